From an optimization exercise on the open Yosys and OpenROAD flow, aimed at small area; shortcuts taken in it are not production practice. At most, simulation tests tie the RTL to the original design; equivalence was not proved. Runs are listed by start time; runs that overlapped did not see each other's results, and the first one shown may already differ from the original design. The series may have gaps, and a smaller design here may also do less where the tests do not look. Only the layout flow was run in runs 9 and 10; the RTL was not checked for function there. The flow treats the clock pin as an ideal source. Dropping or thinning the clock tree relies on that and would not hold on a real chip.

`flow/config.mk`:
```
export PLATFORM = sky130hd
export DESIGN_NAME = SDI_Delay_NB6L295
export DESIGN_NICKNAME = SDI_Delay_NB6L295
export VERILOG_FILES = /design/flow/design.v
export SDC_FILE = /design/flow/constraint.sdc
export NUM_CORES = 4
export LEC_CHECK = 0
export CAP_MARGIN = 20
export CORE_MARGIN = 2
export CORE_UTILIZATION = 40
export PLACE_DENSITY = 0.6
export SLEW_MARGIN = 20
```
`flow/design.v`:
```
`timescale 1ns / 1ps
module SDI_Delay_NB6L295(
    input [10:0]        In_1, In_2, In_3, In_4, In_5, In_6, In_7, In_8,   
    input               Clk,
    input               Reset,
    output reg          [7:0] EN,  
    output reg          SDIN,  
    output reg          SLOAD,  
    output              SCLK  
    );
    reg                 start_clk;
    assign SCLK = start_clk;  
    reg                 phase;      
    reg [21:0]          In_1_reg, In_2_reg, In_3_reg, In_4_reg, In_5_reg, In_6_reg, In_7_reg, In_8_reg;  
    reg [7:0]           select;  
    parameter           DATA_SHIFT_WIDTH = 11;  
    reg [4:0]           clk_cnt;
    reg [DATA_SHIFT_WIDTH-1:0]  Data_reg;   
    reg                  start;  
    reg                  dataSent;  
    parameter            dly = 1;  
    reg                  delayReady;
    parameter RESET		= 3'd0;
    parameter IDLE      = 3'd1;
    parameter LOAD      = 3'd2;
    parameter SHIFT     = 3'd3;
    parameter END       = 3'd4;    
    reg [2:0] STATE;  
    wire                 fsm_idle = (STATE == RESET) | (STATE == IDLE);
    always @ (posedge Clk)
    begin   
        if (select == 'd0)     delayReady <= 'b1;
        else                   delayReady <= 'b0;   
    end
    always @ (posedge Clk)
        begin
            if (Reset)
                begin
                    In_1_reg         <= 'd0;
                    In_2_reg         <= 'd0;
                    In_3_reg         <= 'd0;
                    In_4_reg         <= 'd0;
                    In_5_reg         <= 'd0;
                    In_6_reg         <= 'd0;
                    In_7_reg         <= 'd0;
                    In_8_reg         <= 'd0; 
                    Data_reg         <= 'd0;
                    select           <= 'd0;
                    start            <= 1'b0;;                 
                    EN               <= 8'b11111111;
                end
            else
                begin
                     if (~start & delayReady & (select == 8'd0))
                        begin  
                                select[7]    <= In_1_reg != In_1;
                                select[6]    <= In_2_reg != In_2;  
                                select[5]    <= In_3_reg != In_3;
                                select[4]    <= In_4_reg != In_4;
                                select[3]    <= In_5_reg != In_5;
                                select[2]    <= In_6_reg != In_6;
                                select[1]    <= In_7_reg != In_7;
                                select[0]    <= In_8_reg != In_8;
                          end
                      else
                         begin
                            if (clk_cnt == 4'd12 & ~start_clk)  
                                    start                 <= 1'b0;
                                else
                                    start                 <= 1'b1;
                          end                    
                        casex (select)
                            8'b1???????: 
                               begin 
                                 if (~dataSent)
                                   begin
                                        if (fsm_idle) In_1_reg            <= In_1;
                                        if (fsm_idle) Data_reg            <= In_1;
                                        EN                  <= 8'b01111111;
                                        start               <= 1'b1;
                                        end
                                   else 
                                     begin
                                        start               <= 1'b0;
                                        select[7]           <= 1'b0;
                                     end
                                end
                            8'b01??????: 
                                begin 
                                 if (~dataSent)
                                   begin
                                        if (fsm_idle) In_2_reg             <= In_2;
                                        if (fsm_idle) Data_reg             <= In_2;
                                        EN                   <= 8'b10111111;
                                        start                <= 1'b1;
                                    end
                                  else 
                                    begin
                                        select[6]            <= 1'b0;
                                        start                <= 1'b0;
                                    end
                                end
                            8'b001?????: 
                                begin 
                                if (~dataSent)
                                   begin
                                       if (fsm_idle) In_3_reg              <= In_3;
                                       if (fsm_idle) Data_reg              <= In_3;
                                       EN                    <= 8'b11011111;
                                       start                 <= 1'b1;                                      
                                   end
                                 else 
                                        begin
                                           select[5]         <= 1'b0;
                                           start             <= 1'b0;
                                         end
                                end
                            8'b0001????: 
                                begin 
                                if (~dataSent)
                                   begin
                                       if (fsm_idle) In_4_reg              <= In_4;
                                       if (fsm_idle) Data_reg              <= In_4;
                                       EN                    <= 8'b11101111;
                                       start                 <= 1'b1;
                                   end
                                 else 
                                        begin
                                           select[4]         <= 1'b0;
                                           start             <= 1'b0;
                                         end
                                end
                            8'b00001???: 
                                begin 
                                if (~dataSent)
                                    begin
                                       if (fsm_idle) In_5_reg              <= In_5;
                                       if (fsm_idle) Data_reg              <= In_5;
                                       EN                    <= 8'b11110111;
                                       start                 <= 1'b1;
                                    end
                                 else 
                                        begin
                                           select[3]         <= 1'b0;
                                           start             <= 1'b0;
                                         end
                                end
                            8'b000001??: 
                                begin
                                if (~dataSent)
                                    begin 
                                       if (fsm_idle) In_6_reg              <= In_6;
                                       if (fsm_idle) Data_reg              <= In_6;
                                       EN                    <= 8'b11111011;
                                       start                 <= 1'b1;
                                    end
                                 else 
                                        begin
                                           select[2]         <= 1'b0;
                                           start             <= 1'b0;
                                         end
                                end
                            8'b0000001?: 
                                begin 
                                 if (~dataSent)
                                    begin
                                       if (fsm_idle) In_7_reg              <= In_7;
                                       if (fsm_idle) Data_reg              <= In_7;
                                       EN                    <= 8'b11111101;
                                       start                 <= 1'b1;
                                    end
                                  else 
                                        begin
                                           select[1]         <= 1'b0;
                                           start             <= 1'b0;
                                         end
                                end
                            8'b00000001: 
                                begin 
                                 if (~dataSent)
                                    begin
                                       if (fsm_idle) In_8_reg              <= In_8;
                                       if (fsm_idle) Data_reg              <= In_8;
                                       EN                    <= 8'b11111110;
                                       start                 <= 1'b1;
                                    end
                                   else 
                                        begin
                                           select[0]         <= 1'b0;
                                           start             <= 1'b0;
                                         end
                                end
                            default: 
                                begin
                                    EN                       <= 8'b11111111;
                                    start                    <= 1'b0;
                                end
                        endcase
                    end 
          end        
        reg [DATA_SHIFT_WIDTH-1:0]	tmp;
        always @ (posedge Clk)
        begin
            if (Reset)
                begin
                    STATE         <= RESET;
                    tmp           <= 'd0;
                    dataSent      <= 1'b0;
                    start_clk     <= 1'b0;
                    SLOAD         <= 1'b0;  
                    clk_cnt       <= 1'b0; 
                    SDIN          <= 1'b0;
                    phase         <= 1'b0;
                end
            else
                begin
                    case (STATE)
                        RESET:
                            begin
                                if (Reset)
                                    STATE    <= RESET;
                                else
                                    STATE    <= IDLE;
                            end  
                        IDLE:
                           begin
                                SDIN         <= 1'b0;
                                clk_cnt      <= 5'd0;
                                dataSent     <= 1'b0;
                                SLOAD        <= 1'b0;
                                phase        <= 1'b0;
                                if (start & ~dataSent)
                                    STATE    <= LOAD;
                                else
                                    STATE    <= IDLE;
                            end  
                        LOAD:
                            begin
                                tmp          <= Data_reg;
                                STATE        <= SHIFT;
                            end  
                        SHIFT:
                            begin
                                if (clk_cnt < 4'd12)  
                                    begin
                                        phase           <= ~phase;
                                        if (~phase)
                                            begin
                                                start_clk       <= 1'b0;
                                                tmp             <= {tmp[DATA_SHIFT_WIDTH-2:0], 1'b0}; 
                                                SDIN            <= tmp[DATA_SHIFT_WIDTH-1];
                                            end
                                        else
                                            begin
                                                start_clk       <= 1'b1;
                                                clk_cnt         <= clk_cnt +1;                                       
                                            end
                                    end    
                                else
                                     begin
                                         SLOAD          <= 1'b1;
                                         clk_cnt		   <= clk_cnt;
                                         start_clk      <= 1'b0;
                                         STATE          <= END;
                                         SDIN           <= 1'b0;
                                     end
                              end  
                        END:
                            begin
                                SLOAD            <= 1'b0;
                                start_clk        <= 1'b0;
                                dataSent         <= 1'b1;
                                clk_cnt		     <= clk_cnt;
                                SDIN             <= 1'b0;   
                                STATE            <= IDLE;
                            end  
                        default:
                            STATE    <= RESET;
                    endcase
                end    
        end     
endmodule
```
`flow/run.sh`:
```
#!/bin/bash
# synth_recipe.tcl (not shown) runs the flow's synth.tcl, then flattens the netlist and writes it again
# the make line also repeats each setting of config.mk as NAME=value (left out here)
make -C /OpenROAD-flow-scripts/flow DESIGN_CONFIG=/design/flow/config.mk WORK_HOME=/design/flow/orfs CLKGATE_MAP_FILE= SYNTH_SCRIPT=/design/flow/synth_recipe.tcl finish
```
`flow/constraint.sdc`:
```
create_clock -name core_clock -period 5.0 [get_ports {Clk}]
set_input_delay 1.0000 -clock core_clock [delete_from_list [all_inputs] [get_ports {Clk}]]
set_output_delay 1.0000 -clock core_clock [all_outputs]
set_load 0.01 [all_outputs]
```
==> impl_results.md, run 1 <==
- WHS Path Cells: 2
- Min-Delay Path Class: flop to flop
- Slew HR: 0.392
- Mapped Cells: 828
- Status: no timing/DRC/antenna violations
- First-pass GRT wire length: 31.0 mm
- Total gr overflow: 0
- Clock latency on the worst-skew pair: 0.43 ns
- Initial antenna violation count: 0
- Max-cap violations: 0
- Iteration-0 DRC Markers: 442
- Flops & latches, synth: 141
- ANT cells: 0
- Fin nets: 986
- Layout cells sized above 1: 0.0518
- Post_cts resized: 0
- Reg2Reg Setup Slack: 2.52 ns
- Crit Reg-Reg Endpoint: select[6]
- Fin Clk Skew: 0.00512 ns
- Final core utilization: 0.504
- Crit-path cells: or4_1, nor4_4, o22ai_1, a211oi_1
- Starting density of the core: 0.406
- Clock Path Buffers: 2
- Worst EP required: 5.34 ns
- DRC errors left: 0
- WL/cell: 17.3 um
- Post-DRT Antenna Nets: 0
- FP Rows: 48
- Setup Buffers After CTS: 0
- Total Routed Length: 19.7 mm
- P&R area growth vs syn: 24.2%
- Chip height: 136 um
- CP max-delay cell: or4_1
- Ys async rst share: 0
- Yosys cell types: 50
- TritonCTS clock tree: done
- Crit start category: flop
- Clk slew on worst S/H paths: 0.06 ns
- Worst Max-Slew Pin Slew: 0.911 ns
- Vias per cell: 5.43
- Setup TNS: 0 ns
- GPL Wtd Cong: 0.830
- Worst EP arrival: 2.82 ns
- Ys Warns: 1
- Root Driver: clkbuf_16
- Slowest stage delay, CP: 0.75 ns
- Final Max Slew Viols: 0
- WHS Endpoint: In_1_reg[5]
- First-pass DRT Iterations: 5
- Sequential fraction of the synthesis area: 0.405
- Clock sink count: 141
- Fin crit period: 2.48 ns
- Post-CTS Hold Buffers: 0
- Maximum clock frequency: 404 MHz
- Die X: 136 um
- Number of I/O port buffers: 100
- Core area: 0.0172 mm2
- H-tree Lvls: 4
- CP endpoint kind: flop
- Number of global-route vias before repair: 5735
- Die area: 0.0185 mm2
- Mapped cell area: 0.00697 mm2
- Endpoints failing hold: 0
- EDFF count, synth: 0
- I/O Pins: 101
- RSZ-0062 raised after global routing: false
- Total track usage: 0.219
- Mean area per synthesized cell: 8.42 um2
- Prevailing post-synth register cell: dfxtp_1
- Final setup fails: 0
- CTS Buf Count: 17
- CP Class: flop to flop
- Worst r2r path cells: 4
- Dpl hpwl: 14.1 mm
- Via count: 6155
- Fin crit share: 0.495
- Reg-to-Reg Start: select[6]
- Startpoint of the worst hold path: In_1_reg[5]
- Crit-path max FO: 31
- Pin count of the biggest net entering global routing: 69
[cells in the mapped netlist (10+ instances only)]
cell type  number  area [um2]
clkbuf_1       47         176
mux2i_1        57         571
nor4_1         10        62.6
a221oi_1       11        96.3
nand4_1        14        87.6
xnor2_1        65         569
xor2_1         23         201
dfxtp_1       141        2820
buf_2          10        50.1
o211ai_1       10        75.1
nor2_1         68         255
nand3b_1       14         105
a32oi_1        11        96.3
nand2_1       112         420
o21ai_0        26         130
a21oi_1        82         410
a211oi_1       12        90.1
nor3_1         18        90.1
nand3_1        21         105
[final cells by class]
class	instances	area (um2)
fill	1720	8520
multi-input combinational	616	3880
sequential	141	2820
timing repair buffer	110	1070
clock buffer	26	509
tap	225	282
clock inverter	6	57.6
inverter	9	33.8
[metrics by stage]
stage                     hold WS [ns]  worst slack (ns)  area, um2  std cells
after global routing             0.481              2.26       8660       1133
after global placement           0.454              2.26       8090       1101
final                            0.465              2.52       8660       1133
after detailed placement         0.459              2.24       8090       1101
after floorplan                  0.435              2.63       6970        828
after CTS                        0.467              2.51       8660       1133
[logic make-up (layout without fill, tap and decap cells)]
| family | Yosys count | after routing | synth area share |
|---|---|---|---|
| xor+xnor | 88 | 88 | 0.111 |
| buf+inv | 71 | 151 | 0.0411 |
| fa+ha+maj | 1 | 1 | 0.00179 |
| simple gates | 286 | 286 | 0.192 |
| compound gates | 184 | 184 | 0.167 |
| flops | 141 | 141 | 0.405 |
| mux | 57 | 57 | 0.0818 |
[how the worst max path moves through the flow]
| stage | depth (start not counted) | end | startpoint | slack [ns] |
|---|---|---|---|---|
| 2_1_floorplan | 5 | Data_reg[0] | Reset | 2.63 |
| 3_3_place_gp | 5 | Data_reg[9] | Reset | 2.26 |
| 3_5_place_dp | 5 | Data_reg[3] | Reset | 2.24 |
| 4_1_cts | 4 | select[6] | select[6] | 2.51 |
| 5_1_grt | 5 | In_7_reg[1] | select[6] | 2.26 |
| 6_report | 4 | select[6] | select[6] | 2.52 |
[worst max-delay path, delay by kind of cell, from the launching register on]
kind	cells	cell delay, ns
AO/OA/AOI/OAI	2	0.39
AND/OR/NAND/NOR	2	1.39
flip-flops	1	0.60
[layer usage]
metal / part of all wire / wire [um] / vias to the layer above / global-route usage
li1: - / - / 3065 / -
met1: 0.47 / 9250 / 2906 / 0.297
met2: 0.46 / 9100 / 155 / 0.351
met3: 0.043 / 850 / 29 / 0.0336
met4: 0.023 / 454 / 0 / 0.0851
met5: 0 / 0 / - / 0
[cells in the final DEF, fill, tap and decap left out, types with 21 or more instances in the layout]
| cell | n |
|---|---|
| o21ai_0 | 26 |
| dfxtp_1 | 141 |
| nand2_1 | 112 |
| mux2i_1 | 57 |
| xor2_1 | 23 |
| xnor2_1 | 65 |
| nor2_1 | 68 |
| a21oi_1 | 82 |
| clkdlybuf4s50_1 | 99 |
| nand3_1 | 21 |
Power of run 1 is not shown: the default activity estimate is doubtful for this run.
==> run 2, diff against run 1 <==
==> flow/design.v (replaced) <==
`timescale 1ns / 1ps
module SDI_Delay_NB6L295(
    input [10:0]        In_1, In_2, In_3, In_4, In_5, In_6, In_7, In_8,
    input               Clk,
    input               Reset,
    output [7:0]        EN,       
    output reg          SDIN,     
    output reg          SLOAD,    
    output              SCLK      
    );
    reg                 start_clk;
    assign SCLK = start_clk;
    reg [10:0]          In_1_reg, In_2_reg, In_3_reg, In_4_reg, In_5_reg, In_6_reg, In_7_reg, In_8_reg;
    reg [7:0]           select;   
    reg [4:0]           cnt;
    wire idle    = (cnt == 5'd25);
    wire c24     = (cnt == 5'd24);
    wire c23     = (cnt == 5'd23);
    wire last    = (cnt == 5'd26);
    wire [7:0] cur;
    assign cur[7] = select[7];
    assign cur[6] = select[6] & ~select[7];
    assign cur[5] = select[5] & ~|select[7:6];
    assign cur[4] = select[4] & ~|select[7:5];
    assign cur[3] = select[3] & ~|select[7:4];
    assign cur[2] = select[2] & ~|select[7:3];
    assign cur[1] = select[1] & ~|select[7:2];
    assign cur[0] = select[0] & ~|select[7:1];
    wire [7:0] rest = select & ~cur;
    assign EN = (idle | c24) ? 8'hFF : ~cur;
    wire [7:0] diff;
    assign diff[7] = In_1_reg != In_1;
    assign diff[6] = In_2_reg != In_2;
    assign diff[5] = In_3_reg != In_3;
    assign diff[4] = In_4_reg != In_4;
    assign diff[3] = In_5_reg != In_5;
    assign diff[2] = In_6_reg != In_6;
    assign diff[1] = In_7_reg != In_7;
    assign diff[0] = In_8_reg != In_8;
    wire [10:0] word = ({11{cur[7]}} & In_1_reg) | ({11{cur[6]}} & In_2_reg)
                     | ({11{cur[5]}} & In_3_reg) | ({11{cur[4]}} & In_4_reg)
                     | ({11{cur[3]}} & In_5_reg) | ({11{cur[2]}} & In_6_reg)
                     | ({11{cur[1]}} & In_7_reg) | ({11{cur[0]}} & In_8_reg);
    wire [15:0] bits = {5'd0, word};
    always @(posedge Clk) begin
        if (Reset) begin
            In_1_reg <= 11'd0;
            In_2_reg <= 11'd0;
            In_3_reg <= 11'd0;
            In_4_reg <= 11'd0;
            In_5_reg <= 11'd0;
            In_6_reg <= 11'd0;
            In_7_reg <= 11'd0;
            In_8_reg <= 11'd0;
        end else if (c23) begin
            if (cur[7]) In_1_reg <= In_1;
            if (cur[6]) In_2_reg <= In_2;
            if (cur[5]) In_3_reg <= In_3;
            if (cur[4]) In_4_reg <= In_4;
            if (cur[3]) In_5_reg <= In_5;
            if (cur[2]) In_6_reg <= In_6;
            if (cur[1]) In_7_reg <= In_7;
            if (cur[0]) In_8_reg <= In_8;
        end
    end
    always @(posedge Clk) begin
        if (Reset) begin
            select    <= 8'd0;
            cnt       <= 5'd25;
            SDIN      <= 1'b0;
            start_clk <= 1'b0;
            SLOAD     <= 1'b0;
        end else begin
            if (idle)
                select <= diff;
            else if (last)
                select <= rest;
            if (idle & ~|diff)
                cnt <= 5'd25;
            else if (last & |rest)
                cnt <= 5'd23;
            else
                cnt <= cnt - 5'd1;
            SDIN      <= bits[cnt[4:1]];
            start_clk <= ~cnt[0] & ((cnt <= 5'd20) | (cnt == 5'd30));
            SLOAD     <= (cnt == 5'd29);
        end
    end
endmodule
==> impl_results.md, run 2 <==
- Via count: 5129 (-17%)
- Worst r2r path cells: 5 (+1)
- Worst Max-Slew Pin Slew: 0.960 ns (+0.0495 ns)
- Layout cells sized above 1: 0.0336 (-0.0182)
- Synth top cells by count: 134 x nand2_1, 104 x dfxtp_1, 79 x xor2_1
- Endpoints failing hold: 0 (unchanged)
- CP max-delay cell: o21ai_1
- Multi-input logic area: 0.00338 mm2 (-13%)
- Setup Buffers After CTS: 0 (unchanged)
- H-tree Lvls: 3 (-1)
- Prevailing post-synth register cell: dfxtp_1
- Sequential cell area: 0.00208 mm2 (-26%)
- Fin Clk Skew: 0.00687 ns (+0.00174 ns)
- Die X: 123 um (-9.6%)
- Crit-path cells: inv_1, ha_1, o21ai_1, nand3_1, clkdlybuf4s50_1
- Slowest stage delay, CP: 0.76 ns (about the same)
- Final WS setup: 1.02 ns (-1.50 ns)
- Crit start category: flop
- I/O Pins: 101 (unchanged)
- DRC errors left: 0 (unchanged)
- Most frequent cells in the layout: 134 x nand2_1, 104 x dfxtp_1, 99 x clkdlybuf4s50_1
- RSZ-0062 raised after global routing: false
- Most common cell after layout, fill and taps aside: nand2_1
- Total gr overflow: 0 (unchanged)
- Die area: 0.0151 mm2 (-18%)
- Fin crit share: 0.796 (+0.301)
- Ys async rst share: 0 (unchanged)
- Clk slew on worst S/H paths: 0.08 ns (+0.02 ns)
- Post_cts resized: 0 (unchanged)
- Worst EP required: 4.00 ns (-1.34 ns)
- CP Class: flop to output pin
- Fin crit period: 3.98 ns (+1.50 ns)
- Reg-to-Reg Start: select[6]
- TritonCTS clock tree: done
- Vias per cell: 5.38 (-1.0%)
- Slew HR: 0.356 (-0.0365)
- Total Routed Length: 16.5 mm (-16%)
- Clock latency on the worst-skew pair: 0.36 ns (-0.07 ns)
- Post-CTS Hold Buffers: 0 (unchanged)
- Final setup fails: 0 (unchanged)
- Chip height: 123 um (-9.6%)
- WHS Path Cells: 2 (unchanged)
- Post-DRT Antenna Nets: 0 (unchanged)
- Buffers & Inverters on Critical Path: 2 (+2)
- Core area: 0.0138 mm2 (-20%)
- Initial antenna violation count: 0 (unchanged)
- Top delay family on crit path: compound AO/OA/AOI/OAI gates
- EDFF count, synth: 0 (unchanged)
- Mapped cell area: 0.00566 mm2 (-19%)
- # fillers: 1318 (-23%)
- Max-cap violations: 0 (unchanged)
- CP endpoint kind: output pin
- Min-Delay Path Class: flop to flop
- Top Layer Used: met4
- Yosys cell types: 49 (-2.0%)
- Worst slack at placement: 1.46 ns (-0.775 ns)
- Number of I/O port buffers: 100 (unchanged)
- ANT cells: 0 (unchanged)
- Ys Warns: 1 (unchanged)
- Worst Setup SP: cnt[1]
- Total track usage: 0.224 (+0.00494)
- Mapped Cells: 699 (-16%)
- CTS Buf Count: 9 (-8)
- Sequential fraction of the synthesis area: 0.368 (-0.0371)
- Status: no timing/DRC/antenna violations
- Number of global-route vias before repair: 4861 (-15%)
- Top post-synthesis cells by area: dfxtp_1 37%, xor2_1 12%, nand2_1 8.9%, mux2i_1 7.8%, a21oi_1 5.7%
- Area leader, netlist: dfxtp_1
- Flops & latches, synth: 104 (-26%)
- Startpoint of the worst hold path: In_1_reg[2]
- Synth top area share: 0.368 (-0.0371)
- WP depth: 5 (+1)
- Met2 wire len: 7.56 mm (-17%)
- Crit-path max FO: 14 (-55%)
- Met3 WL: 952 um (+12%)
- Worst EP arrival: 2.98 ns (+0.16 ns)
- Count leader, synth: nand2_1
- Final Max Slew Viols: 0 (unchanged)
- First-pass GRT wire length: 25.9 mm (-17%)
- Pin count of the biggest net entering global routing: 39 (-43%)
- Reg2Reg Setup Slack: 1.96 ns (-0.56 ns)
- FP Rows: 43 (-10%)
- M1 wire length: 7.85 mm (-15%)
- Mean area per synthesized cell: 8.10 um2 (-3.8%)
- Iteration-0 DRC Markers: 482 (+9.0%)
- Dpl hpwl: 12.4 mm (-12%)
- First-pass DRT Iterations: 5 (unchanged)
- WL/cell: 17.3 um (-0.17%)
- WHS Endpoint: In_1_reg[2]
- GPL Wtd Cong: 0.871 (+5.0%)
- Clock sink count: 104 (-26%)
- Starting density of the core: 0.409 (+0.00358)
- Setup TNS: 0 ns (unchanged)
- Worst hold margin: 0.494 ns (+0.0282 ns)
- Maximum clock frequency: 251 MHz (-38%)
- Root Driver: clkbuf_16
- Clock Path Buffers: 2 (unchanged)
- P&R area growth vs syn: 24.5%
- Crit Reg-Reg Endpoint: In_7_reg[1]
- Final core utilization: 0.510 (+0.00556)
- Fin nets: 864 (-12%)
==> run 2: changes by cell type in the layout (fill, tap and decap cells not counted), sizes merged, moves of 13 or more <==
cell	change
mux2i	-13
a21oi	-18
xnor2	-53
dfxtp	-37
nor2	-13
xor2	+56
o21ai	-15
nand2	+22
clkbuf	-17
==> run 2: tightest hold or removal path, stage by stage, from the launching register on <==
cell and delay (ns):
dfxtp_1 0.33, nand2_1 0.06, a21oi_1 0.06
==> run 2: worst max-delay path by stage <==
stage | slack, ns | end
2_1_floorplan | 2.36 | EN[0]
3_3_place_gp | 1.42 | EN[0]
3_5_place_dp | 1.46 | EN[1]
4_1_cts | 1.06 | EN[1]
5_1_grt | 0.87 | EN[1]
6_report | 1.02 | EN[0]
==> run 2: cell families (layout without fill, tap and decap cells) <==
family | count (synthesis) | in the layout | synth area share
simple gates | 277 | 277 | 0.221
mux | 44 | 44 | 0.0778
fa+ha+maj | 7 | 7 | 0.0146
flops | 104 | 104 | 0.368
xor+xnor | 91 | 91 | 0.141
buf+inv | 51 | 126 | 0.0378
compound gates | 125 | 125 | 0.140
==> run 2: routing by layer <==
layer | vias to the layer above | GRT usage
met5 | - | 0
met4 | 0 | 0.0469
met3 | 7 | 0.0512
met2 | 146 | 0.351
met1 | 2425 | 0.317
li1 | 2551 | -
==> run 2: area by class of cell <==
class,instances,area share
Clock buffer,9,0.0320
Clock inverter,7,0.0126
Inverter,6,0.00320
Multi-Input combinational cell,544,0.479
Sequential cell,104,0.295
Tap cell,180,0.0320
Timing Repair Buffer,104,0.146
==> run 2: through the flow <==
stage | instances | area [um2]
after floorplan | 699 | 5660
after global placement | 938 | 6730
after detailed placement | 938 | 6730
after CTS | 954 | 7050
after global routing | 954 | 7050
final | 954 | 7050
Power of run 2 is not shown: the default activity estimate is doubtful for this run.
==> run 3, diff against run 2 <==
--- a/flow/design.v
+++ b/flow/design.v
@@ -30,37 +30,35 @@
     assign EN = (idle | c24) ? 8'hFF : ~cur;
     wire [7:0] diff;
-    assign diff[7] = In_1_reg != In_1;
-    assign diff[6] = In_2_reg != In_2;
-    assign diff[5] = In_3_reg != In_3;
-    assign diff[4] = In_4_reg != In_4;
-    assign diff[3] = In_5_reg != In_5;
-    assign diff[2] = In_6_reg != In_6;
-    assign diff[1] = In_7_reg != In_7;
-    assign diff[0] = In_8_reg != In_8;
-    wire [10:0] word = ({11{cur[7]}} & In_1_reg) | ({11{cur[6]}} & In_2_reg)
-                     | ({11{cur[5]}} & In_3_reg) | ({11{cur[4]}} & In_4_reg)
-                     | ({11{cur[3]}} & In_5_reg) | ({11{cur[2]}} & In_6_reg)
-                     | ({11{cur[1]}} & In_7_reg) | ({11{cur[0]}} & In_8_reg);
-    wire [15:0] bits = {5'd0, word};
+    wire [10:0] word;
+    genvar j;
+    generate
+        for (j = 0; j < 11; j = j + 1) begin : g_word
+            sdi_sel8 sel (.s(cur), .v({In_1_reg[j], In_2_reg[j], In_3_reg[j], In_4_reg[j],
+                                       In_5_reg[j], In_6_reg[j], In_7_reg[j], In_8_reg[j]}),
+                          .y(word[j]));
+        end
+    endgenerate
+    wire sbit;
+    sdi_bitmux bmux (.a(cnt[4:1]), .w(word), .y(sbit));
+    wire [7:0] ld = {8{c23 & ~Reset}} & cur;
+    wire [7:0] hd = ~ld & {8{~Reset}};
+    wire [10:0] d1, d2, d3, d4, d5, d6, d7, d8;
+    sdi_chan ch1 (.i(In_1), .r(In_1_reg), .ld(ld[7]), .hd(hd[7]), .d(d1), .diff(diff[7]));
+    sdi_chan ch2 (.i(In_2), .r(In_2_reg), .ld(ld[6]), .hd(hd[6]), .d(d2), .diff(diff[6]));
+    sdi_chan ch3 (.i(In_3), .r(In_3_reg), .ld(ld[5]), .hd(hd[5]), .d(d3), .diff(diff[5]));
+    sdi_chan ch4 (.i(In_4), .r(In_4_reg), .ld(ld[4]), .hd(hd[4]), .d(d4), .diff(diff[4]));
+    sdi_chan ch5 (.i(In_5), .r(In_5_reg), .ld(ld[3]), .hd(hd[3]), .d(d5), .diff(diff[3]));
+    sdi_chan ch6 (.i(In_6), .r(In_6_reg), .ld(ld[2]), .hd(hd[2]), .d(d6), .diff(diff[2]));
+    sdi_chan ch7 (.i(In_7), .r(In_7_reg), .ld(ld[1]), .hd(hd[1]), .d(d7), .diff(diff[1]));
+    sdi_chan ch8 (.i(In_8), .r(In_8_reg), .ld(ld[0]), .hd(hd[0]), .d(d8), .diff(diff[0]));
     always @(posedge Clk) begin
-        if (Reset) begin
-            In_1_reg <= 11'd0;
-            In_2_reg <= 11'd0;
-            In_3_reg <= 11'd0;
-            In_4_reg <= 11'd0;
-            In_5_reg <= 11'd0;
-            In_6_reg <= 11'd0;
-            In_7_reg <= 11'd0;
-            In_8_reg <= 11'd0;
-        end else if (c23) begin
-            if (cur[7]) In_1_reg <= In_1;
-            if (cur[6]) In_2_reg <= In_2;
-            if (cur[5]) In_3_reg <= In_3;
-            if (cur[4]) In_4_reg <= In_4;
-            if (cur[3]) In_5_reg <= In_5;
-            if (cur[2]) In_6_reg <= In_6;
-            if (cur[1]) In_7_reg <= In_7;
-            if (cur[0]) In_8_reg <= In_8;
-        end
+        In_1_reg <= d1;
+        In_2_reg <= d2;
+        In_3_reg <= d3;
+        In_4_reg <= d4;
+        In_5_reg <= d5;
+        In_6_reg <= d6;
+        In_7_reg <= d7;
+        In_8_reg <= d8;
     end
     always @(posedge Clk) begin
@@ -82,5 +80,5 @@
             else
                 cnt <= cnt - 5'd1;
-            SDIN      <= bits[cnt[4:1]];
+            SDIN      <= sbit;
             start_clk <= ~cnt[0] & ((cnt <= 5'd20) | (cnt == 5'd30));
             SLOAD     <= (cnt == 5'd29);
@@ -88,2 +86,35 @@
     end
 endmodule
+module sdi_chan(
+    input  [10:0] i,      
+    input  [10:0] r,      
+    input         ld,     
+    input         hd,     
+    output [10:0] d,      
+    output        diff    
+    );
+    wire [10:0] x;
+    sdi_bit b0  (.i(i[0]),  .r(r[0]),  .ld(ld), .hd(hd), .d(d[0]),  .x(x[0]));
+    sdi_bit b1  (.i(i[1]),  .r(r[1]),  .ld(ld), .hd(hd), .d(d[1]),  .x(x[1]));
+    sdi_bit b2  (.i(i[2]),  .r(r[2]),  .ld(ld), .hd(hd), .d(d[2]),  .x(x[2]));
+    sdi_bit b3  (.i(i[3]),  .r(r[3]),  .ld(ld), .hd(hd), .d(d[3]),  .x(x[3]));
+    sdi_bit b4  (.i(i[4]),  .r(r[4]),  .ld(ld), .hd(hd), .d(d[4]),  .x(x[4]));
+    sdi_bit b5  (.i(i[5]),  .r(r[5]),  .ld(ld), .hd(hd), .d(d[5]),  .x(x[5]));
+    sdi_bit b6  (.i(i[6]),  .r(r[6]),  .ld(ld), .hd(hd), .d(d[6]),  .x(x[6]));
+    sdi_bit b7  (.i(i[7]),  .r(r[7]),  .ld(ld), .hd(hd), .d(d[7]),  .x(x[7]));
+    sdi_bit b8  (.i(i[8]),  .r(r[8]),  .ld(ld), .hd(hd), .d(d[8]),  .x(x[8]));
+    sdi_bit b9  (.i(i[9]),  .r(r[9]),  .ld(ld), .hd(hd), .d(d[9]),  .x(x[9]));
+    sdi_bit b10 (.i(i[10]), .r(r[10]), .ld(ld), .hd(hd), .d(d[10]), .x(x[10]));
+    assign diff = |x;
+endmodule
+module sdi_bit(input i, input r, input ld, input hd, output d, output x);
+    assign d = (ld & i) | (hd & r);
+    assign x = i ^ r;
+endmodule
+module sdi_sel8(input [7:0] s, input [7:0] v, output y);
+    assign y = |(s & v);
+endmodule
+module sdi_bitmux(input [3:0] a, input [10:0] w, output y);
+    wire [15:0] b = {5'd0, w};
+    assign y = b[a];
+endmodule
--- a/flow/config.mk
+++ b/flow/config.mk
@@ -11,2 +11,3 @@
 export PLACE_DENSITY = 0.6
 export SLEW_MARGIN = 20
+export SYNTH_HIERARCHICAL = 1
==> impl_results.md, run 3 <==
- Status: no timing/DRC/antenna violations
- Final setup fails: 0 (unchanged)
- Reg-to-Reg Start: select[7]
- Slew HR: 0.340 (-0.0152)
- First-pass DRT Iterations: 5 (unchanged)
- Setup Buffers After CTS: 0 (unchanged)
- Via count: 4462 (-13%)
- Setup crit end: EN[3]
- Most common cell after layout, fill and taps aside: dfxtp_1
- FP Rows: 40 (-7.0%)
- Fin crit share: 0.757 (-0.0386)
- Synth top area share: 0.416 (+0.0486)
- Maximum clock frequency: 264 MHz (+5.1%)
- Min-Delay Path Class: flop to flop
- I/O Pins: 101 (unchanged)
- TritonCTS clock tree: done
- CP Class: flop to output pin
- Layout cells sized above 1: 0.0427 (+0.00910)
- Yosys cell types: 40 (-18%)
- Ys async rst share: 0 (unchanged)
- M1 wire length: 6.78 mm (-14%)
- Crit Reg-Reg Endpoint: SDIN
- Dpl hpwl: 11.5 mm (-7.3%)
- Number of global-route vias before repair: 4247 (-13%)
- Top Layer Used: met4
- Core area: 0.0121 mm2 (-12%)
- Post-CTS Hold Buffers: 0 (unchanged)
- Flops & latches, synth: 104 (unchanged)
- Max-cap violations: 0 (unchanged)
- Clock Path Buffers: 2 (unchanged)
- Clock sink count: 104 (unchanged)
- Number of I/O port buffers: 100 (unchanged)
- DRC errors left: 0 (unchanged)
- ANT cells: 0 (unchanged)
- Most frequent cells in the layout: 104 x dfxtp_1, 100 x clkdlybuf4s50_1, 90 x xor2_1
- Fin crit period: 3.79 ns (-0.193 ns)
- Reg2Reg Setup Slack: 2.04 ns (+0.08 ns)
- Mapped Cells: 499 (-29%)
- Final Max Slew Viols: 0 (unchanged)
- Crit-path max FO: 11 (-3)
- Chip height: 116 um (-5.8%)
- Post_cts resized: 0 (unchanged)
- First-pass GRT wire length: 22.9 mm (-12%)
- WL/cell: 19.3 um (+12%)
- Starting density of the core: 0.413 (+0.00345)
- H-tree Lvls: 3 (unchanged)
- CP endpoint kind: output pin
- Crit start category: flop
- Post-DRT Antenna Nets: 0 (unchanged)
- Total track usage: 0.227 (+0.00262)
- Synth top cells by count: 104 x dfxtp_1, 90 x xor2_1, 89 x a22o_1
- Final WS setup: 1.21 ns (+0.193 ns)
- Prevailing post-synth register cell: dfxtp_1
- Initial antenna violation count: 0 (unchanged)
- Area leader, netlist: dfxtp_1
- Endpoints failing hold: 0 (unchanged)
- Worst slack at placement: 1.40 ns (-0.0553 ns)
- EDFF count, synth: 0 (unchanged)
- Worst EP arrival: 2.79 ns (-0.19 ns)
- Worst Setup SP: cnt[1]
- Worst Max-Slew Pin Slew: 0.988 ns (+0.0279 ns)
- Met3 WL: 845 um (-11%)
- # fillers: 1145 (-13%)
- CTS Buf Count: 9 (unchanged)
- Met2 wire len: 7.21 mm (-4.6%)
- Mean area per synthesized cell: 10.0 um2 (+24%)
- Die X: 116 um (-5.8%)
- Pin count of the biggest net entering global routing: 26 (-33%)
- P&R area growth vs syn: 29.8%
- Clock latency on the worst-skew pair: 0.35 ns (about the same)
- Total gr overflow: 0 (unchanged)
- Worst r2r path cells: 8 (+3)
- GPL Wtd Cong: 0.876 (+0.49%)
- RSZ-0062 raised after global routing: false
- Top post-synthesis cells by area: dfxtp_1 42%, xor2_1 16%, a22o_1 16%, a22oi_1 6.9%, nor4_1 2.6%
- Setup TNS: 0 ns (unchanged)
- Vias per cell: 5.74 (+6.8%)
- Total Routed Length: 15.0 mm (-9.2%)
- Sequential fraction of the synthesis area: 0.416 (+0.0486)
- Mapped cell area: 0.00500 mm2 (-12%)
- Count leader, synth: dfxtp_1
- Die area: 0.0134 mm2 (-11%)
- Iteration-0 DRC Markers: 417 (-13%)
- Fin nets: 701 (-19%)
- Clk slew on worst S/H paths: 0.06 ns (-0.02 ns)
- Worst EP required: 4.00 ns (about the same)
- Root Driver: clkbuf_16
- Final core utilization: 0.536 (+0.0265)
- Fin Clk Skew: 0.00489 ns (-0.00198 ns)
- Ys Warns: 7 (+6)
-- run 3: cell count changes in the layout (fill, tap and decap cells not counted), sizes merged, moves of 11 or more --
cell / change
nand2: -115
a22o: +86
a21oi: -50
mux2i: -43
a22oi: +38
nor2: -36
nand3: -13
xnor2: -11
xor2: +11
-- run 3: area by class of cell --
cell class	instances	area, um2	share of cell area
multi-input cells	383	2880	0.443
flip-flops and latches	104	2080	0.321
repair buffers	105	1040	0.160
clock buffers	14	274	0.0422
well taps	168	210	0.0324
inverters	3	11.3	0.00173
-- run 3: metrics by stage --
step,cells,hold WS (ns),area [um2]
6_report,777,0.483,6490
5_1_grt,777,0.521,6490
4_1_cts,777,0.483,6490
3_5_place_dp,763,0.471,6220
3_3_place_gp,763,0.459,6220
2_1_floorplan,499,0.425,5000
-- run 3: cells by family after synthesis --
logic type | count (synthesis) | synth area share
mux | 3 | 0.0118
buf+inv | 12 | 0.00951
compound gates | 167 | 0.264
simple gates | 117 | 0.127
fa+ha+maj | 5 | 0.0125
xor+xnor | 91 | 0.159
flops | 104 | 0.416
-- run 3: critical path: stages, from the launching register on --
cell	delay [ns]
dfxtp_1	0.56
inv_1	0.15
ha_1	0.35
o21ai_1	0.65
nand2_1	0.19
clkdlybuf4s50_1	0.52
-- run 3: worst min path at each step --
stage / start / to / slack [ns] / cells after the start
floorplan: cnt[0] / cnt[0] / 0.43 / 1
global placement: cnt[0] / cnt[0] / 0.46 / 1
detailed placement: cnt[0] / cnt[0] / 0.47 / 1
CTS: cnt[0] / cnt[0] / 0.48 / 1
global route: cnt[0] / cnt[0] / 0.52 / 1
finish: cnt[0] / cnt[0] / 0.48 / 1
-- run 3: Yosys stat by module (local to each module, per instance) --
module	copies in the design	cells inside	flip-flops and latches	cell area (um2)
sdi_chan	8	4	0	22.5
sdi_bit	88	2	0	17.5
SDI_Delay_NB6L295	1	228	104	2780
sdi_sel8	11	5	0	36.3
sdi_bitmux	1	8	0	100
-- run 3: metal layers --
metal  global-route usage  vias up
met5                    0        -
met4               0.0524        0
met3               0.0523       13
met2                0.375      152
met1                0.303     2158
li1                     -     2139
Power of run 3 is not shown: the default activity estimate is doubtful for this run.
==> run 4, diff against run 3 <==
==> flow/flow/run.sh (new file) <==
#!/bin/bash
# Layout flow: the standard ORFS flow (standard.sh, unchanged synthesis,
# floorplan, power grid, placement, CTS and routing) with one difference: the
# buffers that buffer_ports puts on every input and output port are the
# smallest buffer cell, sky130_fd_sc_hd__buf_1, instead of the cell the
# resizer picks by default. Timing repair may still resize them.
# make's full output goes to flow_make.log in this folder; each ORFS step
# writes its own log under orfs/logs/.
set -euo pipefail
export BUFFER_PORTS_ARGS="-buffer_cell sky130_fd_sc_hd__buf_1"
bash standard.sh finish > flow_make.log 2>&1
==> flow/standard.sh (new file) <==
#!/bin/bash
# synth_recipe.tcl (not shown) runs the flow's synth.tcl, then flattens the netlist and writes it again
# the make line also repeats each setting of config.mk as NAME=value (left out here)
make -C /OpenROAD-flow-scripts/flow DESIGN_CONFIG=/design/flow/config.mk WORK_HOME=/design/flow/orfs CLKGATE_MAP_FILE= SYNTH_SCRIPT=/design/flow/synth_recipe.tcl "${@:-finish}"
removed: flow/run.sh
==> impl_results.md, run 4 <==
- Top post-synthesis cells by area: dfxtp_1 42%, xor2_1 16%, a22o_1 16%, a22oi_1 6.9%, nor4_1 2.6%
- Iteration-0 DRC Markers: 367 (-12%)
- Setup TNS: 0 ns (unchanged)
- Layout cells sized above 1: 0.0460 (+0.00328)
- CTS Buf Count: 9 (unchanged)
- Post-route cell area: 0.00592 mm2 (-8.8%)
- Mean area per synthesized cell: 10.0 um2 (unchanged)
- DRC errors left: 0 (unchanged)
- Reg-to-Reg Start: select[7]
- Endpoints failing hold: 0 (unchanged)
- Vias per cell: 5.73 (-0.29%)
- Core area: 0.0121 mm2 (unchanged)
- Post-DRT Antenna Nets: 0 (unchanged)
- Fin nets: 700 (-0.14%)
- CP Class: flop to output pin
- Slew HR: 0.324 (-0.0162)
- I/O Pins: 101 (unchanged)
- Worst EP required: 4.00 ns (about the same)
- Root Driver: clkbuf_16
- Clock sink count: 104 (unchanged)
- Placed cell area: 0.00559 mm2 (-10%)
- Die X: 116 um (unchanged)
- Fin Clk Skew: 0.00833 ns (+0.00344 ns)
- Fin crit share: 0.680 (-0.0774)
- Crit start category: flop
- Crit-path max FO: 11 (unchanged)
- Synth top cells by count: 104 x dfxtp_1, 90 x xor2_1, 89 x a22o_1
- First-pass DRT Iterations: 5 (unchanged)
- Synth top area share: 0.416 (unchanged)
- Non-filler cells, final: 777 (unchanged)
- Worst EP arrival: 2.40 ns (-0.39 ns)
- Prevailing post-synth register cell: dfxtp_1
- Most common cell after layout, fill and taps aside: dfxtp_1
- Startpoint of the worst hold path: cnt[0]
- Starting density of the core: 0.413 (unchanged)
- First-pass GRT wire length: 22.2 mm (-3.1%)
- FP Rows: 40 (unchanged)
- Clk slew on worst S/H paths: 0.07 ns (about the same)
- Dpl hpwl: 11.0 mm (-4.1%)
- Count leader, synth: dfxtp_1
- Yosys cell types: 40 (unchanged)
- Maximum clock frequency: 294 MHz (+11%)
- Clock Path Buffers: 2 (unchanged)
- Total gr overflow: 0 (unchanged)
- Worst Setup SP: cnt[1]
- CP endpoint kind: output pin
- Final setup fails: 0 (unchanged)
- TritonCTS clock tree: done
- Mapped cell area: 0.00500 mm2 (unchanged)
- Number of I/O port buffers: 100 (unchanged)
- Sequential fraction of the synthesis area: 0.416 (unchanged)
- Fin crit period: 3.40 ns (-0.387 ns)
- WL/cell: 18.4 um (-4.5%)
- # placed instances: 762 (-0.13%)
- Setup Buffers After CTS: 0 (unchanged)
- Total track usage: 0.218 (-0.00875)
- Post_cts resized: 0 (unchanged)
- Number of global-route vias before repair: 4178 (-1.6%)
- Flops & latches, synth: 104 (unchanged)
- GPL Wtd Cong: 0.870 (-0.70%)
- Post-CTS Hold Buffers: 0 (unchanged)
- Total Routed Length: 14.3 mm (-4.5%)
- H-tree Lvls: 3 (unchanged)
- RSZ-0062 raised after global routing: false
- Area leader, netlist: dfxtp_1
- Ys async rst share: 0 (unchanged)
- Final Max Slew Viols: 0 (unchanged)
- ANT cells: 0 (unchanged)
- Clock latency on the worst-skew pair: 0.35 ns (about the same)
- EDFF count, synth: 0 (unchanged)
- Max-cap violations: 0 (unchanged)
- Chip height: 116 um (unchanged)
- Die area: 0.0134 mm2 (unchanged)
- Initial antenna violation count: 0 (unchanged)
- Status: no timing/DRC/antenna violations
- P&R area growth vs syn: 18.5%
- Pin count of the biggest net entering global routing: 26 (unchanged)
- Min-Delay Path Class: flop to flop
- Most frequent cells in the layout: 104 x dfxtp_1, 100 x buf_1, 90 x xor2_1
- Worst Max-Slew Pin Slew: 1.01 ns (+0.0243 ns)
- Via count: 4449 (-0.29%)
- Ys Warns: 7 (unchanged)
- Mapped Cells: 499 (unchanged)
==> run 4: cell counts after synthesis <==
Identical to the previous run, type by type.
==> run 4: layout make-up <==
cell class              count  area (um2)
flip-flops and latches    104        2080
repair buffers            104         405
clock inverters             4        76.3
clock buffers              11         253
multi-input cells         383        2890
inverters                   3        11.3
well taps                 168         210
fillers                  1177        6190
==> run 4: per-layer routing <==
metal  wire (um)  track usage  vias up
met5           0            0        -
met3         923       0.0455       19
met4         266       0.0738        0
met1        6450        0.292     2139
li1            -            -     2137
met2        6680        0.352      154
==> run 4: modules after synthesis, one instance, submodules excluded <==
module	cells	times used	flops+latches	area [um2]
SDI_Delay_NB6L295	228	1	104	2780
sdi_sel8	5	11	0	36.3
sdi_bitmux	8	1	0	100
sdi_bit	2	88	0	17.5
sdi_chan	4	8	0	22.5
==> run 4: worst max-delay path, stage by stage (launching register included) <==
cell and delay [ns]:
dfxtp_1 0.55, inv_1 0.15, ha_1 0.33, o21ai_1 0.62, nand2_1 0.22, buf_1 0.17
==> run 4: kinds of logic (layout without fill, tap and decap cells) <==
| family | Yosys count | count (layout) | synth area share |
|---|---|---|---|
| xor gates and xnor gates | 91 | 91 | 0.159 |
| DFF | 104 | 104 | 0.416 |
| buffers and inverters | 12 | 122 | 0.00951 |
| muxes | 3 | 3 | 0.0118 |
| AOI/OAI and AO/OA | 167 | 167 | 0.264 |
| adders and majority gates | 5 | 5 | 0.0125 |
| and+or+nand+nor | 117 | 117 | 0.127 |
==> run 4: worst paths after layout <==
path                            endpoint  slack (ns)  cells past startpoint
worst max register to register      SDIN        2.07                      8
worst min-delay path              cnt[0]        0.47                      1
worst min register to register    cnt[0]        0.47                      1
worst max-delay path               EN[3]        1.60                      5
==> run 4: stage by stage <==
step                      utilization  hold WS, ns  setup slack [ns]
after floorplan                     -        0.425              1.98
after global placement          0.461        0.462              1.81
after detailed placement        0.461        0.460              1.71
after CTS                       0.488        0.476              1.55
after global routing            0.489        0.511              1.46
final                           0.489        0.474              1.60
Power of run 4 is not shown: the default activity estimate is doubtful for this run.
==> run 5, diff against run 4 <==
==> flow/run.sh (new file) <==
#!/bin/bash
# synth_recipe.tcl (not shown) runs the flow's synth.tcl, then flattens the netlist and writes it again
# the make line also repeats each setting of config.mk as NAME=value (left out here)
make -C /OpenROAD-flow-scripts/flow DESIGN_CONFIG=/design/flow/config.mk WORK_HOME=/design/flow/orfs CLKGATE_MAP_FILE= SYNTH_SCRIPT=/design/flow/synth_recipe.tcl finish
--- a/flow/config.mk
+++ b/flow/config.mk
@@ -9,4 +9,5 @@
 export CORE_MARGIN = 2
 export CORE_UTILIZATION = 40
+export CTS_BUF_LIST = sky130_fd_sc_hd__clkbuf_8
 export PLACE_DENSITY = 0.6
 export SLEW_MARGIN = 20
removed: flow/flow/run.sh
removed: flow/standard.sh
==> impl_results.md, run 5 <==
- Status: no timing/DRC/antenna violations
- Endpoints failing hold: 0 (unchanged)
- Fin crit period: 3.84 ns (+0.446 ns)
- Number of I/O port buffers: 100 (unchanged)
- Worst EP arrival: 2.84 ns (+0.44 ns)
- Fin nets: 701 (+0.14%)
- EDFF count, synth: 0 (unchanged)
- Non-filler cells, final: 777 (unchanged)
- Final Max Slew Viols: 0 (unchanged)
- Total Routed Length: 15.0 mm (+4.4%)
- Final setup fails: 0 (unchanged)
- Fin crit share: 0.769 (+0.0891)
- Initial antenna violation count: 0 (unchanged)
- Post-DRT Antenna Nets: 0 (unchanged)
- Ys async rst share: 0 (unchanged)
- Dpl hpwl: 11.5 mm (+4.2%)
- CP Class: flop to output pin
- Worst Max-Slew Pin Slew: 0.963 ns (-0.0499 ns)
- Slew HR: 0.357 (+0.0333)
- Count leader, synth: dfxtp_1
- Flops & latches, synth: 104 (unchanged)
- TritonCTS clock tree: done
- Core area: 0.0121 mm2 (unchanged)
- Post_cts resized: 0 (unchanged)
- Top post-synthesis cells by area: dfxtp_1 42%, xor2_1 16%, a22o_1 16%, a22oi_1 6.9%, nor4_1 2.6%
- RSZ-0062 raised after global routing: false
- Area leader, netlist: dfxtp_1
- Maximum clock frequency: 260 MHz (-12%)
- Min-Delay Path Class: flop to flop
- First-pass GRT wire length: 22.9 mm (+3.5%)
- Vias per cell: 5.72 (-0.18%)
- Clock latency on the worst-skew pair: 0.38 ns (+0.03 ns)
- Synth top cells by count: 104 x dfxtp_1, 90 x xor2_1, 89 x a22o_1
- GPL Wtd Cong: 0.876 (+0.70%)
- Starting density of the core: 0.413 (unchanged)
- Iteration-0 DRC Markers: 344 (-6.3%)
- Fin Clk Skew: 0.00626 ns (-0.00207 ns)
- Most common cell after layout, fill and taps aside: dfxtp_1
- Mapped Cells: 499 (unchanged)
- Pin count of the biggest net entering global routing: 26 (unchanged)
- WL/cell: 19.2 um (+4.4%)
- Clk slew on worst S/H paths: 0.09 ns (+0.02 ns)
- Most frequent cells in the layout: 104 x dfxtp_1, 100 x clkdlybuf4s50_1, 90 x xor2_1
- Max-cap violations: 0 (unchanged)
- ANT cells: 0 (unchanged)
- Total track usage: 0.227 (+0.00875)
- First-pass DRT Iterations: 5 (unchanged)
- Yosys cell types: 40 (unchanged)
- Die X: 116 um (unchanged)
- Crit-path max FO: 11 (unchanged)
- Synth top area share: 0.416 (unchanged)
- Layout cells sized above 1: 0.0427 (-0.00328)
- Die area: 0.0134 mm2 (unchanged)
- Worst EP required: 4.00 ns (about the same)
- Via count: 4441 (-0.18%)
- Root Driver: clkbuf_8
- Mapped cell area: 0.00500 mm2 (unchanged)
- Total gr overflow: 0 (unchanged)
- Sequential fraction of the synthesis area: 0.416 (unchanged)
- Crit start category: flop
- DRC errors left: 0 (unchanged)
- Mean area per synthesized cell: 10.0 um2 (unchanged)
- I/O Pins: 101 (unchanged)
- Prevailing post-synth register cell: dfxtp_1
- FP Rows: 40 (unchanged)
- Clock sink count: 104 (unchanged)
- Setup TNS: 0 ns (unchanged)
- P&R area growth vs syn: 27.8%
- Setup Buffers After CTS: 0 (unchanged)
- # fillers: 1157 (-1.7%)
- Clock Path Buffers: 2 (unchanged)
- Ys Warns: 7 (unchanged)
- H-tree Lvls: 3 (unchanged)
- Post-CTS Hold Buffers: 0 (unchanged)
- # placed instances: 763 (+0.13%)
- CTS Buf Count: 9 (unchanged)
- Chip height: 116 um (unchanged)
- Number of global-route vias before repair: 4259 (+1.9%)
- CP endpoint kind: output pin
==> run 5: critical path, stage by stage (launching register included) <==
cell             delay [ns]
dfxtp_1                0.58
inv_1                  0.16
ha_1                   0.35
o21ai_1                0.65
nand2_1                0.21
clkdlybuf4s50_1        0.52
==> run 5: modules after synthesis, one instance, submodules excluded <==
module | area, um2 | flops+latches
SDI_Delay_NB6L295 | 2780 | 104
sdi_bit | 17.5 | 0
sdi_bitmux | 100 | 0
sdi_chan | 22.5 | 0
sdi_sel8 | 36.3 | 0
==> run 5: cells by family after synthesis <==
| logic type | synth area share |
|---|---|
| simple gates | 0.127 |
| fa+ha+maj | 0.0125 |
| buf+inv | 0.00951 |
| xor+xnor | 0.159 |
| flops | 0.416 |
| compound gates | 0.264 |
| mux | 0.0118 |
==> run 5: worst paths after layout <==
| kind | start | endpoint | slack (ns) | cells after the start |
|---|---|---|---|---|
| worst min-delay path | cnt[0] | cnt[0] | 0.49 | 1 |
| worst max-delay path | cnt[1] | EN[3] | 1.16 | 5 |
| worst min register to register | cnt[0] | cnt[0] | 0.49 | 1 |
| worst max register to register | select[7] | SDIN | 2.07 | 8 |
==> run 5: area by class of cell <==
cell class | instances | area, um2 | area share
Multi-Input combinational cell | 383 | 2880 | 0.450
Clock inverter | 2 | 7.51 | 0.00117
Sequential cell | 104 | 2080 | 0.326
Tap cell | 168 | 210 | 0.0329
Inverter | 3 | 11.3 | 0.00176
Clock buffer | 12 | 165 | 0.0258
Timing Repair Buffer | 105 | 1040 | 0.162
==> run 5: per-layer routing <==
| layer | part of all wire | vias up | GRT usage |
|---|---|---|---|
| met3 | 0.057 | 14 | 0.0539 |
| met1 | 0.45 | 2137 | 0.303 |
| met5 | 0 | - | 0 |
| met2 | 0.48 | 150 | 0.376 |
| li1 | - | 2140 | - |
| met4 | 0.010 | 0 | 0.0476 |
==> run 5: metrics by stage <==
| step | instance area, um2 | util | setup slack (ns) | hold WS (ns) |
|---|---|---|---|---|
| after floorplan | 5000 | - | 1.98 | 0.425 |
| final | 6390 | 0.528 | 1.16 | 0.491 |
| after global routing | 6390 | 0.528 | 0.963 | 0.528 |
| after global placement | 6220 | 0.514 | 1.45 | 0.459 |
| after CTS | 6390 | 0.528 | 1.11 | 0.488 |
| after detailed placement | 6220 | 0.514 | 1.40 | 0.471 |
Power of run 5 is not shown: the default activity estimate is doubtful for this run.
==> run 6, diff against run 5 <==
==> flow/flow/run.sh (new file) <==
#!/bin/bash
# Layout flow: the standard ORFS flow (standard.sh: unchanged synthesis,
# floorplan, power grid, placement, CTS and routing) with these settings:
#  - the buffers that buffer_ports puts on every input and output port are the
#    smallest buffer cell, sky130_fd_sc_hd__buf_1 (timing repair may resize them);
#  - the clock tree is built from sky130_fd_sc_hd__clkbuf_4 (root clkbuf_16) without dummy loads;
#  - the buffers ABC inserted are removed at floorplan (repair_design adds back
#    what is needed), and non-critical gates are downsized after global routing.
# make's full output goes to flow_make.log in this folder; each ORFS step
# writes its own log under orfs/logs/.
set -euo pipefail
export BUFFER_PORTS_ARGS="-buffer_cell sky130_fd_sc_hd__buf_1"
export CTS_ARGS="-sink_clustering_enable -repair_clock_nets -root_buf sky130_fd_sc_hd__clkbuf_16 -buf_list sky130_fd_sc_hd__clkbuf_4 -dont_use_dummy_load"
export REMOVE_ABC_BUFFERS=1
export RECOVER_POWER=100
bash standard.sh finish > flow_make.log 2>&1
==> flow/standard.sh (new file) <==
#!/bin/bash
# synth_recipe.tcl (not shown) runs the flow's synth.tcl, then flattens the netlist and writes it again
# the make line also repeats each setting of config.mk as NAME=value (left out here)
make -C /OpenROAD-flow-scripts/flow DESIGN_CONFIG=/design/flow/config.mk WORK_HOME=/design/flow/orfs CLKGATE_MAP_FILE= SYNTH_SCRIPT=/design/flow/synth_recipe.tcl "${@:-finish}"
--- a/flow/config.mk
+++ b/flow/config.mk
@@ -9,5 +9,4 @@
 export CORE_MARGIN = 2
 export CORE_UTILIZATION = 40
-export CTS_BUF_LIST = sky130_fd_sc_hd__clkbuf_8
 export PLACE_DENSITY = 0.6
 export SLEW_MARGIN = 20
removed: flow/run.sh
==> impl_results.md, run 6 <==
- Status: no timing/DRC/antenna violations
- Die X: 116 um (unchanged)
- Ys Warns: 7 (unchanged)
- CP max-delay cell: o21ai_0
- Post_cts resized: 0 (unchanged)
- Dpl hpwl: 10.9 mm (-5.3%)
- Starting density of the core: 0.413 (unchanged)
- Max-cap violations: 0 (unchanged)
- CP Class: flop to output pin
- Setup Buffers After CTS: 0 (unchanged)
- RSZ-0062 raised after global routing: false
- Vias per cell: 5.72 (about the same)
- Total gr overflow: 0 (unchanged)
- Endpoints failing hold: 0 (unchanged)
- Die area: 0.0134 mm2 (unchanged)
- Most frequent cells in the layout: 104 x dfxtp_1, 100 x buf_1, 90 x xor2_1
- FP Rows: 40 (unchanged)
- Synth top cells by count: 104 x dfxtp_1, 90 x xor2_1, 89 x a22o_1
- Crit-path cells: inv_1, ha_1, o21ai_0, nand2_1, buf_1
- Crit start category: flop
- Total track usage: 0.219 (-0.00750)
- Reg2Reg Setup Slack: 1.79 ns (-0.28 ns)
- Mapped Cells: 499 (unchanged)
- Iteration-0 DRC Markers: 383 (+11%)
- Area leader, netlist: dfxtp_1
- P&R area growth vs syn: 16.0%
- Non-filler cells, final: 771 (-0.77%)
- CTS Buf Count: 9 (unchanged)
- Root Driver: clkbuf_16
- Fin Clk Skew: 0.0194 ns (+0.0131 ns)
- ANT cells: 0 (unchanged)
- Clock latency on the worst-skew pair: 0.35 ns (-0.03 ns)
- Via count: 4410 (-0.70%)
- Fin crit share: 0.764 (-0.00474)
- WL/cell: 18.5 um (-3.8%)
- Worst Max-Slew Pin Slew: 1.27 ns (+0.311 ns)
- Slowest stage delay, CP: 1.04 ns (+0.39 ns)
- EDFF count, synth: 0 (unchanged)
- Post-route cell area: 0.00580 mm2 (-9.3%)
- Fin nets: 700 (-0.14%)
- CP endpoint kind: output pin
- First-pass GRT wire length: 22.4 mm (-2.5%)
- # placed instances: 762 (-0.13%)
- Layout cells sized above 1: 0.0282 (-0.0145)
- WHS Path Cells: 1 (unchanged)
- Total Routed Length: 14.3 mm (-4.6%)
- # fillers: 1194 (+3.2%)
- Maximum clock frequency: 262 MHz (+0.62%)
- DRC errors left: 0 (unchanged)
- Clock Path Buffers: 2 (unchanged)
- Flops & latches, synth: 104 (unchanged)
- Worst EP arrival: 2.82 ns (-0.02 ns)
- Worst r2r path cells: 6 (-2)
- First-pass DRT Iterations: 6 (+1)
- Slew HR: 0.142 (-0.215)
- Core area: 0.0121 mm2 (unchanged)
- I/O Pins: 101 (unchanged)
- Final Max Slew Viols: 0 (unchanged)
- Min-Delay Path Class: flop to flop
- Post-CTS Hold Buffers: 0 (unchanged)
- H-tree Lvls: 3 (unchanged)
- Post-DRT Antenna Nets: 0 (unchanged)
- Worst EP required: 4.00 ns (about the same)
- Number of global-route vias before repair: 4312 (+1.2%)
- Chip height: 116 um (unchanged)
- Clock sink count: 104 (unchanged)
- Prevailing post-synth register cell: dfxtp_1
- Sequential fraction of the synthesis area: 0.416 (unchanged)
- Count leader, synth: dfxtp_1
- Fin crit period: 3.82 ns (-0.0237 ns)
- Most common cell after layout, fill and taps aside: dfxtp_1
- Synth top area share: 0.416 (unchanged)
- Pin count of the biggest net entering global routing: 26 (unchanged)
- Yosys cell types: 40 (unchanged)
- Initial antenna violation count: 0 (unchanged)
- Final setup fails: 0 (unchanged)
- Number of I/O port buffers: 100 (unchanged)
- Setup TNS: 0 ns (unchanged)
- GPL Wtd Cong: 0.890 (+1.7%)
- Clk slew on worst S/H paths: 0.06 ns (-0.03 ns)
- Placed cell area: 0.00559 mm2 (-10%)
- Crit-path max FO: 11 (unchanged)
- Final WS setup: 1.18 ns (+0.0237 ns)
- Ys async rst share: 0 (unchanged)
- Top post-synthesis cells by area: dfxtp_1 42%, xor2_1 16%, a22o_1 16%, a22oi_1 6.9%, nor4_1 2.6%
- Mapped cell area: 0.00500 mm2 (unchanged)
- Worst slack at placement: 1.80 ns (+0.400 ns)
- TritonCTS clock tree: done
- Mean area per synthesized cell: 10.0 um2 (unchanged)
-- run 6: layer usage --
| metal | GRT usage | routed length (um) | share of wire |
|---|---|---|---|
| met5 | 0 | 0 | 0 |
| met4 | 0.0730 | 327 | 0.023 |
| met3 | 0.0575 | 1050 | 0.074 |
| met2 | 0.347 | 6520 | 0.46 |
| met1 | 0.293 | 6380 | 0.45 |
-- run 6: through the flow --
stage / util / hold slack [ns]
3_5_place_dp: 0.461 / 0.466
2_1_floorplan: - / 0.425
5_1_grt: 0.479 / 0.509
4_1_cts: 0.480 / 0.479
3_3_place_gp: 0.461 / 0.459
6_report: 0.479 / 0.478
-- run 6: worst paths after layout --
check,end,startpoint
setup / recovery,EN[4],cnt[1]
hold / removal,cnt[0],cnt[0]
setup reg to reg,In_8_reg[4],select[5]
hold reg to reg,cnt[0],cnt[0]
-- run 6: modules after synthesis (local to each module, per instance) --
module / cells inside / copies in the design / flops+latches
sdi_bit: 2 / 88 / 0
sdi_sel8: 5 / 11 / 0
sdi_bitmux: 8 / 1 / 0
sdi_chan: 4 / 8 / 0
SDI_Delay_NB6L295: 228 / 1 / 104
-- run 6: kinds of logic after synthesis --
kind of cell / Yosys count / share of synthesized area
buffers and inverters: 12 / 0.00951
flip-flops: 104 / 0.416
adder cells (fa/ha/maj): 5 / 0.0125
AO/OA/AOI/OAI: 167 / 0.264
multiplexers: 3 / 0.0118
AND/OR/NAND/NOR: 117 / 0.127
XOR/XNOR: 91 / 0.159
-- run 6: worst max-delay path, delay by kind of cell (launching register included) --
family                   cells  cell delay (ns)
AND/OR/NAND/NOR              1             0.22
AO/OA/AOI/OAI                1             1.04
adder cells (fa/ha/maj)      1             0.34
buffers and inverters        2             0.33
flip-flops                   1             0.55
-- run 6: area by class of cell --
type / instances / area (um2) / area share
multi-input combinational: 383 / 2870 / 0.495
sequential: 104 / 2080 / 0.359
timing repair buffer: 104 / 398 / 0.0686
clock buffer: 9 / 225 / 0.0388
tap: 168 / 210 / 0.0362
inverter: 3 / 11.3 / 0.00194
Power of run 6 is not shown: the default activity estimate is doubtful for this run.
==> run 7, diff against run 6 <==
==> flow/flow/run.sh (replaced) <==
#!/bin/bash
# Layout flow: the standard ORFS flow (standard.sh: unchanged synthesis,
# floorplan, power grid, placement, CTS and routing) with these settings:
#  - the buffers that buffer_ports puts on every input and output port are the
#    smallest buffer cell, sky130_fd_sc_hd__buf_1 (timing repair may resize them);
#  - the clock tree is built from sky130_fd_sc_hd__clkbuf_8 without dummy loads;
#  - the buffers ABC inserted are removed at floorplan (repair_design adds back
#    what is needed), and non-critical gates are downsized after global routing.
# make's full output goes to flow_make.log in this folder; each ORFS step
# writes its own log under orfs/logs/.
set -euo pipefail
export BUFFER_PORTS_ARGS="-buffer_cell sky130_fd_sc_hd__buf_1"
export CTS_ARGS="-sink_clustering_enable -repair_clock_nets -buf_list sky130_fd_sc_hd__clkbuf_8 -dont_use_dummy_load"
export REMOVE_ABC_BUFFERS=1
export RECOVER_POWER=100
bash standard.sh finish > flow_make.log 2>&1
==> impl_results.md, run 7 <==
- Status: no timing/DRC/antenna violations
- Crit start category: flop
- CP endpoint kind: output pin
- Ys async rst share: 0 (unchanged)
- P&R area growth vs syn: 14.1%
- Largest family of logic cells by synthesized area: compound AO/OA/AOI/OAI gates
- Pin count of the biggest net entering global routing: 26 (unchanged)
- Non-filler cells, final: 771 (unchanged)
- Area leader, netlist: dfxtp_1
- Crit-path max FO: 11 (unchanged)
- Starting density of the core: 0.413 (unchanged)
- CP Class: flop to output pin
- Multi-input logic area: 0.00288 mm2 (+0.22%)
- Fin crit period: 3.84 ns (+0.0173 ns)
- Post-synthesis simple-gate area fraction: 0.127 (unchanged)
- Max-cap violations: 0 (unchanged)
- Total gr overflow: 0 (unchanged)
- Startpoint of the worst hold path: cnt[0]
- Root Driver: clkbuf_8
- Worst EP required: 4.00 ns (about the same)
- Prevailing post-synth register cell: dfxtp_1
- WL/cell: 18.5 um (-0.11%)
- Worst r2r path cells: 6 (unchanged)
- Post-DRT Antenna Nets: 0 (unchanged)
- Die area: 0.0134 mm2 (unchanged)
- Top post-synthesis cells by area: dfxtp_1 42%, xor2_1 16%, a22o_1 16%, a22oi_1 6.9%, nor4_1 2.6%
- Post_cts resized: 0 (unchanged)
- Number of I/O port buffers: 100 (unchanged)
- Endpoints failing hold: 0 (unchanged)
- H-tree Lvls: 3 (unchanged)
- First-pass GRT wire length: 22.2 mm (-0.80%)
- TritonCTS clock tree: done
- Die X: 116 um (unchanged)
- I/O Pins: 101 (unchanged)
- Most common cell after layout, fill and taps aside: dfxtp_1
- Ys Warns: 7 (unchanged)
- Final core utilization: 0.471 (-0.00785)
- Total track usage: 0.217 (-0.00253)
- Complex-gate fraction of the synthesized area: 0.264 (unchanged)
- Worst Max-Slew Pin Slew: 1.23 ns (-0.0394 ns)
- Iteration-0 DRC Markers: 384 (+0.26%)
- Number of global-route vias before repair: 4322 (+0.23%)
- Min-Delay Path Class: flop to flop
- Chip height: 116 um (unchanged)
- Mean area per synthesized cell: 10.0 um2 (unchanged)
- Count leader, synth: dfxtp_1
- Most frequent cells in the layout: 104 x dfxtp_1, 100 x buf_1, 90 x xor2_1
- Mapped cell area: 0.00500 mm2 (unchanged)
- First-pass DRT Iterations: 5 (-1)
- Post-Synth XOR/XNOR Area: 0.159 (unchanged)
- Adder and majority gate portion of the synthesized area: 0.0125 (unchanged)
- Sequential cell area: 0.00208 mm2 (unchanged)
- Via count: 4431 (+0.48%)
- Total Routed Length: 14.3 mm (-0.11%)
- Reg-to-Reg Start: select[5]
- Final setup fails: 0 (unchanged)
- Synth top area share: 0.416 (unchanged)
- WHS Path Cells: 1 (unchanged)
- # fillers: 1200 (+0.50%)
- Setup Buffers After CTS: 0 (unchanged)
- Clock Path Buffers: 2 (unchanged)
- Initial antenna violation count: 0 (unchanged)
- Placed cell area: 0.00559 mm2 (unchanged)
- Multiplexer area fraction after synthesis: 0.0118 (unchanged)
- Setup TNS: 0 ns (unchanged)
- # placed instances: 762 (unchanged)
- Clock sink count: 104 (unchanged)
- Mapped Cells: 499 (unchanged)
- Fin Clk Skew: 0.0317 ns (+0.0123 ns)
- Synth top cells by count: 104 x dfxtp_1, 90 x xor2_1, 89 x a22o_1
- Worst EP arrival: 2.84 ns (+0.02 ns)
- CTS Buf Count: 9 (unchanged)
- Layout cells sized above 1: 0.0299 (+0.00166)
- ANT cells: 0 (unchanged)
- Core area: 0.0121 mm2 (unchanged)
- Final Max Slew Viols: 0 (unchanged)
- Post-CTS Hold Buffers: 0 (unchanged)
- Maximum clock frequency: 261 MHz (-0.45%)
- Fin nets: 700 (unchanged)
- EDFF count, synth: 0 (unchanged)
- DRC errors left: 0 (unchanged)
- GPL Wtd Cong: 0.890 (unchanged)
- RSZ-0062 raised after global routing: false
- Yosys cell types: 40 (unchanged)
- Clock latency on the worst-skew pair: 0.38 ns (+0.03 ns)
- FP Rows: 40 (unchanged)
- Worst Setup SP: cnt[1]
- Dpl hpwl: 10.9 mm (unchanged)
- Vias per cell: 5.75 (+0.48%)
- Sequential fraction of the synthesis area: 0.416 (unchanged)
- Flops & latches, synth: 104 (unchanged)
- Slew HR: 0.169 (+0.0265)
- Clk slew on worst S/H paths: 0.08 ns (+0.02 ns)
- Fin crit share: 0.768 (+0.00345)
- Post-route cell area: 0.00571 mm2 (-1.6%)
## run 7: cell types whose count changed in the layout (fill, tap and decap cells not counted)
cell | before | now
nor4_1 | 22 | 21
clkbuf_16 | 9 | 0
and2_0 | 7 | 8
and2_1 | 2 | 1
clkbuf_8 | 0 | 9
nor4_2 | 0 | 1
## run 7: cells by family (layout without fill, tap and decap cells)
| group | Yosys count | count (layout) |
|---|---|---|
| AO/OA/AOI/OAI | 167 | 167 |
| AND/OR/NAND/NOR | 117 | 117 |
| flip-flops | 104 | 104 |
| XOR/XNOR | 91 | 91 |
| buffers and inverters | 12 | 116 |
| adder cells (fa/ha/maj) | 5 | 5 |
| multiplexers | 3 | 3 |
## run 7: area by class of cell
cell class                      count  share of cell area
Sequential cell                   104               0.365
Tap cell                          168              0.0368
Timing Repair Buffer              104              0.0697
Clock buffer                        9              0.0217
Multi-Input combinational cell    383               0.505
Inverter                            3             0.00197
## run 7: worst paths after layout
path | to | slack, ns
worst max register to register | In_7_reg[5] | 1.86
worst max-delay path | EN[4] | 1.16
worst min-delay path | cnt[0] | 0.48
worst min register to register | cnt[0] | 0.48
## run 7: critical path: stages (launching register included)
cell and delay (ns):
dfxtp_1 0.56, inv_1 0.16, ha_1 0.34, o21ai_0 1.01, nand2_1 0.22, buf_1 0.19
## run 7: through the flow
| step | setup WS [ns] | hold slack, ns |
|---|---|---|
| floorplan | 2.03 | 0.425 |
| global placement | 1.83 | 0.459 |
| detailed placement | 1.80 | 0.466 |
| CTS | 1.46 | 0.482 |
| global route | 0.944 | 0.512 |
| finish | 1.16 | 0.477 |
## run 7: metal layers
metal  global-route usage  part of all wire  up-vias
met5                    0                 0        -
met3               0.0659             0.069       26
li1                     -                 -     2125
met4               0.0754             0.025        0
met1                0.285              0.45     2128
met2                0.340              0.46      152
## run 7: modules after synthesis (local to each module, per instance)
module | flops+latches | cells | copies in the design | cell area [um2]
sdi_sel8 | 0 | 5 | 11 | 36.3
sdi_bitmux | 0 | 8 | 1 | 100
SDI_Delay_NB6L295 | 104 | 228 | 1 | 2780
sdi_bit | 0 | 2 | 88 | 17.5
sdi_chan | 0 | 4 | 8 | 22.5
Power of run 7 is not shown: the default activity estimate is doubtful for this run.
==> run 8, diff against run 7 <==
--- a/flow/config.mk
+++ b/flow/config.mk
@@ -8,6 +8,6 @@
 export CAP_MARGIN = 20
 export CORE_MARGIN = 2
-export CORE_UTILIZATION = 40
-export PLACE_DENSITY = 0.6
+export CORE_UTILIZATION = 70
+export PLACE_DENSITY = 0.85
 export SLEW_MARGIN = 20
 export SYNTH_HIERARCHICAL = 1
==> impl_results.md, run 8 <==
- Non-filler cells, final: 699 (-9.3%)
- Root Driver: clkbuf_8
- ANT cells: 0 (unchanged)
- I/O Pins: 101 (unchanged)
- TritonCTS clock tree: done
- Mean area per synthesized cell: 10.0 um2 (unchanged)
- Maximum clock frequency: 283 MHz (+8.5%)
- Buffers & Inverters on Critical Path: 2 (unchanged)
- Prevailing post-synth register cell: dfxtp_1
- Yosys cell types: 40 (unchanged)
- CP max-delay cell: and2_0
- Reg2Reg Setup Slack: 1.77 ns (-0.09 ns)
- Iteration-0 DRC Markers: 380 (-1.0%)
- Layout cells sized above 1: 0.0299 (unchanged)
- WHS Endpoint: cnt[0]
- Final core utilization: 0.817 (+0.346)
- Most common cell after layout, fill and taps aside: dfxtp_1
- Top post-synthesis cells by area: dfxtp_1 42%, xor2_1 16%, a22o_1 16%, a22oi_1 6.9%, nor4_1 2.6%
- Worst EP required: 5.25 ns (+1.25 ns)
- Final WS setup: 1.46 ns (+0.301 ns)
- H-tree Lvls: 3 (unchanged)
- WHS Path Cells: 1 (unchanged)
- Clk slew on worst S/H paths: 0.09 ns (about the same)
- Top cell by count, worst path: nor2_1
- Setup Buffers After CTS: 0 (unchanged)
- Total gr overflow: 0 (unchanged)
- CTS Buf Count: 9 (unchanged)
- Sequential fraction of the synthesis area: 0.416 (unchanged)
- Fin Clk Skew: 0.0190 ns (-0.0127 ns)
- Pin count of the biggest net entering global routing: 26 (unchanged)
- Startpoint of the worst hold path: cnt[0]
- Number of global-route vias before repair: 4233 (-2.1%)
- First-pass DRT Iterations: 5 (unchanged)
- Total track usage: 0.350 (+0.133)
- First-pass GRT wire length: 20.9 mm (-5.8%)
- CP Class: primary input to flop
- Via count: 4605 (+3.9%)
- Slowest stage delay, CP: 0.63 ns (-0.38 ns)
- DRC errors left: 0 (unchanged)
- Fin crit share: 0.707 (-0.0602)
- Clock latency on the worst-skew pair: 0.37 ns (about the same)
- Worst Setup SP: Reset
- Final setup fails: 0 (unchanged)
- Slew HR: 0.259 (+0.0903)
- Worst Max-Slew Pin Slew: 1.11 ns (-0.122 ns)
- Min-Delay Path Class: flop to flop
- Mapped Cells: 499 (unchanged)
- Endpoints failing hold: 0 (unchanged)
- Number of I/O port buffers: 100 (unchanged)
- Area leader, netlist: dfxtp_1
- Post-CTS Hold Buffers: 0 (unchanged)
- Crit start category: primary input
- Dpl hpwl: 10.1 mm (-6.6%)
- Worst r2r path cells: 6 (unchanged)
- Vias per cell: 6.59 (+15%)
- EDFF count, synth: 0 (unchanged)
- Crit-path cells: buf_1, clkbuf_1, nor2b_1, nand3_1, nor2_1, and2_0, nor2_1, a22o_1
- Flops & latches, synth: 104 (unchanged)
- Die area: 0.00784 mm2 (-42%)
- Mapped cell area: 0.00500 mm2 (unchanged)
- Ys async rst share: 0 (unchanged)
- Initial antenna violation count: 0 (unchanged)
- Crit Reg-Reg Endpoint: In_7_reg[5]
- Fin nets: 700 (unchanged)
- Post_cts resized: 0 (unchanged)
- Die X: 88.5 um (-24%)
- Ys Warns: 7 (unchanged)
- Chip height: 88.5 um (-24%)
- Synth top area share: 0.416 (unchanged)
- Clock Path Buffers: 2 (unchanged)
- Clock sink count: 104 (unchanged)
- Most frequent cells in the layout: 104 x dfxtp_1, 100 x buf_1, 90 x xor2_1
- Crit-path max FO: 21 (+10)
- FP Rows: 30 (-25%)
- Core area: 0.00687 mm2 (-43%)
- # placed instances: 690 (-9.4%)
- Final Max Slew Viols: 0 (unchanged)
- Post-DRT Antenna Nets: 0 (unchanged)
- Reg-to-Reg Start: select[5]
- Setup TNS: 0 ns (unchanged)
- Status: no timing/DRC/antenna violations
- Worst slack at placement: 1.82 ns (+0.0186 ns)
- CP endpoint kind: flop
- Fin crit period: 3.54 ns (-0.301 ns)
- Total Routed Length: 13.5 mm (-5.5%)
- Worst EP arrival: 3.79 ns (+0.95 ns)
- GPL Wtd Cong: 0.987 (+11%)
- Starting density of the core: 0.728 (+0.315)
- Count leader, synth: dfxtp_1
- RSZ-0062 raised after global routing: false
- Max-cap violations: 0 (unchanged)
- Top delay family on crit path: simple AND/OR/NAND/NOR gates
- Synth top cells by count: 104 x dfxtp_1, 90 x xor2_1, 89 x a22o_1
- P&R area growth vs syn: 12.3%
- WL/cell: 19.3 um (+4.3%)
[run 8: how the worst max path moves through the flow]
stage	endpoint	slack, ns	depth (start not counted)
after detailed placement	In_3_reg[9]	1.82	8
after floorplan	EN[2]	2.03	3
final	In_3_reg[7]	1.46	8
after global placement	In_3_reg[3]	1.92	8
after CTS	EN[4]	1.64	3
after global routing	EN[0]	1.19	5
[run 8: worst register-to-register path, cell delays in order, from the launching register on]
cell     delay [ns]
dfxtp_1        0.39
or4_1          0.61
nor3_1         0.23
and2_0         0.61
and2_0         0.64
nor2_1         0.35
a22o_1         0.31
[run 8: final cells by class]
cell class / instances / area [um2]
sequential: 104 / 2080
tap: 96 / 120
clock buffer: 9 / 124
inverter: 3 / 11.3
timing repair buffer: 104 / 398
fill: 477 / 1250
multi-input combinational: 383 / 2880
[run 8: stage by stage]
| stage | hold WS (ns) | instance area (um2) |
|---|---|---|
| 2_1_floorplan | 0.425 | 4960 |
| 3_3_place_gp | 0.463 | 5500 |
| 3_5_place_dp | 0.478 | 5500 |
| 4_1_cts | 0.493 | 5620 |
| 5_1_grt | 0.510 | 5610 |
| 6_report | 0.503 | 5610 |
[run 8: cell families after synthesis]
logic type,synth area share
xor gates and xnor gates,0.159
buffers and inverters,0.00951
and+or+nand+nor,0.127
muxes,0.0118
AOI/OAI and AO/OA,0.264
DFF,0.416
adders and majority gates,0.0125
[run 8: modules after synthesis, one instance, submodules excluded]
module	copies in the design	area, um2
SDI_Delay_NB6L295	1	2780
sdi_chan	8	22.5
sdi_sel8	11	36.3
sdi_bit	88	17.5
sdi_bitmux	1	100
[run 8: routing by layer]
layer | vias to the layer above | share of wire | routed length (um) | GRT usage
met2 | 260 | 0.47 | 6270 | 0.560
met4 | 0 | 0.033 | 450 | 0.139
met1 | 2175 | 0.41 | 5520 | 0.453
met5 | - | 0 | 0 | 0
met3 | 42 | 0.092 | 1230 | 0.0924
li1 | 2128 | - | - | -
Power of run 8 is not shown: the default activity estimate is doubtful for this run.
==> run 9, diff against run 8 <==
==> flow/design.v (replaced) <==
`timescale 1ns / 1ps
module SDI_Delay_NB6L295(
    input [10:0]        In_1, In_2, In_3, In_4, In_5, In_6, In_7, In_8,
    input               Clk,
    input               Reset,
    output [7:0]        EN,       
    output reg          SDIN,     
    output reg          SLOAD,    
    output              SCLK      
    );
    reg                 start_clk;
    assign SCLK = start_clk;
    reg [10:0]          In_1_reg, In_2_reg, In_3_reg, In_4_reg, In_5_reg, In_6_reg, In_7_reg, In_8_reg;
    reg [7:0]           select;   
    reg [4:0]           cnt;
    wire idle    = (cnt == 5'd3);
    wire take    = (cnt == 5'd1);
    wire last    = (cnt == 5'd4);
    wire act     = (cnt[4:1] != 4'd1);    
    wire [7:0] above;     
    assign above[7] = 1'b0;
    assign above[6] = select[7];
    assign above[5] = |select[7:6];
    assign above[4] = |select[7:5];
    assign above[3] = |select[7:4];
    assign above[2] = |select[7:3];
    assign above[1] = |select[7:2];
    assign above[0] = |select[7:1];
    wire [7:0] cur  = select & ~above;
    assign EN = ~(cur & {8{act}});
    wire [7:0] ld = {8{take & ~Reset}} & cur;
    wire [7:0] hd = ~ld & {8{~Reset}};
    wire [7:0] diff;
    wire [10:0] d1, d2, d3, d4, d5, d6, d7, d8;
    sdi_chan ch1 (.i(In_1), .r(In_1_reg), .ld(ld[7]), .hd(hd[7]), .d(d1), .diff(diff[7]));
    sdi_chan ch2 (.i(In_2), .r(In_2_reg), .ld(ld[6]), .hd(hd[6]), .d(d2), .diff(diff[6]));
    sdi_chan ch3 (.i(In_3), .r(In_3_reg), .ld(ld[5]), .hd(hd[5]), .d(d3), .diff(diff[5]));
    sdi_chan ch4 (.i(In_4), .r(In_4_reg), .ld(ld[4]), .hd(hd[4]), .d(d4), .diff(diff[4]));
    sdi_chan ch5 (.i(In_5), .r(In_5_reg), .ld(ld[3]), .hd(hd[3]), .d(d5), .diff(diff[3]));
    sdi_chan ch6 (.i(In_6), .r(In_6_reg), .ld(ld[2]), .hd(hd[2]), .d(d6), .diff(diff[2]));
    sdi_chan ch7 (.i(In_7), .r(In_7_reg), .ld(ld[1]), .hd(hd[1]), .d(d7), .diff(diff[1]));
    sdi_chan ch8 (.i(In_8), .r(In_8_reg), .ld(ld[0]), .hd(hd[0]), .d(d8), .diff(diff[0]));
    always @(posedge Clk) begin
        In_1_reg <= d1;
        In_2_reg <= d2;
        In_3_reg <= d3;
        In_4_reg <= d4;
        In_5_reg <= d5;
        In_6_reg <= d6;
        In_7_reg <= d7;
        In_8_reg <= d8;
    end
    wire [10:0] word;
    genvar j;
    generate
        for (j = 0; j < 11; j = j + 1) begin : g_word
            sdi_sel8 sel (.s(cur), .v({In_1_reg[j], In_2_reg[j], In_3_reg[j], In_4_reg[j],
                                       In_5_reg[j], In_6_reg[j], In_7_reg[j], In_8_reg[j]}),
                          .y(word[j]));
        end
    endgenerate
    wire sbit;
    sdi_bitmux bmux (.a(cnt[4:1]), .w(word), .y(sbit));
    wire [7:0] keep = ~(({8{last}} & cur) | {8{Reset}});
    wire [7:0] select_d = ({8{idle & ~Reset}} & diff) | (select & keep);
    wire       more = |select_d;     
    always @(posedge Clk)
        select <= select_d;
    always @(posedge Clk) begin
        if (Reset) begin
            cnt       <= 5'd3;
            SDIN      <= 1'b0;
            start_clk <= 1'b0;
            SLOAD     <= 1'b0;
        end else begin
            if (idle & ~|diff)
                cnt <= 5'd3;
            else if (last & more)
                cnt <= 5'd1;
            else
                cnt <= cnt - 5'd1;
            SDIN      <= sbit;
            start_clk <= ~cnt[0] & (cnt[4] | cnt[3]);
            SLOAD     <= (cnt == 5'd7);
        end
    end
endmodule
module sdi_chan(
    input  [10:0] i,      
    input  [10:0] r,      
    input         ld,     
    input         hd,     
    output [10:0] d,      
    output        diff    
    );
    wire [10:0] x;
    genvar j;
    generate
        for (j = 0; j < 11; j = j + 1) begin : g_bit
            sdi_bit b (.i(i[j]), .r(r[j]), .ld(ld), .hd(hd), .d(d[j]), .x(x[j]));
        end
    endgenerate
    assign diff = |x;
endmodule
module sdi_bit(input i, input r, input ld, input hd, output d, output x);
    assign d = (ld & i) | (hd & r);
    assign x = i ^ r;
endmodule
module sdi_sel8(input [7:0] s, input [7:0] v, output y);
    assign y = |(s & v);
endmodule
module sdi_bitmux(input [3:0] a, input [10:0] w, output y);
    wire [15:0] b = {w, 5'd0};
    assign y = b[a];
endmodule
--- a/flow/config.mk
+++ b/flow/config.mk
@@ -8,6 +8,6 @@
 export CAP_MARGIN = 20
 export CORE_MARGIN = 2
-export CORE_UTILIZATION = 70
-export PLACE_DENSITY = 0.85
+export CORE_UTILIZATION = 40
+export PLACE_DENSITY = 0.6
 export SLEW_MARGIN = 20
 export SYNTH_HIERARCHICAL = 1
==> impl_results.md, run 9 <==
- Mapped cell area: 0.00488 mm2 (-2.4%)
- First-pass DRT Iterations: 5 (unchanged)
- Count leader, synth: dfxtp_1
- Area leader, netlist: dfxtp_1
- Fin crit share: 0.722 (+0.0145)
- Core area: 0.0120 mm2 (+74%)
- Die X: 114 um (+29%)
- Reg-to-Reg Start: select[7]
- Endpoints failing hold: 0 (unchanged)
- Root Driver: clkbuf_8
- Starting density of the core: 0.408 (-0.320)
- Most frequent cells in the layout: 104 x dfxtp_1, 100 x buf_1, 89 x xor2_1
- Startpoint of the worst hold path: In_4_reg[5]
- I/O Pins: 101 (unchanged)
- Final setup fails: 0 (unchanged)
- Total gr overflow: 0 (unchanged)
- P&R area growth vs syn: 13.5%
- Maximum clock frequency: 277 MHz (-2.0%)
- Pin count of the biggest net entering global routing: 20 (-23%)
- Vias per cell: 5.82 (-12%)
- Clock latency on the worst-skew pair: 0.39 ns (+0.02 ns)
- Crit start category: flop
- Min-Delay Path Class: flop to flop
- Top post-synthesis cells by area: dfxtp_1 43%, xor2_1 16%, a22o_1 16%, a22oi_1 6.9%, nor4_1 2.4%
- First-pass GRT wire length: 21.4 mm (+2.5%)
- Crit-path max FO: 19 (-9.5%)
- Number of global-route vias before repair: 4114 (-2.8%)
- CP endpoint kind: output pin
- WHS Endpoint: In_4_reg[5]
- Reg2Reg Setup Slack: 1.75 ns (-0.02 ns)
- Prevailing post-synth register cell: dfxtp_1
- Ys async rst share: 0 (unchanged)
- Crit Reg-Reg Endpoint: In_4_reg[8]
- Clock sink count: 104 (unchanged)
- GPL Wtd Cong: 0.874 (-11%)
- TritonCTS clock tree: done
- Synth top area share: 0.426 (+0.0100)
- Setup TNS: 0 ns (unchanged)
- Post-DRT Antenna Nets: 0 (unchanged)
- Most common cell after layout, fill and taps aside: dfxtp_1
- DRC errors left: 0 (unchanged)
- Iteration-0 DRC Markers: 342 (-10%)
- CP Class: flop to output pin
- Fin crit period: 3.61 ns (+0.0726 ns)
- Sequential fraction of the synthesis area: 0.426 (+0.0100)
- Max-cap violations: 0 (unchanged)
- Flops & latches, synth: 104 (unchanged)
- Worst EP required: 4.00 ns (-1.25 ns)
- ANT cells: 0 (unchanged)
- Synth top cells by count: 104 x dfxtp_1, 89 x xor2_1, 88 x a22o_1
- Layout cells sized above 1: 0.0225 (-0.00732)
- Total Routed Length: 13.8 mm (+2.6%)
- Final Max Slew Viols: 0 (unchanged)
- Number of I/O port buffers: 100 (unchanged)
- FP Rows: 40 (+33%)
- Slew HR: 0.462 (+0.203)
- Fin nets: 673 (-3.9%)
- Post-CTS Hold Buffers: 0 (unchanged)
- WL/cell: 19.1 um (-0.96%)
- H-tree Lvls: 3 (unchanged)
- Setup Buffers After CTS: 0 (unchanged)
- Clk slew on worst S/H paths: 0.09 ns (about the same)
- Post_cts resized: 0 (unchanged)
- WHS Path Cells: 1 (unchanged)
- Clock Path Buffers: 2 (unchanged)
- Status: no timing/DRC/antenna violations
- Worst Max-Slew Pin Slew: 0.801 ns (-0.310 ns)
- Mapped Cells: 470 (-5.8%)
- CTS Buf Count: 9 (unchanged)
- # fillers: 1165 (+140%)
- EDFF count, synth: 0 (unchanged)
- Worst EP arrival: 2.61 ns (-1.18 ns)
- Dpl hpwl: 10.6 mm (+4.7%)
- Via count: 4211 (-8.6%)
- Chip height: 114 um (+29%)
- Total track usage: 0.215 (-0.135)
- Die area: 0.0131 mm2 (+67%)
- Ys Warns: 7 (unchanged)
- Worst r2r path cells: 5 (-1)
- Mean area per synthesized cell: 10.4 um2 (+3.7%)
- Fin Clk Skew: 0.0293 ns (+0.0103 ns)
- Initial antenna violation count: 0 (unchanged)
- Worst Setup SP: select[7]
- Yosys cell types: 38 (-5.0%)
- RSZ-0062 raised after global routing: false
[run 9: changes by cell type after synthesis, sizes merged, moves of 4 or more]
cell,change
and3,+4
clkbuf,-6
o21ai,-8
a32o,+6
nor2,-5
a21oi,-12
[run 9: worst max path at each step]
stage,slack [ns],to,cells after the start
6_report,1.39,EN[4],4
5_1_grt,1.12,In_2_reg[10],7
4_1_cts,1.54,EN[0],4
3_5_place_dp,1.79,In_2_reg[7],7
3_3_place_gp,1.88,In_2_reg[7],7
2_1_floorplan,2.16,EN[3],3
[run 9: Yosys stat by module (local to each module, per instance)]
| module | flops+latches | cell area [um2] |
|---|---|---|
| SDI_Delay_NB6L295 | 104 | 2660 |
| sdi_bit | 0 | 17.5 |
| sdi_bitmux | 0 | 104 |
| sdi_chan | 0 | 22.5 |
| sdi_sel8 | 0 | 36.3 |
[run 9: cell type report]
cell class,instances,area (um2),area share
multi-input cells,359,2760,0.498
flip-flops and latches,104,2080,0.376
inverters,3,11.3,0.00203
clock buffers,9,124,0.0223
well taps,147,184,0.0332
repair buffers,102,383,0.0691
[run 9: stage by stage]
stage	instances	cell area, um2	worst slack (ns)	util	hold WS, ns
5_1_grt	724	5540	1.12	0.463	0.546
6_report	724	5540	1.39	0.463	0.527
4_1_cts	724	5560	1.54	0.465	0.528
2_1_floorplan	466	4860	2.16	-	0.472
3_5_place_dp	715	5440	1.79	0.454	0.505
3_3_place_gp	715	5440	1.88	0.454	0.502
[run 9: layer usage]
layer	routed length (um)	GRT usage
met3	899	0.0662
met1	6450	0.286
met5	0	0
met2	6190	0.325
met4	284	0.0829
[run 9: cell families (layout without fill, tap and decap cells)]
logic type,count (synthesis),in the layout,share of synthesized area
adder cells (fa/ha/maj),4,4,0.0102
AND/OR/NAND/NOR,115,115,0.131
XOR/XNOR,91,91,0.163
buffers and inverters,7,114,0.00666
AO/OA/AOI/OAI,143,143,0.244
flip-flops,104,104,0.426
multiplexers,6,6,0.0182
[run 9: critical path: stages (launching register included)]
cell     delay, ns
dfxtp_1       0.54
nor3_1        0.72
and2_0        0.64
nand2_1       0.14
buf_1         0.18
Power of run 9 is not shown: the default activity estimate is doubtful for this run.
==> run 10, diff against run 9 <==
--- a/flow/design.v
+++ b/flow/design.v
@@ -108,5 +108,15 @@
 endmodule
 module sdi_sel8(input [7:0] s, input [7:0] v, output y);
-    assign y = |(s & v);
+    wire n0, n1, n2;
+    sdi_aoi222 g0 (.a(s[7]), .b(v[7]), .c(s[6]), .d(v[6]), .e(s[5]), .f(v[5]), .y(n0));
+    sdi_aoi222 g1 (.a(s[4]), .b(v[4]), .c(s[3]), .d(v[3]), .e(s[2]), .f(v[2]), .y(n1));
+    sdi_aoi22  g2 (.a(s[1]), .b(v[1]), .c(s[0]), .d(v[0]), .y(n2));
+    assign y = ~(n0 & n1 & n2);
+endmodule
+module sdi_aoi222(input a, input b, input c, input d, input e, input f, output y);
+    assign y = ~((a & b) | (c & d) | (e & f));
+endmodule
+module sdi_aoi22(input a, input b, input c, input d, output y);
+    assign y = ~((a & b) | (c & d));
 endmodule
 module sdi_bitmux(input [3:0] a, input [10:0] w, output y);
==> impl_results.md, run 10 <==
- Total track usage: 0.214 (-0.000854)
- Dpl hpwl: 10.5 mm (-1.3%)
- Max-cap violations: 0 (unchanged)
- Total Routed Length: 13.7 mm (-0.59%)
- Prevailing post-synth register cell: dfxtp_1
- Flops & latches, synth: 104 (unchanged)
- Top post-synthesis cells by area: dfxtp_1 43%, xor2_1 16%, a22o_1 16%, a222oi_1 4.5%, a22oi_2 2.8%
- TritonCTS clock tree: done
- ANT cells: 0 (unchanged)
- Setup TNS: 0 ns (unchanged)
- Non-filler cells, final: 713 (-1.5%)
- Worst EP arrival: 3.93 ns (+1.32 ns)
- Post_cts resized: 0 (unchanged)
- EDFF count, synth: 0 (unchanged)
- Fin crit share: 0.727 (+0.00503)
- Reg2Reg Setup Slack: 1.66 ns (-0.09 ns)
- Die X: 115 um (+0.14%)
- Crit Reg-Reg Endpoint: In_8_reg[9]
- RSZ-0062 raised after global routing: false
- Fin nets: 662 (-1.6%)
- Endpoints failing hold: 0 (unchanged)
- Vias per cell: 5.95 (+2.3%)
- GPL Wtd Cong: 0.903 (+3.3%)
- Initial antenna violation count: 0 (unchanged)
- Total gr overflow: 0 (unchanged)
- DRC errors left: 0 (unchanged)
- Slew HR: 0.442 (-0.0196)
- Die area: 0.0131 mm2 (+0.28%)
- Maximum clock frequency: 275 MHz (-0.69%)
- Count leader, synth: dfxtp_1
- Startpoint of the worst hold path: In_3_reg[3]
- Area leader, netlist: dfxtp_1
- FP Rows: 40 (unchanged)
- CP Class: primary input to flop
- Worst EP required: 5.30 ns (+1.30 ns)
- Clock sink count: 104 (unchanged)
- Mapped cell area: 0.00490 mm2 (+0.28%)
- Synth top cells by count: 104 x dfxtp_1, 89 x xor2_1, 88 x a22o_1
- Fin crit period: 3.63 ns (+0.0251 ns)
- Sequential fraction of the synthesis area: 0.425 (-0.00120)
- Clock latency on the worst-skew pair: 0.38 ns (about the same)
- I/O Pins: 101 (unchanged)
- Pin count of the biggest net entering global routing: 20 (unchanged)
- Fin Clk Skew: 0.0233 ns (-0.00605 ns)
- Final Max Slew Viols: 0 (unchanged)
- # placed instances: 704 (-1.5%)
- H-tree Lvls: 3 (unchanged)
- Slowest stage delay, CP: 0.70 ns (-0.02 ns)
- Synth top area share: 0.425 (-0.00120)
- P&R area growth vs syn: 13.4%
- Most frequent cells in the layout: 104 x dfxtp_1, 100 x buf_1, 89 x xor2_1
- Chip height: 115 um (+0.14%)
- Crit-path cells: buf_1, clkbuf_1, clkinv_1, and3_1, and2_0, nor2_1, a22o_1
- Most common cell after layout, fill and taps aside: dfxtp_1
- CP endpoint kind: flop
- WHS Path Cells: 1 (unchanged)
- Crit start category: primary input
- Via count: 4243 (+0.76%)
- Crit-path max FO: 14 (-5)
- Root Driver: clkbuf_8
- Status: no timing/DRC/antenna violations
- First-pass GRT wire length: 21.4 mm (-0.29%)
- Worst hold margin: 0.522 ns (-0.00456 ns)
- Post-route cell area: 0.00555 mm2 (+0.16%)
- WL/cell: 19.3 um (+0.95%)
- Clk slew on worst S/H paths: 0.09 ns (about the same)
- WHS Endpoint: In_3_reg[3]
- Clock Path Buffers: 2 (unchanged)
- Yosys cell types: 40 (+5.3%)
- Final setup fails: 0 (unchanged)
- Post-DRT Antenna Nets: 0 (unchanged)
- First-pass DRT Iterations: 7 (+2)
- Starting density of the core: 0.409 (+0.00115)
- Placed cell area: 0.00545 mm2 (+0.25%)
- Number of global-route vias before repair: 4063 (-1.2%)
- Iteration-0 DRC Markers: 378 (+11%)
- Post-CTS Hold Buffers: 0 (unchanged)
- Reg-to-Reg Start: select[7]
- Worst r2r path cells: 5 (unchanged)
- Mean area per synthesized cell: 10.7 um2 (+2.7%)
- Core area: 0.0120 mm2 (unchanged)
- Layout cells sized above 1: 0.0406 (+0.0181)
- Worst Max-Slew Pin Slew: 0.837 ns (+0.0356 ns)
- CTS Buf Count: 9 (unchanged)
- Mapped Cells: 459 (-2.3%)
- Number of I/O port buffers: 100 (unchanged)
- Min-Delay Path Class: flop to flop
- Ys Warns: 7 (unchanged)
- Ys async rst share: 0 (unchanged)
- CP max-delay cell: nor2_1
- Setup Buffers After CTS: 0 (unchanged)
==> run 10: changes by cell type after synthesis, sizes merged <==
| cell | before | now |
|---|---|---|
| nand4 | 12 | 1 |
| a22oi | 45 | 12 |
| a222oi | 0 | 22 |
| nand3 | 10 | 21 |
==> run 10: worst max path at each step <==
stage                     startpoint           end
final                          Reset   In_5_reg[2]
after global routing           Reset  In_5_reg[10]
after CTS                  select[7]         EN[1]
after detailed placement       Reset   In_3_reg[9]
after global placement         Reset   In_2_reg[7]
after floorplan            select[7]         EN[3]
==> run 10: logic make-up after synthesis <==
group | Yosys count | synth area share
and+or+nand+nor | 115 | 0.128
xor gates and xnor gates | 91 | 0.163
adders and majority gates | 4 | 0.0102
buffers and inverters | 7 | 0.00664
muxes | 6 | 0.0181
DFF | 104 | 0.425
AOI/OAI and AO/OA | 132 | 0.249
==> run 10: per-module statistics from Yosys (local to each module, per instance) <==
| module | flip-flops and latches | area (um2) |
|---|---|---|
| SDI_Delay_NB6L295 | 104 | 2660 |
| sdi_bitmux | 0 | 104 |
| sdi_chan | 0 | 22.5 |
| sdi_bit | 0 | 17.5 |
| sdi_aoi22 | 0 | 12.5 |
| sdi_aoi222 | 0 | 10.0 |
| sdi_sel8 | 0 | 5.00 |
==> run 10: stage by stage <==
| step | util | setup WS [ns] |
|---|---|---|
| 2_1_floorplan | - | 2.16 |
| 3_3_place_gp | 0.456 | 1.85 |
| 5_1_grt | 0.464 | 1.09 |
| 3_5_place_dp | 0.456 | 1.79 |
| 4_1_cts | 0.466 | 1.46 |
| 6_report | 0.464 | 1.37 |
==> run 10: critical path: cells and delay by family <==
family | cells | cell delay (ns)
AND/OR/NAND/NOR | 3 | 1.54
AO/OA/AOI/OAI | 1 | 0.23
buffers and inverters | 3 | 1.15
==> run 10: layout make-up <==
| class | instances | area [um2] |
|---|---|---|
| fill | 1164 | 6410 |
| inverter | 3 | 11.3 |
| multi-input combinational | 348 | 2770 |
| sequential | 104 | 2080 |
| timing repair buffer | 102 | 383 |
| tap | 147 | 184 |
| clock buffer | 9 | 124 |
==> run 10: routing by layer <==
metal / vias to the layer above / track usage / part of all wire / routed length [um]
li1: 2017 / - / - / -
met2: 154 / 0.320 / 0.43 / 5900
met5: - / 0 / 0 / 0
met1: 2047 / 0.294 / 0.48 / 6550
met3: 25 / 0.0503 / 0.064 / 882
met4: 0 / 0.0935 / 0.030 / 414
Power of run 10 is not shown: the default activity estimate is doubtful for this run.
==> run 11, diff against run 10 <==
--- a/flow/design.v
+++ b/flow/design.v
@@ -67,21 +67,20 @@
     always @(posedge Clk)
         select <= select_d;
+    wire hold  = idle & ~|diff;
+    wire jump  = last & more;
+    wire z1    = ~(cnt[1] | cnt[0]);
+    wire z2    = z1 & ~cnt[2];
+    wire z3    = z2 & ~cnt[3];
+    wire [4:0] cnt_d;
+    assign cnt_d[0] = Reset | ~cnt[0] | hold;
+    assign cnt_d[1] = Reset | (~jump & ~(cnt[1] ^ cnt[0]));
+    assign cnt_d[2] = ~Reset & (cnt[2] ^ z1);
+    assign cnt_d[3] = ~Reset & (cnt[3] ^ z2);
+    assign cnt_d[4] = ~Reset & (cnt[4] ^ z3);
     always @(posedge Clk) begin
-        if (Reset) begin
-            cnt       <= 5'd3;
-            SDIN      <= 1'b0;
-            start_clk <= 1'b0;
-            SLOAD     <= 1'b0;
-        end else begin
-            if (idle & ~|diff)
-                cnt <= 5'd3;
-            else if (last & more)
-                cnt <= 5'd1;
-            else
-                cnt <= cnt - 5'd1;
-            SDIN      <= sbit;
-            start_clk <= ~cnt[0] & (cnt[4] | cnt[3]);
-            SLOAD     <= (cnt == 5'd7);
-        end
+        cnt       <= cnt_d;
+        SDIN      <= ~Reset & sbit;
+        start_clk <= ~Reset & ~cnt[0] & (cnt[4] | cnt[3]);
+        SLOAD     <= ~Reset & (cnt == 5'd7);
     end
 endmodule
@@ -108,15 +107,5 @@
 endmodule
 module sdi_sel8(input [7:0] s, input [7:0] v, output y);
-    wire n0, n1, n2;
-    sdi_aoi222 g0 (.a(s[7]), .b(v[7]), .c(s[6]), .d(v[6]), .e(s[5]), .f(v[5]), .y(n0));
-    sdi_aoi222 g1 (.a(s[4]), .b(v[4]), .c(s[3]), .d(v[3]), .e(s[2]), .f(v[2]), .y(n1));
-    sdi_aoi22  g2 (.a(s[1]), .b(v[1]), .c(s[0]), .d(v[0]), .y(n2));
-    assign y = ~(n0 & n1 & n2);
-endmodule
-module sdi_aoi222(input a, input b, input c, input d, input e, input f, output y);
-    assign y = ~((a & b) | (c & d) | (e & f));
-endmodule
-module sdi_aoi22(input a, input b, input c, input d, output y);
-    assign y = ~((a & b) | (c & d));
+    assign y = |(s & v);
 endmodule
 module sdi_bitmux(input [3:0] a, input [10:0] w, output y);
==> impl_results.md, run 11 <==
- Status: no timing/DRC/antenna violations
- Setup Buffers After CTS: 0 (unchanged)
- Sequential fraction of the synthesis area: 0.427 (+0.00175)
- Worst EP arrival: 2.77 ns (-1.16 ns)
- Setup TNS: 0 ns (unchanged)
- Mapped cell area: 0.00488 mm2 (-0.41%)
- CP endpoint kind: output pin
- RSZ-0062 raised after global routing: false
- Final core utilization: 0.461 (-0.00324)
- Clock Path Buffers: 2 (unchanged)
- Final WS setup: 1.23 ns (-0.139 ns)
- Area leader, netlist: dfxtp_1
- Dpl hpwl: 10.7 mm (+1.9%)
- Ys Warns: 7 (unchanged)
- Clk slew on worst S/H paths: 0.09 ns (about the same)
- Final Max Slew Viols: 0 (unchanged)
- Top post-synthesis cells by area: dfxtp_1 43%, a22o_1 16%, xor2_1 16%, a22oi_1 6.8%, nor4_1 2.1%
- Fin Clk Skew: 0.0188 ns (-0.00443 ns)
- Initial antenna violation count: 0 (unchanged)
- Final setup fails: 0 (unchanged)
- Fin nets: 672 (+1.5%)
- Count leader, synth: dfxtp_1
- Most common cell after layout, fill and taps aside: dfxtp_1
- WL/cell: 19.4 um (+0.73%)
- Synth top cells by count: 104 x dfxtp_1, 88 x a22o_1, 88 x xor2_1
- Die area: 0.0131 mm2 (-0.40%)
- H-tree Lvls: 3 (unchanged)
- Root Driver: clkbuf_8
- Post-CTS Hold Buffers: 0 (unchanged)
- TritonCTS clock tree: done
- Number of I/O port buffers: 100 (unchanged)
- Most frequent cells in the layout: 104 x dfxtp_1, 100 x buf_1, 88 x a22o_1, 88 x xor2_1, 44 x a22oi_1
- First-pass GRT wire length: 21.8 mm (+1.8%)
- Mapped Cells: 470 (+2.4%)
- Worst EP required: 4.00 ns (-1.30 ns)
- Die X: 114 um (-0.20%)
- Core area: 0.0120 mm2 (unchanged)
- First-pass DRT Iterations: 6 (-1)
- CP Class: flop to output pin
- GPL Wtd Cong: 0.929 (+2.9%)
- Worst slack at placement: 1.87 ns (+0.0736 ns)
- Via count: 4173 (-1.6%)
- Slew HR: 0.339 (-0.103)
- Fin crit period: 3.77 ns (+0.139 ns)
- Max-cap violations: 0 (unchanged)
- Worst Max-Slew Pin Slew: 0.982 ns (+0.145 ns)
- Total Routed Length: 14.0 mm (+2.0%)
- DRC errors left: 0 (unchanged)
- Starting density of the core: 0.408 (-0.00167)
- Post_cts resized: 0 (unchanged)
- Mean area per synthesized cell: 10.4 um2 (-2.7%)
- Total gr overflow: 0 (unchanged)
- CTS Buf Count: 9 (unchanged)
- Layout cells sized above 1: 0.0226 (-0.0180)
- I/O Pins: 101 (unchanged)
- ANT cells: 0 (unchanged)
- P&R area growth vs syn: 13.1%
- Crit-path max FO: 19 (+5)
- Min-Delay Path Class: flop to flop
- Crit start category: flop
- FP Rows: 40 (unchanged)
- Pin count of the biggest net entering global routing: 20 (unchanged)
- EDFF count, synth: 0 (unchanged)
- Iteration-0 DRC Markers: 333 (-12%)
- Synth top area share: 0.427 (+0.00175)
- Endpoints failing hold: 0 (unchanged)
- Chip height: 114 um (-0.20%)
- Clock sink count: 104 (unchanged)
- Reg2Reg Setup Slack: 1.51 ns (-0.15 ns)
- Number of global-route vias before repair: 4024 (-0.96%)
- Worst hold margin: 0.513 ns (-0.00887 ns)
- Maximum clock frequency: 265 MHz (-3.7%)
- Fin crit share: 0.755 (+0.0279)
- Clock latency on the worst-skew pair: 0.38 ns (about the same)
- Post-DRT Antenna Nets: 0 (unchanged)
- Prevailing post-synth register cell: dfxtp_1
- Ys async rst share: 0 (unchanged)
- Total track usage: 0.219 (+0.00482)
- Vias per cell: 5.78 (-2.9%)
- Yosys cell types: 39 (-2.5%)
- Flops & latches, synth: 104 (unchanged)
run 11: cell type report:
type	count	area, um2
Fill cell	1177	6450
Multi-Input combinational cell	351	2710
Sequential cell	104	2080
Timing Repair Buffer	101	379
Tap cell	147	184
Clock buffer	9	124
Inverter	10	37.5
run 11: path summary, 6_finish.rpt:
path,start,to,cells after the start
setup / recovery,select[7],EN[1],4
hold reg to reg,cnt[0],start_clk,1
hold / removal,cnt[0],start_clk,1
setup reg to reg,select[7],In_5_reg[6],5
run 11: Yosys stat by module (local to each module, per instance):
| module | cells inside | cell area, um2 | copies in the design |
|---|---|---|---|
| sdi_sel8 | 5 | 36.3 | 11 |
| SDI_Delay_NB6L295 | 198 | 2650 | 1 |
| sdi_bitmux | 9 | 104 | 1 |
| sdi_chan | 4 | 22.5 | 8 |
| sdi_bit | 2 | 17.5 | 88 |
run 11: worst max-delay path, stage by stage, from the launching register on:
cell and delay, ns:
dfxtp_1 0.50, nor4_1 0.92, and3_1 0.67, nand2_1 0.14, buf_1 0.16
run 11: cells by family after synthesis:
logic type	Yosys count	synth area share
buf+inv	15	0.0126
simple gates	109	0.124
flops	104	0.427
compound gates	142	0.246
xor+xnor	89	0.160
mux	6	0.0182
fa+ha+maj	5	0.0128
run 11: metrics by stage:
stage,instances,instance area [um2]
after floorplan,465,4850
final,722,5510
after global placement,713,5420
after CTS,722,5540
after detailed placement,713,5420
after global routing,722,5510
run 11: metal layers:
layer  share of wire  global-route usage
met1            0.46               0.302
met4           0.017              0.0577
met5               0                   0
met2            0.46               0.340
met3           0.061              0.0572
Power of run 11 is not shown: the default activity estimate is doubtful for this run.
==> run 12, diff against run 11 <==
--- a/flow/design.v
+++ b/flow/design.v
@@ -107,5 +107,11 @@
 endmodule
 module sdi_sel8(input [7:0] s, input [7:0] v, output y);
-    assign y = |(s & v);
+    wire n0, n1;
+    sdi_aoi222 g0 (.a(s[7]), .b(v[7]), .c(s[6]), .d(v[6]), .e(s[5]), .f(v[5]), .y(n0));
+    sdi_aoi222 g1 (.a(s[4]), .b(v[4]), .c(s[3]), .d(v[3]), .e(s[2]), .f(v[2]), .y(n1));
+    assign y = ~(n0 & n1) | (s[1] & v[1]) | (s[0] & v[0]);
+endmodule
+module sdi_aoi222(input a, input b, input c, input d, input e, input f, output y);
+    assign y = ~((a & b) | (c & d) | (e & f));
 endmodule
 module sdi_bitmux(input [3:0] a, input [10:0] w, output y);
--- a/flow/flow/run.sh
+++ b/flow/flow/run.sh
@@ -11,5 +11,5 @@
 set -euo pipefail
 export BUFFER_PORTS_ARGS="-buffer_cell sky130_fd_sc_hd__buf_1"
-export CTS_ARGS="-sink_clustering_enable -repair_clock_nets -buf_list sky130_fd_sc_hd__clkbuf_8 -dont_use_dummy_load"
+export CTS_ARGS="-sink_clustering_enable -repair_clock_nets -buf_list \"sky130_fd_sc_hd__clkbuf_4 sky130_fd_sc_hd__clkbuf_8\" -dont_use_dummy_load"
 export REMOVE_ABC_BUFFERS=1
 export RECOVER_POWER=100
==> impl_results.md, run 12 <==
- First-pass GRT wire length: 20.6 mm (-5.5%)
- Starting density of the core: 0.406 (-0.00175)
- Die area: 0.0130 mm2 (-0.81%)
- Crit-path max FO: 19 (unchanged)
- Initial antenna violation count: 0 (unchanged)
- Iteration-0 DRC Markers: 356 (+6.9%)
- Ys async rst share: 0 (unchanged)
- Endpoints failing hold: 0 (unchanged)
- Post_cts resized: 0 (unchanged)
- Total track usage: 0.207 (-0.0118)
- RSZ-0062 raised after global routing: false
- Fin crit period: 3.74 ns (-0.0333 ns)
- Post-CTS Hold Buffers: 0 (unchanged)
- CP Class: flop to output pin
- TritonCTS clock tree: done
- Layout cells sized above 1: 0.0230 (+0.000441)
- Number of global-route vias before repair: 3958 (-1.6%)
- Chip height: 114 um (-0.41%)
- Setup Buffers After CTS: 0 (unchanged)
- Worst EP required: 4.00 ns (about the same)
- Synth top area share: 0.431 (+0.00364)
- Vias per cell: 5.88 (+1.7%)
- Setup TNS: 0 ns (unchanged)
- Top post-synthesis cells by area: dfxtp_1 43%, a22o_1 16%, xor2_1 16%, a222oi_1 4.6%, nand3_1 2.2%
- CTS Buf Count: 9 (unchanged)
- EDFF count, synth: 0 (unchanged)
- Die X: 114 um (-0.41%)
- Mean area per synthesized cell: 10.5 um2 (+1.5%)
- WL/cell: 18.9 um (-2.5%)
- Worst EP arrival: 2.74 ns (-0.03 ns)
- Total gr overflow: 0 (unchanged)
- Crit-path cells: nor4_1, and2_0, nand2_1, buf_1
- Synth top cells by count: 104 x dfxtp_1, 88 x a22o_1, 88 x xor2_1
- Final WS setup: 1.26 ns (+0.0333 ns)
- Area leader, netlist: dfxtp_1
- Mapped Cells: 459 (-2.3%)
- Total Routed Length: 13.5 mm (-3.9%)
- CP max-delay cell: nor4_1
- Crit start category: flop
- Final setup fails: 0 (unchanged)
- Flops & latches, synth: 104 (unchanged)
- Fin nets: 661 (-1.6%)
- H-tree Lvls: 3 (unchanged)
- Min-Delay Path Class: flop to flop
- Prevailing post-synth register cell: dfxtp_1
- Pin count of the biggest net entering global routing: 20 (unchanged)
- Final Max Slew Viols: 0 (unchanged)
- FP Rows: 40 (unchanged)
- Maximum clock frequency: 267 MHz (+0.89%)
- Mapped cell area: 0.00484 mm2 (-0.85%)
- Ys Warns: 7 (unchanged)
- First-pass DRT Iterations: 5 (-1)
- Clk slew on worst S/H paths: 0.10 ns (about the same)
- Fin crit share: 0.748 (-0.00666)
- Fin Clk Skew: 0.0222 ns (+0.00336 ns)
- Yosys cell types: 40 (+2.6%)
- Most frequent cells in the layout: 104 x dfxtp_1, 100 x buf_1, 88 x a22o_1, 88 x xor2_1, 22 x a222oi_1
- Worst slack at placement: 1.92 ns (+0.0466 ns)
- DRC errors left: 0 (unchanged)
- Count leader, synth: dfxtp_1
- Root Driver: clkbuf_8
- Sequential fraction of the synthesis area: 0.431 (+0.00364)
- Via count: 4178 (+0.12%)
- P&R area growth vs syn: 13.2% (about the same)
- Clock latency on the worst-skew pair: 0.37 ns (about the same)
- Clock Path Buffers: 2 (unchanged)
- Post-DRT Antenna Nets: 0 (unchanged)
- Reg2Reg Setup Slack: 1.53 ns (+0.02 ns)
- I/O Pins: 101 (unchanged)
- Max-cap violations: 0 (unchanged)
- Slew HR: 0.384 (+0.0452)
- Number of I/O port buffers: 100 (unchanged)
- Status: no timing/DRC/antenna violations
- Slowest stage delay, CP: 0.87 ns (-0.05 ns)
- Dpl hpwl: 10.1 mm (-5.0%)
- CP endpoint kind: output pin
- Clock sink count: 104 (unchanged)
- GPL Wtd Cong: 0.844 (-9.2%)
- Core area: 0.0119 mm2 (-0.42%)
- Most common cell after layout, fill and taps aside: dfxtp_1
- ANT cells: 0 (unchanged)
- Worst Max-Slew Pin Slew: 0.915 ns (-0.0672 ns)
==> run 12: cell type report <==
class / instances / area (um2)
fillers: 1202 / 6440
multi-input cells: 340 / 2670
flip-flops and latches: 104 / 2080
repair buffers: 101 / 379
well taps: 147 / 184
clock buffers: 9 / 124
inverters: 10 / 37.5
==> run 12: critical path, delay by kind of cell, from the launching register on <==
kind,cells,cell delay (ns)
flip-flops,1,0.51
AND/OR/NAND/NOR,3,1.68
buffers and inverters,1,0.16
==> run 12: metal layers <==
layer | vias up | track usage | wire, um
met5 | - | 0 | 0
met1 | 1994 | 0.279 | 6110
met2 | 174 | 0.326 | 6150
li1 | 1989 | - | -
met3 | 21 | 0.0531 | 907
met4 | 0 | 0.0650 | 294
==> run 12: Yosys stat by module (local to each module, per instance) <==
module	times used	cells	flops+latches	area, um2
sdi_aoi222	22	1	0	10.0
sdi_bitmux	1	9	0	104
SDI_Delay_NB6L295	1	198	104	2650
sdi_bit	88	2	0	17.5
sdi_sel8	11	2	0	12.5
sdi_chan	8	4	0	22.5
==> run 12: cell families (layout without fill, tap and decap cells) <==
| group | count (synthesis) | count (layout) | share of synthesized area |
|---|---|---|---|
| mux | 6 | 6 | 0.0184 |
| compound gates | 131 | 131 | 0.242 |
| simple gates | 109 | 109 | 0.122 |
| xor+xnor | 89 | 89 | 0.161 |
| flops | 104 | 104 | 0.431 |
| fa+ha+maj | 5 | 5 | 0.0129 |
| buf+inv | 15 | 120 | 0.0127 |
==> run 12: per-stage QoR <==
step / cell area (um2) / instances / hold slack [ns] / util
CTS: 5500 / 711 / 0.494 / 0.462
global route: 5470 / 711 / 0.534 / 0.459
global placement: 5380 / 702 / 0.484 / 0.452
finish: 5470 / 711 / 0.491 / 0.459
floorplan: 4810 / 454 / 0.452 / -
detailed placement: 5380 / 702 / 0.487 / 0.452
==> run 12: path summary, 6_finish.rpt <==
| path | start | cells after the start | end |
|---|---|---|---|
| setup / recovery | select[7] | 4 | EN[3] |
| hold reg to reg | cnt[0] | 1 | start_clk |
| setup reg to reg | select[7] | 5 | In_5_reg[3] |
| hold / removal | cnt[0] | 1 | start_clk |
Power of run 12 is not shown: the default activity estimate is doubtful for this run.
==> run 13, diff against run 12 <==
--- a/flow/flow/run.sh
+++ b/flow/flow/run.sh
@@ -11,5 +11,5 @@
 set -euo pipefail
 export BUFFER_PORTS_ARGS="-buffer_cell sky130_fd_sc_hd__buf_1"
-export CTS_ARGS="-sink_clustering_enable -repair_clock_nets -buf_list \"sky130_fd_sc_hd__clkbuf_4 sky130_fd_sc_hd__clkbuf_8\" -dont_use_dummy_load"
+export CTS_ARGS="-sink_clustering_enable -repair_clock_nets -root_buf sky130_fd_sc_hd__clkbuf_8 -buf_list sky130_fd_sc_hd__clkbuf_4 -sink_clustering_size 8 -sink_clustering_max_diameter 40 -dont_use_dummy_load"
 export REMOVE_ABC_BUFFERS=1
 export RECOVER_POWER=100
==> impl_results.md, run 13 <==
- Status: no timing/DRC/antenna violations
- Clock sink count: 104 (unchanged)
- # fillers: 1202 (unchanged)
- Top post-synthesis cells by area: dfxtp_1 43%, a22o_1 16%, xor2_1 16%, a222oi_1 4.6%, nand3_1 2.2%
- Vias per cell: 5.88 (unchanged)
- Worst EP required: 4.00 ns (about the same)
- GPL Wtd Cong: 0.844 (unchanged)
- Core area: 0.0119 mm2 (unchanged)
- EDFF count, synth: 0 (unchanged)
- Worst slack at placement: 1.92 ns (unchanged)
- Number of I/O port buffers: 100 (unchanged)
- Fin crit period: 3.74 ns (unchanged)
- Root Driver: clkbuf_8
- Die area: 0.0130 mm2 (unchanged)
- Sequential cell area: 0.00208 mm2 (unchanged)
- Slowest stage delay, CP: 0.87 ns (about the same)
- Total Routed Length: 13.5 mm (unchanged)
- Worst Max-Slew Pin Slew: 0.915 ns (unchanged)
- Mapped Cells: 459 (unchanged)
- Total track usage: 0.207 (unchanged)
- Sequential fraction of the synthesis area: 0.431 (unchanged)
- M2 GR Usage: 0.326 (unchanged)
- Worst EP arrival: 2.74 ns (about the same)
- CP endpoint kind: output pin
- Final setup fails: 0 (unchanged)
- CTS Buf Count: 9 (unchanged)
- RSZ-0062 raised after global routing: false
- Most frequent cells in the layout: 104 x dfxtp_1, 100 x buf_1, 88 x a22o_1, 88 x xor2_1, 22 x a222oi_1
- H-tree Lvls: 3 (unchanged)
- Count leader, synth: dfxtp_1
- Number of global-route vias before repair: 3958 (unchanged)
- Buffers & Inverters on Critical Path: 1 (unchanged)
- Mean area per synthesized cell: 10.5 um2 (unchanged)
- Crit-path max FO: 19 (unchanged)
- CP Class: flop to output pin
- DRC errors left: 0 (unchanged)
- Final WS setup: 1.26 ns (unchanged)
- First-pass DRT Iterations: 5 (unchanged)
- Post-CTS Hold Buffers: 0 (unchanged)
- Fin nets: 661 (unchanged)
- Busiest layer in global routing: met2
- Dpl hpwl: 10.1 mm (unchanged)
- Fin crit share: 0.748 (unchanged)
- Fin Clk Skew: 0.0222 ns (unchanged)
- Max-cap violations: 0 (unchanged)
- Die X: 114 um (unchanged)
- CP max-delay cell: nor4_1
- Total gr overflow: 0 (unchanged)
- Starting density of the core: 0.406 (unchanged)
- ANT cells: 0 (unchanged)
- Clock latency on the worst-skew pair: 0.37 ns (about the same)
- Setup Buffers After CTS: 0 (unchanged)
- Clk slew on worst S/H paths: 0.10 ns (about the same)
- Synth top area share: 0.431 (unchanged)
- Pin count of the biggest net entering global routing: 20 (unchanged)
- Crit start category: flop
- Chip height: 114 um (unchanged)
- Routing usage on met3: 0.0531 (unchanged)
- Post_cts resized: 0 (unchanged)
- Met1 Track Usage GR: 0.279 (unchanged)
- Setup TNS: 0 ns (unchanged)
- Ys async rst share: 0 (unchanged)
- Ys Warns: 7 (unchanged)
- Flops & latches, synth: 104 (unchanged)
- Mapped cell area: 0.00484 mm2 (unchanged)
- Maximum clock frequency: 267 MHz (unchanged)
- Top delay family on crit path: simple AND/OR/NAND/NOR gates
- Yosys cell types: 40 (unchanged)
- Synth top cells by count: 104 x dfxtp_1, 88 x a22o_1, 88 x xor2_1
- TritonCTS clock tree: done
- FP Rows: 40 (unchanged)
- Via count: 4178 (unchanged)
- Iteration-0 DRC Markers: 356 (unchanged)
- Multi-input logic area: 0.00267 mm2 (unchanged)
- Min-Delay Path Class: flop to flop
- Reg2Reg Setup Slack: 1.53 ns (about the same)
- Prevailing post-synth register cell: dfxtp_1
- Area leader, netlist: dfxtp_1
- Layout cells sized above 1: 0.0230 (unchanged)
- Final Max Slew Viols: 0 (unchanged)
- P&R area growth vs syn: 13.2% (unchanged)
- Most common cell after layout, fill and taps aside: dfxtp_1
- First-pass GRT wire length: 20.6 mm (unchanged)
- Clock Path Buffers: 2 (unchanged)
- Slew HR: 0.384 (unchanged)
- Post-DRT Antenna Nets: 0 (unchanged)
- I/O Pins: 101 (unchanged)
- Initial antenna violation count: 0 (unchanged)
- WL/cell: 18.9 um (unchanged)
- Crit-path cells: nor4_1, and2_0, nand2_1, buf_1
- Endpoints failing hold: 0 (unchanged)
[run 13: worst register-to-register path: stages, from the launching register on]
cell     delay [ns]
dfxtp_1        0.51
nor4_1         0.87
and2_0         0.67
and2_0         0.64
nor2_1         0.35
a22o_1         0.30
[run 13: path summary, 6_finish.rpt]
kind | start | endpoint | depth (start not counted)
worst min-delay path | cnt[0] | start_clk | 1
worst max register to register | select[7] | In_5_reg[3] | 5
worst max-delay path | select[7] | EN[3] | 4
worst min register to register | cnt[0] | start_clk | 1
[run 13: metrics by stage]
stage,cells,util,hold WS (ns),cell area [um2]
6_report,711,0.459,0.491,5470
5_1_grt,711,0.459,0.534,5470
2_1_floorplan,454,-,0.452,4810
3_5_place_dp,702,0.452,0.487,5380
4_1_cts,711,0.462,0.494,5500
3_3_place_gp,702,0.452,0.484,5380
[run 13: layout make-up]
| class | count | area share |
|---|---|---|
| multi-input cells | 340 | 0.487 |
| flip-flops and latches | 104 | 0.380 |
| repair buffers | 101 | 0.0693 |
| well taps | 147 | 0.0336 |
| clock buffers | 9 | 0.0226 |
| inverters | 10 | 0.00686 |
[run 13: kinds of logic after synthesis]
group,share of synthesized area
adders and majority gates,0.0129
DFF,0.431
AOI/OAI and AO/OA,0.242
xor gates and xnor gates,0.161
buffers and inverters,0.0127
and+or+nand+nor,0.122
muxes,0.0184
[run 13: layer usage]
metal,part of all wire,wire length (um),vias to the layer above
met4,0.022,294,0
met3,0.067,907,21
met2,0.46,6150,174
met5,0,0,-
met1,0.45,6110,1994
li1,-,-,1989
[run 13: modules after synthesis (local to each module, per instance)]
module	times used	cells inside	area (um2)	flops+latches
SDI_Delay_NB6L295	1	198	2650	104
sdi_sel8	11	2	12.5	0
sdi_bitmux	1	9	104	0
sdi_chan	8	4	22.5	0
sdi_aoi222	22	1	10.0	0
sdi_bit	88	2	17.5	0
Power of run 13 is not shown: the default activity estimate is doubtful for this run.
==> run 14, diff against run 13 <==
--- a/flow/flow/run.sh
+++ b/flow/flow/run.sh
@@ -11,5 +11,5 @@
 set -euo pipefail
 export BUFFER_PORTS_ARGS="-buffer_cell sky130_fd_sc_hd__buf_1"
-export CTS_ARGS="-sink_clustering_enable -repair_clock_nets -root_buf sky130_fd_sc_hd__clkbuf_8 -buf_list sky130_fd_sc_hd__clkbuf_4 -sink_clustering_size 8 -sink_clustering_max_diameter 40 -dont_use_dummy_load"
+export CTS_ARGS="-sink_clustering_enable -repair_clock_nets -buf_list sky130_fd_sc_hd__clkbuf_8 -dont_use_dummy_load"
 export REMOVE_ABC_BUFFERS=1
 export RECOVER_POWER=100
==> impl_results.md, run 14 <==
- FP Rows: 40 (unchanged)
- Count leader, synth: dfxtp_1
- Crit start category: flop
- Fin Clk Skew: 0.0222 ns (unchanged)
- Reg-to-Reg Start: select[7]
- GPL Wtd Cong: 0.844 (unchanged)
- Core area: 0.0119 mm2 (unchanged)
- Clk slew on worst S/H paths: 0.10 ns (about the same)
- Area leader, netlist: dfxtp_1
- CP endpoint kind: output pin
- H-tree Lvls: 3 (unchanged)
- Worst Max-Slew Pin Slew: 0.915 ns (unchanged)
- Most frequent cells in the layout: 104 x dfxtp_1, 100 x buf_1, 88 x a22o_1, 88 x xor2_1, 22 x a222oi_1
- Mapped cell area: 0.00484 mm2 (unchanged)
- Worst EP arrival: 2.74 ns (about the same)
- Sequential fraction of the synthesis area: 0.431 (unchanged)
- CP Class: flop to output pin
- First-pass GRT wire length: 20.6 mm (unchanged)
- I/O Pins: 101 (unchanged)
- Dpl hpwl: 10.1 mm (unchanged)
- Final core utilization: 0.459 (unchanged)
- Endpoints failing hold: 0 (unchanged)
- Synth top cells by count: 104 x dfxtp_1, 88 x a22o_1, 88 x xor2_1
- Yosys cell types: 40 (unchanged)
- Layout cells sized above 1: 0.0230 (unchanged)
- Root Driver: clkbuf_8
- Total gr overflow: 0 (unchanged)
- Number of global-route vias before repair: 3958 (unchanged)
- Ys Warns: 7 (unchanged)
- Worst r2r path cells: 5 (unchanged)
- Buffers & Inverters on Critical Path: 1 (unchanged)
- ANT cells: 0 (unchanged)
- Placed cell area: 0.00538 mm2 (unchanged)
- Vias per cell: 5.88 (unchanged)
- Setup TNS: 0 ns (unchanged)
- Total track usage: 0.207 (unchanged)
- Min-Delay Path Class: flop to flop
- Setup Buffers After CTS: 0 (unchanged)
- CTS Buf Count: 9 (unchanged)
- Iteration-0 DRC Markers: 356 (unchanged)
- Crit-path cells: nor4_1, and2_0, nand2_1, buf_1
- Die area: 0.0130 mm2 (unchanged)
- Via count: 4178 (unchanged)
- Fin nets: 661 (unchanged)
- Fin crit period: 3.74 ns (unchanged)
- Top post-synthesis cells by area: dfxtp_1 43%, a22o_1 16%, xor2_1 16%, a222oi_1 4.6%, nand3_1 2.2%
- Prevailing post-synth register cell: dfxtp_1
- Fin crit share: 0.748 (unchanged)
- Final Max Slew Viols: 0 (unchanged)
- Crit-path max FO: 19 (unchanged)
- Post-route cell area: 0.00547 mm2 (unchanged)
- EDFF count, synth: 0 (unchanged)
- Slowest stage delay, CP: 0.87 ns (about the same)
- Most common cell after layout, fill and taps aside: dfxtp_1
- Crit Reg-Reg Endpoint: In_5_reg[3]
- Mapped Cells: 459 (unchanged)
- # fillers: 1202 (unchanged)
- Post-DRT Antenna Nets: 0 (unchanged)
- Final setup fails: 0 (unchanged)
- P&R area growth vs syn: 13.2% (unchanged)
- Flops & latches, synth: 104 (unchanged)
- Slew HR: 0.384 (unchanged)
- Worst EP required: 4.00 ns (about the same)
- Initial antenna violation count: 0 (unchanged)
- Die X: 114 um (unchanged)
- Maximum clock frequency: 267 MHz (unchanged)
- Setup crit end: EN[3]
- Starting density of the core: 0.406 (unchanged)
- WL/cell: 18.9 um (unchanged)
- Top delay family on crit path: simple AND/OR/NAND/NOR gates
- TritonCTS clock tree: done
- Worst Setup SP: select[7]
- WP depth: 4 (unchanged)
- Number of I/O port buffers: 100 (unchanged)
- Mean area per synthesized cell: 10.5 um2 (unchanged)
- Total Routed Length: 13.5 mm (unchanged)
- Pin count of the biggest net entering global routing: 20 (unchanged)
- Post_cts resized: 0 (unchanged)
- Post-CTS Hold Buffers: 0 (unchanged)
- CP max-delay cell: nor4_1
- Status: no timing/DRC/antenna violations
- Clock sink count: 104 (unchanged)
- First-pass DRT Iterations: 5 (unchanged)
- Chip height: 114 um (unchanged)
- DRC errors left: 0 (unchanged)
- Clock Path Buffers: 2 (unchanged)
- RSZ-0062 raised after global routing: false
- Reg2Reg Setup Slack: 1.53 ns (about the same)
- Clock latency on the worst-skew pair: 0.37 ns (about the same)
- Synth top area share: 0.431 (unchanged)
- Ys async rst share: 0 (unchanged)
- Max-cap violations: 0 (unchanged)
run 14: modules after synthesis (local to each module, per instance):
module             cells inside  area (um2)  times used
sdi_chan                      4        22.5           8
sdi_aoi222                    1        10.0          22
sdi_bitmux                    9         104           1
SDI_Delay_NB6L295           198        2650           1
sdi_sel8                      2        12.5          11
sdi_bit                       2        17.5          88
run 14: final cells by class:
| type | instances | area (um2) | area share |
|---|---|---|---|
| repair buffers | 101 | 379 | 0.0693 |
| multi-input cells | 340 | 2670 | 0.487 |
| well taps | 147 | 184 | 0.0336 |
| clock buffers | 9 | 124 | 0.0226 |
| inverters | 10 | 37.5 | 0.00686 |
| flip-flops and latches | 104 | 2080 | 0.380 |
run 14: worst min path at each step:
| stage | depth (start not counted) | end | slack (ns) | startpoint |
|---|---|---|---|---|
| floorplan | 1 | start_clk | 0.45 | cnt[0] |
| global placement | 1 | start_clk | 0.48 | cnt[0] |
| detailed placement | 1 | start_clk | 0.49 | cnt[0] |
| CTS | 1 | start_clk | 0.49 | cnt[0] |
| global route | 1 | start_clk | 0.53 | cnt[0] |
| finish | 1 | start_clk | 0.49 | cnt[0] |
run 14: cell families (layout without fill, tap and decap cells):
kind of cell | after synthesis | count (layout) | share of synthesized area
AOI/OAI and AO/OA | 131 | 131 | 0.242
DFF | 104 | 104 | 0.431
muxes | 6 | 6 | 0.0184
xor gates and xnor gates | 89 | 89 | 0.161
and+or+nand+nor | 109 | 109 | 0.122
adders and majority gates | 5 | 5 | 0.0129
buffers and inverters | 15 | 120 | 0.0127
run 14: layer usage:
layer	GRT usage	wire length, um
met1	0.279	6110
met2	0.326	6150
met3	0.0531	907
met4	0.0650	294
met5	0	0
run 14: stage by stage:
stage               setup slack, ns  instances  hold slack, ns
floorplan                      2.48        454           0.452
global placement               1.97        702           0.484
detailed placement             1.92        702           0.487
CTS                            1.68        711           0.494
global route                   1.05        711           0.534
finish                         1.26        711           0.491
Power of run 14 is not shown: the default activity estimate is doubtful for this run.
==> run 15, diff against run 14 <==
--- a/flow/flow/run.sh
+++ b/flow/flow/run.sh
@@ -4,5 +4,7 @@
 #  - the buffers that buffer_ports puts on every input and output port are the
 #    smallest buffer cell, sky130_fd_sc_hd__buf_1 (timing repair may resize them);
-#  - the clock tree is built from sky130_fd_sc_hd__clkbuf_8 without dummy loads;
+#  - after CTS, flow/clock_tree.tcl rebuilds the clock tree as four equal
+#    sky130_fd_sc_hd__buf_12 buffers fed from the clock port, one per group of
+#    nearby flip-flops;
 #  - the buffers ABC inserted are removed at floorplan (repair_design adds back
 #    what is needed), and non-critical gates are downsized after global routing.
@@ -12,4 +14,7 @@
 export BUFFER_PORTS_ARGS="-buffer_cell sky130_fd_sc_hd__buf_1"
 export CTS_ARGS="-sink_clustering_enable -repair_clock_nets -buf_list sky130_fd_sc_hd__clkbuf_8 -dont_use_dummy_load"
+export POST_CTS_TCL="$PWD/flow/clock_tree.tcl"
+export CLK_TREE_LEVELS=2
+export CLK_TREE_CELL=sky130_fd_sc_hd__buf_12
 export REMOVE_ABC_BUFFERS=1
 export RECOVER_POWER=100
==> flow/flow/clock_tree.tcl (new file) <==
# POST_CTS_TCL hook (sourced by ORFS's cts.tcl after clock tree synthesis and
# its timing repair). Rebuilds the clock tree as one level of buffers: the
# buffers CTS made are removed, the flip-flops are split into 2^CLK_TREE_LEVELS
# groups of equal size by location (at the median x, then each half at its
# median y), and each group gets one CLK_TREE_CELL buffer, placed at the
# group's centre and driven straight from the clock port. With two levels the
# port drives 4 buffer inputs. All buffers are the same cell, so the clock
# arrives at every flip-flop through one equal buffer stage.
set block [ord::get_db_block]
set db [ord::get_db]
set clk_port_net [$block findNet Clk]
if {$clk_port_net == "NULL"} { error "clock_tree.tcl: no net Clk" }

# 1. find the buffers of the tree CTS made (everything between Clk and the
#    flip-flops) and the flip-flop clock pins
set tree_insts {}
set sinks {}
set todo [list $clk_port_net]
while {[llength $todo] > 0} {
  set net [lindex $todo 0]
  set todo [lrange $todo 1 end]
  foreach it [$net getITerms] {
    if {[$it isOutputSignal]} { continue }
    set inst [$it getInst]
    set m [[$inst getMaster] getName]
    if {[string match "*dfxtp*" $m]} {
      lappend sinks $it
    } elseif {[string match "sky130_fd_sc_hd__clkbuf_*" $m] || [string match "sky130_fd_sc_hd__buf_*" $m]} {
      lappend tree_insts $inst
      foreach o [$inst getITerms] {
        if {[$o isOutputSignal] && [$o getNet] != "NULL"} { lappend todo [$o getNet] }
      }
    } else {
      error "clock_tree.tcl: unexpected cell $m ([$inst getName]) on the clock tree"
    }
  }
}
puts "clock_tree.tcl: CTS tree has [llength $tree_insts] buffers and [llength $sinks] flip-flop clock pins"

# 2. remove the CTS buffers and their nets
set flops {}
foreach it $sinks { lappend flops [$it getInst]; $it disconnect }
foreach inst $tree_insts {
  foreach it [$inst getITerms] {
    set n [$it getNet]
    if {$n == "NULL"} { continue }
    set sig [$it isOutputSignal]
    $it disconnect
    if {$sig && [$n getName] != "Clk" && [llength [$n getITerms]] == 0 && [llength [$n getBTerms]] == 0} {
      odb::dbNet_destroy $n
    }
  }
  odb::dbInst_destroy $inst
}

# 3. group the flip-flops by location
proc split_groups {insts levels axis} {
  if {$levels == 0} { return [list $insts] }
  set keyed {}
  foreach i $insts { lappend keyed [list [lindex [$i getLocation] $axis] $i] }
  set sorted [lsort -integer -index 0 $keyed]
  set half [expr {[llength $sorted] / 2}]
  set a {}; set b {}; set k 0
  foreach e $sorted {
    if {$k < $half} { lappend a [lindex $e 1] } else { lappend b [lindex $e 1] }
    incr k
  }
  set nax [expr {1 - $axis}]
  return [concat [split_groups $a [expr {$levels - 1}] $nax] [split_groups $b [expr {$levels - 1}] $nax]]
}
set groups [split_groups $flops $::env(CLK_TREE_LEVELS) 0]

# 4. one buffer per group
set master [$db findMaster $::env(CLK_TREE_CELL)]
if {$master == "NULL"} { error "clock_tree.tcl: no cell $::env(CLK_TREE_CELL)" }
set g 0
foreach grp $groups {
  set sx 0; set sy 0
  foreach f $grp {
    set loc [$f getLocation]
    set sx [expr {$sx + [lindex $loc 0]}]
    set sy [expr {$sy + [lindex $loc 1]}]
  }
  set cx [expr {$sx / [llength $grp]}]
  set cy [expr {$sy / [llength $grp]}]
  set buf [odb::dbInst_create $block $master "clkbuf_grp_$g"]
  $buf setSourceType TIMING
  $buf setLocation $cx $cy
  $buf setPlacementStatus PLACED
  set net [odb::dbNet_create $block "clknet_grp_$g"]
  $net setSigType CLOCK
  [$buf findITerm A] connect $clk_port_net
  [$buf findITerm X] connect $net
  foreach f $grp { [$f findITerm CLK] connect $net }
  puts "clock_tree.tcl: clkbuf_grp_$g ($::env(CLK_TREE_CELL)) drives [llength $grp] flip-flops"
  incr g
}
global_connect
detailed_placement
check_placement -verbose
set_propagated_clock [all_clocks]
estimate_parasitics -placement
report_clock_skew
==> impl_results.md, run 15 <==
- Met3 WL: 874 um (-3.6%)
- Top post-synthesis cells by area: dfxtp_1 43%, a22o_1 16%, xor2_1 16%, a222oi_1 4.6%, nand3_1 2.2%
- Reg2Reg Setup Slack: 1.56 ns (+0.03 ns)
- Startpoint of the worst hold path: cnt[0]
- Top Layer Used: met4
- Synth top cells by count: 104 x dfxtp_1, 88 x a22o_1, 88 x xor2_1
- Yosys cell types: 40 (unchanged)
- Most common cell after layout, fill and taps aside: dfxtp_1
- Fin crit period: 3.78 ns (+0.0387 ns)
- Mapped cell area: 0.00484 mm2 (unchanged)
- Post-DRT Antenna Nets: 0 (unchanged)
- Via count: 4163 (-0.36%)
- Final setup fails: 0 (unchanged)
- Slew HR: 0.394 (+0.00967)
- WHS Path Cells: 1 (unchanged)
- Mapped Cells: 459 (unchanged)
- Prevailing post-synth register cell: dfxtp_1
- Die area: 0.0130 mm2 (unchanged)
- Maximum clock frequency: 265 MHz (-1.0%)
- Core area: 0.0119 mm2 (unchanged)
- Endpoints failing hold: 0 (unchanged)
- Total Routed Length: 13.4 mm (-0.56%)
- CP Class: primary input to flop
- Max-cap violations: 0 (unchanged)
- WHS Endpoint: start_clk
- Number of global-route vias before repair: 3921 (-0.93%)
- Fin nets: 657 (-0.61%)
- Area leader, netlist: dfxtp_1
- Crit Reg-Reg Endpoint: In_5_reg[9]
- Final WS setup: 1.22 ns (-0.0387 ns)
- Worst EP arrival: 3.86 ns (+1.12 ns)
- Ys Warns: 7 (unchanged)
- Clk slew on worst S/H paths: 0.10 ns (about the same)
- Crit-path max FO: 16 (-3)
- First-pass GRT wire length: 20.4 mm (-0.67%)
- P&R area growth vs syn: 12.3%
- Pin count of the biggest net entering global routing: 27 (+35%)
- Reg-to-Reg Start: select[7]
- Ys async rst share: 0 (unchanged)
- Crit-path cells: buf_1, clkbuf_1, inv_1, and3_1, and2_0, nor2_1, a22o_1
- # fillers: 1203 (+0.083%)
- Slowest stage delay, CP: 0.70 ns (-0.17 ns)
- Status: no timing/DRC/antenna violations
- EDFF count, synth: 0 (unchanged)
- DRC errors left: 0 (unchanged)
- Chip height: 114 um (unchanged)
- Flops & latches, synth: 104 (unchanged)
- Die X: 114 um (unchanged)
- Crit start category: primary input
- Worst r2r path cells: 5 (unchanged)
- Fin crit share: 0.756 (+0.00775)
- CP endpoint kind: flop
- Synth top area share: 0.431 (unchanged)
- WL/cell: 19.0 um (+0.14%)
- Layout cells sized above 1: 0.0143 (-0.00874)
- Initial antenna violation count: 0 (unchanged)
- Worst Max-Slew Pin Slew: 0.901 ns (-0.0144 ns)
- Most frequent cells in the layout: 104 x dfxtp_1, 100 x buf_1, 88 x a22o_1, 88 x xor2_1, 22 x a222oi_1
- Dpl hpwl: 10.1 mm (unchanged)
- M1 wire length: 6.15 mm (+0.67%)
- Min-Delay Path Class: flop to flop
- Setup TNS: 0 ns (unchanged)
- Final Max Slew Viols: 0 (unchanged)
- Total gr overflow: 0 (unchanged)
- Fin Clk Skew: 0.00909 ns (-0.0131 ns)
- Met2 wire len: 6.05 mm (-1.6%)
- Non-filler cells, final: 706 (-0.70%)
- ANT cells: 0 (unchanged)
- Number of I/O port buffers: 100 (unchanged)
- GPL Wtd Cong: 0.844 (unchanged)
- RSZ-0062 raised after global routing: false
- # placed instances: 702 (unchanged)
- Count leader, synth: dfxtp_1
- Mean area per synthesized cell: 10.5 um2 (unchanged)
- Worst slack at placement: 1.92 ns (unchanged)
- Iteration-0 DRC Markers: 358 (+0.56%)
- Clock latency on the worst-skew pair: 0.14 ns (-0.23 ns)
- FP Rows: 40 (unchanged)
- Clock sink count: 104 (unchanged)
- CP max-delay cell: nor2_1
- Starting density of the core: 0.406 (unchanged)
- First-pass DRT Iterations: 7 (+2)
- Worst EP required: 5.08 ns (+1.08 ns)
- I/O Pins: 101 (unchanged)
- Vias per cell: 5.90 (+0.35%)
- Sequential fraction of the synthesis area: 0.431 (unchanged)
- Total track usage: 0.203 (-0.00414)
-- run 15: per-module statistics from Yosys, one instance, submodules excluded --
module	flops+latches	cell area (um2)
sdi_bit	0	17.5
sdi_aoi222	0	10.0
SDI_Delay_NB6L295	104	2650
sdi_sel8	0	12.5
sdi_bitmux	0	104
sdi_chan	0	22.5
-- run 15: area by class of cell, clock buffers not listed --
| class | count | area [um2] | share of cell area |
|---|---|---|---|
| multi-input combinational | 340 | 2670 | 0.491 |
| sequential | 104 | 2080 | 0.383 |
| timing repair buffer | 101 | 379 | 0.0698 |
| tap | 147 | 184 | 0.0339 |
| inverter | 10 | 37.5 | 0.00691 |
-- run 15: worst max-delay path by stage --
stage | start | to | slack (ns) | cells after the start
after floorplan | In_3[4] | cnt[0] | 2.48 | 6
after global placement | Reset | In_3_reg[2] | 1.97 | 7
after detailed placement | Reset | In_3_reg[9] | 1.92 | 7
after global routing | Reset | In_3_reg[1] | 0.95 | 7
final | Reset | In_3_reg[3] | 1.22 | 7
-- run 15: logic make-up after synthesis --
logic type / Yosys count / share of synthesized area
compound gates: 131 / 0.242
xor+xnor: 89 / 0.161
fa+ha+maj: 5 / 0.0129
buf+inv: 15 / 0.0127
flops: 104 / 0.431
mux: 6 / 0.0184
simple gates: 109 / 0.122
-- run 15: through the flow --
stage / hold WS [ns] / area (um2) / utilization
after floorplan: 0.452 / 4810 / -
after global placement: 0.484 / 5380 / 0.452
after detailed placement: 0.487 / 5380 / 0.452
after global routing: 0.539 / 5430 / 0.456
final: 0.496 / 5430 / 0.456
-- run 15: metal layers --
layer,GRT usage,up-vias
met5,0,-
li1,-,1984
met3,0.0351,18
met2,0.327,164
met4,0.0577,0
met1,0.281,1997
-- run 15: critical path, delay by kind of cell --
| kind | cells | cell delay, ns |
|---|---|---|
| buf+inv | 3 | 1.12 |
| simple gates | 3 | 1.49 |
| compound gates | 1 | 0.23 |
Power of run 15 is not shown: the default activity estimate is doubtful for this run.

## static timing again, ports no longer ideal
How much do the figures lean on ideal ports? The routed layouts below were timed once more, with nothing changed but the port constraints.
Step 1, drivers: a clkbuf_16 drives Clk and a buf_2 each remaining input, both assumed.
Step 2 also shifts input and output timing later by t, the mid clock arrival at the registers, as if the neighbouring blocks saw the same clock.
a / b / c = ideal / step 1 / step 2; a / b = the first two.
run | t (ns) | setup WS [ns] | hold WS [ns] | slew at the worst register clock pin (ns) | worst data-port slew with drivers (ns)
run 1 | 0.470 | 2.524 / 2.524 / 2.176 | 0.465 / 0.465 / 0.465 | 0.06 / 0.06 | 0.04
run 2 | 0.403 | 1.021 / 0.979 / 1.382 | 0.494 / 0.494 / 0.494 | 0.08 / 0.08 | 0.04
run 3 | 0.389 | 1.214 / 1.175 / 1.440 | 0.483 / 0.483 / 0.483 | 0.07 / 0.07 | 0.04
run 4 | 0.389 | 1.601 / 1.560 / 1.645 | 0.474 / 0.474 / 0.474 | 0.07 / 0.07 | 0.04
run 5 | 0.411 | 1.155 / 1.122 / 1.406 | 0.491 / 0.491 / 0.491 | 0.09 / 0.09 | 0.04
run 6 | 0.384 | 1.179 / 1.137 / 1.161 | 0.478 / 0.478 / 0.478 | 0.07 / 0.07 | 0.04
run 7 | 0.403 | 1.162 / 1.125 / 1.216 | 0.477 / 0.477 / 0.477 | 0.10 / 0.10 | 0.04
run 8 | 0.397 | 1.463 / 1.435 / 1.074 | 0.503 / 0.503 / 0.503 | 0.10 / 0.10 | 0.04
run 9 | 0.417 | 1.390 / 1.353 / 0.993 | 0.527 / 0.527 / 0.527 | 0.11 / 0.11 | 0.04
run 10 | 0.400 | 1.365 / 1.378 / 0.978 | 0.522 / 0.522 / 0.522 | 0.10 / 0.10 | 0.05
run 11 | 0.407 | 1.226 / 1.192 / 0.964 | 0.513 / 0.513 / 0.513 | 0.10 / 0.10 | 0.04
run 12 | 0.394 | 1.259 / 1.224 / 1.101 | 0.491 / 0.491 / 0.491 | 0.10 / 0.10 | 0.04
run 13 | 0.394 | 1.259 / 1.224 / 1.101 | 0.491 / 0.491 / 0.491 | 0.10 / 0.10 | 0.04
run 14 | 0.394 | 1.259 / 1.224 / 1.101 | 0.491 / 0.491 / 0.491 | 0.10 / 0.10 | 0.04
run 15 | 0.228 | 1.220 / 1.288 / 1.061 | 0.496 / 0.496 / 0.496 | 0.10 / 0.10 | 0.04
After both steps setup and hold are still met in every run listed. For run 9, which loses most, drivers alone change the setup slack by -0.037 ns; drivers and shift together by -0.397 ns.
